This design comes from an exercise in tuning for small area on the open sky130 flow, not from production work.
Where RTL was checked, it was by simulation tests only, not by an equivalence proof against the original.
The runs stand in the order in which they began. Some may have run side by side, so a run need not build on the results above it, and the first need not be the original design.
The series may have gaps, and a smaller design here may also do less where the tests do not look.
Only the layout flow was run in runs 2 to 5 and 8 to 10; the RTL was not checked for function there. The clock port is modelled as an ideal driver; clocking choices that lean on that would not hold on a real chip.

`run.sh`:
```
#!/bin/bash
# synth_recipe.tcl (not shown) runs the flow's synth.tcl, then flattens the netlist and writes it again
# the make line also repeats each setting of config.mk as NAME=value (left out here)
make -C /OpenROAD-flow-scripts/flow DESIGN_CONFIG=/design/flow/config.mk WORK_HOME=/design/flow/orfs CLKGATE_MAP_FILE= SYNTH_SCRIPT=/design/flow/synth_recipe.tcl finish
```
`design.v`:
```
module memory (clk_24, rst, rx, rx_in, adv, write_index, waiting, ascii, cur);
    input clk_24;
    input rst;
    input rx;                
    input [6:0] rx_in;
    input adv;               
    output reg [10:0] write_index;
    output waiting;          
    output [6:0] ascii;      
    output reg [6:0] cur;    
    reg [10:0] diff;
    reg [5:0] wptr, rptr;
    reg [3:0] rx_d;          
    reg pend;
    reg [6:0] d_in;
    reg [447:0] ring;        
    wire ins = pend && (wptr == 6'd63);
    wire [6:0] ring_in = ins ? d_in : ring[447:441];
    wire bypass = rx_d[3] && (diff[5:0] == 6'd1);
    assign waiting = (diff != {10'b0, |rx_d});
    assign ascii = bypass ? d_in : cur;
    always @(posedge clk_24)
    begin
        if (rst)
        begin
            write_index <= 11'd0;
            diff <= 11'd0;
            rx_d <= 4'd0;
            wptr <= 6'd63;
            rptr <= 6'd0;
        end
        else
        begin
            write_index <= write_index + rx;
            if (rx && !adv)
                diff <= diff + 1'b1;
            else if (adv && !rx)
                diff <= diff - 1'b1;
            rx_d <= {rx_d[2:0], rx};
            wptr <= wptr + {rx, ~rx};
            rptr <= rptr + {adv, ~adv};
        end
    end
    always @(posedge clk_24)
    begin
        pend <= rx || (pend && !ins);
        if (rx)
            d_in <= rx_in;
        if (bypass)
            cur <= d_in;
        else if ((rptr == 6'd63) && !(|rx_d))
            cur <= ring_in;
    end
    always @(posedge clk_24)
        ring <= {ring[440:0], ring_in};
endmodule
module morse(ascii_in, out, len);
    input [6:0] ascii_in;
    output reg [6:0] out;
    output reg [2:0] len;
    reg [4:0] punc_index;
    function [9:0] numbers(input [3:0] i);
        case (i)
            4'd0: numbers = {6'b00_11111, 3'd5};  
            4'd1: numbers = {6'b00_11110, 3'd5};  
            4'd2: numbers = {6'b00_11100, 3'd5};  
            4'd3: numbers = {6'b00_11000, 3'd5};  
            4'd4: numbers = {6'b00_10000, 3'd5};  
            4'd5: numbers = {6'b00_00000, 3'd5};  
            4'd6: numbers = {6'b00_00001, 3'd5};  
            4'd7: numbers = {6'b00_00011, 3'd5};  
            4'd8: numbers = {6'b00_00111, 3'd5};  
            4'd9: numbers = {6'b00_01111, 3'd5};  
            default: numbers = 10'b0;
        endcase
    endfunction
    function [9:0] letters(input [4:0] i);
        case (i)
            5'd0: letters = {7'b00000_10, 3'd2};  
            5'd1: letters = {7'b000_0001, 3'd4};  
            5'd2: letters = {7'b000_0101, 3'd4};  
            5'd3: letters = {7'b0000_001, 3'd3};  
            5'd4: letters = {7'b000000_0, 3'd1};  
            5'd5: letters = {7'b000_0100, 3'd4};  
            5'd6: letters = {7'b0000_011, 3'd3};  
            5'd7: letters = {7'b000_0000, 3'd4};  
            5'd8: letters = {7'b00000_00, 3'd2};  
            5'd9: letters = {7'b000_1110, 3'd4};  
            5'd10: letters = {7'b0000_101, 3'd3};  
            5'd11: letters = {7'b000_0010, 3'd4};  
            5'd12: letters = {7'b00000_11, 3'd2};  
            5'd13: letters = {7'b00000_01, 3'd2};  
            5'd14: letters = {7'b0000_111, 3'd3};  
            5'd15: letters = {7'b000_0110, 3'd4};  
            5'd16: letters = {7'b000_1011, 3'd4};  
            5'd17: letters = {7'b0000_010, 3'd3};  
            5'd18: letters = {7'b0000_000, 3'd3};  
            5'd19: letters = {7'b000000_1, 3'd1};  
            5'd20: letters = {7'b0000_100, 3'd3};  
            5'd21: letters = {7'b000_1000, 3'd4};  
            5'd22: letters = {7'b0000_110, 3'd3};  
            5'd23: letters = {7'b000_1001, 3'd4};  
            5'd24: letters = {7'b000_1101, 3'd4};  
            5'd25: letters = {7'b000_0011, 3'd4};  
            default: letters = 10'b0;
        endcase
    endfunction
    function [9:0] punctuation(input [4:0] i);
        case (i)
            5'd0: punctuation = {7'b0_110101, 3'd6};  
            5'd1: punctuation = {7'b0_010010, 3'd6};  
            5'd2: punctuation = {7'b 1001000, 3'd7};  
            5'd3: punctuation = {7'b00_00010, 3'd5};  
            5'd4: punctuation = {7'b0_011110, 3'd6};  
            5'd5: punctuation = {7'b00_01101, 3'd5};  
            5'd6: punctuation = {7'b0_101101, 3'd6};  
            5'd7: punctuation = {7'b00_01010, 3'd5};  
            5'd8: punctuation = {7'b0_110011, 3'd6};  
            5'd9: punctuation = {7'b0_100001, 3'd6};  
            5'd10: punctuation = {7'b0_101010, 3'd6};  
            5'd11: punctuation = {7'b00_01001, 3'd5};  
            5'd12: punctuation = {7'b0_000111, 3'd6};  
            5'd13: punctuation = {7'b0_010101, 3'd6};  
            5'd14: punctuation = {7'b00_10001, 3'd5};  
            5'd15: punctuation = {7'b0_001100, 3'd6};  
            5'd16: punctuation = {7'b0_010110, 3'd6};  
            5'd17: punctuation = {7'b0_101100, 3'd6};  
            5'd18: punctuation = {7'b0, 3'd1};  
            5'd19: punctuation = {7'b0, 3'd0};  
            default: punctuation = 10'b0;
        endcase
    endfunction
    always @*
    begin
        punc_index = 5'd19;
        if (ascii_in >= 48 && ascii_in < 58)  
        begin
            {out, len} = numbers(ascii_in - 48);
        end
        else if (ascii_in >= 65 && ascii_in < 91)  
        begin
            {out, len} = letters(ascii_in - 65);
        end
        else if (ascii_in >= 97 && ascii_in < 123)  
        begin
            {out, len} = letters(ascii_in - 97);
        end
        else  
        begin
            case (ascii_in)
                7'd33      : punc_index = 5'd0;
                7'd34      : punc_index = 5'd1;
                7'd36      : punc_index = 5'd2;
                7'd38      : punc_index = 5'd3;
                7'd39      : punc_index = 5'd4;
                7'd40      : punc_index = 5'd5;
                7'd41      : punc_index = 5'd6;
                7'd43      : punc_index = 5'd7;
                7'd44      : punc_index = 5'd8;
                7'd45      : punc_index = 5'd9;
                7'd46      : punc_index = 5'd10;
                7'd47      : punc_index = 5'd11;
                7'd58      : punc_index = 5'd12;
                7'd59      : punc_index = 5'd13;
                7'd61      : punc_index = 5'd14;
                7'd63      : punc_index = 5'd15;
                7'd64      : punc_index = 5'd16;
                7'd95      : punc_index = 5'd17;
                7'd32      : punc_index = 5'd18;
                default    : punc_index = 5'd19;
            endcase
            {out, len} = punctuation(punc_index);
        end
    end
endmodule
module audio(clk_24, rst, vol, speaker);
    input clk_24;
    input rst;
    input vol;
    output speaker;
    reg down_freq;
    reg [4:0] count;
    assign speaker = vol & down_freq;
    always @(posedge clk_24)
        if (rst)
        begin
            count <= 5'd0;
            down_freq <= 1'b0;
        end
        else if (count == 5'd24)
        begin
            count <= 5'd0;
            down_freq <= ~down_freq;
        end
        else
            count <= count + 1'b1;
endmodule
module rxuart(i_clk, i_reset, i_uart_rx, o_wr, o_data, o_busy);
    input  wire       i_clk, i_reset;
    input  wire       i_uart_rx;
    output wire       o_wr;
    output reg  [6:0] o_data;
    output wire       o_busy;
    localparam [3:0] S_STOP   = 4'h8,    
                     S_IDLE_P = 4'hb,    
                     S_IDLE_W = 4'hc,    
                     S_RI_P   = 4'hd,    
                     S_RI     = 4'he,    
                     S_IDLE   = 4'hf;
    reg q_uart, qq_uart, ck_uart;
    always @(posedge i_clk)
    begin
        q_uart <= i_uart_rx;
        qq_uart <= q_uart;
        ck_uart <= qq_uart;
    end
    reg [7:0] chg_counter;
    always @(posedge i_clk)
        if (i_reset || (qq_uart != ck_uart))
            chg_counter <= 8'h00;
        else if (!chg_counter[7])
            chg_counter <= chg_counter + 1'b1;
    reg line_synch, half_baud_time;
    always @(posedge i_clk)
    begin
        line_synch <= chg_counter[7] && ck_uart;
        half_baud_time <= (~ck_uart) && (chg_counter >= 8'd3);
    end
    reg [3:0] state;
    reg [2:0] baud_counter;
    wire zero_baud_counter = (baud_counter == 3'd0);
    wire in_frame = !state[3] || (state == S_STOP);
    always @(posedge i_clk)
        if (i_reset || !in_frame)
            baud_counter <= 3'd7;
        else
            baud_counter <= baud_counter - 1'b1;
    always @(posedge i_clk)
        if (i_reset)
            state <= S_RI;
        else case (state)
            S_RI:     state <= line_synch ? S_IDLE : S_RI;
            S_RI_P:   state <= line_synch ? S_IDLE_P : S_RI_P;
            S_IDLE_P: state <= S_IDLE_W;
            S_IDLE_W: state <= S_IDLE;
            S_IDLE:   state <= ((~ck_uart) && half_baud_time) ? 4'h0 : S_IDLE;
            S_STOP:   if (zero_baud_counter)
                          state <= ck_uart ? S_IDLE_P : S_RI_P;
            default:  if (zero_baud_counter)
                          state <= state + 1'b1;
        endcase
    always @(posedge i_clk)
        if (zero_baud_counter && !state[3] && (state[2:0] != 3'd7))
            o_data <= { ck_uart, o_data[6:1] };
    assign o_wr = (state == S_IDLE_W);
    assign o_busy = !((state == S_IDLE) || (state == S_IDLE_P) || (state == S_IDLE_W));
endmodule
module top(clk_24, rst_n, led, audio_out, uart_rx, uart_tx, write_index);
    input uart_rx;
    input rst_n;
    output [0:2] led;
    output audio_out;
    output [10:0] write_index;
    output uart_tx;
    input clk_24;
    wire rst = ~rst_n;
    wire recieved;
    wire [6:0] rx_serial;
    wire is_rx;
    rxuart r1(clk_24, rst, uart_rx, recieved, rx_serial, is_rx);
    reg [7:0] count;
    wire tick = (count == 8'd249);
    reg [2:0] morse_index;
    reg out_val;
    reg [1:0] repeat_time;
    reg tx_go;
    reg [6:0] to_tx;
    wire waiting;
    wire [6:0] ascii;
    wire [6:0] ascii_prev;
    wire [6:0] morse_value;
    wire [2:0] morse_len;
    wire [7:0] morse_value_ext = {1'b0, morse_value};
    wire play = tick && (repeat_time == 2'd0) && waiting;
    wire next_char = play && (morse_index == morse_len);
    memory mem1(clk_24, rst, recieved, rx_serial, next_char, write_index,
                waiting, ascii, ascii_prev);
    morse m1(ascii_prev, morse_value, morse_len);
    audio a1(clk_24, rst, out_val, audio_out);
    wire is_tx;
    txuart t1(clk_24, rst, count, tx_go, to_tx, uart_tx, is_tx);
    assign led = {~out_val, ~is_rx, ~is_tx};
    always @(posedge clk_24)
        if (tick)
            to_tx <= ascii;
    always @(posedge clk_24)
    begin
        if (rst)
        begin
            count <= 8'hff;
            tx_go <= 1'b0;
            morse_index <= 3'd0;
            out_val <= 1'b0;
            repeat_time <= 2'd0;
        end
        else if (tick)
        begin
            count <= 8'hff;
            tx_go <= 1'b0;
            if (play)
            begin
                if (morse_index == morse_len)
                begin
                    morse_index <= 3'd0;
                    repeat_time <= 2'd3;
                    out_val <= 1'b0;
                end
                else if (out_val)
                begin
                    out_val <= 1'b0;
                    repeat_time <= 2'd1;
                end
                else
                begin
                    if (morse_index == 3'd0)
                        tx_go <= 1'b1;
                    repeat_time <= morse_value_ext[morse_index] ? 2'd3 : 2'd1;
                    morse_index <= morse_index + 1'b1;
                    out_val <= (ascii != 7'd32);
                end
            end
            else
                repeat_time <= repeat_time - 1'b1;
        end
        else
            count <= count + 1'b1;
    end
endmodule
module txuart(i_clk, i_reset, i_cnt, i_go, i_data, o_uart_tx, o_busy);
    input  wire       i_clk, i_reset;
    input  wire [7:0] i_cnt;
    input  wire       i_go;      
    input  wire [6:0] i_data;
    output wire       o_uart_tx;
    output wire       o_busy;
    reg reset_wait;
    always @(posedge i_clk)
        if (i_reset)
            reset_wait <= 1'b1;
        else if (i_cnt == 8'd127)
            reset_wait <= 1'b0;
    wire [8:0] frame = {1'b0, i_data, 1'b0};
    wire in_frame = i_go && (i_cnt < 8'd72);
    assign o_uart_tx = !in_frame || frame[i_cnt[6:3]];
    assign o_busy = reset_wait || (i_go && (i_cnt < 8'd79));
endmodule
```
`config.mk`:
```
export PLATFORM = sky130hd
export DESIGN_NAME = top
export DESIGN_NICKNAME = top
export VERILOG_FILES = /design/flow/design.v
export SDC_FILE = /design/flow/constraint.sdc
export NUM_CORES = 4
export LEC_CHECK = 0
export CAP_MARGIN = 20
export CORE_MARGIN = 2
export CORE_UTILIZATION = 40
export PLACE_DENSITY = 0.6
export SLEW_MARGIN = 20
```
`constraint.sdc`:
```
create_clock -name core_clock -period 8.0 [get_ports {clk_24}]
set_input_delay 1.6000 -clock core_clock [delete_from_list [all_inputs] [get_ports {clk_24}]]
set_output_delay 1.6000 -clock core_clock [all_outputs]
set_load 0.01 [all_outputs]
```
==> results.yml, run 1 <==
outcome:
  status: "timing/DRC/antenna clean"
clock_network:
  cts.sinks: 563
  cts_resized: 0
  htreeDepth: 2
  postCtsSetupBuffers: 0
  clk_pin_slew_worst_paths_ns: 0.07
  clockBufferDepth: 3
  cts-hold-fix-buffers: 0
  tritoncts: "built"
  cts_buffers: 52
  insertion_delay_ns: 0.58
  cts-root-buf: "clkbuf_16"
critical_path:
  end_kind: "flip-flop"
  regToRegStartpoint: "mem1.cur[1]$_DFFE_PN_"
  path_class: "reg -> reg"
  crit_required_ns: 8.47
  crit_arrival_ns: 7.42
  crit_start: "mem1.cur[1]$_DFFE_PN_"
  reg2reg_depth: 23
  ff2ff_setup_slack_ns: 1.05
  cp-start-kind: "flip-flop"
  path_max_fanout: 18
  timing.rr.end: "mem1.diff[9]$_SDFFE_PN0P_"
  worstSetupEndpoint: "mem1.diff[9]$_SDFFE_PN0P_"
routing:
  wl_mm: 24.8
  drtIter0Drc: 419
  ant_nets: 0
  num_vias: 8795
  routed_via_density: 4.65
  avgRoutedWirePerCell_um: 13.1
  firstDrtPassIters: 5
  drc: 0
floorplan:
  row_count: 74
  design.portCount: 19
  dieHeight_um: 206
  dieArea_um2: 42600
  coreArea_um2: 40600
  die_w_um: 206
  start_util_pct: 40.3
yosys:
  synth_seq_area_share_pct: 70.6
  ys_seq_elements: 563
  synth_xor_area_share_pct: 2.62
  ys_async_sr_fraction_pct: 0
  synth_mux_area_share_pct: 2.53
  synth_compound_area_share_pct: 8.58
  synth_area_um2: 16400
  yosys_warnings: 6
  synthAdderAreaFrac_pct: 3.65
  synth_edf_count: 28
  synth_top_family_by_area: "simple AND/OR/NAND/NOR gates"
  synth_cells: 1276
  synth_cell_types: 96
  synth.avg_cell_area_um2: 12.8
  synth_fp_nets: 1325
  ys_dominant_reg_cell: "dfxtp_1"
  synthSimpleGateAreaFrac_pct: 9.94
sta:
  rsz0062_at_grt: "no"
  final_max_slew_viol_count: 0
  setup_viol: 0
  skew_ns: 0.0125
  max_slew_margin_pct: 32.0
  period_share_pct: 86.9
  period_needed_ns: 6.95
  clock.fmax_mhz: 144
  worst_pin_slew_ns: 1.01
  finalHoldViolations: 0
  finalSetupTns_ns: 0
hold_path:
  holdCritPathClass: "reg -> reg"
  hold_start: "mem1.ring[252]$_DFF_P_"
placement:
  io_buffers: 18
  gp_congestion: 0.841
  hpwl_mm: 15.1
cells_and_area:
  fin_nets: 1365
  final_common_cell: "dfxtp_1"
  syn_to_final_growth_pct: 16.0
  antenna_cells: 0
  layout-drive-gt1-share_pct: 12.0
  mostFrequentLayoutCells: "535 x dfxtp_1, 87 x nand2_1, 56 x nor2_1"
global_routing:
  use_met2_pct: 17.9
  antenna_found_initial: 1
  grt_util_met1_pct: 16.7
  grt_busiest_layer: "met2"
  grt_pass1_wl_mm: 41.9
  grt_util_all_layers_pct: 11.9
  gr-total-overflow: 0
  grt_pass1_vias: 8490
  met3_usage_pct: 2.78
  grt_max_degree: 67
job:
  drv_cap: 0
## layout make-up
cell class	count	area (um2)
tap	532	666
clock buffer	66	1480
fill	3581	21700
timing repair buffer	26	235
inverter	40	150
sequential	563	11600
multi-input combinational	633	4480
clock inverter	32	429
## cells by family (layout without fill, tap and decap cells)
logic type / after synthesis / after routing
muxes: 36 / 36
and+or+nand+nor: 315 / 315
xor gates and xnor gates: 46 / 46
DFF: 563 / 563
adders and majority gates: 46 / 46
AOI/OAI and AO/OA: 190 / 190
buffers and inverters: 80 / 164
## synthesized netlist by cell type, types with 6 or more instances
library cell / n / area [um2]
mux2i_1: 11 / 110
a21oi_1: 28 / 140
nor3_1: 11 / 55.1
o31ai_1: 9 / 67.6
xnor2_1: 30 / 263
clkbuf_1: 21 / 78.8
ha_1: 43 / 538
nor4_1: 6 / 37.5
a21boi_0: 9 / 67.6
inv_1: 39 / 146
o21ai_0: 44 / 220
and3_1: 9 / 56.3
nand2_1: 87 / 327
o211ai_1: 8 / 60.1
nor2_1: 56 / 210
or3_1: 14 / 87.6
buf_2: 14 / 70.1
edfxtp_1: 28 / 841
nand2b_1: 14 / 87.6
nand4_1: 10 / 62.6
dfxtp_1: 535 / 10700
mux2_2: 23 / 259
xor2_1: 14 / 123
nand3_1: 36 / 180
and2_1: 30 / 188
a21o_1: 7 / 52.6
nor2b_1: 14 / 87.6
## worst max-delay path, stage by stage, from the launching register on
cell,delay [ns]
edfxtp_1,0.73
ha_1,0.62
nor2_1,0.10
a221oi_2,0.50
o21ai_2,0.30
a41oi_1,0.55
inv_1,0.17
ha_1,0.26
and2_1,0.14
a31oi_1,0.27
a221o_1,0.24
o211ai_2,0.13
or3_4,0.40
ha_1,0.26
inv_1,0.36
ha_1,0.31
a21o_1,0.17
a21oi_1,0.22
o21bai_1,0.09
a21oi_1,0.23
o21bai_1,0.10
a21oi_1,0.21
o21ai_0,0.16
a311o_1,0.33
## worst min path at each step
stage / to / depth (start not counted)
final: mem1.ring[259]$_DFF_P_ / 0
after global routing: mem1.ring[288]$_DFF_P_ / 0
after CTS: mem1.ring[259]$_DFF_P_ / 0
after detailed placement: mem1.ring[180]$_DFF_P_ / 0
after global placement: mem1.ring[77]$_DFF_P_ / 0
after floorplan: mem1.ring[100]$_DFF_P_ / 0
## state kept, by name, summed over array words and instances, names as in the netlist, 2 cells and up, named ones only
name / cells
mem1.ring: 448
mem1.diff: 11
mem1.write_index: 11
count: 8
r1.chg_counter: 8
mem1.cur: 7
mem1.d_in: 7
r1.o_data: 7
to_tx: 7
mem1.rptr: 6
mem1.wptr: 6
a1.count: 5
mem1.rx_d: 4
r1.state: 4
morse_index: 3
r1.baud_counter: 3
repeat_time: 2
## routing by layer
metal / wire (um) / vias up
met5: 13 / -
met4: 644 / 2
met3: 1010 / 49
met2: 10700 / 120
met1: 12400 / 4165
li1: - / 4459
## stage by stage
stage | worst slack [ns] | std cells | hold WS, ns | utilization [%] | instance area (um2)
finish | 1.05 | 1892 | 0.319 | 46.7 | 19000
global placement | 1.20 | 1794 | 0.311 | 42.0 | 17100
global route | 0.381 | 1892 | 0.320 | 46.7 | 19000
detailed placement | 1.01 | 1794 | 0.312 | 42.0 | 17100
CTS | 1.03 | 1892 | 0.317 | 46.7 | 19000
floorplan | 2.08 | 1276 | 0.310 | - | 16400
Power of run 1 is not shown: the default activity estimate is doubtful for this run.
==> run 2, diff against run 1 <==
--- a/design.v
+++ b/design.v
@@ -202,10 +202,12 @@
     output reg  [6:0] o_data;
     output wire       o_busy;
-    localparam [3:0] S_STOP   = 4'h8,    
-                     S_IDLE_P = 4'hb,    
-                     S_IDLE_W = 4'hc,    
-                     S_RI_P   = 4'hd,    
-                     S_RI     = 4'he,    
-                     S_IDLE   = 4'hf;
+    localparam [3:0] S_STOP   = 4'b1000,
+                     S_RI     = 4'b1001,    
+                     S_RI_P   = 4'b1011,    
+                     S_RI2    = 4'b1101,    
+                     S_RI2_P  = 4'b1111,    
+                     S_IDLE   = 4'b1100,
+                     S_IDLE_P = 4'b1110,    
+                     S_IDLE_W = 4'b1010;    
     reg q_uart, qq_uart, ck_uart;
     always @(posedge i_clk)
@@ -215,34 +217,32 @@
         ck_uart <= qq_uart;
     end
-    reg [7:0] chg_counter;
-    always @(posedge i_clk)
-        if (i_reset || (qq_uart != ck_uart))
-            chg_counter <= 8'h00;
-        else if (!chg_counter[7])
-            chg_counter <= chg_counter + 1'b1;
-    reg line_synch, half_baud_time;
-    always @(posedge i_clk)
-    begin
-        line_synch <= chg_counter[7] && ck_uart;
-        half_baud_time <= (~ck_uart) && (chg_counter >= 8'd3);
-    end
     reg [3:0] state;
-    reg [2:0] baud_counter;
-    wire zero_baud_counter = (baud_counter == 3'd0);
+    reg [7:0] counter;
     wire in_frame = !state[3] || (state == S_STOP);
+    wire zero_baud_counter = (counter[2:0] == 3'd0);
+    wire start = (state == S_IDLE) && !ck_uart && (counter >= 8'd4);
+    wire synch = counter[7] && ck_uart;
     always @(posedge i_clk)
-        if (i_reset || !in_frame)
-            baud_counter <= 3'd7;
-        else
-            baud_counter <= baud_counter - 1'b1;
+        if (i_reset)
+            counter <= 8'd0;
+        else if (start)
+            counter <= 8'd7;
+        else if (in_frame && !((state == S_STOP) && zero_baud_counter))
+            counter[2:0] <= counter[2:0] - 1'b1;
+        else if (qq_uart != ck_uart)
+            counter <= 8'd0;
+        else if (!counter[7])
+            counter <= counter + 1'b1;
     always @(posedge i_clk)
         if (i_reset)
             state <= S_RI;
         else case (state)
-            S_RI:     state <= line_synch ? S_IDLE : S_RI;
-            S_RI_P:   state <= line_synch ? S_IDLE_P : S_RI_P;
+            S_RI:     if (synch) state <= S_RI2;
+            S_RI_P:   if (synch) state <= S_RI2_P;
+            S_RI2:    state <= S_IDLE;
+            S_RI2_P:  state <= S_IDLE_P;
             S_IDLE_P: state <= S_IDLE_W;
             S_IDLE_W: state <= S_IDLE;
-            S_IDLE:   state <= ((~ck_uart) && half_baud_time) ? 4'h0 : S_IDLE;
+            S_IDLE:   if (start) state <= 4'd0;
             S_STOP:   if (zero_baud_counter)
                           state <= ck_uart ? S_IDLE_P : S_RI_P;
--- a/config.mk
+++ b/config.mk
@@ -8,5 +8,7 @@
 export CAP_MARGIN = 20
 export CORE_MARGIN = 2
-export CORE_UTILIZATION = 40
-export PLACE_DENSITY = 0.6
+export CORE_UTILIZATION = 60
+export CTS_BUF_LIST = sky130_fd_sc_hd__clkbuf_2 sky130_fd_sc_hd__clkbuf_4 sky130_fd_sc_hd__clkbuf_8
+export CTS_CLUSTER_SIZE = 30
+export PLACE_DENSITY = 0.75
 export SLEW_MARGIN = 20
==> results.yml, run 2 <==
outcome:
  status: "timing/DRC/antenna clean"
yosys:
  synth_cells: 1300
  synth_cell_types: 90
  synth.avg_cell_area_um2: 12.6
  ys_async_sr_fraction_pct: 0
  synth_seq_area_share_pct: 70.0
  ys_dominant_reg_cell: "dfxtp_1"
  yosys.area.top_type_share_pct: 64.8
  synth_area_um2: 16400
  synth_top_cell_by_area: "dfxtp_1"
  synth_area_leaders: "dfxtp_1 65%, edfxtp_1 5.1%, ha_1 3.4%"
  synthTopCellsByCount: "530 x dfxtp_1, 74 x nand2_1, 72 x nor2_1"
  synth_fp_nets: 1350
  synth_edf_count: 28
  yosys_warnings: 6
  ys_seq_elements: 558
  synth_most_common_cell: "dfxtp_1"
sta:
  period_share_pct: 88.2
  worst_pin_slew_ns: 0.994
  rsz0062_at_grt: "no"
  setup_viol: 0
  finalHoldViolations: 0
  final_max_slew_viol_count: 0
  period_needed_ns: 7.06
  skew_ns: 0.0296
  finalSetupTns_ns: 0
  clock.fmax_mhz: 142
  max_slew_margin_pct: 33.7
clock_network:
  clockBufferDepth: 3
  cts_buffers: 77
  cts_resized: 0
  postCtsSetupBuffers: 0
  clk_pin_slew_worst_paths_ns: 0.06
  tritoncts: "built"
  cts-root-buf: "clkbuf_8"
  cts-hold-fix-buffers: 0
  htreeDepth: 3
  insertion_delay_ns: 0.59
  cts.sinks: 558
critical_path:
  end_kind: "flip-flop"
  crit_required_ns: 8.46
  path_class: "reg -> reg"
  timing.rr.end: "mem1.diff[8]$_SDFFE_PN0P_"
  path_max_fanout: 18
  reg2reg_depth: 25
  ff2ff_setup_slack_ns: 0.94
  crit_arrival_ns: 7.52
  cp-start-kind: "flip-flop"
  worstSetupEndpoint: "mem1.diff[8]$_SDFFE_PN0P_"
  regToRegStartpoint: "mem1.cur[1]$_DFFE_PN_"
  crit_start: "mem1.cur[1]$_DFFE_PN_"
cells_and_area:
  mostFrequentLayoutCells: "530 x dfxtp_1, 96 x clkbuf_8, 74 x nand2_1"
  regMostFlops: "mem1.ring"
  fin_nets: 1410
  final_common_cell: "dfxtp_1"
  syn_to_final_growth_pct: 12.7
  layout-drive-gt1-share_pct: 14.0
  antenna_cells: 0
  largest_reg_flops: 448
  largest_registers: "mem1.ring x448, mem1.diff x11, mem1.write_index x11"
global_routing:
  grt_util_all_layers_pct: 19.2
  grt_pass1_vias: 9003
  grt_max_degree: 60
  grt_util_met1_pct: 26.1
  met3_usage_pct: 3.87
  use_met2_pct: 30.4
  grt_busiest_layer: "met2"
  grt_pass1_wl_mm: 44.6
  gr-total-overflow: 0
  antenna_found_initial: 0
routing:
  firstDrtPassIters: 7
  wl_mm: 26.9
  drtIter0Drc: 644
  num_vias: 9135
  drc: 0
  avgRoutedWirePerCell_um: 15.3
  ant_nets: 0
  routed_via_density: 5.20
hold_path:
  holdCritPathClass: "reg -> reg"
floorplan:
  design.portCount: 19
  dieArea_um2: 28600
  dieHeight_um: 169
  start_util_pct: 60.9
  coreArea_um2: 26900
  row_count: 60
  die_w_um: 169
placement:
  gp_congestion: 0.892
  hpwl_mm: 16.0
  io_buffers: 18
job:
  drv_cap: 0
-- run 2: cell families after synthesis --
kind of cell / after synthesis / synth area share [%]
flops: 558 / 70.0
simple gates: 306 / 9.67
compound gates: 216 / 9.34
buf+inv: 93 / 2.38
fa+ha+maj: 47 / 3.73
mux: 42 / 2.83
xor+xnor: 38 / 2.08
-- run 2: metrics by stage --
stage	setup WS [ns]	area [um2]	util [%]	hold slack (ns)	instances
final	0.943	18500	68.7	0.306	1756
after global routing	0.308	18500	68.7	0.315	1756
after CTS	1.06	18500	68.7	0.303	1756
after detailed placement	1.10	16800	62.6	0.312	1622
after global placement	1.25	16800	62.6	0.310	1622
after floorplan	2.07	16400	-	0.310	1300
-- run 2: how the worst min path moves through the flow --
stage,from,to,slack [ns],cells past startpoint
floorplan,mem1.ring[93]$_DFF_P_,mem1.ring[100]$_DFF_P_,0.31,0
global route,mem1.ring[88]$_DFF_P_,mem1.ring[95]$_DFF_P_,0.31,0
detailed placement,mem1.ring[241]$_DFF_P_,mem1.ring[248]$_DFF_P_,0.31,0
finish,mem1.ring[88]$_DFF_P_,mem1.ring[95]$_DFF_P_,0.31,0
CTS,mem1.ring[324]$_DFF_P_,mem1.ring[331]$_DFF_P_,0.30,0
global placement,mem1.ring[67]$_DFF_P_,mem1.ring[74]$_DFF_P_,0.31,0
-- run 2: worst max-delay path, stage by stage, from the launching register on --
cell and delay, ns:
edfxtp_1 0.65, inv_1 0.28, ha_1 0.57, inv_2 0.13, a221o_1 0.42, a21oi_2 0.23
nand2_1 0.10, a21oi_1 0.27, inv_1 0.14, ha_1 0.21, or3_1 0.41, a31oi_2 0.25
nor4_4 0.09, or4_4 0.57, ha_1 0.29, inv_1 0.34, ha_1 0.34, nor2b_1 0.14
o21ai_0 0.20, a21boi_0 0.15, o21ai_0 0.22, a21boi_0 0.14, o21ai_0 0.27, nor3b_1 0.24
o31ai_1 0.09, and2_1 0.18
-- run 2: area by class of cell --
class | instances | area [um2]
Sequential cell | 558 | 11500
Clock inverter | 11 | 100
Clock buffer | 123 | 1520
Tap cell | 341 | 427
Multi-Input combinational cell | 649 | 4530
Fill cell | 1842 | 8420
Timing Repair Buffer | 27 | 248
Inverter | 47 | 176
-- run 2: routing by layer --
| metal | vias to the layer above | wire (um) |
|---|---|---|
| li1 | 4595 | - |
| met1 | 4272 | 12900 |
| met2 | 212 | 12200 |
| met3 | 56 | 1180 |
| met4 | 0 | 654 |
| met5 | - | 0 |
Power of run 2 is not shown: the default activity estimate is doubtful for this run.
==> run 3, diff against run 2 <==
==> config.mk (replaced) <==
export PLATFORM = sky130hd
export DESIGN_NAME = top
export DESIGN_NICKNAME = top
export VERILOG_FILES = /design/flow/design.v
export SDC_FILE = /design/flow/constraint.sdc
export NUM_CORES = 4
export LEC_CHECK = 0
export CAP_MARGIN = 20
export CORE_MARGIN = 2
export CORE_UTILIZATION = 40
export CTS_BUF_LIST = sky130_fd_sc_hd__clkbuf_4
export PLACE_DENSITY = 0.6
export SLEW_MARGIN = 20
==> results.yml, run 3 <==
sta:
  fin_hold_ws_ns: 0.301
  period_needed_ns: 7.01
  setup_viol: 0
  skew_ns: 0.0541
  final_max_slew_viol_count: 0
  period_share_pct: 87.7
  clock.fmax_mhz: 143
  worst_pin_slew_ns: 0.860
  max_slew_margin_pct: 42.7
  rsz0062_at_grt: "no"
  finalHoldViolations: 0
  finalSetupTns_ns: 0
critical_path:
  end_kind: "flip-flop"
  crit_required_ns: 8.68
  path_class: "reg -> reg"
  slowest_stage: "edfxtp_1"
  reg2reg_depth: 25
  cp-start-kind: "flip-flop"
  regToRegStartpoint: "mem1.cur[0]$_DFFE_PN_"
  crit_start: "mem1.cur[0]$_DFFE_PN_"
  timing.rr.end: "mem1.diff[8]$_SDFFE_PN0P_"
  cp_slowest_stage_delay_ns: 0.82
  path_max_fanout: 22
  worstSetupEndpoint: "mem1.diff[8]$_SDFFE_PN0P_"
  crit_arrival_ns: 7.69
  ff2ff_setup_slack_ns: 0.99
outcome:
  status: "timing/DRC/antenna clean"
global_routing:
  antenna_found_initial: 2
  grt_pass1_wl_mm: 45.6
  gr-total-overflow: 0
  grt_pass1_vias: 9614
  grt_max_degree: 61
  grt_util_all_layers_pct: 13.2
cells_and_area:
  final-seq-area_um2: 11500
  largest_reg_flops: 448
  largest_registers: "mem1.ring x448, mem1.diff x11, mem1.write_index x11"
  fillers: 3708
  multi_input_area_um2: 4530
  final_common_cell: "dfxtp_1"
  fin_nets: 1463
  regMostFlops: "mem1.ring"
  syn_to_final_growth_pct: 14.9
  final_area_um2: 18800
  mostFrequentLayoutCells: "530 x dfxtp_1, 193 x clkbuf_4, 74 x nand2_1"
  layout-drive-gt1-share_pct: 18.2
clock_network:
  tritoncts: "built"
  cts.sinks: 558
  cts_buffers: 133
  htreeDepth: 4
  postCtsSetupBuffers: 0
  cts-root-buf: "clkbuf_4"
  insertion_delay_ns: 0.81
  cts-hold-fix-buffers: 0
  cts_resized: 0
  clk_pin_slew_worst_paths_ns: 0.07
  clockBufferDepth: 3
routing:
  wl_mm: 26.5
  ant_nets: 0
  num_vias: 9469
  firstDrtPassIters: 4
  routed_via_density: 4.63
  avgRoutedWirePerCell_um: 12.9
  drc: 0
  drtIter0Drc: 492
yosys:
  synth_area_um2: 16400
  synth.avg_cell_area_um2: 12.6
  synth_cell_types: 90
  yosys.area.top_type_share_pct: 64.8
  synth_seq_area_share_pct: 70.0
  yosys_warnings: 6
  synth_fp_nets: 1350
  synth_top_cell_by_area: "dfxtp_1"
  ys_seq_elements: 558
  ys_async_sr_fraction_pct: 0
  synth_cells: 1300
  ys_dominant_reg_cell: "dfxtp_1"
  synthTopCellsByCount: "530 x dfxtp_1, 74 x nand2_1, 72 x nor2_1"
  synth_most_common_cell: "dfxtp_1"
  synth_area_leaders: "dfxtp_1 65%, edfxtp_1 5.1%, ha_1 3.4%"
  synth_edf_count: 28
placement:
  dpl-instance-area_um2: 17000
  gp_congestion: 0.817
  hpwl_mm: 15.7
  io_buffers: 18
floorplan:
  start_util_pct: 40.3
  design.portCount: 19
  coreArea_um2: 40600
  die_w_um: 206
  dieHeight_um: 206
  dieArea_um2: 42500
  row_count: 74
job:
  drv_cap: 0
hold_path:
  holdCritPathClass: "reg -> reg"
-- run 3: cell counts after synthesis --
Identical to the previous run, type by type.
-- run 3: metrics by stage --
step / std cells / setup slack [ns] / util (%)
after floorplan: 1300 / 2.07 / -
after global placement: 1810 / 1.07 / 41.9
after CTS: 2046 / 0.995 / 46.2
after detailed placement: 1810 / 1.08 / 41.9
after global routing: 2047 / 0.228 / 46.3
final: 2047 / 0.986 / 46.3
-- run 3: cells by family after synthesis --
group | synth area share, %
xor+xnor | 2.08
fa+ha+maj | 3.73
compound gates | 9.34
buf+inv | 2.38
mux | 2.83
flops | 70.0
simple gates | 9.67
-- run 3: worst min-delay path by stage --
| stage | depth (start not counted) | end | startpoint | slack, ns |
|---|---|---|---|---|
| after global placement | 0 | mem1.ring[28]$_DFF_P_ | mem1.ring[21]$_DFF_P_ | 0.31 |
| final | 0 | mem1.ring[350]$_DFF_P_ | mem1.ring[343]$_DFF_P_ | 0.30 |
| after floorplan | 0 | mem1.ring[100]$_DFF_P_ | mem1.ring[93]$_DFF_P_ | 0.31 |
| after global routing | 0 | mem1.ring[301]$_DFF_P_ | mem1.ring[294]$_DFF_P_ | 0.31 |
| after detailed placement | 0 | mem1.ring[104]$_DFF_P_ | mem1.ring[97]$_DFF_P_ | 0.31 |
| after CTS | 0 | mem1.ring[350]$_DFF_P_ | mem1.ring[343]$_DFF_P_ | 0.30 |
-- run 3: area by class of cell --
| cell class | instances | share of cell area, % |
|---|---|---|
| Sequential cell | 558 | 60.9 |
| Multi-Input combinational cell | 649 | 24.1 |
| Clock buffer | 193 | 7.71 |
| Tap cell | 532 | 3.54 |
| Clock inverter | 43 | 1.62 |
| Timing Repair Buffer | 24 | 1.20 |
| Inverter | 47 | 0.938 |
| Antenna cell | 1 | 0.0133 |
-- run 3: critical path, delay by kind of cell (launching register included) --
family | cells | cell delay, ns
AO/OA/AOI/OAI | 11 | 2.38
adder cells (fa/ha/maj) | 4 | 1.34
buffers and inverters | 3 | 0.85
flip-flops | 1 | 0.82
AND/OR/NAND/NOR | 7 | 1.53
-- run 3: routing by layer --
| layer | wire length, um | GRT usage [%] |
|---|---|---|
| met1 | 13400 | 17.7 |
| met2 | 11200 | 18.5 |
| met3 | 1230 | 4.48 |
| met4 | 621 | 7.60 |
| met5 | 13 | 0 |
Power of run 3 is not shown: the default activity estimate is doubtful for this run.
==> run 4, diff against run 3 <==
--- a/design.v
+++ b/design.v
@@ -59,118 +59,89 @@
     output reg [6:0] out;
     output reg [2:0] len;
-    reg [4:0] punc_index;
-    function [9:0] numbers(input [3:0] i);
-        case (i)
-            4'd0: numbers = {6'b00_11111, 3'd5};  
-            4'd1: numbers = {6'b00_11110, 3'd5};  
-            4'd2: numbers = {6'b00_11100, 3'd5};  
-            4'd3: numbers = {6'b00_11000, 3'd5};  
-            4'd4: numbers = {6'b00_10000, 3'd5};  
-            4'd5: numbers = {6'b00_00000, 3'd5};  
-            4'd6: numbers = {6'b00_00001, 3'd5};  
-            4'd7: numbers = {6'b00_00011, 3'd5};  
-            4'd8: numbers = {6'b00_00111, 3'd5};  
-            4'd9: numbers = {6'b00_01111, 3'd5};  
-            default: numbers = 10'b0;
-        endcase
-    endfunction
-    function [9:0] letters(input [4:0] i);
-        case (i)
-            5'd0: letters = {7'b00000_10, 3'd2};  
-            5'd1: letters = {7'b000_0001, 3'd4};  
-            5'd2: letters = {7'b000_0101, 3'd4};  
-            5'd3: letters = {7'b0000_001, 3'd3};  
-            5'd4: letters = {7'b000000_0, 3'd1};  
-            5'd5: letters = {7'b000_0100, 3'd4};  
-            5'd6: letters = {7'b0000_011, 3'd3};  
-            5'd7: letters = {7'b000_0000, 3'd4};  
-            5'd8: letters = {7'b00000_00, 3'd2};  
-            5'd9: letters = {7'b000_1110, 3'd4};  
-            5'd10: letters = {7'b0000_101, 3'd3};  
-            5'd11: letters = {7'b000_0010, 3'd4};  
-            5'd12: letters = {7'b00000_11, 3'd2};  
-            5'd13: letters = {7'b00000_01, 3'd2};  
-            5'd14: letters = {7'b0000_111, 3'd3};  
-            5'd15: letters = {7'b000_0110, 3'd4};  
-            5'd16: letters = {7'b000_1011, 3'd4};  
-            5'd17: letters = {7'b0000_010, 3'd3};  
-            5'd18: letters = {7'b0000_000, 3'd3};  
-            5'd19: letters = {7'b000000_1, 3'd1};  
-            5'd20: letters = {7'b0000_100, 3'd3};  
-            5'd21: letters = {7'b000_1000, 3'd4};  
-            5'd22: letters = {7'b0000_110, 3'd3};  
-            5'd23: letters = {7'b000_1001, 3'd4};  
-            5'd24: letters = {7'b000_1101, 3'd4};  
-            5'd25: letters = {7'b000_0011, 3'd4};  
-            default: letters = 10'b0;
-        endcase
-    endfunction
-    function [9:0] punctuation(input [4:0] i);
-        case (i)
-            5'd0: punctuation = {7'b0_110101, 3'd6};  
-            5'd1: punctuation = {7'b0_010010, 3'd6};  
-            5'd2: punctuation = {7'b 1001000, 3'd7};  
-            5'd3: punctuation = {7'b00_00010, 3'd5};  
-            5'd4: punctuation = {7'b0_011110, 3'd6};  
-            5'd5: punctuation = {7'b00_01101, 3'd5};  
-            5'd6: punctuation = {7'b0_101101, 3'd6};  
-            5'd7: punctuation = {7'b00_01010, 3'd5};  
-            5'd8: punctuation = {7'b0_110011, 3'd6};  
-            5'd9: punctuation = {7'b0_100001, 3'd6};  
-            5'd10: punctuation = {7'b0_101010, 3'd6};  
-            5'd11: punctuation = {7'b00_01001, 3'd5};  
-            5'd12: punctuation = {7'b0_000111, 3'd6};  
-            5'd13: punctuation = {7'b0_010101, 3'd6};  
-            5'd14: punctuation = {7'b00_10001, 3'd5};  
-            5'd15: punctuation = {7'b0_001100, 3'd6};  
-            5'd16: punctuation = {7'b0_010110, 3'd6};  
-            5'd17: punctuation = {7'b0_101100, 3'd6};  
-            5'd18: punctuation = {7'b0, 3'd1};  
-            5'd19: punctuation = {7'b0, 3'd0};  
-            default: punctuation = 10'b0;
-        endcase
-    endfunction
     always @*
-    begin
-        punc_index = 5'd19;
-        if (ascii_in >= 48 && ascii_in < 58)  
-        begin
-            {out, len} = numbers(ascii_in - 48);
-        end
-        else if (ascii_in >= 65 && ascii_in < 91)  
-        begin
-            {out, len} = letters(ascii_in - 65);
-        end
-        else if (ascii_in >= 97 && ascii_in < 123)  
-        begin
-            {out, len} = letters(ascii_in - 97);
-        end
-        else  
-        begin
-            case (ascii_in)
-                7'd33      : punc_index = 5'd0;
-                7'd34      : punc_index = 5'd1;
-                7'd36      : punc_index = 5'd2;
-                7'd38      : punc_index = 5'd3;
-                7'd39      : punc_index = 5'd4;
-                7'd40      : punc_index = 5'd5;
-                7'd41      : punc_index = 5'd6;
-                7'd43      : punc_index = 5'd7;
-                7'd44      : punc_index = 5'd8;
-                7'd45      : punc_index = 5'd9;
-                7'd46      : punc_index = 5'd10;
-                7'd47      : punc_index = 5'd11;
-                7'd58      : punc_index = 5'd12;
-                7'd59      : punc_index = 5'd13;
-                7'd61      : punc_index = 5'd14;
-                7'd63      : punc_index = 5'd15;
-                7'd64      : punc_index = 5'd16;
-                7'd95      : punc_index = 5'd17;
-                7'd32      : punc_index = 5'd18;
-                default    : punc_index = 5'd19;
-            endcase
-            {out, len} = punctuation(punc_index);
-        end
-    end
+        case (ascii_in)
+            7'd32: {out, len} = {7'b0000000, 3'd1};
+            7'd33: {out, len} = {7'b0110101, 3'd6};
+            7'd34: {out, len} = {7'b0010010, 3'd6};
+            7'd36: {out, len} = {7'b1001000, 3'd7};
+            7'd38: {out, len} = {7'b0000010, 3'd5};
+            7'd39: {out, len} = {7'b0011110, 3'd6};
+            7'd40: {out, len} = {7'b0001101, 3'd5};
+            7'd41: {out, len} = {7'b0101101, 3'd6};
+            7'd43: {out, len} = {7'b0001010, 3'd5};
+            7'd44: {out, len} = {7'b0110011, 3'd6};
+            7'd45: {out, len} = {7'b0100001, 3'd6};
+            7'd46: {out, len} = {7'b0101010, 3'd6};
+            7'd47: {out, len} = {7'b0001001, 3'd5};
+            7'd48: {out, len} = {7'b0011111, 3'd5};
+            7'd49: {out, len} = {7'b0011110, 3'd5};
+            7'd50: {out, len} = {7'b0011100, 3'd5};
+            7'd51: {out, len} = {7'b0011000, 3'd5};
+            7'd52: {out, len} = {7'b0010000, 3'd5};
+            7'd53: {out, len} = {7'b0000000, 3'd5};
+            7'd54: {out, len} = {7'b0000001, 3'd5};
+            7'd55: {out, len} = {7'b0000011, 3'd5};
+            7'd56: {out, len} = {7'b0000111, 3'd5};
+            7'd57: {out, len} = {7'b0001111, 3'd5};
+            7'd58: {out, len} = {7'b0000111, 3'd6};
+            7'd59: {out, len} = {7'b0010101, 3'd6};
+            7'd61: {out, len} = {7'b0010001, 3'd5};
+            7'd63: {out, len} = {7'b0001100, 3'd6};
+            7'd64: {out, len} = {7'b0010110, 3'd6};
+            7'd65: {out, len} = {7'b0000010, 3'd2};
+            7'd66: {out, len} = {7'b0000001, 3'd4};
+            7'd67: {out, len} = {7'b0000101, 3'd4};
+            7'd68: {out, len} = {7'b0000001, 3'd3};
+            7'd69: {out, len} = {7'b0000000, 3'd1};
+            7'd70: {out, len} = {7'b0000100, 3'd4};
+            7'd71: {out, len} = {7'b0000011, 3'd3};
+            7'd72: {out, len} = {7'b0000000, 3'd4};
+            7'd73: {out, len} = {7'b0000000, 3'd2};
+            7'd74: {out, len} = {7'b0001110, 3'd4};
+            7'd75: {out, len} = {7'b0000101, 3'd3};
+            7'd76: {out, len} = {7'b0000010, 3'd4};
+            7'd77: {out, len} = {7'b0000011, 3'd2};
+            7'd78: {out, len} = {7'b0000001, 3'd2};
+            7'd79: {out, len} = {7'b0000111, 3'd3};
+            7'd80: {out, len} = {7'b0000110, 3'd4};
+            7'd81: {out, len} = {7'b0001011, 3'd4};
+            7'd82: {out, len} = {7'b0000010, 3'd3};
+            7'd83: {out, len} = {7'b0000000, 3'd3};
+            7'd84: {out, len} = {7'b0000001, 3'd1};
+            7'd85: {out, len} = {7'b0000100, 3'd3};
+            7'd86: {out, len} = {7'b0001000, 3'd4};
+            7'd87: {out, len} = {7'b0000110, 3'd3};
+            7'd88: {out, len} = {7'b0001001, 3'd4};
+            7'd89: {out, len} = {7'b0001101, 3'd4};
+            7'd90: {out, len} = {7'b0000011, 3'd4};
+            7'd95: {out, len} = {7'b0101100, 3'd6};
+            7'd97: {out, len} = {7'b0000010, 3'd2};
+            7'd98: {out, len} = {7'b0000001, 3'd4};
+            7'd99: {out, len} = {7'b0000101, 3'd4};
+            7'd100: {out, len} = {7'b0000001, 3'd3};
+            7'd101: {out, len} = {7'b0000000, 3'd1};
+            7'd102: {out, len} = {7'b0000100, 3'd4};
+            7'd103: {out, len} = {7'b0000011, 3'd3};
+            7'd104: {out, len} = {7'b0000000, 3'd4};
+            7'd105: {out, len} = {7'b0000000, 3'd2};
+            7'd106: {out, len} = {7'b0001110, 3'd4};
+            7'd107: {out, len} = {7'b0000101, 3'd3};
+            7'd108: {out, len} = {7'b0000010, 3'd4};
+            7'd109: {out, len} = {7'b0000011, 3'd2};
+            7'd110: {out, len} = {7'b0000001, 3'd2};
+            7'd111: {out, len} = {7'b0000111, 3'd3};
+            7'd112: {out, len} = {7'b0000110, 3'd4};
+            7'd113: {out, len} = {7'b0001011, 3'd4};
+            7'd114: {out, len} = {7'b0000010, 3'd3};
+            7'd115: {out, len} = {7'b0000000, 3'd3};
+            7'd116: {out, len} = {7'b0000001, 3'd1};
+            7'd117: {out, len} = {7'b0000100, 3'd3};
+            7'd118: {out, len} = {7'b0001000, 3'd4};
+            7'd119: {out, len} = {7'b0000110, 3'd3};
+            7'd120: {out, len} = {7'b0001001, 3'd4};
+            7'd121: {out, len} = {7'b0001101, 3'd4};
+            7'd122: {out, len} = {7'b0000011, 3'd4};
+            default: {out, len} = 10'd0;
+        endcase
 endmodule
 module audio(clk_24, rst, vol, speaker);
@@ -221,5 +192,5 @@
     wire in_frame = !state[3] || (state == S_STOP);
     wire zero_baud_counter = (counter[2:0] == 3'd0);
-    wire start = (state == S_IDLE) && !ck_uart && (counter >= 8'd4);
+    wire start = (state == S_IDLE) && !ck_uart && (counter[7:2] != 6'd0);
     wire synch = counter[7] && ck_uart;
     always @(posedge i_clk)
@@ -351,6 +322,8 @@
             reset_wait <= 1'b0;
     wire [8:0] frame = {1'b0, i_data, 1'b0};
-    wire in_frame = i_go && (i_cnt < 8'd72);
+    wire lt72 = !i_cnt[7] && !(i_cnt[6] && (i_cnt[5:3] != 3'd0));
+    wire lt79 = !i_cnt[7] && !(i_cnt[6] && ((i_cnt[5:4] != 2'd0) || (i_cnt[3:0] == 4'hf)));
+    wire in_frame = i_go && lt72;
     assign o_uart_tx = !in_frame || frame[i_cnt[6:3]];
-    assign o_busy = reset_wait || (i_go && (i_cnt < 8'd79));
+    assign o_busy = reset_wait || (i_go && lt79);
 endmodule
--- a/config.mk
+++ b/config.mk
@@ -6,8 +6,11 @@
 export NUM_CORES = 4
 export LEC_CHECK = 0
+export ABC_AREA = 1
 export CAP_MARGIN = 20
 export CORE_MARGIN = 2
-export CORE_UTILIZATION = 40
-export CTS_BUF_LIST = sky130_fd_sc_hd__clkbuf_4
-export PLACE_DENSITY = 0.6
+export CORE_UTILIZATION = 60
+export CTS_BUF_LIST = sky130_fd_sc_hd__clkbuf_8
+export CTS_CLUSTER_DIAMETER = 60
+export CTS_CLUSTER_SIZE = 20
+export PLACE_DENSITY = 0.75
 export SLEW_MARGIN = 20
==> results.yml, run 4 <==
outcome:
  status: "timing/DRC/antenna clean"
global_routing:
  grt_util_all_layers_pct: 18.1
  antenna_found_initial: 0
  grt_max_degree: 35
  grt_pass1_wl_mm: 41.6
  gr-total-overflow: 0
  grt_pass1_vias: 8609
yosys:
  synth_cells: 1373
  synth_seq_area_share_pct: 72.9
  ys_async_sr_fraction_pct: 0
  synth_most_common_cell: "dfxtp_1"
  synth_area_um2: 15800
  synth_area_leaders: "dfxtp_1 68%, edfxtp_1 5.3%, nand2_1 4.7%"
  yosys_warnings: 6
  synth_fp_nets: 1420
  synth_cell_types: 51
  ys_seq_elements: 562
  synth_edf_count: 28
  yosys.area.top_type_share_pct: 67.6
  synth.avg_cell_area_um2: 11.5
  ys_dominant_reg_cell: "dfxtp_1"
  synthTopCellsByCount: "534 x dfxtp_1, 199 x nand2_1, 127 x inv_1"
  synth_top_cell_by_area: "dfxtp_1"
critical_path:
  crit_arrival_ns: 2.36
  timing.rr.end: "mem1.diff[8]$_SDFFE_PN0P_"
  regToRegStartpoint: "count[3]$_SDFF_PP1_"
  cp-start-kind: "flip-flop"
  path_class: "reg -> out"
  end_kind: "output port"
  reg2reg_depth: 18
  ff2ff_setup_slack_ns: 4.14
  crit_start: "r1.state[3]$_SDFFE_PN1P_"
  path_max_fanout: 12
  crit_required_ns: 6.40
cells_and_area:
  mostFrequentLayoutCells: "534 x dfxtp_1, 199 x nand2_1, 129 x inv_1"
  largest_reg_flops: 448
  regMostFlops: "mem1.ring"
  fillers: 1998
  antenna_cells: 0
  fin_nets: 1462
  fin_util_pct: 65.3
  final_common_cell: "dfxtp_1"
  syn_to_final_growth_pct: 7.28
  layout-drive-gt1-share_pct: 6.66
  largest_registers: "mem1.ring x448, mem1.diff x11, mem1.write_index x11"
floorplan:
  dieHeight_um: 166
  design.portCount: 19
  coreArea_um2: 26000
  dieArea_um2: 27700
  row_count: 59
  die_w_um: 166
  start_util_pct: 60.8
sta:
  finalHoldViolations: 0
  setup_viol: 0
  max_slew_margin_pct: 40.9
  fin_hold_ws_ns: 0.319
  skew_ns: 0.0326
  finalSetupTns_ns: 0
  period_needed_ns: 3.96
  worst_pin_slew_ns: 0.880
  final_max_slew_viol_count: 0
  period_share_pct: 49.5
  clock.fmax_mhz: 252
  rsz0062_at_grt: "no"
clock_network:
  clockBufferDepth: 3
  postCtsSetupBuffers: 0
  tritoncts: "built"
  cts-root-buf: "clkbuf_8"
  clk_pin_slew_worst_paths_ns: 0.11
  insertion_delay_ns: 0.58
  htreeDepth: 2
  cts-hold-fix-buffers: 0
  cts.sinks: 562
  cts_buffers: 37
  cts_resized: 0
routing:
  num_vias: 8676
  avgRoutedWirePerCell_um: 13.8
  drc: 0
  drtIter0Drc: 587
  wl_mm: 24.3
  ant_nets: 0
  firstDrtPassIters: 5
  routed_via_density: 4.93
placement:
  hpwl_mm: 15.7
  gp_congestion: 0.895
  io_buffers: 18
hold_path:
  holdCritPathClass: "reg -> reg"
  holdPathEnd: "mem1.ring[8]$_DFF_P_"
  hold-path-cell-count: 0
  hold_start: "mem1.ring[1]$_DFF_P_"
job:
  drv_cap: 0
run 4: cell types whose count changed in the layout (fill, tap and decap cells not counted), moves of 24 or more:
| cell | previous run | this run |
|---|---|---|
| inv_1 | 41 | 129 |
| nor2_1 | 72 | 97 |
| clkbuf_8 | 0 | 38 |
| and2_1 | 30 | 6 |
| nand3_1 | 26 | 72 |
| nand2_1 | 74 | 199 |
| clkbuf_4 | 193 | 0 |
run 4: worst max path at each step:
stage / end / slack [ns] / cells past startpoint
global route: mem1.diff[8]$_SDFFE_PN0P_ / 3.75 / 18
finish: led[1] / 4.04 / 8
floorplan: mem1.diff[7]$_SDFFE_PN0P_ / 4.87 / 18
detailed placement: count[2]$_SDFF_PP1_ / 4.20 / 5
CTS: led[1] / 4.00 / 8
global placement: repeat_time[1]$_SDFFE_PN0P_ / 4.29 / 6
run 4: metal layers:
metal	routed length, um	vias up	share of wire (%)	track usage (%)
met5	0	-	0	0
met4	551	0	2.3	5.43
met3	1140	39	4.7	3.41
met2	10500	195	43	28.2
met1	12100	3966	50	26.2
li1	-	4476	-	-
run 4: kinds of logic (layout without fill, tap and decap cells):
kind of cell | after synthesis | count (layout) | share of synthesized area, %
buffers and inverters | 150 | 203 | 3.92
xor gates and xnor gates | 22 | 22 | 1.22
adders and majority gates | 44 | 44 | 3.62
and+or+nand+nor | 455 | 455 | 13.4
DFF | 562 | 562 | 72.9
AOI/OAI and AO/OA | 140 | 140 | 4.95
run 4: area by class of cell:
type	instances	area (um2)	area share, %
well taps	335	419	2.47
repair buffers	21	203	1.19
inverters	132	500	2.95
multi-input cells	661	3660	21.6
clock buffers	38	523	3.08
flip-flops and latches	562	11500	68.0
clock inverters	12	126	0.745
run 4: worst max-delay path: stages (launching register included):
cell	delay [ns]
dfxtp_1	0.47
inv_1	0.10
nor2_1	0.09
inv_1	0.07
nor2_1	0.08
buf_4	0.21
inv_1	0.15
nand2_1	0.08
clkdlybuf4s50_1	0.55
run 4: metrics by stage:
| stage | setup slack, ns | instances | instance area (um2) |
|---|---|---|---|
| after floorplan | 4.87 | 1373 | 15800 |
| after global placement | 4.29 | 1711 | 16300 |
| after detailed placement | 4.20 | 1711 | 16300 |
| after CTS | 4.00 | 1761 | 17000 |
| after global routing | 3.75 | 1761 | 17000 |
| final | 4.04 | 1761 | 17000 |
Power of run 4 is not shown: the default activity estimate is doubtful for this run.
==> run 5, diff against run 4 <==
--- a/config.mk
+++ b/config.mk
@@ -10,7 +10,7 @@
 export CORE_MARGIN = 2
 export CORE_UTILIZATION = 60
-export CTS_BUF_LIST = sky130_fd_sc_hd__clkbuf_8
-export CTS_CLUSTER_DIAMETER = 60
-export CTS_CLUSTER_SIZE = 20
+export CTS_BUF_LIST = sky130_fd_sc_hd__clkbuf_16
+export CTS_CLUSTER_DIAMETER = 100
+export CTS_CLUSTER_SIZE = 30
 export PLACE_DENSITY = 0.75
 export SLEW_MARGIN = 20
==> results.yml, run 5 <==
outcome:
  status: "timing/DRC/antenna clean"
yosys:
  ys_dominant_reg_cell: "dfxtp_1"
  synth_most_common_cell: "dfxtp_1"
  synth_mux_area_share_pct: 0
  synth_area_um2: 15800
  yosys.area.top_type_share_pct: 67.6
  synth.avg_cell_area_um2: 11.5
  yosys_warnings: 6
  synth_top_family_by_area: "simple AND/OR/NAND/NOR gates"
  synthSimpleGateAreaFrac_pct: 13.4
  synth_compound_area_share_pct: 4.95
  synth_cells: 1373
  synth_cell_types: 51
  synth_top_cell_by_area: "dfxtp_1"
  synth_area_leaders: "dfxtp_1 68%, edfxtp_1 5.3%, nand2_1 4.7%"
  synthTopCellsByCount: "534 x dfxtp_1, 199 x nand2_1, 127 x inv_1"
  synth_edf_count: 28
  synth_xor_area_share_pct: 1.22
  ys_async_sr_fraction_pct: 0
  synthAdderAreaFrac_pct: 3.62
  synth_fp_nets: 1420
  synth_seq_area_share_pct: 72.9
  ys_seq_elements: 562
clock_network:
  cts-hold-fix-buffers: 0
  clockBufferDepth: 3
  cts_resized: 0
  tritoncts: "built"
  postCtsSetupBuffers: 0
  cts_buffers: 22
  clk_pin_slew_worst_paths_ns: 0.11
  htreeDepth: 1
  insertion_delay_ns: 0.55
  cts-root-buf: "clkbuf_16"
  cts.sinks: 562
critical_path:
  slowest_stage: "clkdlybuf4s50_1"
  crit_path_frequent_cell: "inv_1"
  path_class: "reg -> out"
  regToRegStartpoint: "count[3]$_SDFF_PP1_"
  path_depth: 8
  crit_arrival_ns: 2.36
  path_max_fanout: 12
  timing.rr.end: "mem1.diff[7]$_SDFFE_PN0P_"
  ff2ff_setup_slack_ns: 4.13
  crit_required_ns: 6.40
  worstPathCellList: "inv_1, nor2_1, inv_1, nor2_1, buf_4, inv_1, nand2_1, clkdlybuf4s50_1"
  crit_family: "buffers and inverters"
  path_buf_inv: 5
  end_kind: "output port"
  cp_slowest_stage_delay_ns: 0.55
  cp-start-kind: "flip-flop"
  worstSetupEndpoint: "led[1]"
  crit_start: "r1.state[3]$_SDFFE_PN1P_"
  reg2reg_depth: 18
sta:
  clock.fmax_mhz: 253
  max_slew_margin_pct: 40.0
  rsz0062_at_grt: "no"
  setup_viol: 0
  finalSetupTns_ns: 0
  final_max_slew_viol_count: 0
  period_share_pct: 49.5
  skew_ns: 0.0192
  period_needed_ns: 3.96
  worst_pin_slew_ns: 0.893
  finalHoldViolations: 0
cells_and_area:
  mostFrequentLayoutCells: "534 x dfxtp_1, 199 x nand2_1, 131 x inv_1"
  final_common_cell: "dfxtp_1"
  largest_reg_flops: 448
  regMostFlops: "mem1.ring"
  antenna_cells: 0
  layout-drive-gt1-share_pct: 5.06
  fillers: 1986
  largest_registers: "mem1.ring x448, mem1.diff x11, mem1.write_index x11"
  fin_nets: 1447
  syn_to_final_growth_pct: 6.91
floorplan:
  die_w_um: 166
  dieArea_um2: 27700
  design.portCount: 19
  coreArea_um2: 26000
  row_count: 59
  dieHeight_um: 166
  start_util_pct: 60.8
global_routing:
  grt_pass1_wl_mm: 41.5
  grt_max_degree: 35
  antenna_found_initial: 0
  grt_util_all_layers_pct: 18.0
  gr-total-overflow: 0
  grt_pass1_vias: 8457
routing:
  drtIter0Drc: 628
  num_vias: 8567
  drc: 0
  routed_via_density: 4.93
  firstDrtPassIters: 5
  wl_mm: 24.5
  avgRoutedWirePerCell_um: 14.1
  ant_nets: 0
placement:
  hpwl_mm: 15.7
  gp_congestion: 0.895
  io_buffers: 18
job:
  drv_cap: 0
hold_path:
  holdCritPathClass: "reg -> reg"
## run 5: layout make-up
| type | count | area (um2) | area share [%] |
|---|---|---|---|
| repair buffers | 21 | 203 | 1.20 |
| well taps | 335 | 419 | 2.48 |
| clock buffers | 22 | 551 | 3.26 |
| flip-flops and latches | 562 | 11500 | 68.2 |
| inverters | 132 | 500 | 2.96 |
| multi-input cells | 661 | 3660 | 21.7 |
| clock inverters | 6 | 40.0 | 0.237 |
## run 5: cells by family (layout without fill, tap and decap cells)
group | count (synthesis) | count (layout)
AND/OR/NAND/NOR | 455 | 455
AO/OA/AOI/OAI | 140 | 140
adder cells (fa/ha/maj) | 44 | 44
XOR/XNOR | 22 | 22
buffers and inverters | 150 | 181
flip-flops | 562 | 562
## run 5: worst min path at each step
stage	startpoint	end	slack (ns)	cells after the start
2_1_floorplan	mem1.ring[93]$_DFF_P_	mem1.ring[100]$_DFF_P_	0.31	0
3_3_place_gp	mem1.ring[1]$_DFF_P_	mem1.ring[8]$_DFF_P_	0.31	0
3_5_place_dp	mem1.ring[106]$_DFF_P_	mem1.ring[113]$_DFF_P_	0.31	0
4_1_cts	mem1.ring[373]$_DFF_P_	mem1.ring[380]$_DFF_P_	0.31	0
5_1_grt	mem1.ring[373]$_DFF_P_	mem1.ring[380]$_DFF_P_	0.33	0
6_report	mem1.ring[373]$_DFF_P_	mem1.ring[380]$_DFF_P_	0.32	0
## run 5: layer usage
| layer | wire length [um] | GRT usage (%) | share of wire (%) | up-vias |
|---|---|---|---|---|
| met5 | 0 | 0 | 0 | - |
| met4 | 574 | 5.06 | 2.3 | 0 |
| met3 | 992 | 2.48 | 4.1 | 45 |
| met2 | 10600 | 28.2 | 43 | 161 |
| met1 | 12300 | 26.4 | 50 | 3927 |
| li1 | - | - | - | 4434 |
## run 5: through the flow
stage          hold slack, ns  utilization [%]  std cells  worst slack (ns)  instance area [um2]
6_report                0.318             65.1       1739              4.04                16900
5_1_grt                 0.331             65.1       1739              3.66                16900
4_1_cts                 0.313             65.1       1739              4.01                16900
3_5_place_dp            0.312             62.8       1711              4.20                16300
3_3_place_gp            0.310             62.8       1711              4.29                16300
2_1_floorplan           0.310                -       1373              4.87                15800
Power of run 5 is not shown: the default activity estimate is doubtful for this run.
==> run 6, diff against run 5 <==
--- a/design.v
+++ b/design.v
@@ -57,91 +57,284 @@
 module morse(ascii_in, out, len);
     input [6:0] ascii_in;
-    output reg [6:0] out;
-    output reg [2:0] len;
-    always @*
-        case (ascii_in)
-            7'd32: {out, len} = {7'b0000000, 3'd1};
-            7'd33: {out, len} = {7'b0110101, 3'd6};
-            7'd34: {out, len} = {7'b0010010, 3'd6};
-            7'd36: {out, len} = {7'b1001000, 3'd7};
-            7'd38: {out, len} = {7'b0000010, 3'd5};
-            7'd39: {out, len} = {7'b0011110, 3'd6};
-            7'd40: {out, len} = {7'b0001101, 3'd5};
-            7'd41: {out, len} = {7'b0101101, 3'd6};
-            7'd43: {out, len} = {7'b0001010, 3'd5};
-            7'd44: {out, len} = {7'b0110011, 3'd6};
-            7'd45: {out, len} = {7'b0100001, 3'd6};
-            7'd46: {out, len} = {7'b0101010, 3'd6};
-            7'd47: {out, len} = {7'b0001001, 3'd5};
-            7'd48: {out, len} = {7'b0011111, 3'd5};
-            7'd49: {out, len} = {7'b0011110, 3'd5};
-            7'd50: {out, len} = {7'b0011100, 3'd5};
-            7'd51: {out, len} = {7'b0011000, 3'd5};
-            7'd52: {out, len} = {7'b0010000, 3'd5};
-            7'd53: {out, len} = {7'b0000000, 3'd5};
-            7'd54: {out, len} = {7'b0000001, 3'd5};
-            7'd55: {out, len} = {7'b0000011, 3'd5};
-            7'd56: {out, len} = {7'b0000111, 3'd5};
-            7'd57: {out, len} = {7'b0001111, 3'd5};
-            7'd58: {out, len} = {7'b0000111, 3'd6};
-            7'd59: {out, len} = {7'b0010101, 3'd6};
-            7'd61: {out, len} = {7'b0010001, 3'd5};
-            7'd63: {out, len} = {7'b0001100, 3'd6};
-            7'd64: {out, len} = {7'b0010110, 3'd6};
-            7'd65: {out, len} = {7'b0000010, 3'd2};
-            7'd66: {out, len} = {7'b0000001, 3'd4};
-            7'd67: {out, len} = {7'b0000101, 3'd4};
-            7'd68: {out, len} = {7'b0000001, 3'd3};
-            7'd69: {out, len} = {7'b0000000, 3'd1};
-            7'd70: {out, len} = {7'b0000100, 3'd4};
-            7'd71: {out, len} = {7'b0000011, 3'd3};
-            7'd72: {out, len} = {7'b0000000, 3'd4};
-            7'd73: {out, len} = {7'b0000000, 3'd2};
-            7'd74: {out, len} = {7'b0001110, 3'd4};
-            7'd75: {out, len} = {7'b0000101, 3'd3};
-            7'd76: {out, len} = {7'b0000010, 3'd4};
-            7'd77: {out, len} = {7'b0000011, 3'd2};
-            7'd78: {out, len} = {7'b0000001, 3'd2};
-            7'd79: {out, len} = {7'b0000111, 3'd3};
-            7'd80: {out, len} = {7'b0000110, 3'd4};
-            7'd81: {out, len} = {7'b0001011, 3'd4};
-            7'd82: {out, len} = {7'b0000010, 3'd3};
-            7'd83: {out, len} = {7'b0000000, 3'd3};
-            7'd84: {out, len} = {7'b0000001, 3'd1};
-            7'd85: {out, len} = {7'b0000100, 3'd3};
-            7'd86: {out, len} = {7'b0001000, 3'd4};
-            7'd87: {out, len} = {7'b0000110, 3'd3};
-            7'd88: {out, len} = {7'b0001001, 3'd4};
-            7'd89: {out, len} = {7'b0001101, 3'd4};
-            7'd90: {out, len} = {7'b0000011, 3'd4};
-            7'd95: {out, len} = {7'b0101100, 3'd6};
-            7'd97: {out, len} = {7'b0000010, 3'd2};
-            7'd98: {out, len} = {7'b0000001, 3'd4};
-            7'd99: {out, len} = {7'b0000101, 3'd4};
-            7'd100: {out, len} = {7'b0000001, 3'd3};
-            7'd101: {out, len} = {7'b0000000, 3'd1};
-            7'd102: {out, len} = {7'b0000100, 3'd4};
-            7'd103: {out, len} = {7'b0000011, 3'd3};
-            7'd104: {out, len} = {7'b0000000, 3'd4};
-            7'd105: {out, len} = {7'b0000000, 3'd2};
-            7'd106: {out, len} = {7'b0001110, 3'd4};
-            7'd107: {out, len} = {7'b0000101, 3'd3};
-            7'd108: {out, len} = {7'b0000010, 3'd4};
-            7'd109: {out, len} = {7'b0000011, 3'd2};
-            7'd110: {out, len} = {7'b0000001, 3'd2};
-            7'd111: {out, len} = {7'b0000111, 3'd3};
-            7'd112: {out, len} = {7'b0000110, 3'd4};
-            7'd113: {out, len} = {7'b0001011, 3'd4};
-            7'd114: {out, len} = {7'b0000010, 3'd3};
-            7'd115: {out, len} = {7'b0000000, 3'd3};
-            7'd116: {out, len} = {7'b0000001, 3'd1};
-            7'd117: {out, len} = {7'b0000100, 3'd3};
-            7'd118: {out, len} = {7'b0001000, 3'd4};
-            7'd119: {out, len} = {7'b0000110, 3'd3};
-            7'd120: {out, len} = {7'b0001001, 3'd4};
-            7'd121: {out, len} = {7'b0001101, 3'd4};
-            7'd122: {out, len} = {7'b0000011, 3'd4};
-            default: {out, len} = 10'd0;
-        endcase
+    output [6:0] out;
+    output [2:0] len;
+    wire [9:0] t;
+    assign {out, len} = t;
+    assign t[0] = (ascii_in == 7'd32) ||
+                  (ascii_in == 7'd36) ||
+                  (ascii_in == 7'd38) ||
+                  (ascii_in == 7'd40) ||
+                  (ascii_in == 7'd43) ||
+                  (ascii_in == 7'd47) ||
+                  (ascii_in == 7'd48) ||
+                  (ascii_in == 7'd49) ||
+                  (ascii_in == 7'd50) ||
+                  (ascii_in == 7'd51) ||
+                  (ascii_in == 7'd52) ||
+                  (ascii_in == 7'd53) ||
+                  (ascii_in == 7'd54) ||
+                  (ascii_in == 7'd55) ||
+                  (ascii_in == 7'd56) ||
+                  (ascii_in == 7'd57) ||
+                  (ascii_in == 7'd61) ||
+                  (ascii_in == 7'd68) ||
+                  (ascii_in == 7'd69) ||
+                  (ascii_in == 7'd71) ||
+                  (ascii_in == 7'd75) ||
+                  (ascii_in == 7'd79) ||
+                  (ascii_in == 7'd82) ||
+                  (ascii_in == 7'd83) ||
+                  (ascii_in == 7'd84) ||
+                  (ascii_in == 7'd85) ||
+                  (ascii_in == 7'd87) ||
+                  (ascii_in == 7'd100) ||
+                  (ascii_in == 7'd101) ||
+                  (ascii_in == 7'd103) ||
+                  (ascii_in == 7'd107) ||
+                  (ascii_in == 7'd111) ||
+                  (ascii_in == 7'd114) ||
+                  (ascii_in == 7'd115) ||
+                  (ascii_in == 7'd116) ||
+                  (ascii_in == 7'd117) ||
+                  (ascii_in == 7'd119);
+    assign t[1] = (ascii_in == 7'd33) ||
+                  (ascii_in == 7'd34) ||
+                  (ascii_in == 7'd36) ||
+                  (ascii_in == 7'd39) ||
+                  (ascii_in == 7'd41) ||
+                  (ascii_in == 7'd44) ||
+                  (ascii_in == 7'd45) ||
+                  (ascii_in == 7'd46) ||
+                  (ascii_in == 7'd58) ||
+                  (ascii_in == 7'd59) ||
+                  (ascii_in == 7'd63) ||
+                  (ascii_in == 7'd64) ||
+                  (ascii_in == 7'd65) ||
+                  (ascii_in == 7'd68) ||
+                  (ascii_in == 7'd71) ||
+                  (ascii_in == 7'd73) ||
+                  (ascii_in == 7'd75) ||
+                  (ascii_in == 7'd77) ||
+                  (ascii_in == 7'd78) ||
+                  (ascii_in == 7'd79) ||
+                  (ascii_in == 7'd82) ||
+                  (ascii_in == 7'd83) ||
+                  (ascii_in == 7'd85) ||
+                  (ascii_in == 7'd87) ||
+                  (ascii_in == 7'd95) ||
+                  (ascii_in == 7'd97) ||
+                  (ascii_in == 7'd100) ||
+                  (ascii_in == 7'd103) ||
+                  (ascii_in == 7'd105) ||
+                  (ascii_in == 7'd107) ||
+                  (ascii_in == 7'd109) ||
+                  (ascii_in == 7'd110) ||
+                  (ascii_in == 7'd111) ||
+                  (ascii_in == 7'd114) ||
+                  (ascii_in == 7'd115) ||
+                  (ascii_in == 7'd117) ||
+                  (ascii_in == 7'd119);
+    assign t[2] = (ascii_in == 7'd33) ||
+                  (ascii_in == 7'd34) ||
+                  (ascii_in == 7'd36) ||
+                  (ascii_in == 7'd38) ||
+                  (ascii_in == 7'd39) ||
+                  (ascii_in == 7'd40) ||
+                  (ascii_in == 7'd41) ||
+                  (ascii_in == 7'd43) ||
+                  (ascii_in == 7'd44) ||
+                  (ascii_in == 7'd45) ||
+                  (ascii_in == 7'd46) ||
+                  (ascii_in == 7'd47) ||
+                  (ascii_in == 7'd48) ||
+                  (ascii_in == 7'd49) ||
+                  (ascii_in == 7'd50) ||
+                  (ascii_in == 7'd51) ||
+                  (ascii_in == 7'd52) ||
+                  (ascii_in == 7'd53) ||
+                  (ascii_in == 7'd54) ||
+                  (ascii_in == 7'd55) ||
+                  (ascii_in == 7'd56) ||
+                  (ascii_in == 7'd57) ||
+                  (ascii_in == 7'd58) ||
+                  (ascii_in == 7'd59) ||
+                  (ascii_in == 7'd61) ||
+                  (ascii_in == 7'd63) ||
+                  (ascii_in == 7'd64) ||
+                  (ascii_in == 7'd66) ||
+                  (ascii_in == 7'd67) ||
+                  (ascii_in == 7'd70) ||
+                  (ascii_in == 7'd72) ||
+                  (ascii_in == 7'd74) ||
+                  (ascii_in == 7'd76) ||
+                  (ascii_in == 7'd80) ||
+                  (ascii_in == 7'd81) ||
+                  (ascii_in == 7'd86) ||
+                  (ascii_in == 7'd88) ||
+                  (ascii_in == 7'd89) ||
+                  (ascii_in == 7'd90) ||
+                  (ascii_in == 7'd95) ||
+                  (ascii_in == 7'd98) ||
+                  (ascii_in == 7'd99) ||
+                  (ascii_in == 7'd102) ||
+                  (ascii_in == 7'd104) ||
+                  (ascii_in == 7'd106) ||
+                  (ascii_in == 7'd108) ||
+                  (ascii_in == 7'd112) ||
+                  (ascii_in == 7'd113) ||
+                  (ascii_in == 7'd118) ||
+                  (ascii_in == 7'd120) ||
+                  (ascii_in == 7'd121) ||
+                  (ascii_in == 7'd122);
+    assign t[3] = (ascii_in == 7'd33) ||
+                  (ascii_in == 7'd40) ||
+                  (ascii_in == 7'd41) ||
+                  (ascii_in == 7'd44) ||
+                  (ascii_in == 7'd45) ||
+                  (ascii_in == 7'd47) ||
+                  (ascii_in == 7'd48) ||
+                  (ascii_in == 7'd54) ||
+                  (ascii_in == 7'd55) ||
+                  (ascii_in == 7'd56) ||
+                  (ascii_in == 7'd57) ||
+                  (ascii_in == 7'd58) ||
+                  (ascii_in == 7'd59) ||
+                  (ascii_in == 7'd61) ||
+                  (ascii_in == 7'd66) ||
+                  (ascii_in == 7'd67) ||
+                  (ascii_in == 7'd68) ||
+                  (ascii_in == 7'd71) ||
+                  (ascii_in == 7'd75) ||
+                  (ascii_in == 7'd77) ||
+                  (ascii_in == 7'd78) ||
+                  (ascii_in == 7'd79) ||
+                  (ascii_in == 7'd81) ||
+                  (ascii_in == 7'd84) ||
+                  (ascii_in == 7'd88) ||
+                  (ascii_in == 7'd89) ||
+                  (ascii_in == 7'd90) ||
+                  (ascii_in == 7'd98) ||
+                  (ascii_in == 7'd99) ||
+                  (ascii_in == 7'd100) ||
+                  (ascii_in == 7'd103) ||
+                  (ascii_in == 7'd107) ||
+                  (ascii_in == 7'd109) ||
+                  (ascii_in == 7'd110) ||
+                  (ascii_in == 7'd111) ||
+                  (ascii_in == 7'd113) ||
+                  (ascii_in == 7'd116) ||
+                  (ascii_in == 7'd120) ||
+                  (ascii_in == 7'd121) ||
+                  (ascii_in == 7'd122);
+    assign t[4] = (ascii_in == 7'd34) ||
+                  (ascii_in == 7'd38) ||
+                  (ascii_in == 7'd39) ||
+                  (ascii_in == 7'd43) ||
+                  (ascii_in == 7'd44) ||
+                  (ascii_in == 7'd46) ||
+                  (ascii_in == 7'd48) ||
+                  (ascii_in == 7'd49) ||
+                  (ascii_in == 7'd55) ||
+                  (ascii_in == 7'd56) ||
+                  (ascii_in == 7'd57) ||
+                  (ascii_in == 7'd58) ||
+                  (ascii_in == 7'd64) ||
+                  (ascii_in == 7'd65) ||
+                  (ascii_in == 7'd71) ||
+                  (ascii_in == 7'd74) ||
+                  (ascii_in == 7'd76) ||
+                  (ascii_in == 7'd77) ||
+                  (ascii_in == 7'd79) ||
+                  (ascii_in == 7'd80) ||
+                  (ascii_in == 7'd81) ||
+                  (ascii_in == 7'd82) ||
+                  (ascii_in == 7'd87) ||
+                  (ascii_in == 7'd90) ||
+                  (ascii_in == 7'd97) ||
+                  (ascii_in == 7'd103) ||
+                  (ascii_in == 7'd106) ||
+                  (ascii_in == 7'd108) ||
+                  (ascii_in == 7'd109) ||
+                  (ascii_in == 7'd111) ||
+                  (ascii_in == 7'd112) ||
+                  (ascii_in == 7'd113) ||
+                  (ascii_in == 7'd114) ||
+                  (ascii_in == 7'd119) ||
+                  (ascii_in == 7'd122);
+    assign t[5] = (ascii_in == 7'd33) ||
+                  (ascii_in == 7'd39) ||
+                  (ascii_in == 7'd40) ||
+                  (ascii_in == 7'd41) ||
+                  (ascii_in == 7'd48) ||
+                  (ascii_in == 7'd49) ||
+                  (ascii_in == 7'd50) ||
+                  (ascii_in == 7'd56) ||
+                  (ascii_in == 7'd57) ||
+                  (ascii_in == 7'd58) ||
+                  (ascii_in == 7'd59) ||
+                  (ascii_in == 7'd63) ||
+                  (ascii_in == 7'd64) ||
+                  (ascii_in == 7'd67) ||
+                  (ascii_in == 7'd70) ||
+                  (ascii_in == 7'd74) ||
+                  (ascii_in == 7'd75) ||
+                  (ascii_in == 7'd79) ||
+                  (ascii_in == 7'd80) ||
+                  (ascii_in == 7'd85) ||
+                  (ascii_in == 7'd87) ||
+                  (ascii_in == 7'd89) ||
+                  (ascii_in == 7'd95) ||
+                  (ascii_in == 7'd99) ||
+                  (ascii_in == 7'd102) ||
+                  (ascii_in == 7'd106) ||
+                  (ascii_in == 7'd107) ||
+                  (ascii_in == 7'd111) ||
+                  (ascii_in == 7'd112) ||
+                  (ascii_in == 7'd117) ||
+                  (ascii_in == 7'd119) ||
+                  (ascii_in == 7'd121);
+    assign t[6] = (ascii_in == 7'd36) ||
+                  (ascii_in == 7'd39) ||
+                  (ascii_in == 7'd40) ||
+                  (ascii_in == 7'd41) ||
+                  (ascii_in == 7'd43) ||
+                  (ascii_in == 7'd46) ||
+                  (ascii_in == 7'd47) ||
+                  (ascii_in == 7'd48) ||
+                  (ascii_in == 7'd49) ||
+                  (ascii_in == 7'd50) ||
+                  (ascii_in == 7'd51) ||
+                  (ascii_in == 7'd57) ||
+                  (ascii_in == 7'd63) ||
+                  (ascii_in == 7'd74) ||
+                  (ascii_in == 7'd81) ||
+                  (ascii_in == 7'd86) ||
+                  (ascii_in == 7'd88) ||
+                  (ascii_in == 7'd89) ||
+                  (ascii_in == 7'd95) ||
+                  (ascii_in == 7'd106) ||
+                  (ascii_in == 7'd113) ||
+                  (ascii_in == 7'd118) ||
+                  (ascii_in == 7'd120) ||
+                  (ascii_in == 7'd121);
+    assign t[7] = (ascii_in == 7'd33) ||
+                  (ascii_in == 7'd34) ||
+                  (ascii_in == 7'd39) ||
+                  (ascii_in == 7'd44) ||
+                  (ascii_in == 7'd48) ||
+                  (ascii_in == 7'd49) ||
+                  (ascii_in == 7'd50) ||
+                  (ascii_in == 7'd51) ||
+                  (ascii_in == 7'd52) ||
+                  (ascii_in == 7'd59) ||
+                  (ascii_in == 7'd61) ||
+                  (ascii_in == 7'd64);
+    assign t[8] = (ascii_in == 7'd33) ||
+                  (ascii_in == 7'd41) ||
+                  (ascii_in == 7'd44) ||
+                  (ascii_in == 7'd45) ||
+                  (ascii_in == 7'd46) ||
+                  (ascii_in == 7'd95);
+    assign t[9] = (ascii_in == 7'd36);
 endmodule
 module audio(clk_24, rst, vol, speaker);
==> results.yml, run 6 <==
routing:
  avgRoutedWirePerCell_um: 14.9
  drc: 0
  wl_mm: 26.2
  num_vias: 8940
  drtIter0Drc: 674
  routed_via_density: 5.09
  firstDrtPassIters: 5
  ant_nets: 0
critical_path:
  ff2ff_setup_slack_ns: 3.72
  crit_start: "count[3]$_SDFF_PP1_"
  worstSetupEndpoint: "uart_tx"
  crit_arrival_ns: 2.77
  timing.rr.end: "mem1.diff[7]$_SDFFE_PN0P_"
  cp-start-kind: "flip-flop"
  worstPathCellList: "inv_1, nor2_1, o311ai_0, clkdlybuf4s50_1"
  path_max_fanout: 8
  path_class: "reg -> out"
  crit_required_ns: 6.40
  slowest_stage: "o311ai_0"
  regToRegStartpoint: "mem1.cur[5]$_DFFE_PP_"
  cp_slowest_stage_delay_ns: 0.82
  end_kind: "output port"
  reg2reg_depth: 23
outcome:
  status: "timing/DRC/antenna clean"
yosys:
  yosys_warnings: 5
  synth_edf_count: 28
  ys_seq_elements: 552
  synth_top_cell_by_area: "dfxtp_1"
  synth_cell_types: 50
  synthTopCellsByCount: "524 x dfxtp_1, 220 x nand2_1, 148 x nor2_1"
  ys_dominant_reg_cell: "dfxtp_1"
  synth_seq_area_share_pct: 73.2
  synth_area_um2: 15500
  synth_most_common_cell: "dfxtp_1"
  synth_fp_nets: 1429
  synth_area_leaders: "dfxtp_1 68%, edfxtp_1 5.4%, nand2_1 5.3%"
  synth.avg_cell_area_um2: 11.1
  yosys.area.top_type_share_pct: 67.7
  ys_async_sr_fraction_pct: 0
  synth_cells: 1391
global_routing:
  grt_max_degree: 32
  antenna_found_initial: 0
  grt_pass1_vias: 8713
  grt_util_all_layers_pct: 19.9
  grt_pass1_wl_mm: 43.1
  gr-total-overflow: 0
cells_and_area:
  antenna_cells: 0
  final_common_cell: "dfxtp_1"
  multi_input_area_um2: 3650
  syn_to_final_growth_pct: 7.73
  mostFrequentLayoutCells: "524 x dfxtp_1, 220 x nand2_1, 148 x nor2_1"
  fillers: 1860
  final-seq-area_um2: 11300
  regMostFlops: "mem1.ring"
  largest_reg_flops: 448
  final_area_um2: 16700
  largest_registers: "mem1.ring x448, mem1.diff x11, mem1.write_index x11"
  fin_nets: 1457
  layout-drive-gt1-share_pct: 4.56
placement:
  hpwl_mm: 16.7
  dpl-instance-area_um2: 16000
  gp_congestion: 0.939
  pre_cts_ws_ns: 3.75
  io_buffers: 18
sta:
  setup_slack_ns: 3.63
  worst_pin_slew_ns: 0.977
  setup_viol: 0
  skew_ns: 0.0255
  period_needed_ns: 4.37
  rsz0062_at_grt: "no"
  max_slew_margin_pct: 34.8
  finalHoldViolations: 0
  period_share_pct: 54.7
  final_max_slew_viol_count: 0
  clock.fmax_mhz: 229
  finalSetupTns_ns: 0
clock_network:
  htreeDepth: 1
  clockBufferDepth: 3
  postCtsSetupBuffers: 0
  cts_buffers: 23
  tritoncts: "built"
  cts-hold-fix-buffers: 0
  insertion_delay_ns: 0.56
  cts-root-buf: "clkbuf_16"
  clk_pin_slew_worst_paths_ns: 0.12
  cts.sinks: 552
  cts_resized: 0
job:
  drv_cap: 0
floorplan:
  dieArea_um2: 27100
  coreArea_um2: 25300
  design.portCount: 19
  dieHeight_um: 165
  start_util_pct: 61.3
  row_count: 58
  die_w_um: 165
hold_path:
  holdCritPathClass: "reg -> reg"
-- run 6: logic make-up (layout without fill, tap and decap cells) --
kind of cell             count (synthesis)  count (layout)  synth area share, %
flip-flops                             552             552                 73.2
buffers and inverters                  130             165                 3.27
adder cells (fa/ha/maj)                 35              35                 2.97
AND/OR/NAND/NOR                        506             506                 14.1
multiplexers                             6               6                0.436
XOR/XNOR                                15              15                0.848
AO/OA/AOI/OAI                          147             147                 5.21
-- run 6: worst min-delay path by stage --
stage                                 from                      to  slack (ns)  depth (start not counted)
floorplan            mem1.ring[93]$_DFF_P_  mem1.ring[100]$_DFF_P_        0.31                          0
global placement     mem1.ring[47]$_DFF_P_   mem1.ring[54]$_DFF_P_        0.31                          0
detailed placement  mem1.ring[113]$_DFF_P_  mem1.ring[120]$_DFF_P_        0.31                          0
CTS                 mem1.ring[347]$_DFF_P_  mem1.ring[354]$_DFF_P_        0.32                          0
global route        mem1.ring[305]$_DFF_P_  mem1.ring[312]$_DFF_P_        0.33                          0
finish              mem1.ring[305]$_DFF_P_  mem1.ring[312]$_DFF_P_        0.32                          0
-- run 6: worst max-delay path, delay by kind of cell (launching register included) --
kind	cells	cell delay, ns
simple gates	1	0.07
compound gates	1	0.82
buf+inv	2	0.92
flops	1	0.40
-- run 6: metrics by stage --
step	util, %	std cells	hold slack, ns
floorplan	-	1391	0.310
global placement	63.4	1724	0.311
detailed placement	63.4	1724	0.312
CTS	66.1	1756	0.319
global route	66.1	1756	0.328
finish	66.1	1756	0.322
-- run 6: final cells by class --
class	count	area share, %
Clock inverter	9	0.600
Timing Repair Buffer	19	1.12
Tap cell	330	2.47
Clock buffer	23	3.45
Multi-Input combinational cell	709	21.9
Inverter	114	2.56
Sequential cell	552	67.9
-- run 6: routing by layer --
metal	track usage [%]	vias up	routed length, um
met5	0	-	0
met4	6.48	0	804
met3	2.96	69	1600
met2	31.5	292	11600
met1	28.3	4071	12200
li1	-	4508	-
Power of run 6 is not shown: the default activity estimate is doubtful for this run.
==> run 7, diff against run 6 <==
==> flow/run.sh (new file) <==
#!/bin/bash
# Own layout flow: the standard synthesis, then the combinational logic
# of its netlist mapped again for area (the registers stay as they are,
# same names and cells), then the standard ORFS flow with a clock tree of
# fewer, larger buffers and no dummy loads.
# Each tool's output goes to a log file in the work folder.
set -euo pipefail
W=$PWD
R=$W/orfs/results/${FLOW_PLATFORM}/top/base

# Clock tree: leaf clusters of up to 30 sinks driven by clkbuf_16, no
# dummy loads. Port buffers: the smallest buffer.
export CTS_ARGS="-sink_clustering_enable -repair_clock_nets -buf_list sky130_fd_sc_hd__clkbuf_16 -sink_clustering_size 30 -sink_clustering_max_diameter 100 -dont_use_dummy_load"
export BUFFER_PORTS_ARGS="-buffer_cell sky130_fd_sc_hd__buf_1"

# 1. standard synthesis
bash standard.sh synth > $W/log_1_synth.txt 2>&1

# 2. map the logic again; the registers are black boxes and keep their names
cp $R/1_2_yosys.v $W/std_1_2_yosys.v
yosys -c $W/flow/resyn.tcl > $W/log_2_resyn.txt 2>&1
cp $W/resyn_1_2_yosys.v $R/1_2_yosys.v
rm -f $R/1_synth.odb $R/1_synth.sdc

# 3. the rest of the standard flow
bash standard.sh > $W/log_3_layout.txt 2>&1
==> flow/resyn.abc (new file) <==
strash
&get -n
&deepsyn -J 50 -S 1
&put
&get -n
&dch -f
&nf -R 1000
&put
==> flow/resyn.tcl (new file) <==
# Maps the combinational logic of the standard synthesis again, for area.
# The flip-flops are black boxes, so their instances (names, cells) stay.
set lib $::env(FLOW_HOME)/platforms/sky130hd/lib/sky130_fd_sc_hd__tt_025C_1v80.lib
set dont_use {}
foreach c {probe_p_8 probec_p_8 lpflow_bleeder_1 lpflow_clkbufkapwr_1 lpflow_clkbufkapwr_16
           lpflow_clkbufkapwr_2 lpflow_clkbufkapwr_4 lpflow_clkbufkapwr_8 lpflow_clkinvkapwr_1
           lpflow_clkinvkapwr_16 lpflow_clkinvkapwr_2 lpflow_clkinvkapwr_4 lpflow_clkinvkapwr_8
           lpflow_decapkapwr_12 lpflow_decapkapwr_3 lpflow_decapkapwr_4 lpflow_decapkapwr_6
           lpflow_decapkapwr_8 lpflow_inputiso0n_1 lpflow_inputiso0p_1 lpflow_inputiso1n_1
           lpflow_inputiso1p_1 lpflow_inputisolatch_1 lpflow_isobufsrc_1 lpflow_isobufsrc_16
           lpflow_isobufsrc_2 lpflow_isobufsrc_4 lpflow_isobufsrc_8 lpflow_isobufsrckapwr_16
           lpflow_lsbuf_lh_hl_isowell_tap_1 lpflow_lsbuf_lh_hl_isowell_tap_2
           lpflow_lsbuf_lh_hl_isowell_tap_4 lpflow_lsbuf_lh_isowell_4
           lpflow_lsbuf_lh_isowell_tap_1 lpflow_lsbuf_lh_isowell_tap_2
           lpflow_lsbuf_lh_isowell_tap_4} {
  lappend dont_use -dont_use sky130_fd_sc_hd__$c
}

yosys read_liberty -ignore_miss_func $lib
# every sequential cell stays a black box
yosys blackbox sky130_fd_sc_hd__df* sky130_fd_sc_hd__edf* sky130_fd_sc_hd__sdf* sky130_fd_sc_hd__sed* sky130_fd_sc_hd__dl* sky130_fd_sc_hd__dfb* sky130_fd_sc_hd__sdl*
yosys read_verilog std_1_2_yosys.v
yosys hierarchy -top top
yosys flatten
yosys rename -hide w:*.*
yosys opt -purge
yosys abc -script $::env(PWD)/flow/resyn.abc -liberty $lib {*}$dont_use
yosys opt_clean -purge
yosys hilomap -singleton -hicell sky130_fd_sc_hd__conb_1 HI -locell sky130_fd_sc_hd__conb_1 LO
yosys insbuf -buf sky130_fd_sc_hd__buf_4 A X
yosys tee -o resyn_check.txt check -mapped
yosys tee -o resyn_stat.txt stat -liberty $lib
yosys write_verilog -noattr -nohex -nodec resyn_1_2_yosys.v
==> standard.sh (new file) <==
#!/bin/bash
# synth_recipe.tcl (not shown) runs the flow's synth.tcl, then flattens the netlist and writes it again
# the make line also repeats each setting of config.mk as NAME=value (left out here)
make -C /OpenROAD-flow-scripts/flow DESIGN_CONFIG=/design/flow/config.mk WORK_HOME=/design/flow/orfs CLKGATE_MAP_FILE= SYNTH_SCRIPT=/design/flow/synth_recipe.tcl "${@:-finish}"
--- a/config.mk
+++ b/config.mk
@@ -10,7 +10,4 @@
 export CORE_MARGIN = 2
 export CORE_UTILIZATION = 60
-export CTS_BUF_LIST = sky130_fd_sc_hd__clkbuf_16
-export CTS_CLUSTER_DIAMETER = 100
-export CTS_CLUSTER_SIZE = 30
 export PLACE_DENSITY = 0.75
 export SLEW_MARGIN = 20
removed: run.sh
==> results.yml, run 7 <==
outcome:
  status: "timing/DRC/antenna clean"
yosys:
  synth_fp_nets: 983
  synth_cells: 980
  synth.avg_cell_area_um2: 14.0
  yosys_warnings: 5
  synth_area_um2: 13700
clock_network:
  cts-root-buf: "clkbuf_16"
  cts-hold-fix-buffers: 0
  cts_buffers: 22
  postCtsSetupBuffers: 0
  cts_resized: 0
  clk_pin_slew_worst_paths_ns: 0.11
  tritoncts: "built"
  insertion_delay_ns: 0.55
  clockBufferDepth: 3
  htreeDepth: 1
  cts.sinks: 552
cells_and_area:
  final-seq-area_um2: 11300
  final_common_cell: "dfxtp_1"
  antenna_cells: 0
  layout-drive-gt1-share_pct: 2.83
  regMostFlops: "mem1.ring"
  multi_input_area_um2: 2370
  fin_nets: 1028
  syn_to_final_growth_pct: 7.36
  largest_reg_flops: 448
  fillers: 1613
  mostFrequentLayoutCells: "524 x dfxtp_1, 82 x nor2_1, 53 x o21ai_0"
  largest_registers: "mem1.ring x448, mem1.diff x11, mem1.write_index x11"
sta:
  finalSetupTns_ns: 0
  period_share_pct: 60.0
  fin_hold_ws_ns: 0.284
  clock.fmax_mhz: 208
  setup_viol: 0
  finalHoldViolations: 0
  final_max_slew_viol_count: 0
  worst_pin_slew_ns: 1.02
  skew_ns: 0.0730
  period_needed_ns: 4.80
  max_slew_margin_pct: 30.9
  rsz0062_at_grt: "no"
critical_path:
  ff2ff_setup_slack_ns: 3.20
  crit_arrival_ns: 5.23
  reg2reg_depth: 22
  crit_path_frequent_cell: "nor2_1"
  path_max_fanout: 15
  crit_required_ns: 8.42
  regToRegStartpoint: "mem1.cur[2]$_DFFE_PP_"
  end_kind: "flip-flop"
  slowest_stage: "edfxtp_1"
  cp_slowest_stage_delay_ns: 0.64
  path_class: "reg -> reg"
  timing.rr.end: "mem1.diff[10]$_SDFFE_PN0P_"
  cp-start-kind: "flip-flop"
  worstPathCellList: "nor2_1, nor3_1, a31oi_1, nand3_1, nand2_1, nor3_1, a31oi_1, o21ai_0, a31oi_1, nand4_1, o2111ai_1, nand3_1, o21ai_0, and2_0, nand2_1, nor2_1, nor2_1, nor3b_1, mux2i_1, nor2_1, o21ai_0, a21oi_1"
placement:
  gp_congestion: 0.855
  io_buffers: 18
  hpwl_mm: 11.2
floorplan:
  die_w_um: 155
  dieHeight_um: 155
  dieArea_um2: 24100
  row_count: 55
  coreArea_um2: 22600
  design.portCount: 19
  start_util_pct: 60.8
hold_path:
  holdCritPathClass: "reg -> reg"
  holdPathEnd: "mem1.ring[124]$_DFF_P_"
  hold-path-cell-count: 0
  hold_start: "mem1.ring[117]$_DFF_P_"
global_routing:
  gr-total-overflow: 0
  grt_pass1_vias: 6419
  grt_pass1_wl_mm: 31.9
  grt_util_all_layers_pct: 16.3
  grt_max_degree: 58
  antenna_found_initial: 0
routing:
  wl_mm: 18.9
  drc: 0
  drtIter0Drc: 332
  firstDrtPassIters: 4
  routed_via_density: 5.06
  num_vias: 6616
  ant_nets: 0
  avgRoutedWirePerCell_um: 14.4
job:
  drv_cap: 0
[run 7: cell type report]
cell class              count  share of cell area, %
repair buffers             21                  0.620
clock buffers              22                   3.74
inverters                   9                  0.229
multi-input cells         419                   16.1
flip-flops and latches    552                   76.9
well taps                 285                   2.42
[run 7: worst max path at each step]
stage / depth (start not counted) / end / start
6_report: 22 / mem1.diff[10]$_SDFFE_PN0P_ / mem1.cur[2]$_DFFE_PP_
3_3_place_gp: 22 / mem1.diff[10]$_SDFFE_PN0P_ / mem1.cur[2]$_DFFE_PP_
3_5_place_dp: 22 / mem1.diff[10]$_SDFFE_PN0P_ / mem1.cur[2]$_DFFE_PP_
5_1_grt: 22 / mem1.diff[9]$_SDFFE_PN0P_ / mem1.cur[2]$_DFFE_PP_
2_1_floorplan: 13 / mem1.diff[7]$_SDFFE_PN0P_ / count[5]$_SDFF_PP1_
4_1_cts: 22 / mem1.diff[10]$_SDFFE_PN0P_ / mem1.cur[2]$_DFFE_PP_
[run 7: worst max-delay path: cells and delay by family (launching register included)]
family,cells,cell delay (ns)
and+or+nand+nor,13,2.43
AOI/OAI and AO/OA,8,1.38
DFF,1,0.64
muxes,1,0.22
[run 7: layer usage]
| metal | share of wire [%] | track usage [%] |
|---|---|---|
| met1 | 50 | 23.6 |
| met4 | 2.1 | 4.72 |
| met5 | 0 | 0 |
| met2 | 44 | 25.7 |
| met3 | 4.0 | 2.62 |
[run 7: per-stage QoR]
stage / worst slack (ns) / area (um2) / instances / utilization [%]
finish: 3.20 / 14700 / 1308 / 65.3
global route: 2.56 / 14700 / 1308 / 65.3
CTS: 3.22 / 14700 / 1308 / 65.3
detailed placement: 3.29 / 14200 / 1286 / 62.8
global placement: 3.33 / 14200 / 1286 / 62.8
floorplan: 3.88 / 13700 / 980 / -
Power of run 7 is not shown: the default activity estimate is doubtful for this run.
==> run 8, diff against run 7 <==
--- a/design.v
+++ b/design.v
@@ -10,6 +10,6 @@
     output reg [6:0] cur;    
     reg [10:0] diff;
-    reg [5:0] wptr, rptr;
-    reg [3:0] rx_d;          
+    reg [5:0] wptr;
+    reg [2:0] rx_age;        
     reg pend;
     reg [6:0] d_in;
@@ -17,6 +17,8 @@
     wire ins = pend && (wptr == 6'd63);
     wire [6:0] ring_in = ins ? d_in : ring[447:441];
-    wire bypass = rx_d[3] && (diff[5:0] == 6'd1);
-    assign waiting = (diff != {10'b0, |rx_d});
+    wire rx_recent = (rx_age != 3'd0);
+    wire bypass = (rx_age == 3'd4) && (diff[5:0] == 6'd1);
+    wire read_in = (wptr == diff[5:0] - 6'd2);
+    assign waiting = (diff != {10'b0, rx_recent});
     assign ascii = bypass ? d_in : cur;
     always @(posedge clk_24)
@@ -26,7 +28,6 @@
             write_index <= 11'd0;
             diff <= 11'd0;
-            rx_d <= 4'd0;
+            rx_age <= 3'd0;
             wptr <= 6'd63;
-            rptr <= 6'd0;
         end
         else
@@ -37,7 +38,11 @@
             else if (adv && !rx)
                 diff <= diff - 1'b1;
-            rx_d <= {rx_d[2:0], rx};
+            if (rx)
+                rx_age <= 3'd1;
+            else if (rx_age == 3'd4)
+                rx_age <= 3'd0;
+            else if (rx_recent)
+                rx_age <= rx_age + 1'b1;
             wptr <= wptr + {rx, ~rx};
-            rptr <= rptr + {adv, ~adv};
         end
     end
@@ -49,5 +54,5 @@
         if (bypass)
             cur <= d_in;
-        else if ((rptr == 6'd63) && !(|rx_d))
+        else if (read_in && !rx_recent)
             cur <= ring_in;
     end
==> results.yml, run 8 <==
yosys:
  synth_area_um2: 13600
  synth_cells: 968
  synth_fp_nets: 971
  yosys_warnings: 5
  synth.avg_cell_area_um2: 14.0
sta:
  final_max_slew_viol_count: 0
  finalHoldViolations: 0
  worst_pin_slew_ns: 0.999
  period_share_pct: 57.8
  skew_ns: 0.0580
  max_slew_margin_pct: 33.3
  setup_slack_ns: 3.38
  setup_viol: 0
  clock.fmax_mhz: 216
  finalSetupTns_ns: 0
  fin_hold_ws_ns: 0.258
  period_needed_ns: 4.62
  rsz0062_at_grt: "no"
clock_network:
  clk_pin_slew_worst_paths_ns: 0.11
  cts.sinks: 545
  cts-hold-fix-buffers: 0
  insertion_delay_ns: 0.55
  tritoncts: "built"
  postCtsSetupBuffers: 0
  cts-root-buf: "clkbuf_16"
  clockBufferDepth: 3
  cts_buffers: 22
  htreeDepth: 1
  cts_resized: 0
global_routing:
  grt_pass1_wl_mm: 30.9
  grt_max_degree: 46
  antenna_found_initial: 0
  use_met2_pct: 23.8
  grt_util_all_layers_pct: 15.7
  met3_usage_pct: 2.41
  grt_util_met1_pct: 23.1
  grt_busiest_layer: "met2"
  gr-total-overflow: 0
  grt_pass1_vias: 6329
cells_and_area:
  antenna_cells: 0
  final_common_cell: "dfxtp_1"
  mostFrequentLayoutCells: "517 x dfxtp_1, 64 x nor2_1, 54 x nand2_1"
  fillers: 1604
  syn_to_final_growth_pct: 7.32
  largest_registers: "mem1.ring x448, mem1.diff x11, mem1.write_index x11"
  largest_reg_flops: 448
  layout-drive-gt1-share_pct: 2.57
  regMostFlops: "mem1.ring"
  fin_nets: 1015
  final-seq-area_um2: 11200
  multi_input_area_um2: 2330
critical_path:
  end_kind: "flip-flop"
  path_max_fanout: 14
  cp-start-kind: "flip-flop"
  regToRegStartpoint: "mem1.cur[0]$_DFFE_PP_"
  crit_required_ns: 8.44
  path_class: "reg -> reg"
  crit_start: "mem1.cur[0]$_DFFE_PP_"
  crit_arrival_ns: 5.06
routing:
  firstDrtPassIters: 5
  avgRoutedWirePerCell_um: 14.3
  drtIter0Drc: 613
  ant_nets: 0
  routed_via_density: 5.08
  num_vias: 6575
  drc: 0
  wl_mm: 18.5
floorplan:
  coreArea_um2: 22400
  row_count: 55
  die_w_um: 154
  dieArea_um2: 23900
  start_util_pct: 60.6
  design.portCount: 19
  dieHeight_um: 154
job:
  drv_cap: 0
hold_path:
  hold_start: "mem1.ring[256]$_DFF_P_"
  holdCritPathClass: "reg -> reg"
outcome:
  status: "timing/DRC/antenna clean"
placement:
  io_buffers: 18
  pre_cts_ws_ns: 3.48
  hpwl_mm: 11.2
  gp_congestion: 0.837
==> run 8: layout make-up <==
cell class,instances,area share [%]
Clock buffer,22,3.78
Inverter,18,0.463
Multi-Input combinational cell,405,16.0
Sequential cell,545,76.8
Tap cell,285,2.45
Timing Repair Buffer,20,0.566
==> run 8: worst max-delay path, cell delays in order, from the launching register on <==
cell and delay [ns]:
edfxtp_1 0.68, clkinv_1 0.24, nor2_1 0.25, nor2_1 0.12, or3_1 0.36, a21oi_1 0.30, a21oi_1 0.11, nor2_1 0.13
a31oi_1 0.07, nand2b_1 0.21, and3b_1 0.19, o211ai_1 0.11, xor2_1 0.09, nor3_1 0.28, nand2_1 0.16, mux2i_1 0.24
nand2_1 0.23, a21oi_1 0.25, a21boi_0 0.24, o21ai_0 0.10, a21oi_1 0.14
==> run 8: final timing paths <==
| kind | end | slack [ns] | depth (start not counted) |
|---|---|---|---|
| max reg2reg | mem1.diff[10]$_SDFFE_PN0P_ | 3.38 | 20 |
| min | mem1.ring[263]$_DFF_P_ | 0.26 | 0 |
| max | mem1.diff[10]$_SDFFE_PN0P_ | 3.38 | 20 |
| min reg2reg | mem1.ring[263]$_DFF_P_ | 0.26 | 0 |
==> run 8: stage by stage <==
step | util (%) | area [um2] | instances
2_1_floorplan | - | 13600 | 968
3_3_place_gp | 62.5 | 14000 | 1273
3_5_place_dp | 62.5 | 14000 | 1273
4_1_cts | 65.0 | 14600 | 1295
5_1_grt | 65.0 | 14600 | 1295
6_report | 65.0 | 14600 | 1295
==> run 8: routing by layer <==
metal  share of wire, %  vias to the layer above
li1                   -                     3352
met1                 51                     3027
met2                 42                      142
met3                3.3                       54
met4                3.4                        0
met5                  0                        -
Power of run 8 is not shown: the default activity estimate is doubtful for this run.
==> run 9, diff against run 8 <==
--- a/flow/run.sh
+++ b/flow/run.sh
@@ -11,5 +11,5 @@
 # Clock tree: leaf clusters of up to 30 sinks driven by clkbuf_16, no
 # dummy loads. Port buffers: the smallest buffer.
-export CTS_ARGS="-sink_clustering_enable -repair_clock_nets -buf_list sky130_fd_sc_hd__clkbuf_16 -sink_clustering_size 30 -sink_clustering_max_diameter 100 -dont_use_dummy_load"
+export CTS_ARGS="-sink_clustering_enable -repair_clock_nets -buf_list sky130_fd_sc_hd__clkbuf_16 -sink_clustering_size 35 -sink_clustering_max_diameter 100 -dont_use_dummy_load"
 export BUFFER_PORTS_ARGS="-buffer_cell sky130_fd_sc_hd__buf_1"
 
==> results.yml, run 9 <==
floorplan:
  dieArea_um2: 23900
  row_count: 55
  dieHeight_um: 154
  design.portCount: 19
  coreArea_um2: 22400
  start_util_pct: 60.6
  die_w_um: 154
cells_and_area:
  layout-drive-gt1-share_pct: 2.28
  regMostFlops: "mem1.ring"
  largest_reg_flops: 448
  fillers: 1587
  antenna_cells: 0
  final_common_cell: "dfxtp_1"
  syn_to_final_growth_pct: 6.77
  largest_registers: "mem1.ring x448, mem1.diff x11, mem1.write_index x11"
  mostFrequentLayoutCells: "517 x dfxtp_1, 64 x nor2_1, 54 x nand2_1"
  final_area_um2: 14500
  fin_nets: 1012
clock_network:
  clk_pin_slew_worst_paths_ns: 0.11
  htreeDepth: 1
  cts-hold-fix-buffers: 0
  tritoncts: "built"
  cts.sinks: 545
  postCtsSetupBuffers: 0
  clockBufferDepth: 3
  cts_buffers: 19
  cts_resized: 0
  cts-root-buf: "clkbuf_16"
  insertion_delay_ns: 0.53
routing:
  routed_via_density: 5.09
  ant_nets: 0
  num_vias: 6580
  firstDrtPassIters: 5
  wl_mm: 18.5
  avgRoutedWirePerCell_um: 14.3
  drc: 0
  drtIter0Drc: 599
sta:
  max_slew_margin_pct: 36.1
  skew_ns: 0.0421
  finalSetupTns_ns: 0
  worst_pin_slew_ns: 0.956
  setup_viol: 0
  final_max_slew_viol_count: 0
  clock.fmax_mhz: 219
  period_needed_ns: 4.57
  finalHoldViolations: 0
  fin_hold_ws_ns: 0.321
  rsz0062_at_grt: "no"
  setup_slack_ns: 3.43
  period_share_pct: 57.2
yosys:
  synth_fp_nets: 971
  yosys_warnings: 5
  synth_cells: 968
  synth_area_um2: 13600
  synth.avg_cell_area_um2: 14.0
placement:
  io_buffers: 18
  hpwl_mm: 11.2
  dpl-instance-area_um2: 14000
  pre_cts_ws_ns: 3.48
  gp_congestion: 0.837
global_routing:
  antenna_found_initial: 0
  grt_pass1_wl_mm: 30.9
  grt_max_degree: 46
  grt_pass1_vias: 6263
  grt_util_all_layers_pct: 15.7
  gr-total-overflow: 0
job:
  drv_cap: 0
critical_path:
  cp-start-kind: "flip-flop"
  crit_required_ns: 8.44
  path_class: "reg -> reg"
  crit_path_frequent_cell: "a21oi_1"
  crit_family: "simple AND/OR/NAND/NOR gates"
  worstPathCellList: "clkinv_1, nor2_1, nor2_1, or3_1, a21oi_1, a21oi_1, nor2_1, a31oi_1, nand2b_1, and3b_1, o211ai_1, xor2_1, nor3_1, nand2_1, mux2i_1, nand2_1, a21oi_1, a21boi_0, o21ai_0, a21oi_1"
  path_buf_inv: 1
  crit_arrival_ns: 5.01
  path_max_fanout: 14
  cp_slowest_stage_delay_ns: 0.69
  slowest_stage: "edfxtp_1"
  end_kind: "flip-flop"
outcome:
  status: "timing/DRC/antenna clean"
hold_path:
  holdCritPathClass: "reg -> reg"
[run 9: cell count changes in the layout (fill, tap and decap cells not counted)]
| cell | delta |
|---|---|
| clkbuf_16 | -3 |
[run 9: worst reg2reg max path: cells and delay by family, from the launching register on]
kind                      cells  cell delay (ns)
and+or+nand+nor               9             1.94
AOI/OAI and AO/OA             8             1.30
DFF                           1             0.69
muxes                         1             0.25
buffers and inverters         1             0.24
xor gates and xnor gates      1             0.09
[run 9: layout make-up]
cell class                 count  area (um2)  share of cell area [%]
clock buffer                  19         475                    3.28
sequential                   545       11200                    77.1
inverter                      18        67.6                   0.466
timing repair buffer          20        82.6                   0.569
multi-input combinational    405        2330                    16.1
tap                          285         357                    2.46
[run 9: metal layers]
layer	global-route usage (%)	part of all wire [%]
met3	2.52	3.3
met4	5.47	3.1
met5	0	0
met2	23.5	43
met1	23.4	51
[run 9: final timing paths]
path	to	slack, ns	cells past startpoint	from
max reg2reg	mem1.diff[10]$_SDFFE_PN0P_	3.43	20	mem1.cur[0]$_DFFE_PP_
min reg2reg	mem1.ring[361]$_DFF_P_	0.32	0	mem1.ring[354]$_DFF_P_
min	mem1.ring[361]$_DFF_P_	0.32	0	mem1.ring[354]$_DFF_P_
max	mem1.diff[10]$_SDFFE_PN0P_	3.43	20	mem1.cur[0]$_DFFE_PP_
[run 9: metrics by stage]
step / cells / utilization [%]
floorplan: 968 / -
global placement: 1273 / 62.5
detailed placement: 1273 / 62.5
CTS: 1292 / 64.7
global route: 1292 / 64.7
finish: 1292 / 64.7
Power of run 9 is not shown: the default activity estimate is doubtful for this run.
==> run 10, diff against run 9 <==
--- a/design.v
+++ b/design.v
@@ -28,6 +28,4 @@
             write_index <= 11'd0;
             diff <= 11'd0;
-            rx_age <= 3'd0;
-            wptr <= 6'd63;
         end
         else
@@ -38,14 +36,17 @@
             else if (adv && !rx)
                 diff <= diff - 1'b1;
-            if (rx)
-                rx_age <= 3'd1;
-            else if (rx_age == 3'd4)
-                rx_age <= 3'd0;
-            else if (rx_recent)
-                rx_age <= rx_age + 1'b1;
-            wptr <= wptr + {rx, ~rx};
         end
     end
     always @(posedge clk_24)
+    begin
+        if (rx)
+            rx_age <= 3'd1;
+        else if (rx_age == 3'd4)
+            rx_age <= 3'd0;
+        else if (rx_recent)
+            rx_age <= rx_age + 1'b1;
+        wptr <= wptr + {rx, ~rx};
+    end
+    always @(posedge clk_24)
     begin
         pend <= rx || (pend && !ins);
==> results.yml, run 10 <==
critical_path:
  path_depth: 21
  cp-start-kind: "flip-flop"
  crit_arrival_ns: 5.70
  worstSetupEndpoint: "mem1.diff[10]$_SDFFE_PN0P_"
  crit_family: "simple AND/OR/NAND/NOR gates"
  timing.rr.end: "mem1.diff[10]$_SDFFE_PN0P_"
  crit_required_ns: 8.43
  cp_slowest_stage_delay_ns: 0.66
  crit_start: "mem1.cur[2]$_DFFE_PP_"
  worstPathCellList: "nor2b_1, nor2b_1, nor3_1, or3_1, a21o_1, nor2_1, nor3_1, a32oi_1, nand2_1, xor2_1, a211oi_1, a31oi_1, nor2_1, nand2_1, or3_1, nor2b_1, a21oi_1, o21ai_0, a21oi_1, o21ai_0, a21oi_1"
  reg2reg_depth: 21
  path_max_fanout: 16
  ff2ff_setup_slack_ns: 2.73
  end_kind: "flip-flop"
  path_class: "reg -> reg"
  slowest_stage: "edfxtp_1"
  regToRegStartpoint: "mem1.cur[2]$_DFFE_PP_"
  path_buf_inv: 0
sta:
  fin_hold_ws_ns: 0.326
  finalSetupTns_ns: 0
  final_max_slew_viol_count: 0
  skew_ns: 0.0538
  max_slew_margin_pct: 38.0
  finalHoldViolations: 0
  period_needed_ns: 5.27
  setup_viol: 0
  worst_pin_slew_ns: 0.923
  rsz0062_at_grt: "no"
  period_share_pct: 65.8
  clock.fmax_mhz: 190
global_routing:
  gr-total-overflow: 0
  grt_util_all_layers_pct: 15.7
  antenna_found_initial: 0
  grt_max_degree: 36
  grt_pass1_wl_mm: 30.9
  grt_pass1_vias: 6104
cells_and_area:
  fin_nets: 1039
  syn_to_final_growth_pct: 6.79
  largest_registers: "mem1.ring x448, mem1.diff x11, mem1.write_index x11"
  regMostFlops: "mem1.ring"
  multi_input_area_um2: 2440
  antenna_cells: 0
  final-seq-area_um2: 11200
  largest_reg_flops: 448
  layout-drive-gt1-share_pct: 2.32
  fin_util_pct: 64.8
  final_common_cell: "dfxtp_1"
  final_area_um2: 14600
  mostFrequentLayoutCells: "517 x dfxtp_1, 90 x nor2_1, 52 x nand2_1"
  fillers: 1658
clock_network:
  cts-root-buf: "clkbuf_16"
  cts_buffers: 19
  tritoncts: "built"
  clockBufferDepth: 3
  cts_resized: 0
  htreeDepth: 1
  cts-hold-fix-buffers: 0
  insertion_delay_ns: 0.55
  cts.sinks: 545
  clk_pin_slew_worst_paths_ns: 0.12
  postCtsSetupBuffers: 0
routing:
  ant_nets: 0
  drtIter0Drc: 502
  wl_mm: 18.4
  firstDrtPassIters: 5
  routed_via_density: 4.94
  avgRoutedWirePerCell_um: 13.9
  drc: 0
  num_vias: 6516
yosys:
  synth_area_um2: 13700
  synth_cells: 994
  synth.avg_cell_area_um2: 13.7
  yosys_warnings: 5
  synth_fp_nets: 997
floorplan:
  die_w_um: 155
  coreArea_um2: 22500
  dieArea_um2: 24000
  dieHeight_um: 155
  design.portCount: 19
  start_util_pct: 60.7
  row_count: 55
job:
  drv_cap: 0
hold_path:
  holdCritPathClass: "reg -> reg"
placement:
  io_buffers: 18
  hpwl_mm: 11.2
  dpl-instance-area_um2: 14100
  gp_congestion: 0.872
outcome:
  status: "timing/DRC/antenna clean"
[run 10: routing by layer]
metal,wire length (um),GRT usage (%),vias to the layer above,part of all wire [%]
li1,-,-,3414,-
met1,9970,24.8,2952,54
met2,7270,22.2,110,40
met3,616,2.53,40,3.4
met4,493,4.98,0,2.7
met5,0,0,-,0
[run 10: through the flow]
step,instances,setup slack (ns)
after floorplan,994,3.68
after global placement,1300,3.05
after detailed placement,1300,2.89
after CTS,1319,2.81
after global routing,1319,1.98
final,1319,2.73
[run 10: cell type report]
| cell class | instances | share of cell area, % |
|---|---|---|
| Sequential cell | 545 | 76.7 |
| Multi-Input combinational cell | 441 | 16.8 |
| Clock buffer | 19 | 3.26 |
| Tap cell | 285 | 2.44 |
| Timing Repair Buffer | 21 | 0.618 |
| Inverter | 8 | 0.206 |
[run 10: how the worst min path moves through the flow]
stage / startpoint / endpoint / cells past startpoint
floorplan: mem1.ring[93]$_DFF_P_ / mem1.ring[100]$_DFF_P_ / 0
global placement: mem1.ring[0]$_DFF_P_ / mem1.ring[7]$_DFF_P_ / 0
detailed placement: mem1.ring[122]$_DFF_P_ / mem1.ring[129]$_DFF_P_ / 0
CTS: mem1.ring[65]$_DFF_P_ / mem1.ring[72]$_DFF_P_ / 0
global route: mem1.ring[433]$_DFF_P_ / mem1.ring[440]$_DFF_P_ / 0
finish: mem1.ring[299]$_DFF_P_ / mem1.ring[306]$_DFF_P_ / 0
[run 10: worst reg2reg max path, stage by stage (launching register included)]
cell,delay (ns)
edfxtp_1,0.66
nor2b_1,0.34
nor2b_1,0.28
nor3_1,0.07
or3_1,0.42
a21o_1,0.23
nor2_1,0.17
nor3_1,0.11
a32oi_1,0.20
nand2_1,0.09
xor2_1,0.15
a211oi_1,0.22
a31oi_1,0.07
nor2_1,0.16
nand2_1,0.13
or3_1,0.35
nor2b_1,0.15
a21oi_1,0.60
o21ai_0,0.29
a21oi_1,0.23
o21ai_0,0.11
a21oi_1,0.12
Power of run 10 is not shown: the default activity estimate is doubtful for this run.
==> run 11, diff against run 10 <==
--- a/design.v
+++ b/design.v
@@ -1,3 +1,3 @@
-module memory (clk_24, rst, rx, rx_in, adv, write_index, waiting, ascii, cur);
+module memory (clk_24, rst, rx, rx_in, adv, hold, write_index, waiting, ascii, cur);
     input clk_24;
     input rst;
@@ -5,4 +5,5 @@
     input [6:0] rx_in;
     input adv;               
+    input hold;              
     output reg [10:0] write_index;
     output waiting;          
@@ -53,5 +54,7 @@
         if (rx)
             d_in <= rx_in;
-        if (bypass)
+        if (hold)
+            ;
+        else if (bypass)
             cur <= d_in;
         else if (read_in && !rx_recent)
@@ -445,5 +448,4 @@
     reg [1:0] repeat_time;
     reg tx_go;
-    reg [6:0] to_tx;
     wire waiting;
     wire [6:0] ascii;
@@ -454,15 +456,13 @@
     wire play = tick && (repeat_time == 2'd0) && waiting;
     wire next_char = play && (morse_index == morse_len);
-    memory mem1(clk_24, rst, recieved, rx_serial, next_char, write_index,
-                waiting, ascii, ascii_prev);
+    wire echo_hold;
+    memory mem1(clk_24, rst, recieved, rx_serial, next_char, echo_hold,
+                write_index, waiting, ascii, ascii_prev);
     morse m1(ascii_prev, morse_value, morse_len);
     audio a1(clk_24, rst, out_val, audio_out);
     wire is_tx;
-    txuart t1(clk_24, rst, count, tx_go, to_tx, uart_tx, is_tx);
+    txuart t1(clk_24, rst, count, tx_go, ascii_prev, uart_tx, is_tx, echo_hold);
     assign led = {~out_val, ~is_rx, ~is_tx};
     always @(posedge clk_24)
-        if (tick)
-            to_tx <= ascii;
-    always @(posedge clk_24)
     begin
         if (rst)
@@ -507,11 +507,12 @@
     end
 endmodule
-module txuart(i_clk, i_reset, i_cnt, i_go, i_data, o_uart_tx, o_busy);
+module txuart(i_clk, i_reset, i_cnt, i_go, i_data, o_uart_tx, o_busy, o_hold);
     input  wire       i_clk, i_reset;
     input  wire [7:0] i_cnt;
     input  wire       i_go;      
-    input  wire [6:0] i_data;
+    input  wire [6:0] i_data;    
     output wire       o_uart_tx;
     output wire       o_busy;
+    output wire       o_hold;    
     reg reset_wait;
     always @(posedge i_clk)
@@ -525,4 +526,5 @@
     wire in_frame = i_go && lt72;
     assign o_uart_tx = !in_frame || frame[i_cnt[6:3]];
+    assign o_hold = i_go && (lt72 || (i_cnt == 8'hff));
     assign o_busy = reset_wait || (i_go && lt79);
 endmodule
--- a/flow/run.sh
+++ b/flow/run.sh
@@ -11,5 +11,5 @@
 # Clock tree: leaf clusters of up to 30 sinks driven by clkbuf_16, no
 # dummy loads. Port buffers: the smallest buffer.
-export CTS_ARGS="-sink_clustering_enable -repair_clock_nets -buf_list sky130_fd_sc_hd__clkbuf_16 -sink_clustering_size 35 -sink_clustering_max_diameter 100 -dont_use_dummy_load"
+export CTS_ARGS="-sink_clustering_enable -repair_clock_nets -buf_list sky130_fd_sc_hd__clkbuf_16 -sink_clustering_size 30 -sink_clustering_max_diameter 100 -dont_use_dummy_load"
 export BUFFER_PORTS_ARGS="-buffer_cell sky130_fd_sc_hd__buf_1"
 
==> results.yml, run 11 <==
yosys:
  synth.avg_cell_area_um2: 13.9
  yosys_warnings: 5
  synth_fp_nets: 967
  synth_area_um2: 13400
  synth_cells: 964
sta:
  rsz0062_at_grt: "no"
  max_slew_margin_pct: 51.9
  final_max_slew_viol_count: 0
  skew_ns: 0.0286
  clock.fmax_mhz: 226
  period_needed_ns: 4.43
  finalHoldViolations: 0
  period_share_pct: 55.4
  fin_hold_ws_ns: 0.325
  setup_slack_ns: 3.57
  setup_viol: 0
  worst_pin_slew_ns: 0.721
  finalSetupTns_ns: 0
clock_network:
  postCtsSetupBuffers: 0
  cts-hold-fix-buffers: 0
  cts-root-buf: "clkbuf_16"
  clk_pin_slew_worst_paths_ns: 0.11
  insertion_delay_ns: 0.54
  cts.sinks: 538
  clockBufferDepth: 3
  cts_resized: 0
  tritoncts: "built"
  htreeDepth: 1
  cts_buffers: 21
critical_path:
  reg2reg_depth: 18
  crit_required_ns: 8.47
  timing.rr.end: "mem1.diff[5]$_SDFFE_PN0P_"
  cp-start-kind: "flip-flop"
  path_class: "reg -> reg"
  ff2ff_setup_slack_ns: 3.57
  end_kind: "flip-flop"
  path_max_fanout: 19
  crit_arrival_ns: 4.90
  regToRegStartpoint: "mem1.cur[1]$_DFFE_PP_"
floorplan:
  start_util_pct: 61.2
  row_count: 54
  design.portCount: 19
  dieArea_um2: 23500
  dieHeight_um: 153
  coreArea_um2: 21800
  die_w_um: 153
placement:
  pre_cts_ws_ns: 3.66
  hpwl_mm: 10.6
  dpl-instance-area_um2: 13800
  gp_congestion: 0.870
  io_buffers: 18
cells_and_area:
  fillers: 1600
  largest_registers: "mem1.ring x448, mem1.diff x11, mem1.write_index x11"
  antenna_cells: 0
  layout-drive-gt1-share_pct: 2.39
  syn_to_final_growth_pct: 7.21
  final_area_um2: 14300
  regMostFlops: "mem1.ring"
  largest_reg_flops: 448
  final_common_cell: "dfxtp_1"
  fin_nets: 1010
  mostFrequentLayoutCells: "517 x dfxtp_1, 59 x nor2_1, 58 x nand2_1"
routing:
  firstDrtPassIters: 5
  avgRoutedWirePerCell_um: 14.0
  drtIter0Drc: 479
  routed_via_density: 5.02
  wl_mm: 18.0
  drc: 0
  num_vias: 6445
  ant_nets: 0
global_routing:
  grt_pass1_vias: 6216
  gr-total-overflow: 0
  antenna_found_initial: 0
  grt_max_degree: 32
  grt_util_all_layers_pct: 15.5
  grt_pass1_wl_mm: 30.3
hold_path:
  hold-path-cell-count: 0
  holdPathEnd: "mem1.ring[418]$_DFF_P_"
  holdCritPathClass: "reg -> reg"
  hold_start: "mem1.ring[411]$_DFF_P_"
job:
  drv_cap: 0
outcome:
  status: "timing/DRC/antenna clean"
## run 11: worst max-delay path, stage by stage (launching register included)
cell,delay [ns]
edfxtp_1,0.77
clkinv_1,0.33
a211o_1,0.37
o21ai_0,0.25
o22a_1,0.21
o31a_1,0.17
nand4_1,0.13
a31oi_1,0.23
nand2_1,0.10
xor2_1,0.15
nor3_1,0.30
nand2b_1,0.18
or3_1,0.39
nor2_1,0.10
nor2_1,0.05
a21o_1,0.23
a21oi_1,0.18
o21ai_0,0.09
a21oi_1,0.14
## run 11: how the worst max path moves through the flow
stage / end / cells past startpoint / start
after floorplan: mem1.diff[5]$_SDFFE_PN0P_ / 18 / mem1.cur[1]$_DFFE_PP_
after global placement: mem1.diff[9]$_SDFFE_PN0P_ / 18 / mem1.cur[1]$_DFFE_PP_
after detailed placement: mem1.diff[5]$_SDFFE_PN0P_ / 18 / mem1.cur[1]$_DFFE_PP_
after CTS: mem1.diff[5]$_SDFFE_PN0P_ / 18 / mem1.cur[1]$_DFFE_PP_
after global routing: mem1.diff[8]$_SDFFE_PN0P_ / 18 / mem1.cur[1]$_DFFE_PP_
final: mem1.diff[5]$_SDFFE_PN0P_ / 18 / mem1.cur[1]$_DFFE_PP_
## run 11: layout make-up
cell class                 instances  area (um2)  share of cell area [%]
sequential                       538       11000                    76.7
timing repair buffer              20        82.6                   0.577
clock buffer                      21         526                    3.67
tap                              280         350                    2.45
inverter                          14        52.6                   0.367
multi-input combinational        412        2330                    16.2
## run 11: metrics by stage
step / instances / util, %
3_5_place_dp: 1264 / 63.2
2_1_floorplan: 964 / -
4_1_cts: 1285 / 65.6
6_report: 1285 / 65.6
5_1_grt: 1285 / 65.6
3_3_place_gp: 1264 / 63.2
## run 11: routing by layer
layer	track usage (%)	up-vias	share of wire [%]
li1	-	3310	-
met1	23.2	2978	52
met2	23.5	122	42
met3	2.86	35	3.9
met4	4.06	0	2.3
met5	0	-	0
Power of run 11 is not shown: the default activity estimate is doubtful for this run.
==> run 12, diff against run 11 <==
--- a/flow/run.sh
+++ b/flow/run.sh
@@ -11,5 +11,5 @@
 # Clock tree: leaf clusters of up to 30 sinks driven by clkbuf_16, no
 # dummy loads. Port buffers: the smallest buffer.
-export CTS_ARGS="-sink_clustering_enable -repair_clock_nets -buf_list sky130_fd_sc_hd__clkbuf_16 -sink_clustering_size 30 -sink_clustering_max_diameter 100 -dont_use_dummy_load"
+export CTS_ARGS="-sink_clustering_enable -repair_clock_nets -buf_list sky130_fd_sc_hd__clkbuf_16 -sink_clustering_size 33 -sink_clustering_max_diameter 100 -dont_use_dummy_load"
 export BUFFER_PORTS_ARGS="-buffer_cell sky130_fd_sc_hd__buf_1"
 
==> results.yml, run 12 <==
routing:
  firstDrtPassIters: 5
  drtIter0Drc: 468
  wl_mm: 17.8
  num_vias: 6438
  routed_via_density: 5.01
  avgRoutedWirePerCell_um: 13.8
  drc: 0
  ant_nets: 0
floorplan:
  dieArea_um2: 23500
  start_util_pct: 61.2
  dieHeight_um: 153
  design.portCount: 19
  row_count: 54
  coreArea_um2: 21800
  die_w_um: 153
placement:
  dpl-instance-area_um2: 13800
  dpl.cell_count: 1264
  gp_congestion: 0.870
  io_buffers: 18
  hpwl_mm: 10.6
clock_network:
  cts-hold-fix-buffers: 0
  insertion_delay_ns: 0.53
  clk_pin_slew_worst_paths_ns: 0.12
  cts-root-buf: "clkbuf_16"
  htreeDepth: 1
  cts_resized: 0
  postCtsSetupBuffers: 0
  clockBufferDepth: 3
  cts.sinks: 538
  tritoncts: "built"
  cts_buffers: 20
sta:
  fin_hold_ws_ns: 0.288
  max_slew_margin_pct: 52.0
  finalSetupTns_ns: 0
  finalHoldViolations: 0
  worst_pin_slew_ns: 0.720
  period_share_pct: 55.2
  skew_ns: 0.0394
  rsz0062_at_grt: "no"
  final_max_slew_viol_count: 0
  setup_viol: 0
  period_needed_ns: 4.41
  clock.fmax_mhz: 227
critical_path:
  cp-start-kind: "flip-flop"
  crit_arrival_ns: 4.88
  reg2reg_depth: 18
  path_max_fanout: 19
  crit_required_ns: 8.47
  end_kind: "flip-flop"
  timing.rr.end: "mem1.diff[9]$_SDFFE_PN0P_"
  regToRegStartpoint: "mem1.cur[1]$_DFFE_PP_"
  path_class: "reg -> reg"
  ff2ff_setup_slack_ns: 3.59
hold_path:
  hold_start: "mem1.ring[165]$_DFF_P_"
  holdCritPathClass: "reg -> reg"
  hold-path-cell-count: 0
  holdPathEnd: "mem1.ring[172]$_DFF_P_"
cells_and_area:
  largest_registers: "mem1.ring x448, mem1.diff x11, mem1.write_index x11"
  regMostFlops: "mem1.ring"
  final_common_cell: "dfxtp_1"
  final_area_um2: 14300
  largest_reg_flops: 448
  antenna_cells: 0
  syn_to_final_growth_pct: 7.03
  layoutNonFillerInstCount: 1284
  layout-drive-gt1-share_pct: 2.29
  mostFrequentLayoutCells: "517 x dfxtp_1, 59 x nor2_1, 58 x nand2_1"
  fin_nets: 1009
yosys:
  yosys_warnings: 5
  synth.avg_cell_area_um2: 13.9
  synth_area_um2: 13400
  synth_cells: 964
  synth_fp_nets: 967
global_routing:
  gr-total-overflow: 0
  grt_pass1_vias: 6176
  antenna_found_initial: 0
  grt_pass1_wl_mm: 29.9
  grt_max_degree: 34
  grt_util_all_layers_pct: 15.2
outcome:
  status: "timing/DRC/antenna clean"
job:
  drv_cap: 0
run 12: metal layers:
layer	vias up	track usage (%)	wire (um)
li1	3310	-	-
met1	2978	22.9	9160
met2	121	22.8	7520
met3	29	2.41	679
met4	0	4.50	396
met5	-	0	0
run 12: metrics by stage:
stage	utilization [%]	setup slack, ns
after floorplan	-	4.37
after global placement	63.2	3.68
after detailed placement	63.2	3.66
after CTS	65.5	3.63
after global routing	65.5	3.19
final	65.5	3.59
run 12: layout make-up:
cell class	instances	area (um2)
Inverter	14	52.6
Fill cell	1598	7530
Timing Repair Buffer	20	82.6
Sequential cell	538	11000
Clock buffer	20	500
Multi-Input combinational cell	412	2330
Tap cell	280	350
run 12: worst max path at each step:
stage                                     end                   from  cells after the start  slack, ns
detailed placement  mem1.diff[5]$_SDFFE_PN0P_  mem1.cur[1]$_DFFE_PP_                     18       3.66
CTS                 mem1.diff[5]$_SDFFE_PN0P_  mem1.cur[1]$_DFFE_PP_                     18       3.63
finish              mem1.diff[9]$_SDFFE_PN0P_  mem1.cur[1]$_DFFE_PP_                     18       3.59
global placement    mem1.diff[9]$_SDFFE_PN0P_  mem1.cur[1]$_DFFE_PP_                     18       3.68
global route        mem1.diff[8]$_SDFFE_PN0P_  mem1.cur[1]$_DFFE_PP_                     18       3.19
floorplan           mem1.diff[5]$_SDFFE_PN0P_  mem1.cur[1]$_DFFE_PP_                     18       4.37
run 12: critical path: stages, from the launching register on:
cell and delay [ns]:
edfxtp_1 0.78, clkinv_1 0.33, a211o_1 0.37, o21ai_0 0.26
o22a_1 0.21, o31a_1 0.17, nand4_1 0.13, a31oi_1 0.22
nand2_1 0.10, xor2_1 0.15, nor3_1 0.29, nand2b_1 0.18
or3_1 0.39, nor2_1 0.10, nor2_1 0.05, a21o_1 0.23
a21oi_1 0.17, o21ai_0 0.10, a21oi_1 0.13
Power of run 12 is not shown: the default activity estimate is doubtful for this run.
==> run 13, diff against run 12 <==
--- a/flow/run.sh
+++ b/flow/run.sh
@@ -11,5 +11,5 @@
 # Clock tree: leaf clusters of up to 30 sinks driven by clkbuf_16, no
 # dummy loads. Port buffers: the smallest buffer.
-export CTS_ARGS="-sink_clustering_enable -repair_clock_nets -buf_list sky130_fd_sc_hd__clkbuf_16 -sink_clustering_size 33 -sink_clustering_max_diameter 100 -dont_use_dummy_load"
+export CTS_ARGS="-sink_clustering_enable -repair_clock_nets -buf_list {sky130_fd_sc_hd__clkbuf_8 sky130_fd_sc_hd__clkbuf_16} -root_buf sky130_fd_sc_hd__clkbuf_8 -tree_buf sky130_fd_sc_hd__clkbuf_8 -sink_clustering_buffer sky130_fd_sc_hd__clkbuf_16 -sink_clustering_size 30 -sink_clustering_max_diameter 100 -dont_use_dummy_load"
 export BUFFER_PORTS_ARGS="-buffer_cell sky130_fd_sc_hd__buf_1"
 
==> results.yml, run 13 <==
floorplan:
  die_w_um: 153
  design.portCount: 19
  coreArea_um2: 21800
  row_count: 54
  dieArea_um2: 23500
  start_util_pct: 61.2
  dieHeight_um: 153
cells_and_area:
  final-seq-area_um2: 11000
  layout-drive-gt1-share_pct: 2.39
  mostFrequentLayoutCells: "517 x dfxtp_1, 59 x nor2_1, 58 x nand2_1"
  fin_nets: 1010
  largest_registers: "mem1.ring x448, mem1.diff x11, mem1.write_index x11"
  antenna_cells: 0
  largest_reg_flops: 448
  syn_to_final_growth_pct: 6.96
  multi_input_area_um2: 2330
  regMostFlops: "mem1.ring"
  layoutNonFillerInstCount: 1285
  fillers: 1599
  final_common_cell: "dfxtp_1"
critical_path:
  cp-start-kind: "flip-flop"
  crit_required_ns: 8.54
  crit_start: "mem1.cur[1]$_DFFE_PP_"
  path_max_fanout: 19
  regToRegStartpoint: "mem1.cur[1]$_DFFE_PP_"
  end_kind: "flip-flop"
  crit_arrival_ns: 4.93
  path_class: "reg -> reg"
routing:
  wl_mm: 17.9
  routed_via_density: 5.00
  avgRoutedWirePerCell_um: 13.9
  num_vias: 6423
  ant_nets: 0
  firstDrtPassIters: 5
  drc: 0
  drtIter0Drc: 474
sta:
  final_max_slew_viol_count: 0
  finalSetupTns_ns: 0
  finalHoldViolations: 0
  max_slew_margin_pct: 52.2
  setup_viol: 0
  skew_ns: 0.0437
  worst_pin_slew_ns: 0.714
  clock.fmax_mhz: 228
  rsz0062_at_grt: "no"
  period_needed_ns: 4.38
  period_share_pct: 54.8
global_routing:
  gr-total-overflow: 0
  grt_util_all_layers_pct: 15.4
  grt_pass1_vias: 6216
  grt_max_degree: 32
  grt_pass1_wl_mm: 30.2
  antenna_found_initial: 0
clock_network:
  cts.sinks: 538
  cts-root-buf: "clkbuf_8"
  postCtsSetupBuffers: 0
  clockBufferDepth: 3
  clk_pin_slew_worst_paths_ns: 0.11
  htreeDepth: 1
  cts-hold-fix-buffers: 0
  insertion_delay_ns: 0.61
  cts_buffers: 21
  tritoncts: "built"
  cts_resized: 0
placement:
  io_buffers: 18
  dpl.cell_count: 1264
  hpwl_mm: 10.6
  gp_congestion: 0.870
hold_path:
  holdCritPathClass: "reg -> reg"
  hold_start: "mem1.ring[303]$_DFF_P_"
outcome:
  status: "timing/DRC/antenna clean"
yosys:
  synth_area_um2: 13400
  synth_fp_nets: 967
  yosys_warnings: 5
  synth.avg_cell_area_um2: 13.9
  synth_cells: 964
job:
  drv_cap: 0
-- run 13: layout make-up --
| cell class | instances | share of cell area (%) |
|---|---|---|
| Inverter | 14 | 0.368 |
| Clock buffer | 21 | 3.44 |
| Multi-Input combinational cell | 412 | 16.3 |
| Sequential cell | 538 | 76.9 |
| Timing Repair Buffer | 20 | 0.578 |
| Tap cell | 280 | 2.45 |
-- run 13: final timing paths --
check / endpoint / slack, ns / cells past startpoint
setup / recovery: mem1.diff[5]$_SDFFE_PN0P_ / 3.62 / 18
hold / removal: mem1.ring[310]$_DFF_P_ / 0.31 / 0
setup reg to reg: mem1.diff[5]$_SDFFE_PN0P_ / 3.62 / 18
hold reg to reg: mem1.ring[310]$_DFF_P_ / 0.31 / 0
-- run 13: through the flow --
| step | hold WS [ns] | worst slack [ns] | instance area [um2] | util (%) |
|---|---|---|---|---|
| floorplan | 0.310 | 4.37 | 13400 | - |
| global placement | 0.310 | 3.68 | 13800 | 63.2 |
| detailed placement | 0.312 | 3.66 | 13800 | 63.2 |
| CTS | 0.311 | 3.62 | 14300 | 65.4 |
| global route | 0.327 | 3.19 | 14300 | 65.5 |
| finish | 0.310 | 3.62 | 14300 | 65.5 |
-- run 13: worst max-delay path, cell delays in order (launching register included) --
cell and delay (ns):
edfxtp_1 0.76, clkinv_1 0.32, a211o_1 0.36, o21ai_0 0.26, o22a_1 0.21, o31a_1 0.17, nand4_1 0.13, a31oi_1 0.22
nand2_1 0.09, xor2_1 0.15, nor3_1 0.30, nand2b_1 0.18, or3_1 0.39, nor2_1 0.10, nor2_1 0.05, a21o_1 0.23
a21oi_1 0.18, o21ai_0 0.09, a21oi_1 0.14
-- run 13: layer usage --
| metal | share of wire [%] | vias to the layer above | wire (um) | track usage [%] |
|---|---|---|---|---|
| li1 | - | 3314 | - | - |
| met1 | 52 | 2972 | 9210 | 23.0 |
| met2 | 43 | 114 | 7620 | 23.5 |
| met3 | 3.7 | 23 | 665 | 2.61 |
| met4 | 2.1 | 0 | 380 | 4.01 |
| met5 | 0 | - | 0 | 0 |
Power of run 13 is not shown: the default activity estimate is doubtful for this run.
==> run 14, diff against run 13 <==
--- a/flow/run.sh
+++ b/flow/run.sh
@@ -11,5 +11,5 @@
 # Clock tree: leaf clusters of up to 30 sinks driven by clkbuf_16, no
 # dummy loads. Port buffers: the smallest buffer.
-export CTS_ARGS="-sink_clustering_enable -repair_clock_nets -buf_list {sky130_fd_sc_hd__clkbuf_8 sky130_fd_sc_hd__clkbuf_16} -root_buf sky130_fd_sc_hd__clkbuf_8 -tree_buf sky130_fd_sc_hd__clkbuf_8 -sink_clustering_buffer sky130_fd_sc_hd__clkbuf_16 -sink_clustering_size 30 -sink_clustering_max_diameter 100 -dont_use_dummy_load"
+export CTS_ARGS="-sink_clustering_enable -repair_clock_nets -buf_list {sky130_fd_sc_hd__clkbuf_8 sky130_fd_sc_hd__clkbuf_16} -root_buf sky130_fd_sc_hd__clkbuf_8 -tree_buf sky130_fd_sc_hd__clkbuf_8 -sink_clustering_buffer sky130_fd_sc_hd__clkbuf_16 -sink_clustering_size 35 -sink_clustering_max_diameter 100 -dont_use_dummy_load"
 export BUFFER_PORTS_ARGS="-buffer_cell sky130_fd_sc_hd__buf_1"
 
==> results.yml, run 14 <==
clock_network:
  cts_resized: 0
  cts.sinks: 538
  cts_buffers: 19
  clk_pin_slew_worst_paths_ns: 0.12
  tritoncts: "built"
  clockBufferDepth: 3
  postCtsSetupBuffers: 0
  cts-root-buf: "clkbuf_8"
  insertion_delay_ns: 0.60
  cts-hold-fix-buffers: 0
  htreeDepth: 1
critical_path:
  crit_required_ns: 8.53
  reg2reg_depth: 18
  cp_slowest_stage_delay_ns: 0.77
  crit_family: "compound AO/OA/AOI/OAI gates"
  slowest_stage: "edfxtp_1"
  crit_arrival_ns: 4.91
  path_max_fanout: 19
  end_kind: "flip-flop"
  path_buf_inv: 1
  cp-start-kind: "flip-flop"
  path_depth: 18
  path_class: "reg -> reg"
  worstPathCellList: "clkinv_1, a211o_1, o21ai_0, o22a_1, o31a_1, nand4_1, a31oi_1, nand2_1, xor2_1, nor3_1, nand2b_1, or3_1, nor2_1, nor2_1, a21o_1, a21oi_1, o21ai_0, a21oi_1"
sta:
  clock.fmax_mhz: 228
  finalSetupTns_ns: 0
  period_needed_ns: 4.38
  skew_ns: 0.0487
  period_share_pct: 54.8
  max_slew_margin_pct: 50.8
  finalHoldViolations: 0
  worst_pin_slew_ns: 0.735
  setup_viol: 0
  rsz0062_at_grt: "no"
  final_max_slew_viol_count: 0
global_routing:
  antenna_found_initial: 0
  grt_max_degree: 36
  gr-total-overflow: 0
  grt_pass1_vias: 6138
  grt_util_all_layers_pct: 15.1
  grt_pass1_wl_mm: 29.8
routing:
  avgRoutedWirePerCell_um: 13.7
  routed_via_density: 5.04
  firstDrtPassIters: 5
  wl_mm: 17.6
  drtIter0Drc: 465
  drc: 0
  ant_nets: 0
  num_vias: 6469
outcome:
  status: "timing/DRC/antenna clean"
floorplan:
  start_util_pct: 61.2
  design.portCount: 19
  dieHeight_um: 153
  row_count: 54
  coreArea_um2: 21800
  die_w_um: 153
  dieArea_um2: 23500
cells_and_area:
  antenna_cells: 0
  largest_registers: "mem1.ring x448, mem1.diff x11, mem1.write_index x11"
  final_area_um2: 14200
  mostFrequentLayoutCells: "517 x dfxtp_1, 59 x nor2_1, 58 x nand2_1"
  layout-drive-gt1-share_pct: 2.19
  syn_to_final_growth_pct: 6.59
  largest_reg_flops: 448
  final_common_cell: "dfxtp_1"
  fin_nets: 1008
  regMostFlops: "mem1.ring"
placement:
  hpwl_mm: 10.6
  gp_congestion: 0.870
  dpl-instance-area_um2: 13800
  io_buffers: 18
yosys:
  synth_area_um2: 13400
  synth.avg_cell_area_um2: 13.9
  synth_fp_nets: 967
  synth_cells: 964
  yosys_warnings: 5
hold_path:
  holdCritPathClass: "reg -> reg"
  hold-path-cell-count: 0
job:
  drv_cap: 0
run 14: final cells by class:
type / instances / area, um2
inverters: 14 / 52.6
flip-flops and latches: 538 / 11000
clock buffers: 19 / 442
fillers: 1599 / 7590
well taps: 280 / 350
repair buffers: 20 / 82.6
multi-input cells: 412 / 2330
run 14: per-stage QoR:
stage / hold WS, ns / setup slack, ns / cells / util [%]
global route: 0.281 / 3.19 / 1283 / 65.2
global placement: 0.310 / 3.68 / 1264 / 63.2
detailed placement: 0.312 / 3.66 / 1264 / 63.2
floorplan: 0.310 / 4.37 / 964 / -
CTS: 0.280 / 3.64 / 1283 / 65.2
finish: 0.271 / 3.62 / 1283 / 65.2
run 14: routing by layer:
metal | global-route usage, % | vias up | part of all wire [%]
li1 | - | 3308 | -
met2 | 22.7 | 118 | 42
met1 | 22.8 | 3008 | 51
met5 | 0 | - | 0
met3 | 2.67 | 35 | 4.1
met4 | 4.32 | 0 | 2.4
run 14: final timing paths:
| kind | from | end | slack, ns |
|---|---|---|---|
| worst min register to register | mem1.ring[242]$_DFF_P_ | mem1.ring[249]$_DFF_P_ | 0.27 |
| worst max-delay path | mem1.cur[1]$_DFFE_PP_ | mem1.diff[9]$_SDFFE_PN0P_ | 3.62 |
| worst min-delay path | mem1.ring[242]$_DFF_P_ | mem1.ring[249]$_DFF_P_ | 0.27 |
| worst max register to register | mem1.cur[1]$_DFFE_PP_ | mem1.diff[9]$_SDFFE_PN0P_ | 3.62 |
Power of run 14 is not shown: the default activity estimate is doubtful for this run.
==> run 15, diff against run 14 <==
--- a/flow/run.sh
+++ b/flow/run.sh
@@ -11,5 +11,5 @@
 # Clock tree: leaf clusters of up to 30 sinks driven by clkbuf_16, no
 # dummy loads. Port buffers: the smallest buffer.
-export CTS_ARGS="-sink_clustering_enable -repair_clock_nets -buf_list {sky130_fd_sc_hd__clkbuf_8 sky130_fd_sc_hd__clkbuf_16} -root_buf sky130_fd_sc_hd__clkbuf_8 -tree_buf sky130_fd_sc_hd__clkbuf_8 -sink_clustering_buffer sky130_fd_sc_hd__clkbuf_16 -sink_clustering_size 35 -sink_clustering_max_diameter 100 -dont_use_dummy_load"
+export CTS_ARGS="-sink_clustering_enable -repair_clock_nets -buf_list {sky130_fd_sc_hd__clkbuf_4 sky130_fd_sc_hd__clkbuf_8 sky130_fd_sc_hd__clkbuf_16} -root_buf sky130_fd_sc_hd__clkbuf_4 -tree_buf sky130_fd_sc_hd__clkbuf_8 -sink_clustering_buffer sky130_fd_sc_hd__clkbuf_16 -sink_clustering_size 33 -sink_clustering_max_diameter 100 -dont_use_dummy_load"
 export BUFFER_PORTS_ARGS="-buffer_cell sky130_fd_sc_hd__buf_1"
 
==> results.yml, run 15 <==
sta:
  finalHoldViolations: 0
  skew_ns: 0.0407
  clock.fmax_mhz: 227
  finalSetupTns_ns: 0
  max_slew_margin_pct: 52.4
  worst_pin_slew_ns: 0.711
  period_needed_ns: 4.40
  period_share_pct: 55.1
  final_max_slew_viol_count: 0
  setup_viol: 0
  rsz0062_at_grt: "no"
yosys:
  yosys_warnings: 5
  synth_fp_nets: 967
  synth_area_um2: 13400
  synth_cells: 964
  synth.avg_cell_area_um2: 13.9
critical_path:
  path_max_fanout: 19
  cp-start-kind: "flip-flop"
  slowest_stage: "edfxtp_1"
  cp_slowest_stage_delay_ns: 0.77
  end_kind: "flip-flop"
  worstPathCellList: "clkinv_1, a211o_1, o21ai_0, o22a_1, o31a_1, nand4_1, a31oi_1, nand2_1, xor2_1, nor3_1, nand2b_1, or3_1, nor2_1, nor2_1, a21o_1, a21oi_1, o21ai_0, a21oi_1"
  crit_arrival_ns: 5.09
  path_class: "reg -> reg"
  crit_required_ns: 8.69
outcome:
  status: "timing/DRC/antenna clean"
clock_network:
  cts.sinks: 538
  postCtsSetupBuffers: 0
  cts-hold-fix-buffers: 0
  clk_pin_slew_worst_paths_ns: 0.12
  tritoncts: "built"
  clockBufferDepth: 3
  insertion_delay_ns: 0.75
  htreeDepth: 1
  cts_buffers: 20
  cts_resized: 0
  cts-root-buf: "clkbuf_4"
global_routing:
  grt_pass1_wl_mm: 29.9
  grt_util_all_layers_pct: 15.2
  gr-total-overflow: 0
  grt_pass1_vias: 6158
  grt_max_degree: 34
  antenna_found_initial: 1
cells_and_area:
  layout-drive-gt1-share_pct: 2.29
  regMostFlops: "mem1.ring"
  largest_registers: "mem1.ring x448, mem1.diff x11, mem1.write_index x11"
  syn_to_final_growth_pct: 6.65
  final_common_cell: "dfxtp_1"
  fillers: 1616
  fin_util_pct: 65.3
  mostFrequentLayoutCells: "517 x dfxtp_1, 59 x nor2_1, 58 x nand2_1"
  fin_nets: 1009
  largest_reg_flops: 448
placement:
  hpwl_mm: 10.6
  gp_congestion: 0.870
  io_buffers: 18
floorplan:
  coreArea_um2: 21800
  die_w_um: 153
  row_count: 54
  start_util_pct: 61.2
  design.portCount: 19
  dieArea_um2: 23500
  dieHeight_um: 153
routing:
  firstDrtPassIters: 6
  drc: 0
  wl_mm: 17.7
  drtIter0Drc: 426
  num_vias: 6424
  routed_via_density: 5.00
  ant_nets: 0
  avgRoutedWirePerCell_um: 13.8
job:
  drv_cap: 0
hold_path:
  holdCritPathClass: "reg -> reg"
-- run 15: layout make-up --
| cell class | count | area [um2] | area share (%) |
|---|---|---|---|
| clock buffer | 20 | 448 | 3.15 |
| antenna | 1 | 2.50 | 0.0176 |
| multi-input combinational | 412 | 2330 | 16.3 |
| tap | 280 | 350 | 2.46 |
| inverter | 14 | 52.6 | 0.369 |
| timing repair buffer | 20 | 82.6 | 0.580 |
| sequential | 538 | 11000 | 77.1 |
-- run 15: critical path, delay by kind of cell, from the launching register on --
kind,cells,cell delay [ns]
AOI/OAI and AO/OA,9,1.87
xor gates and xnor gates,1,0.15
buffers and inverters,1,0.33
DFF,1,0.77
and+or+nand+nor,7,1.24
-- run 15: path summary, 6_finish.rpt --
path / start / endpoint / slack [ns] / cells after the start
setup reg to reg: mem1.cur[1]$_DFFE_PP_ / mem1.diff[9]$_SDFFE_PN0P_ / 3.60 / 18
setup / recovery: mem1.cur[1]$_DFFE_PP_ / mem1.diff[9]$_SDFFE_PN0P_ / 3.60 / 18
hold reg to reg: mem1.ring[165]$_DFF_P_ / mem1.ring[172]$_DFF_P_ / 0.29 / 0
hold / removal: mem1.ring[165]$_DFF_P_ / mem1.ring[172]$_DFF_P_ / 0.29 / 0
-- run 15: metal layers --
layer	global-route usage, %	vias up	wire length [um]
li1	-	3310	-
met1	23.0	2958	9120
met2	22.7	128	7430
met3	2.41	28	759
met4	4.50	0	420
met5	0	-	0
-- run 15: metrics by stage --
| step | hold slack (ns) | instances | setup slack (ns) | cell area (um2) |
|---|---|---|---|---|
| 2_1_floorplan | 0.310 | 964 | 4.37 | 13400 |
| 3_3_place_gp | 0.310 | 1264 | 3.68 | 13800 |
| 3_5_place_dp | 0.312 | 1264 | 3.66 | 13800 |
| 4_1_cts | 0.293 | 1284 | 3.63 | 14200 |
| 5_1_grt | 0.296 | 1285 | 3.19 | 14200 |
| 6_report | 0.288 | 1285 | 3.60 | 14200 |
Power of run 15 is not shown: the default activity estimate is doubtful for this run.

==> what the ideal ports hide <==
How much do the figures lean on ideal ports? The routed layouts below were timed once more, with nothing changed but the port constraints. Step 1 assumes that a clkbuf_16 drives the clock port and a buf_2 every other input. Step 2 also shifts input and output timing later by t, the mid clock arrival at the registers, as if the neighbouring blocks saw the same clock. Three values: ideal, step 1, step 2; two values: the first two.
run	t (ns)	slack for setup (ns)	worst setup path after step 2	latest minus earliest clock arrival (ns)
run 1	0.623	1.049 / 1.049 / 1.049	register to register	0.020 / 0.019
run 2	0.617	0.943 / 0.943 / 0.943	register to register	0.034 / 0.033
run 3	0.827	0.986 / 0.986 / 0.986	register to register	0.054 / 0.054
run 4	0.608	4.039 / 3.992 / 4.143	register to register	0.040 / 0.040
run 5	0.589	4.041 / 3.991 / 4.129	register to register	0.029 / 0.029
run 6	0.595	3.625 / 3.578 / 3.723	register to register	0.026 / 0.026
run 7	0.565	3.197 / 3.197 / 3.197	register to register	0.077 / 0.076
run 8	0.563	3.379 / 3.379 / 3.379	register to register	0.063 / 0.062
run 9	0.560	3.427 / 3.427 / 3.427	register to register	0.044 / 0.044
run 10	0.567	2.732 / 2.732 / 2.732	register to register	0.054 / 0.054
run 11	0.572	3.570 / 3.570 / 3.570	register to register	0.031 / 0.031
run 12	0.559	3.588 / 3.588 / 3.588	register to register	0.043 / 0.044
run 13	0.634	3.617 / 3.617 / 3.617	register to register	0.046 / 0.046
run 14	0.626	3.619 / 3.619 / 3.619	register to register	0.054 / 0.054
run 15	0.768	3.595 / 3.595 / 3.595	register to register	0.049 / 0.048
After both steps setup and hold are still met in every run listed.
